This is an optimization exercise on Yosys and OpenROAD, whose aim is small area, not a production implementation. At most, simulation tests tie the RTL to the original design; equivalence was not proved. Order is by start time. A run may have started before the one above it ended, and the first run may already hold edits. Some runs may be left out. An edit can pass the tests and still lose a function that they never use. Function not checked in runs 5 to 7, 9 and 15: the RTL went through the layout flow alone. Power figures rest on the tool's default switching activity, not on a simulated workload.

==> flow/design.v <==
module PNC_STMC_Control_Unit (
    clk, rst,
    iAddr,
    ctrl
);
input clk, rst;
input [15:0] iAddr;
output [1:0] ctrl;
reg [1:0] o_ctrl;
always @(posedge clk) begin
    if (rst == 1) begin
        o_ctrl <= 2'b10;
    end
    else begin
        if (iAddr[15] == 1) begin    
            o_ctrl <= 2'b01;
        end
        else begin       
            if (iAddr[14] == 1) begin    
                o_ctrl <= 2'b10;
            end
            else begin
                if (iAddr[13:7] == 7'b0) begin   
                    if (iAddr[6:0] == 7'b0) begin    
                        o_ctrl <= 2'b00;     
                    end
                    else begin                       
                        o_ctrl <= 2'b01;
                    end
                end
                else begin                       
                    o_ctrl <= 2'b11;
                end
            end
        end
    end
end
assign ctrl = o_ctrl;
endmodule
module STACK_MACHINE_ADDR ( clk, rst,
						ctl, o_wait,
						DATA_in, DATA_out
);
parameter DATA_WIDTH = 16;
parameter STACK_SIZE = 3;        
input clk, rst;
input [1:0] ctl;
input [DATA_WIDTH-1:0] DATA_in;
output reg o_wait;
output [DATA_WIDTH-1:0] DATA_out;
reg [1:0] next_state_reg, state_reg;
reg[DATA_WIDTH-1:0] _STACK_REG[STACK_SIZE-1:0];
reg[DATA_WIDTH-1:0] _next_STACK_REG[STACK_SIZE-1:0];
reg [DATA_WIDTH-1:0] buf_DATA_out;
always @(posedge clk) begin
	if (rst == 1'b1) begin
		state_reg <= 0;
	end
	else begin
		state_reg <= next_state_reg;
	end
end
always @(posedge clk) begin
    if (rst == 1'b1)  begin
        _STACK_REG[0] <= 0;
        _STACK_REG[1] <= 0;
        _STACK_REG[2] <= 0;
    end
    else begin
        _STACK_REG[0] <= _next_STACK_REG[0];
        _STACK_REG[1] <= _next_STACK_REG[1];
        _STACK_REG[2] <= _next_STACK_REG[2];
    end
end
always @(posedge clk) begin
	if (rst == 1'b1) begin
		next_state_reg <= 0;
	end
	else begin
		case(state_reg)
			2'b00:
				case (ctl)
				2'b00:
					next_state_reg <= 2'b00;
				2'b01:
					next_state_reg <= 2'b00;
				2'b10:
					next_state_reg <= 2'b00;
				2'b11:
					next_state_reg <= 2'b01;
				default:
					next_state_reg <= 2'b00;
				endcase
			2'b01:
				case (ctl)
				2'b00:
					next_state_reg <= 2'b00;
				2'b01:
					next_state_reg <= 2'b01;
				2'b10:
					next_state_reg <= 2'b01;
				2'b11:
					next_state_reg <= 2'b10;
				default:
					next_state_reg <= 2'b00;
				endcase
			2'b10:
				case (ctl)
				2'b00:
					next_state_reg <= 2'b01;
				2'b01:
					next_state_reg <= 2'b10;
				2'b10:
					next_state_reg <= 2'b10;
				2'b11:
					next_state_reg <= 2'b11;
				default:
					next_state_reg <= 2'b00;
				endcase
			2'b11:
				case (ctl)
				2'b00:
					next_state_reg <= 2'b10;
				2'b01:
					next_state_reg <= 2'b11;
				2'b10:
					next_state_reg <= 2'b11;
				2'b11:
					next_state_reg <= 2'b10;
				default:
					next_state_reg <= 2'b00;
				endcase
			default:
				next_state_reg <= next_state_reg;
		endcase
	end
end
always @(posedge clk) begin
	if (rst == 1'b1) begin
        buf_DATA_out <= 0;
		o_wait <= 1'b0;
        _next_STACK_REG[0] <= 0;
        _next_STACK_REG[1] <= 0;
        _next_STACK_REG[2] <= 0;
	end
	else begin
		case (state_reg)
		2'b00:
			case (ctl)
			2'b00:
            begin
                buf_DATA_out <= _STACK_REG[0];
				o_wait <= 1'b0;
                _next_STACK_REG[0] <= 0;
                _next_STACK_REG[1] <= 0;
                _next_STACK_REG[2] <= 0;
            end
			2'b01:
            begin
                buf_DATA_out <= {DATA_in[DATA_WIDTH-1: DATA_WIDTH-4], {(DATA_WIDTH/2-4){1'b0}}, DATA_in[DATA_WIDTH/2-1:0]};
				o_wait <= 1'b0;
                _next_STACK_REG[0] <= 0;
                _next_STACK_REG[1] <= 0;
                _next_STACK_REG[2] <= 0;
            end
			2'b10:
            begin
                buf_DATA_out <= {DATA_in[DATA_WIDTH-1: DATA_WIDTH-4], {(DATA_WIDTH/2-4){1'b0}}, DATA_in[DATA_WIDTH/2-1:0]};
				o_wait <= 1'b0;
                _next_STACK_REG[0] <= 0;
                _next_STACK_REG[1] <= 0;
                _next_STACK_REG[2] <= 0;
            end
			2'b11:
            begin
                buf_DATA_out <= {DATA_in[DATA_WIDTH-1: DATA_WIDTH-4], {(DATA_WIDTH/2-4){1'b0}}, DATA_in[(DATA_WIDTH/2)-1:0]};
				o_wait <= 1'b0;
                _next_STACK_REG[0] <= {DATA_in[DATA_WIDTH-1: DATA_WIDTH-4], {(DATA_WIDTH/2-4){1'b0}}, DATA_in[DATA_WIDTH-1:(DATA_WIDTH/2)]};
                _next_STACK_REG[1] <= 0;
                _next_STACK_REG[2] <= 0;
            end
			endcase
		2'b01:
			case (ctl)
			2'b00:
            begin
                buf_DATA_out <= _STACK_REG[0];
				o_wait <= 1'b0;
                _next_STACK_REG[0] <= 0;
                _next_STACK_REG[1] <= 0;
                _next_STACK_REG[2] <= 0;
            end
			2'b01:
            begin
                buf_DATA_out <= _STACK_REG[0];
				o_wait <= 1'b0;
                _next_STACK_REG[0] <= {DATA_in[DATA_WIDTH-1: DATA_WIDTH-4], {(DATA_WIDTH/2-4){1'b0}}, DATA_in[(DATA_WIDTH/2)-1:0]};
                _next_STACK_REG[1] <= 0;
                _next_STACK_REG[2] <= 0;
            end
			2'b10:
            begin
                buf_DATA_out <= _STACK_REG[0];
				o_wait <= 1'b0;
                _next_STACK_REG[0] <= {DATA_in[DATA_WIDTH-1: DATA_WIDTH-4], {(DATA_WIDTH/2-4){1'b0}}, DATA_in[(DATA_WIDTH/2)-1:0]};
                _next_STACK_REG[1] <= 0;
                _next_STACK_REG[2] <= 0;
            end
			2'b11:
            begin
                buf_DATA_out <= _STACK_REG[0];
				o_wait <= 1'b0;
                _next_STACK_REG[0] <= {DATA_in[DATA_WIDTH-1: DATA_WIDTH-4], {(DATA_WIDTH/2-4){1'b0}}, DATA_in[(DATA_WIDTH/2)-1:0]};
                _next_STACK_REG[1] <= {DATA_in[DATA_WIDTH-1: DATA_WIDTH-4], {(DATA_WIDTH/2-4){1'b0}}, DATA_in[DATA_WIDTH-1:(DATA_WIDTH/2)]};
                _next_STACK_REG[2] <= 0;
            end
			endcase
		2'b10:
			case (ctl)
			2'b00:
            begin
                buf_DATA_out <= _STACK_REG[0];
				o_wait <= 1'b0;
                _next_STACK_REG[0] <= _STACK_REG[1];
                _next_STACK_REG[1] <= 0;
                _next_STACK_REG[2] <= 0;
            end
			2'b01:
            begin
                buf_DATA_out <= _STACK_REG[0];
				o_wait <= 1'b0;
                _next_STACK_REG[0] <= _STACK_REG[1];
                _next_STACK_REG[1] <= {DATA_in[DATA_WIDTH-1: DATA_WIDTH-4], {(DATA_WIDTH/2-4){1'b0}}, DATA_in[(DATA_WIDTH/2)-1:0]};
                _next_STACK_REG[2] <= 0;
            end
			2'b10:
            begin
                buf_DATA_out <= _STACK_REG[0];
				o_wait <= 1'b0;
                _next_STACK_REG[0] <= _STACK_REG[1];
                _next_STACK_REG[1] <= {DATA_in[DATA_WIDTH-1: DATA_WIDTH-4], {(DATA_WIDTH/2-4){1'b0}}, DATA_in[(DATA_WIDTH/2)-1:0]};
                _next_STACK_REG[2] <= 0;
            end
			2'b11:
            begin
                buf_DATA_out <= _STACK_REG[0];
				o_wait <= 1'b0;
                _next_STACK_REG[0] <= _STACK_REG[1];
                _next_STACK_REG[1] <= {DATA_in[DATA_WIDTH-1: DATA_WIDTH-4], {(DATA_WIDTH/2-4){1'b0}}, DATA_in[(DATA_WIDTH/2)-1:0]};
                _next_STACK_REG[2] <= {DATA_in[DATA_WIDTH-1: DATA_WIDTH-4], {(DATA_WIDTH/2-4){1'b0}}, DATA_in[DATA_WIDTH-1:(DATA_WIDTH/2)]};
            end
			endcase
		2'b11:
			case (ctl)
			2'b00:
            begin
                buf_DATA_out <= _STACK_REG[0];
				o_wait <= 1'b0;
                _next_STACK_REG[0] <= _STACK_REG[1];
                _next_STACK_REG[1] <= _STACK_REG[2];
                _next_STACK_REG[2] <= 0;
            end
			2'b01:
            begin
                buf_DATA_out <= _STACK_REG[0];
				o_wait <= 1'b0;
                _next_STACK_REG[0] <= _STACK_REG[1];
                _next_STACK_REG[1] <= _STACK_REG[2];
                _next_STACK_REG[2] <= {DATA_in[DATA_WIDTH-1: DATA_WIDTH-4], {(DATA_WIDTH/2-4){1'b0}}, DATA_in[(DATA_WIDTH/2)-1:0]};
            end
			2'b10:
            begin
                buf_DATA_out <= _STACK_REG[0];
				o_wait <= 1'b0;
                _next_STACK_REG[0] <= _STACK_REG[1];
                _next_STACK_REG[1] <= _STACK_REG[2];
                _next_STACK_REG[2] <= {DATA_in[DATA_WIDTH-1: DATA_WIDTH-4], {(DATA_WIDTH/2-4){1'b0}}, DATA_in[(DATA_WIDTH/2)-1:0]};
            end
			2'b11:
            begin
                buf_DATA_out <= _STACK_REG[0];
				o_wait <= 1'b1;
                _next_STACK_REG[0] <= _STACK_REG[1];
                _next_STACK_REG[1] <= _STACK_REG[2];
                _next_STACK_REG[2] <= 0;
            end
			endcase
		endcase
	end
end
assign DATA_out = buf_DATA_out;
endmodule
module STACK_MACHINE_DATA  ( clk, rst,
								ctl, o_wait,
								DATA_in, DATA_out,
                            o_STACK_REG0, o_STACK_REG1, o_STACK_REG2,   
                            o_state, o_state_next
);
parameter DATA_WIDTH = 32;
parameter STACK_SIZE = 3;        
input clk, rst;
input [1:0] ctl;
input [DATA_WIDTH-1:0] DATA_in;
output reg o_wait;
output [DATA_WIDTH-1:0] DATA_out;
output [15:0]  o_STACK_REG0, o_STACK_REG1, o_STACK_REG2;   
output [1:0] o_state, o_state_next;
reg [1:0] next_state_reg, state_reg;
reg[DATA_WIDTH-1:0] _STACK_REG[STACK_SIZE-1:0];
reg[DATA_WIDTH-1:0] _next_STACK_REG[STACK_SIZE-1:0];
reg [DATA_WIDTH-1:0] buf_DATA_out;
always @(posedge clk) begin
	state_reg <= next_state_reg;
end
always @(posedge clk) begin
    if (rst)  begin
        _STACK_REG[0] <= 0;
        _STACK_REG[1] <= 0;
        _STACK_REG[2] <= 0;
    end
    else begin
        _STACK_REG[0] <= _next_STACK_REG[0];
        _STACK_REG[1] <= _next_STACK_REG[1];
        _STACK_REG[2] <= _next_STACK_REG[2];
    end
end
always @(posedge clk) begin
	if (rst) begin
		next_state_reg <= 0;
	end
	else begin
		case(state_reg)
			2'b00:
				case (ctl)
				2'b00:
					next_state_reg <= 2'b00;
				2'b01:
					next_state_reg <= 2'b00;
				2'b10:
					next_state_reg <= 2'b00;
				2'b11:
					next_state_reg <= 2'b01;
				default:
					next_state_reg <= 2'b00;
				endcase
			2'b01:
				case (ctl)
				2'b00:
					next_state_reg <= 2'b00;
				2'b01:
					next_state_reg <= 2'b01;
				2'b10:
					next_state_reg <= 2'b01;
				2'b11:
					next_state_reg <= 2'b10;
				default:
					next_state_reg <= 2'b00;
				endcase
			2'b10:
				case (ctl)
				2'b00:
					next_state_reg <= 2'b01;
				2'b01:
					next_state_reg <= 2'b10;
				2'b10:
					next_state_reg <= 2'b10;
				2'b11:
					next_state_reg <= 2'b11;
				default:
					next_state_reg <= 2'b00;
				endcase
			2'b11:
				case (ctl)
				2'b00:
					next_state_reg <= 2'b10;
				2'b01:
					next_state_reg <= 2'b11;
				2'b10:
					next_state_reg <= 2'b11;
				2'b11:
					next_state_reg <= 2'b10;
				default:
					next_state_reg <= 2'b00;
				endcase
			default:
				next_state_reg <= next_state_reg;
		endcase
	end
end
always @(posedge clk) begin
	if (rst) begin
        buf_DATA_out <= 0;
		o_wait <= 1'b0;
        _next_STACK_REG[0] <= 0;
        _next_STACK_REG[1] <= 0;
        _next_STACK_REG[2] <= 0;
	end
	else begin
		case (state_reg)
		2'b00:
			case (ctl)
			2'b00:
            begin
                buf_DATA_out <= _STACK_REG[0];
				o_wait <= 1'b0;
                _next_STACK_REG[0] <= 0;
                _next_STACK_REG[1] <= 0;
                _next_STACK_REG[2] <= 0;
            end
			2'b01:
            begin
                buf_DATA_out <= {{(DATA_WIDTH/2){1'b0}}, DATA_in[DATA_WIDTH/2-1:0]};
				o_wait <= 1'b0;
                _next_STACK_REG[0] <= 0;
                _next_STACK_REG[1] <= 0;
                _next_STACK_REG[2] <= 0;
            end
			2'b10:
            begin
                buf_DATA_out <= DATA_in;
				o_wait <= 1'b0;
                _next_STACK_REG[0] <= 0;
                _next_STACK_REG[1] <= 0;
                _next_STACK_REG[2] <= 0;
            end
			2'b11:
            begin
                buf_DATA_out <= {{(DATA_WIDTH/2){1'b0}}, DATA_in[(DATA_WIDTH/2)-1:0]};
				o_wait <= 1'b0;
                _next_STACK_REG[0] <= {{(DATA_WIDTH/2){1'b0}}, DATA_in[DATA_WIDTH-1:(DATA_WIDTH/2)]};
                _next_STACK_REG[1] <= 0;
                _next_STACK_REG[2] <= 0;
            end
			endcase
		2'b01:
			case (ctl)
			2'b00:
            begin
                buf_DATA_out <= _STACK_REG[0];
				o_wait <= 1'b0;
                _next_STACK_REG[0] <= 0;
                _next_STACK_REG[1] <= 0;
                _next_STACK_REG[2] <= 0;
            end
			2'b01:
            begin
                buf_DATA_out <= _STACK_REG[0];
				o_wait <= 1'b0;
                _next_STACK_REG[0] <= {{(DATA_WIDTH/2){1'b0}}, DATA_in[(DATA_WIDTH/2)-1:0]};
                _next_STACK_REG[1] <= 0;
                _next_STACK_REG[2] <= 0;
            end
			2'b10:
            begin
                buf_DATA_out <= _STACK_REG[0];
				o_wait <= 1'b0;
                _next_STACK_REG[0] <= DATA_in;
                _next_STACK_REG[1] <= 0;
                _next_STACK_REG[2] <= 0;
            end
			2'b11:
            begin
                buf_DATA_out <= _STACK_REG[0];
				o_wait <= 1'b0;
                _next_STACK_REG[0] <= {{(DATA_WIDTH/2){1'b0}}, DATA_in[(DATA_WIDTH/2)-1:0]};
                _next_STACK_REG[1] <= {{(DATA_WIDTH/2){1'b0}}, DATA_in[DATA_WIDTH-1:(DATA_WIDTH/2)]};
                _next_STACK_REG[2] <= 0;
            end
			endcase
		2'b10:
			case (ctl)
			2'b00:
            begin
                buf_DATA_out <= _STACK_REG[0];
				o_wait <= 1'b0;
                _next_STACK_REG[0] <= _STACK_REG[1];
                _next_STACK_REG[1] <= 0;
                _next_STACK_REG[2] <= 0;
            end
			2'b01:
            begin
                buf_DATA_out <= _STACK_REG[0];
				o_wait <= 1'b0;
                _next_STACK_REG[0] <= _STACK_REG[1];
                _next_STACK_REG[1] <= {{(DATA_WIDTH/2){1'b0}}, DATA_in[(DATA_WIDTH/2)-1:0]};
                _next_STACK_REG[2] <= 0;
            end
			2'b10:
            begin
                buf_DATA_out <= _STACK_REG[0];
				o_wait <= 1'b0;
                _next_STACK_REG[0] <= _STACK_REG[1];
                _next_STACK_REG[1] <= DATA_in;
                _next_STACK_REG[2] <= 0;
            end
			2'b11:
            begin
                buf_DATA_out <= _STACK_REG[0];
				o_wait <= 1'b0;
                _next_STACK_REG[0] <= _STACK_REG[1];
                _next_STACK_REG[1] <= {{(DATA_WIDTH/2){1'b0}}, DATA_in[(DATA_WIDTH/2)-1:0]};
                _next_STACK_REG[2] <= {{(DATA_WIDTH/2){1'b0}}, DATA_in[DATA_WIDTH-1:(DATA_WIDTH/2)]};
            end
			endcase
		2'b11:
			case (ctl)
			2'b00:
            begin
                buf_DATA_out <= _STACK_REG[0];
				o_wait <= 1'b0;
                _next_STACK_REG[0] <= _STACK_REG[1];
                _next_STACK_REG[1] <= _STACK_REG[2];
                _next_STACK_REG[2] <= 0;
            end
			2'b01:
            begin
                buf_DATA_out <= _STACK_REG[0];
				o_wait <= 1'b0;
                _next_STACK_REG[0] <= _STACK_REG[1];
                _next_STACK_REG[1] <= _STACK_REG[2];
                _next_STACK_REG[2] <= {{(DATA_WIDTH/2){1'b0}}, DATA_in[(DATA_WIDTH/2)-1:0]}; 
            end
			2'b10:
            begin
                buf_DATA_out <= _STACK_REG[0];
				o_wait <= 1'b0;
                _next_STACK_REG[0] <= _STACK_REG[1];
                _next_STACK_REG[1] <= _STACK_REG[2];
                _next_STACK_REG[2] <= DATA_in;
            end
			2'b11:
            begin
                buf_DATA_out <= _STACK_REG[0];
				o_wait <= 1'b1;
                _next_STACK_REG[0] <= _STACK_REG[1];
                _next_STACK_REG[1] <= _STACK_REG[2];
                _next_STACK_REG[2] <= 0;
            end
			endcase
		endcase
	end
end
assign o_STACK_REG0 = _STACK_REG[0];
assign o_STACK_REG1 = _STACK_REG[1];
assign o_STACK_REG2 = _STACK_REG[2];
assign o_state_next = next_state_reg;
assign o_state = state_reg;
assign DATA_out = buf_DATA_out;
endmodule
module PNC_ADDR_Control_Unit(clk,
                        iADDR_ctl,
                        EN_SYNAPSE, EN_SOMA, EN_STDP,
                        RC_SYNAPSE, RC_SOMA, RC_STDP,
                        W_EN2Synapse, W_EN2SOMA, W_EN2STDP
);
input clk;
input [3:0] iADDR_ctl;
output reg EN_SYNAPSE, EN_SOMA, EN_STDP;
output reg RC_SYNAPSE, RC_SOMA, RC_STDP;
output reg W_EN2SOMA, W_EN2Synapse, W_EN2STDP;
always @(posedge clk) begin
    if (iADDR_ctl[3] == 1) begin    
        case (iADDR_ctl[1:0])
            2'b00:           
            begin
                EN_SYNAPSE <= 1'b1;
                RC_SYNAPSE <= 1'b1;
                W_EN2Synapse <= 1'b1;
                EN_SOMA <= 1'b0;
                RC_SOMA <= 1'b0;
                W_EN2SOMA <= 1'b0;
                EN_STDP <= 1'b0;
                RC_STDP <= 1'b0;
                W_EN2STDP <= 1'b0;
            end
            2'b01:           
            begin
                EN_SYNAPSE <= 1'b1;
                RC_SYNAPSE <= 1'b0;
                W_EN2Synapse <= 1'b1;
                EN_SOMA <= 1'b0;
                RC_SOMA <= 1'b0;
                W_EN2SOMA <= 1'b0;
                EN_STDP <= 1'b0;
                RC_STDP <= 1'b0;
                W_EN2STDP <= 1'b0;
            end
            2'b10:           
            begin
                EN_SYNAPSE <= 1'b0;
                RC_SYNAPSE <= 1'b0;
                W_EN2Synapse <= 1'b0;
                EN_SOMA <= 1'b1;
                RC_SOMA <= 1'b0;
                W_EN2SOMA <= 1'b1;
                EN_STDP <= 1'b0;
                RC_STDP <= 1'b0;
                W_EN2STDP <= 1'b0;
            end
            2'b11:           
            begin
                EN_SYNAPSE <= 1'b0;
                RC_SYNAPSE <= 1'b0;
                W_EN2Synapse <= 1'b0;
                EN_SOMA <= 1'b0;	
                RC_SOMA <= 1'b0;
                W_EN2SOMA <= 1'b0;
                EN_STDP <= 1'b1;
                RC_STDP <= 1'b0;
                W_EN2STDP <= 1'b1;
            end
            default:
            begin
                EN_SYNAPSE <= 1'b0;
                RC_SYNAPSE <= 1'b0;
                W_EN2Synapse <= 1'b0;
                EN_SOMA <= 1'b0;
                RC_SOMA <= 1'b0;
                W_EN2SOMA <= 1'b0;
                EN_STDP <= 1'b1;
                RC_STDP <= 1'b0;
                W_EN2STDP <= 1'b1;
            end
        endcase
    end
    else begin                   
        if (iADDR_ctl[2] == 1) begin    
            EN_SYNAPSE <= 1'b1;
            RC_SYNAPSE <= 1'b1;
            W_EN2Synapse <= 1'b0;
            EN_SOMA <= 1'b0;
            RC_SOMA <= 1'b0;
            W_EN2SOMA <= 1'b0;
            EN_STDP <= 1'b0;
            RC_STDP <= 1'b0;
            W_EN2STDP <= 1'b0;            
        end
        else begin
            EN_SYNAPSE <= 1'b1;
            RC_SYNAPSE <= 1'b0;
            W_EN2Synapse <= 1'b0;
            EN_SOMA <= 1'b0;
            RC_SOMA <= 1'b0;
            W_EN2SOMA <= 1'b0;
            EN_STDP <= 1'b0;
            RC_STDP <= 1'b0;
            W_EN2STDP <= 1'b0;       
        end
    end
end
endmodule
module PhysicalNeuronController_iLoop(
    clk, rst, kill,
    iADDR, W_DATA,
    SWU_EN, SWU_ADDR, SWU_DATA,
    Addr2SYNAPSE, Addr2SOMA, Addr2STDP,
    Data2SYNAPSE, Data2SOMA, Data2STDP,
    EN_SYNAPSE, EN_SOMA, EN_STDP,
    RC_SYNAPSE, RC_SOMA, RC_STDP,
    W_EN2Synapse, W_EN2SOMA, W_EN2STDP,
    o_ctrl, dbg_DATA1, dbg_DATA2
);
input clk, rst, kill;
input [15:0] iADDR;
input [31:0] W_DATA;
input SWU_EN;
input [15:0] SWU_ADDR;
input [7:0] SWU_DATA;
output [6:0] Addr2SYNAPSE, Addr2SOMA, Addr2STDP;
output [31:0] Data2SYNAPSE, Data2SOMA, Data2STDP;
output EN_SYNAPSE, EN_SOMA, EN_STDP;
output RC_SYNAPSE, RC_SOMA, RC_STDP;
output W_EN2Synapse, W_EN2SOMA, W_EN2STDP;
output [1:0] o_ctrl;
output [31:0] dbg_DATA1, dbg_DATA2;
wire [15:0] STMC_gate_ADDR_Din;
wire [15:0] STMC_gate_ADDR_Dout;
wire STMC_gate_ADDR_wait_out;
wire [31:0] STMC_gate_DATA_Din;
wire [31:0] STMC_gate_DATA_Dout;
wire STMC_gate_DATA_wait_out;
assign STMC_gate_ADDR_Din = SWU_EN ? SWU_ADDR : iADDR;  
assign STMC_gate_DATA_Din = SWU_EN ? {24'b0, SWU_DATA} : W_DATA;   
wire [1:0] ctl_line;
PNC_STMC_Control_Unit STMC_CU (
    .clk(clk),
	.rst(rst),
    .iAddr(STMC_gate_ADDR_Din),
    .ctrl(ctl_line)
);
assign o_ctrl = ctl_line;
STACK_MACHINE_ADDR STMC_gate_ADDR (
    .clk(clk),
    .rst(kill),
	 .ctl(ctl_line),
    .o_wait(STMC_gate_ADDR_wait_out),
    .DATA_in(STMC_gate_ADDR_Din),
    .DATA_out(STMC_gate_ADDR_Dout)
);
STACK_MACHINE_DATA STMC_gate_DATA  (
    .clk(clk),
    .rst(kill),
	.ctl(ctl_line),
    .o_wait(STMC_gate_DATA_wait_out),
    .DATA_in(STMC_gate_DATA_Din),
    .DATA_out(STMC_gate_DATA_Dout)
);
assign dbg_DATA1 = STMC_gate_DATA_Din;
assign dbg_DATA2 = STMC_gate_DATA_Dout;
wire w_EN_SYNAPSE, w_EN_SOMA, w_EN_STDP;
wire w_RC_SYNAPSE, w_RC_SOMA, w_RC_STDP;
wire w_W_EN2Synapse, w_W_EN2SOMA, w_W_EN2STDP;
PNC_ADDR_Control_Unit PNC_ADDR_CU(
    .clk(clk),
    .iADDR_ctl(STMC_gate_ADDR_Dout[15:12]),
    .EN_SYNAPSE(w_EN_SYNAPSE), 
    .EN_SOMA(w_EN_SOMA), 
    .EN_STDP(w_EN_STDP),
    .RC_SYNAPSE(w_RC_SYNAPSE), 
    .RC_SOMA(w_RC_SOMA), 
    .RC_STDP(w_RC_STDP),
    .W_EN2Synapse(w_W_EN2Synapse), 
    .W_EN2SOMA(w_W_EN2SOMA), 
    .W_EN2STDP(w_W_EN2STDP)
);
assign Addr2SYNAPSE = w_EN_SYNAPSE ? STMC_gate_ADDR_Dout : 0;
assign Addr2SOMA = w_EN_SOMA ? STMC_gate_ADDR_Dout : 0;
assign Addr2STDP = w_EN_STDP ? STMC_gate_ADDR_Dout : 0;
assign Data2SYNAPSE = w_EN_SYNAPSE ? STMC_gate_DATA_Dout : 0;
assign Data2SOMA = w_EN_SOMA ? STMC_gate_DATA_Dout : 0;
assign Data2STDP = w_EN_STDP ? STMC_gate_DATA_Dout : 0;
assign EN_SYNAPSE = w_EN_SYNAPSE;
assign EN_SOMA = w_EN_SOMA;
assign EN_STDP = w_EN_STDP;
assign RC_SYNAPSE = w_RC_SYNAPSE;
assign RC_SOMA = w_RC_SOMA;
assign RC_STDP = w_RC_STDP;
assign W_EN2Synapse = w_W_EN2Synapse;
assign W_EN2SOMA = w_W_EN2SOMA;
assign W_EN2STDP = w_W_EN2STDP;
endmodule
==> flow/run.sh <==
#!/bin/bash
# synth_recipe.tcl (not shown) runs the flow's synth.tcl, then flattens the netlist and writes it again
# the make line also repeats each setting of config.mk as NAME=value (left out here)
make -C /OpenROAD-flow-scripts/flow DESIGN_CONFIG=/design/flow/config.mk WORK_HOME=/design/flow/orfs CLKGATE_MAP_FILE= SYNTH_SCRIPT=/design/flow/synth_recipe.tcl finish
==> flow/config.mk <==
export PLATFORM = sky130hd
export DESIGN_NAME = PhysicalNeuronController_iLoop
export DESIGN_NICKNAME = PhysicalNeuronController_iLoop
export VERILOG_FILES = /design/flow/design.v
export SDC_FILE = /design/flow/constraint.sdc
export NUM_CORES = 4
export LEC_CHECK = 0
export CAP_MARGIN = 20
export CORE_MARGIN = 2
export CORE_UTILIZATION = 40
export SLEW_MARGIN = 20
==> flow/constraint.sdc <==
create_clock -name core_clock -period 5.0 [get_ports {clk}]
set_input_delay 1.0000 -clock core_clock [delete_from_list [all_inputs] [get_ports {clk}]]
set_output_delay 1.0000 -clock core_clock [all_outputs]
set_load 0.01 [all_outputs]
==> results of run 1 <==
[report_power, final]
group	total (mW)	internal [mW]	switching, mW
Sequential	2.61	2.57	0.0409
Combinational	0.591	0.246	0.344
Clock	2.34	1.36	0.977
[routing by layer]
| metal | vias to the layer above | global-route usage, % | routed length [um] | share of wire [%] |
|---|---|---|---|---|
| met5 | - | 0 | 0 | 0 |
| met4 | 0 | 6.44 | 781 | 2.2 |
| met3 | 47 | 4.99 | 2740 | 7.7 |
| met2 | 361 | 35.1 | 15600 | 44 |
| met1 | 4308 | 32.9 | 16700 | 47 |
| li1 | 4509 | - | - | - |
[worst reg2reg max path: stages (launching register included)]
cell,delay [ps]
dfxtp_1,470
inv_1,100
ha_1,350
or4b_4,710
nand2b_1,600
o22ai_1,520
[how the worst max path moves through the flow]
stage               startpoint           end  slack [ps]  cells past startpoint
floorplan               SWU_EN  dbg_DATA1[0]        2010                      5
global placement        SWU_EN  dbg_DATA1[6]        1120                      4
detailed placement      SWU_EN  dbg_DATA1[3]        1090                      4
CTS                     SWU_EN  dbg_DATA1[3]        1090                      4
global route            SWU_EN  dbg_DATA1[3]        1000                      4
finish                  SWU_EN  dbg_DATA1[3]        1070                      4
[cell usage after synthesis (all sizes together) (6+ instances only)]
master and instances:
buf 23, inv 35, a22oi 57, clkbuf 74, ha 6, nor3 24, o21ai 33, a21oi 52
mux2 21, nand2 50, nor2 152, nor2b 142, nand3b 16, nand2b 30, o22ai 21, mux2i 14
a22o 7, and2 117, a32oi 20, dfxtp 316
[cell type report]
type | instances | share of cell area, %
Sequential cell | 316 | 40.9
Multi-Input combinational cell | 793 | 30.6
Timing Repair Buffer | 282 | 17.9
Clock buffer | 38 | 5.50
Tap cell | 384 | 3.10
Clock inverter | 16 | 1.13
Inverter | 35 | 0.849
Antenna cell | 1 | 0.0162
[metrics by stage]
step | area [um^2] | setup slack (ps) | hold slack (ps)
after floorplan | 11600 | 2010 | 310
after global placement | 14400 | 1120 | 311
after detailed placement | 14400 | 1090 | 313
after CTS | 15500 | 1090 | 327
after global routing | 15500 | 998 | 342
final | 15500 | 1070 | 326
[logic make-up (layout without fill, tap and decap cells)]
family	count (synthesis)	after routing	synth area share [%]
and+or+nand+nor	549	549	25.4
DFF	316	316	54.5
AOI/OAI and AO/OA	201	201	11.3
buffers and inverters	132	371	4.74
muxes	35	35	3.31
adders and majority gates	6	6	0.647
other	1	3	0.0323
==> summary.md, run 1 <==
| Metric | Value |
|---|---|
| Synth-to-Final Area Change | `33.5%` |
| FF+latch area | `6330 um^2` |
| Die area | `30,400 um^2` |
| Core Util, Final | `54.1%` |
| Setup total negative slack | `0 ps` |
| Most used DFF post-synth | `dfxtp_1` |
| Most frequent cells in the layout | `dfxtp_1, clkdlybuf4s50_1, nor2_1` |
| Worst Hold Class | `reg2reg` |
| H-tree Lvls | `1` |
| Fill cell count | `2,624` |
| Min-delay src | `STMC_gate_DATA.next_state_reg[1]$_SDFF_PP0_` |
| RePlAce Congestion | `0.831` |
| Synth cell types | `45` |
| Buffers and inverters on the worst path | `3` |
| Ys async rst share | `0%` |
| Initial core utilization | `40.5%` |
| Total number of vias | `around 9,200` |
| Post-route non-filler standard cell count | `~1,900` |
| Nature of the critical path endpoint | `output pin` |
| Gr usage total | `between 20 and 25%` |
| Global-route wire length before repair | `~54,000 um` |
| Final min period | `3930 ps` |
| Static Leak | `5.87 nW` |
| Share of layout cells above drive strength 1 | `just under 7%` |
| Largest net degree at the start of global routing | `87` |
| Max FO, Critical Path | `26` |
| Vias in the first global route | `8,692` |
| Synth Cell Area | `11,600 um^2` |
| Final ANT Viol Nets | `0` |
| Worst skew pair latency | `560 ps` |
| Mapped Avg Cell Area | `9.35 um^2` |
| Achievable frequency | `254 MHz` |
| Worst slew pin tran | `1040 ps` |
| PD cells | `358 nW/um^2` |
| CTS Hold Buffers Added | `0` |
| Status | `finished clean` |
| Critical-path cell list | `buf_2 -> buf_4 -> mux2_2 -> clkdlybuf4s50_1` |
| Hold endpoint | `STMC_gate_DATA.state_reg[1]$_DFF_P_` |
| Crit path DAT | `2930 ps` |
| Most common library cell in the layout ignoring fill and taps | `dfxtp_1` |
| Unrepaired setup endpoints after global routing | `no` |
| Slowest stage delay, CP | `roughly 560 ps` |
| Relative max-transition margin | `30.5%` |
| Sequential element share of the synthesized area | `54.5%` |
| VDD IR max | `0.254 mV` |
| Slew Viols, Final | `0` |
| TritonCTS Sinks | `316` |
| Final period utilization | `78.6%` |
| Crit Path Class | `in2out` |
| Initial antenna violation count | `1` |
| Gate count after technology mapping | `1,240` |
| Row cnt | `62` |
| Reg2Reg Depth | `5` |
| DR iter-0 viols | `728` |
| Max-Cap Viols | `0` |
| Post-cts gate resize count | `0` |
| Total wire length | `35,700 um` |
| Area of the multi-input gates | `4730 um^2` |
| CP delay by family, top | `buffers and inverters` |
| Clock Root Buffer | `clkbuf_16` |
| Clk_skew | `6.95 ps` |
| TritonCTS clock tree | `built` |
| Setup violators final | `0` |
| Top-area cell type share of the netlist area | `a little over half` |
| Buffer count from post-CTS setup fixing | `0` |
| Worst-path clk slew | `60 ps` |
| DIE WIDTH | `174 um` |
| Hold Path Stages | `0` |
| Tot Pwr | `between 5 and 6 mW` |
| Number of synthesized flops with an enable pin | `0` |
| Yosys warnings | `8` |
| Reg2reg end | `STMC_gate_DATA._next_STACK_REG[0][9]$_SDFF_PP0_` |
| HPWL after DPL | `24,900 um` |
| Top flop regs | `STMC_gate_DATA._STACK_REG (96), STMC_gate_DATA._next_STACK_REG (96)` |
| Post-route DRC | `0` |
| Nets | `approximately 1,500` |
| Reg2reg setup slack | `2130 ps` |
| Top-level I/O count | `268` |
| Worst R2R Start | `STMC_CU.o_ctrl[0]$_SDFF_PP0_` |
| Post-detailed-route wirelength per cell | `around 19 um` |
| Synth area leaders | `dfxtp_1, nor2b_1, and2_1, nor2_1, a22oi_1` |
| Core area | `28,600 um^2` |
| Grt total ovfl | `0` |
| Worst path required time | `4000 ps` |
| Drt via density | `4.95` |
| Final hold violations | `0` |
| FF+latch count, synth | `316` |
| Post-Place Cells | `1,810` |
| Synth area leader | `dfxtp_1` |
| Initial DRT Pass Iterations | `5` |
| Startpoint types | `input port` |
| Clock buffer depth | `3` |
| Num CTS Buffers | `31` |
| Die height | `roughly 170 um` |
| Port Buffers | `265` |
| Highest-delay cell along the critical path | `buf_2` |
==> inputs of run 2 (changes only) <==
==> flow/design.v (replaced) <==
module PhysicalNeuronController_iLoop(
    clk, rst, kill,
    iADDR, W_DATA,
    SWU_EN, SWU_ADDR, SWU_DATA,
    Addr2SYNAPSE, Addr2SOMA, Addr2STDP,
    Data2SYNAPSE, Data2SOMA, Data2STDP,
    EN_SYNAPSE, EN_SOMA, EN_STDP,
    RC_SYNAPSE, RC_SOMA, RC_STDP,
    W_EN2Synapse, W_EN2SOMA, W_EN2STDP,
    o_ctrl, dbg_DATA1, dbg_DATA2
);
input clk, rst, kill;
input [15:0] iADDR;
input [31:0] W_DATA;
input SWU_EN;
input [15:0] SWU_ADDR;
input [7:0] SWU_DATA;
output [6:0] Addr2SYNAPSE, Addr2SOMA, Addr2STDP;
output [31:0] Data2SYNAPSE, Data2SOMA, Data2STDP;
output EN_SYNAPSE, EN_SOMA, EN_STDP;
output RC_SYNAPSE, RC_SOMA, RC_STDP;
output W_EN2Synapse, W_EN2SOMA, W_EN2STDP;
output [1:0] o_ctrl;
output [31:0] dbg_DATA1, dbg_DATA2;
wire [15:0] a_in = SWU_EN ? SWU_ADDR : iADDR;
wire [31:0] d_in = SWU_EN ? {24'b0, SWU_DATA} : W_DATA;
assign dbg_DATA1 = d_in;
reg [1:0] ctl;
always @(posedge clk) begin
    if (rst)
        ctl <= 2'b10;
    else if (a_in[15])
        ctl <= 2'b01;
    else if (a_in[14])
        ctl <= 2'b10;
    else if (|a_in[13:7])
        ctl <= 2'b11;
    else if (|a_in[6:0])
        ctl <= 2'b01;
    else
        ctl <= 2'b00;
end
assign o_ctrl = ctl;
reg [1:0] nst, st;
always @(posedge clk) begin
    st <= nst;
    if (kill)
        nst <= 2'b00;
    else
        case (st)
        2'b00: nst <= (ctl == 2'b11) ? 2'b01 : 2'b00;
        2'b01: nst <= (ctl == 2'b00) ? 2'b00 : (ctl == 2'b11) ? 2'b10 : 2'b01;
        2'b10: nst <= (ctl == 2'b00) ? 2'b01 : (ctl == 2'b11) ? 2'b11 : 2'b10;
        2'b11: nst <= (ctl == 2'b01 || ctl == 2'b10) ? 2'b11 : 2'b10;
        endcase
end
wire [42:0] w_word = {a_in[15:12], a_in[6:0],
                      (ctl == 2'b10) ? d_in[31:16] : 16'b0, d_in[15:0]};
wire [42:0] h_word = {a_in[15:12], a_in[14:8], 16'b0, d_in[31:16]};
reg [42:0] n0, n1, n2, s0, s1, s2, buf_out;
always @(posedge clk) begin
    s0 <= n0;
    s1 <= n1;
    s2 <= n2;
    n0 <= st[1] ? s1 : (st[0] ? w_word : h_word);
    n1 <= st[1] ? (st[0] ? s2 : w_word) : h_word;
    n2 <= st[0] ? w_word : h_word;
    if (kill)
        buf_out <= 43'b0;
    else if (st != 2'b00)
        buf_out <= s0;
    else if (ctl != 2'b00)
        buf_out <= w_word;
    else
        buf_out <= 43'b0;
end
wire [3:0] nib = buf_out[42:39];
reg f_a, f_b, f_c;
always @(posedge clk) begin
    f_a <= nib[3] & nib[1];
    f_b <= nib[3] & (~nib[1] | nib[0]);
    f_c <= nib[3] ? (nib[1:0] == 2'b00) : nib[2];
end
assign EN_SYNAPSE = ~f_a;
assign EN_SOMA = f_a & ~f_b;
assign EN_STDP = f_a & f_b;
assign RC_SYNAPSE = f_c;
assign RC_SOMA = 1'b0;
assign RC_STDP = 1'b0;
assign W_EN2Synapse = ~f_a & f_b;
assign W_EN2SOMA = EN_SOMA;
assign W_EN2STDP = EN_STDP;
wire [6:0] a_out = buf_out[38:32];
wire [31:0] d_out = buf_out[31:0];
assign Addr2SYNAPSE = EN_SYNAPSE ? a_out : 7'b0;
assign Addr2SOMA = EN_SOMA ? a_out : 7'b0;
assign Addr2STDP = EN_STDP ? a_out : 7'b0;
assign Data2SYNAPSE = EN_SYNAPSE ? d_out : 32'b0;
assign Data2SOMA = EN_SOMA ? d_out : 32'b0;
assign Data2STDP = EN_STDP ? d_out : 32'b0;
assign dbg_DATA2 = d_out;
endmodule
==> summary.md, run 2 <==
| Metric | Value |
|---|---|
| Count leader, synth | `dfxtp_1` |
| Fill cell count | `2,249 (-14%)` |
| Post-synthesis adder-cell area fraction | `0.486% (-0.16 points)` |
| Worst-path clk slew | `60 ps (about the same)` |
| H-tree Lvls | `1 (unchanged)` |
| Final period utilization | `72.2% (-6.4 points)` |
| Die height | `164 um (-5.7%)` |
| HPWL after DPL | `18,000 um (-28%)` |
| Diodes inserted | `0 (-1)` |
| Grt total ovfl | `0 (unchanged)` |
| Initial antenna violation count | `0 (-1)` |
| TritonCTS Sinks | `310 (-1.9%)` |
| Row cnt | `58 (-6.5%)` |
| Sequential element share of the synthesized area | `60.3% (+5.8 points)` |
| Worst path required time | `4000 ps (about the same)` |
| Worst R2R Start | `st[1]$_DFF_P_` |
| DIE WIDTH | `164 um (-5.7%)` |
| Clk_skew | `13.8 ps (+6.80 ps)` |
| Design area | `13,800 um^2 (-11%)` |
| Number of synthesized flops with an enable pin | `0 (unchanged)` |
| Largest net degree at the start of global routing | `86 (-1.1%)` |
| Port Buffers | `265 (unchanged)` |
| Most common library cell in the layout ignoring fill and taps | `dfxtp_1` |
| Xor-xnor portion of the synthesized cell area | `0% (unchanged)` |
| Num CTS Buffers | `30 (-3.2%)` |
| Crit path DAT | `2610 ps (-320 ps)` |
| Tot Pwr | `5.51 mW (-0.41%)` |
| Global-route wire length before repair | `38,900 um (-28%)` |
| CTS Hold Buffers Added | `0 (unchanged)` |
| Relative max-transition margin | `34.0% (+3.4 points)` |
| Mux cell area share after synthesis | `7.05% (+3.7 points)` |
| Hold WS | `320 ps (-6.20 ps)` |
| Slew Viols, Final | `0 (unchanged)` |
| Total wire length | `26,200 um (-27%)` |
| Share of layout cells above drive strength 1 | `9.82% (+2.9 points)` |
| Max FO, Critical Path | `34 (+31%)` |
| VDD IR max | `0.260 mV (+2.1%)` |
| Synth area leader | `dfxtp_1` |
| Hold endpoint | `s2[6]$_DFF_P_` |
| Reg2Reg Depth | `6 (+1)` |
| RePlAce Congestion | `0.731 (-12%)` |
| Final ANT Viol Nets | `0 (unchanged)` |
| Mapped Avg Cell Area | `10.5 um^2 (+12%)` |
| Clock Root Buffer | `clkbuf_16` |
| Cell area after placement | `12,900 um^2 (-11%)` |
| Post-cts gate resize count | `0 (unchanged)` |
| Ys async rst share | `0% (unchanged)` |
| Crit Path Class | `in2out` |
| Max-Cap Viols | `0 (unchanged)` |
| Post-detailed-route wirelength per cell | `17.1 um (-11%)` |
| Startpoint types | `input port` |
| Nature of the critical path endpoint | `output pin` |
| Final hold violations | `0 (unchanged)` |
| Synth Cell Area | `10,300 um^2 (-11%)` |
| Gate count after technology mapping | `978 (-21%)` |
| Top-area cell type share of the netlist area | `60.3% (+5.8 points)` |
| Reg2reg setup slack | `2210 ps (+80 ps)` |
| PD cells | `398 nW/um^2 (+11%)` |
| Reg2reg end | `buf_out[33]$_SDFF_PP0_` |
| Synth cell types | `34 (-24%)` |
| Synth-to-Final Area Change | `34.6%` |
| Buffer count from post-CTS setup fixing | `0 (unchanged)` |
| Min-delay src | `n2[6]$_DFF_P_` |
| Post-synthesis compound-gate area fraction | `9.40% (-1.9 points)` |
| Synth area leaders | `dfxtp_1, mux2_2, a22oi_1, nor2b_1, nor2_1` |
| DR iter-0 viols | `282 (-61%)` |
| Vias in the first global route | `6,777 (-22%)` |
| Setup total negative slack | `0 ps (unchanged)` |
| Static Leak | `5.70 nW (-2.8%)` |
| Worst slew pin tran | `991 ps (-49.1 ps)` |
| Nets | `1,263 (-18%)` |
| Most frequent cells in the layout | `dfxtp_1, clkdlybuf4s50_1, nor2_1` |
| Top-level I/O count | `268 (unchanged)` |
| FF+latch count, synth | `310 (-1.9%)` |
| Worst skew pair latency | `540 ps (-20 ps)` |
| Unrepaired setup endpoints after global routing | `no` |
| TritonCTS clock tree | `built` |
| Hold Path Stages | `0 (unchanged)` |
| Post-route DRC | `0 (unchanged)` |
| Worst Hold Class | `reg2reg` |
| Core area | `25,300 um^2 (-12%)` |
| Setup violators final | `0 (unchanged)` |
| Initial DRT Pass Iterations | `4 (-1)` |
| Most used DFF post-synth | `dfxtp_1` |
| Initial core utilization | `40.7% (+0.23 points)` |
| Clock buffer depth | `3 (unchanged)` |
| Commonest cells post-synth | `dfxtp_1, nor2_1, nor2b_1` |
| Achievable frequency | `277 MHz (+8.9%)` |
| Gr usage total | `18.6% (-4.5 points)` |
| Die area | `27,000 um^2 (-11%)` |
| Yosys warnings | `1 (-7)` |
| Total number of vias | `7,195 (-22%)` |
| Largest family of logic cells by synthesized area | `simple AND/OR/NAND/NOR gates` |
| Drt via density | `4.70 (-5.1%)` |
| Final min period | `3610 ps (-320 ps)` |
| Status | `finished clean` |
| Simple-gate area share of the yosys netlist | `16.2% (-9.1 points)` |
## run 2: changes by cell type in the layout (fill, tap and decap cells not counted), sizes merged, moves of 13 or more
cell	before	now
nor2	152	79
o31ai	0	16
and2	117	41
nor3	24	11
and3	3	39
a32oi	20	0
mux2	21	54
o22ai	21	0
a21oi	52	27
nor2b	142	57
nand3b	16	0
## run 2: worst max-delay path, stage by stage
cell,delay [ps]
buf_2,590
nand2b_1,350
inv_1,140
clkdlybuf4s50_1,510
## run 2: stage by stage
stage / setup WS, ps / utilization (%) / std cells
after floorplan: 2290 / - / 979
after global placement: 1380 / 51.0 / 1481
after detailed placement: 1350 / 51.0 / 1481
after CTS: 1350 / 54.8 / 1532
after global routing: 1250 / 54.8 / 1532
final: 1390 / 54.8 / 1532
## run 2: report_power, final
part           switching (mW)  internal [mW]
logic                   0.303          0.286
registers              0.0862           2.66
clock network           0.896           1.28
total                    1.28           4.23
## run 2: worst max path at each step
stage	startpoint	end	slack [ps]	cells past startpoint
after floorplan	SWU_EN	dbg_DATA1[0]	2290	3
after global placement	SWU_EN	dbg_DATA1[16]	1380	4
after detailed placement	SWU_EN	dbg_DATA1[16]	1350	4
after CTS	SWU_EN	dbg_DATA1[16]	1350	4
after global routing	f_a$_DFF_P_	Data2SOMA[16]	1250	5
final	SWU_EN	dbg_DATA1[20]	1390	4
## run 2: metal layers
metal  GRT usage (%)  up-vias  wire (um)
met5               0        -          0
met4            4.03        0        320
li1                -     3598          -
met3            2.74       26       1600
met2            31.8      220      12400
met1            24.9     3351      11900
## run 2: final cells by class
type                    count  area [um^2]  area share, %
clock buffers              46          902           6.52
clock inverters             5         52.6          0.380
inverters                  32          120          0.868
multi-input cells         534         3420           24.7
flip-flops and latches    310         6210           44.9
well taps                 330          413           2.98
repair buffers            275         2720           19.6
## run 2: kinds of logic (layout without fill, tap and decap cells)
group	after synthesis	count (layout)
adder cells (fa/ha/maj)	4	4
flip-flops	310	310
AND/OR/NAND/NOR	317	317
AO/OA/AOI/OAI	146	146
multiplexers	65	65
other	1	2
buffers and inverters	135	358
==> inputs of run 3 (changes only) <==
==> flow/flow/run.sh (new file) <==
#!/bin/bash
set -euo pipefail
export BUFFER_PORTS_ARGS="-buffer_cell sky130_fd_sc_hd__buf_1"
export CTS_ARGS="-sink_clustering_enable -repair_clock_nets -dont_use_dummy_load -buf_list {${CTS_BUFS:-sky130_fd_sc_hd__clkbuf_8}} -sink_clustering_size ${CTS_SIZE:-20} -sink_clustering_max_diameter ${CTS_DIAM:-60}"
bash standard.sh > standard.log 2>&1
==> flow/standard.sh (new file) <==
#!/bin/bash
# synth_recipe.tcl (not shown) runs the flow's synth.tcl, then flattens the netlist and writes it again
# the make line also repeats each setting of config.mk as NAME=value (left out here)
make -C /OpenROAD-flow-scripts/flow DESIGN_CONFIG=/design/flow/config.mk WORK_HOME=/design/flow/orfs CLKGATE_MAP_FILE= SYNTH_SCRIPT=/design/flow/synth_recipe.tcl "${@:-finish}"
removed: flow/run.sh
==> summary.md, run 3 <==
| Metric | Value |
|---|---|
| Status | `finished clean` |
| Post-synthesis adder-cell area fraction | `0.486% (unchanged)` |
| Final ANT Viol Nets | `0 (unchanged)` |
| Buffer count from post-CTS setup fixing | `0 (unchanged)` |
| Worst setup margin | `1680 ps (+294 ps)` |
| Core area | `25,300 um^2 (unchanged)` |
| Top-level I/O count | `268 (unchanged)` |
| Total wire length | `25,300 um (-3.5%)` |
| Grt total ovfl | `0 (unchanged)` |
| Setup total negative slack | `0 ps (unchanged)` |
| Setup violators final | `0 (unchanged)` |
| Crit Path Class | `in2out` |
| Yosys warnings | `1 (unchanged)` |
| Max-Cap Viols | `0 (unchanged)` |
| Worst Hold Class | `reg2reg` |
| Mux cell area share after synthesis | `7.05% (unchanged)` |
| Synth-to-Final Area Change | `12.4%` |
| Final period utilization | `66.3% (-5.9 points)` |
| Synth area leaders | `dfxtp_1, mux2_2, a22oi_1, nor2b_1, nor2_1` |
| Worst-path clk slew | `100 ps (+40 ps)` |
| Share of layout cells above drive strength 1 | `8.43% (-1.4 points)` |
| Tot Pwr | `4.36 mW (-21%)` |
| Most common library cell in the layout ignoring fill and taps | `dfxtp_1` |
| Worst skew pair latency | `540 ps (about the same)` |
| Relative max-transition margin | `40.0% (+6.0 points)` |
| Worst slew pin tran | `899 ps (-91.3 ps)` |
| Clock Root Buffer | `clkbuf_8` |
| Die area | `27,000 um^2 (unchanged)` |
| Post-cts gate resize count | `0 (unchanged)` |
| Mapped Avg Cell Area | `10.5 um^2 (unchanged)` |
| Commonest cells post-synth | `dfxtp_1, nor2_1, nor2b_1` |
| DR iter-0 viols | `327 (+16%)` |
| Initial core utilization | `40.7% (unchanged)` |
| H-tree Lvls | `1 (unchanged)` |
| Gate count after technology mapping | `978 (unchanged)` |
| TritonCTS Sinks | `310 (unchanged)` |
| Row cnt | `58 (unchanged)` |
| Worst path required time | `4000 ps (about the same)` |
| Largest net degree at the start of global routing | `81 (-5.8%)` |
| DIE WIDTH | `164 um (unchanged)` |
| Slew Viols, Final | `0 (unchanged)` |
| Top-area cell type share of the netlist area | `60.3% (unchanged)` |
| Most frequent cells in the layout | `dfxtp_1, buf_1, nor2_1` |
| Simple-gate area share of the yosys netlist | `16.2% (unchanged)` |
| Static Leak | `4.77 nW (-16%)` |
| CTS Hold Buffers Added | `0 (unchanged)` |
| Number of synthesized flops with an enable pin | `0 (unchanged)` |
| Most used DFF post-synth | `dfxtp_1` |
| Post-route DRC | `0 (unchanged)` |
| Post-place setup slack | `1580 ps (+228 ps)` |
| Initial DRT Pass Iterations | `4 (unchanged)` |
| VDD IR max | `0.168 mV (-35%)` |
| Sequential element share of the synthesized area | `60.3% (unchanged)` |
| Clk_skew | `45.2 ps (+31.5 ps)` |
| Final hold violations | `0 (unchanged)` |
| Reg2reg setup slack | `2420 ps (+210 ps)` |
| Synth Cell Area | `10,300 um^2 (unchanged)` |
| TritonCTS clock tree | `built` |
| Initial antenna violation count | `0 (unchanged)` |
| Die height | `164 um (unchanged)` |
| Count leader, synth | `dfxtp_1` |
| Fill cell count | `2,477 (+10%)` |
| Nets | `1,257 (-0.48%)` |
| Crit path DAT | `2320 ps (-290 ps)` |
| Achievable frequency | `301 MHz (+8.9%)` |
| RePlAce Congestion | `0.760 (+4.0%)` |
| FF+latch count, synth | `310 (unchanged)` |
| Gr usage total | `18.1% (-0.42 points)` |
| Post-detailed-route wirelength per cell | `16.8 um (-1.8%)` |
| Vias in the first global route | `6,597 (-2.7%)` |
| Ys async rst share | `0% (unchanged)` |
| PD cells | `377 nW/um^2 (-5.3%)` |
| Xor-xnor portion of the synthesized cell area | `0% (unchanged)` |
| Diodes inserted | `0 (unchanged)` |
| Unrepaired setup endpoints after global routing | `no` |
| Port Buffers | `265 (unchanged)` |
| Synth cell types | `34 (unchanged)` |
| HPWL after DPL | `17,600 um (-1.9%)` |
| Startpoint types | `input port` |
| Synth area leader | `dfxtp_1` |
| Num CTS Buffers | `23 (-23%)` |
| Nature of the critical path endpoint | `output pin` |
| Drt via density | `4.70 (about the same)` |
| Total number of vias | `7,069 (-1.8%)` |
| Global-route wire length before repair | `37,600 um (-3.3%)` |
| Post-synthesis compound-gate area fraction | `9.40% (unchanged)` |
| Final min period | `3320 ps (-294 ps)` |
| Max FO, Critical Path | `34 (unchanged)` |
| Clock buffer depth | `3 (unchanged)` |
| Largest family of logic cells by synthesized area | `simple AND/OR/NAND/NOR gates` |
[run 3: per-layer routing]
layer	wire, um	GRT usage [%]	part of all wire [%]
met1	12200	25.0	48
met2	11600	30.7	46
met3	1230	2.61	4.9
met4	292	3.32	1.2
met5	0	0	0
[run 3: worst paths after layout]
| check | start | end | cells after the start |
|---|---|---|---|
| setup reg to reg | st[1]$_DFF_P_ | buf_out[31]$_SDFF_PP0_ | 4 |
| hold / removal | n2[0]$_DFF_P_ | s2[0]$_DFF_P_ | 0 |
| hold reg to reg | n2[0]$_DFF_P_ | s2[0]$_DFF_P_ | 0 |
| setup / recovery | SWU_EN | dbg_DATA1[19] | 4 |
[run 3: final cells by class]
class	count	area (um^2)	share of cell area, %
inverters	32	120	1.04
repair buffers	276	1080	9.33
well taps	330	413	3.57
multi-input cells	534	3420	29.6
clock buffers	23	317	2.74
flip-flops and latches	310	6210	53.7
[run 3: worst max-delay path, stage by stage]
cell	delay, ps
clkbuf_2	660
nand2b_1	360
inv_1	120
buf_1	150
[run 3: kinds of logic after synthesis]
kind of cell    count (synthesis)
flops                         310
fa+ha+maj                       4
mux                            65
simple gates                  317
other cells                     1
buf+inv                       135
compound gates                146
[run 3: where the power goes]
group	leakage (nW)	internal (mW)	switching, mW	total, mW
sequential	2.56	2.66	0.0783	2.74
clock	0.165	0.414	0.729	1.14
combinational	2.04	0.173	0.309	0.482
[run 3: through the flow]
step           std cells  hold WS, ps  util, %  area [um^2]
2_1_floorplan        979          310        -        10300
4_1_cts             1505          287     45.8        11600
6_report            1505          285     45.8        11600
5_1_grt             1505          286     45.8        11600
3_3_place_gp        1482          310     44.6        11300
3_5_place_dp        1482          312     44.6        11300
==> inputs of run 4 (changes only) <==
==> flow/flow/run.sh (replaced) <==
#!/bin/bash
set -euo pipefail
export BUFFER_PORTS_ARGS="-buffer_cell sky130_fd_sc_hd__buf_1"
export CTS_ARGS="-sink_clustering_enable -repair_clock_nets -dont_use_dummy_load -buf_list {${CTS_BUFS:-sky130_fd_sc_hd__clkbuf_4}} -sink_clustering_size ${CTS_SIZE:-12} -sink_clustering_max_diameter ${CTS_DIAM:-40}"
bash standard.sh > standard.log 2>&1
==> summary.md, run 4 <==
| Metric | Value |
|---|---|
| Ys async rst share | `0% (unchanged)` |
| Min-delay src | `nst[0]$_SDFF_PP0_` |
| HPWL after DPL | `17,600 um (unchanged)` |
| Max FO, Critical Path | `42 (+24%)` |
| Largest net degree at the start of global routing | `81 (unchanged)` |
| VDD IR max | `0.196 mV (+16%)` |
| FF+latch count, synth | `310 (unchanged)` |
| Crit path DAT | `2330 ps (about the same)` |
| Post-route DRC | `0 (unchanged)` |
| Number of synthesized flops with an enable pin | `0 (unchanged)` |
| Synth area leaders | `dfxtp_1, mux2_2, a22oi_1, nor2b_1, nor2_1` |
| Most common library cell in the layout ignoring fill and taps | `dfxtp_1` |
| Worst-path clk slew | `120 ps (+20 ps)` |
| Top-level I/O count | `268 (unchanged)` |
| Nature of the critical path endpoint | `output pin` |
| CTS Hold Buffers Added | `0 (unchanged)` |
| Worst path required time | `4000 ps (about the same)` |
| Xor-xnor portion of the synthesized cell area | `0% (unchanged)` |
| Top-area cell type share of the netlist area | `60.3% (unchanged)` |
| Hold WS | `242 ps (-43.2 ps)` |
| Final min period | `3330 ps (+10.4 ps)` |
| Die height | `164 um (unchanged)` |
| Synth Cell Area | `10,300 um^2 (unchanged)` |
| Status | `finished clean` |
| Setup total negative slack | `0 ps (unchanged)` |
| Relative max-transition margin | `39.9% (-0.13 points)` |
| Achievable frequency | `301 MHz (-0.31%)` |
| Critical path origin | `f_b$_DFF_P_` |
| Nets | `1,274 (+1.4%)` |
| Worst slew pin tran | `901 ps (+1.88 ps)` |
| Most frequent cells in the layout | `dfxtp_1, buf_1, nor2_1` |
| Reg2Reg Depth | `4 (unchanged)` |
| Drt via density | `4.71 (+0.36%)` |
| Most used DFF post-synth | `dfxtp_1` |
| Clock buffer depth | `3 (unchanged)` |
| Global-route wire length before repair | `38,100 um (+1.4%)` |
| Post-cts gate resize count | `0 (unchanged)` |
| Worst Hold Class | `reg2reg` |
| Worst R2R Start | `st[0]$_DFF_P_` |
| Post-synthesis compound-gate area fraction | `9.40% (unchanged)` |
| Unrepaired setup endpoints after global routing | `no` |
| Row cnt | `58 (unchanged)` |
| Setup violators final | `0 (unchanged)` |
| Total wire length | `25,400 um (+0.17%)` |
| Final ANT Viol Nets | `0 (unchanged)` |
| Synth-to-Final Area Change | `12.3%` |
| Initial DRT Pass Iterations | `4 (unchanged)` |
| Sequential element share of the synthesized area | `60.3% (unchanged)` |
| Gate count after technology mapping | `978 (unchanged)` |
| Vias in the first global route | `6,768 (+2.6%)` |
| Core area | `25,300 um^2 (unchanged)` |
| RePlAce Congestion | `0.760 (unchanged)` |
| Final period utilization | `66.6% (+0.21 points)` |
| Hold Path Stages | `0 (unchanged)` |
| Port Buffers | `265 (unchanged)` |
| Synth cell types | `34 (unchanged)` |
| Max-Cap Viols | `0 (unchanged)` |
| Clock Root Buffer | `clkbuf_4` |
| Grt total ovfl | `0 (unchanged)` |
| Buffer count from post-CTS setup fixing | `0 (unchanged)` |
| Final hold violations | `0 (unchanged)` |
| Gr usage total | `18.5% (+0.39 points)` |
| Count leader, synth | `dfxtp_1` |
| Clk_skew | `73.4 ps (+28.2 ps)` |
| Slew Viols, Final | `0 (unchanged)` |
| DIE WIDTH | `164 um (unchanged)` |
| H-tree Lvls | `2 (+1)` |
| Largest family of logic cells by synthesized area | `simple AND/OR/NAND/NOR gates` |
| Post-synthesis adder-cell area fraction | `0.486% (unchanged)` |
| PD cells | `375 nW/um^2 (-0.59%)` |
| TritonCTS Sinks | `310 (unchanged)` |
| Worst skew pair latency | `650 ps (+110 ps)` |
| Post-route non-filler standard cell count | `1,523 (+1.2%)` |
| Simple-gate area share of the yosys netlist | `16.2% (unchanged)` |
| DR iter-0 viols | `299 (-8.6%)` |
| Startpoint types | `flip-flop` |
| Mux cell area share after synthesis | `7.05% (unchanged)` |
| Fill cell count | `2,478 (+0.040%)` |
| Die area | `27,000 um^2 (unchanged)` |
| Yosys warnings | `1 (unchanged)` |
| Reg2reg setup slack | `2440 ps (+20 ps)` |
| Crit Path Class | `reg2out` |
| Initial antenna violation count | `1 (+1)` |
| Initial core utilization | `40.7% (unchanged)` |
| Post-detailed-route wirelength per cell | `16.6 um (-1.0%)` |
| Total number of vias | `7,179 (+1.6%)` |
| Num CTS Buffers | `40 (+74%)` |
| Static Leak | `4.78 nW (+0.39%)` |
| Post-Place Cells | `1,482 (unchanged)` |
| Mapped Avg Cell Area | `10.5 um^2 (unchanged)` |
| Synth area leader | `dfxtp_1` |
| Share of layout cells above drive strength 1 | `9.73% (+1.3 points)` |
| Commonest cells post-synth | `dfxtp_1, nor2_1, nor2b_1` |
| TritonCTS clock tree | `built` |
-- run 4: stage by stage --
stage	worst slack (ps)	cell area [um^2]	utilization [%]	power, mW
2_1_floorplan	2290	10300	-	3.11
3_3_place_gp	1590	11300	44.6	3.28
3_5_place_dp	1580	11300	44.6	3.29
4_1_cts	1550	11600	45.7	4.40
5_1_grt	1460	11600	45.8	4.58
6_report	1670	11600	45.8	4.33
-- run 4: cell families after synthesis --
group	Yosys count
flip-flops	310
buffers and inverters	135
other	1
AO/OA/AOI/OAI	146
adder cells (fa/ha/maj)	4
multiplexers	65
AND/OR/NAND/NOR	317
-- run 4: worst paths after layout --
| path | endpoint |
|---|---|
| max | Data2SOMA[16] |
| min | st[0]$_DFF_P_ |
| max reg2reg | buf_out[31]$_SDFF_PP0_ |
| min reg2reg | st[0]$_DFF_P_ |
-- run 4: final cells by class --
class                      instances  area (um^2)  share of cell area [%]
sequential                       310         6210                    53.8
clock buffer                      40          300                    2.60
inverter                          32          120                    1.04
tap                              330          413                    3.57
multi-input combinational        534         3420                    29.6
timing repair buffer             276         1080                    9.34
antenna                            1         2.50                  0.0217
-- run 4: metal layers --
layer  vias to the layer above  track usage, %  share of wire, %
li1                       3605               -                 -
met1                      3314            24.8                47
met2                       218            30.9                46
met3                        42            3.16               5.1
met4                         0            5.22               1.7
met5                         -               0                 0
-- run 4: power by group --
group	switching (mW)	leakage (nW)	internal [mW]
registers	0.0784	2.56	2.66
logic	0.308	2.04	0.173
clock network	0.744	0.184	0.369
total	1.13	4.78	3.20
-- run 4: worst max-delay path: stages (launching register included) --
cell and delay, ps:
dfxtp_1 300, buf_4 240, nor2_2 450, buf_4 370, and2_1 200, buf_1 150
==> inputs of run 5 (changes only) <==
--- a/flow/design.v
+++ b/flow/design.v
@@ -54,10 +54,12 @@
         2'b11: nst <= (ctl == 2'b01 || ctl == 2'b10) ? 2'b11 : 2'b10;
         endcase
 end
-wire [42:0] w_word = {a_in[15:12], a_in[6:0],
+wire [3:0] t = a_in[15:12];
+wire [2:0] k = {t[3] & t[1], t[3] & (~t[1] | t[0]), t[3] ? (t[1:0] == 2'b00) : t[2]};
+wire [41:0] w_word = {k, a_in[6:0],
                       (ctl == 2'b10) ? d_in[31:16] : 16'b0, d_in[15:0]};
-wire [42:0] h_word = {a_in[15:12], a_in[14:8], 16'b0, d_in[31:16]};
-reg [42:0] n0, n1, n2, s0, s1, s2, buf_out;
+wire [41:0] h_word = {k, a_in[14:8], 16'b0, d_in[31:16]};
+reg [41:0] n0, n1, n2, s0, s1, s2, buf_out;
 always @(posedge clk) begin
     s0 <= n0;
     s1 <= n1;
@@ -66,21 +68,18 @@
     n1 <= st[1] ? (st[0] ? s2 : w_word) : h_word;
     n2 <= st[0] ? w_word : h_word;
     if (kill)
-        buf_out <= 43'b0;
+        buf_out <= 42'b0;
     else if (st != 2'b00)
         buf_out <= s0;
     else if (ctl != 2'b00)
         buf_out <= w_word;
     else
-        buf_out <= 43'b0;
+        buf_out <= 42'b0;
 end
-wire [3:0] nib = buf_out[42:39];
-reg f_a, f_b, f_c;
-always @(posedge clk) begin
-    f_a <= nib[3] & nib[1];
-    f_b <= nib[3] & (~nib[1] | nib[0]);
-    f_c <= nib[3] ? (nib[1:0] == 2'b00) : nib[2];
-end
+reg [2:0] f;
+always @(posedge clk)
+    f <= buf_out[41:39];
+wire f_a = f[2], f_b = f[1], f_c = f[0];
 assign EN_SYNAPSE = ~f_a;
 assign EN_SOMA = f_a & ~f_b;
 assign EN_STDP = f_a & f_b;
==> flow/flow/run.sh (replaced) <==
#!/bin/bash
set -euo pipefail
export BUFFER_PORTS_ARGS="-buffer_cell sky130_fd_sc_hd__buf_1"
export CTS_ARGS="-sink_clustering_enable -repair_clock_nets -dont_use_dummy_load -buf_list {${CTS_BUFS:-sky130_fd_sc_hd__clkbuf_8}} -sink_clustering_size ${CTS_SIZE:-16} -sink_clustering_max_diameter ${CTS_DIAM:-50}"
bash standard.sh > standard.log 2>&1
--- a/flow/config.mk
+++ b/flow/config.mk
@@ -7,5 +7,5 @@
 export LEC_CHECK = 0
 export CAP_MARGIN = 20
 export CORE_MARGIN = 2
-export CORE_UTILIZATION = 40
+export CORE_UTILIZATION = 60
 export SLEW_MARGIN = 20
==> summary.md, run 5 <==
| Metric | Value |
|---|---|
| FF+latch area | `6070 um^2 (-2.3%)` |
| Die area | `18,100 um^2 (-33%)` |
| Synth area leaders | `dfxtp_1, mux2_2, buf_4, a22oi_1, nor2b_1` |
| Sequential element share of the synthesized area | `59.2% (-1.2 points)` |
| Synth cell types | `35 (+2.9%)` |
| Worst skew pair latency | `550 ps (-100 ps)` |
| Nets | `1,248 (-2.0%)` |
| Num CTS Buffers | `24 (-40%)` |
| Synth-to-Final Area Change | `9.95%` |
| HPWL after DPL | `16,100 um (-8.4%)` |
| Achievable frequency | `311 MHz (+3.5%)` |
| H-tree Lvls | `1 (-1)` |
| Max-Cap Viols | `0 (unchanged)` |
| Post-cts gate resize count | `0 (unchanged)` |
| Setup total negative slack | `0 ps (unchanged)` |
| Status | `finished clean` |
| TritonCTS clock tree | `built` |
| Post-route DRC | `0 (unchanged)` |
| Post-route non-filler standard cell count | `1,386 (-9.0%)` |
| Nature of the critical path endpoint | `output pin` |
| Final period utilization | `64.3% (-2.3 points)` |
| Tot Pwr | `4.29 mW (-1.1%)` |
| Number of synthesized flops with an enable pin | `0 (unchanged)` |
| Flop pwr share | `62.2% (-1.0 points)` |
| Max FO, Critical Path | `33 (-21%)` |
| Initial core utilization | `61.6% (+21 points)` |
| Port Buffers | `265 (unchanged)` |
| Final hold violations | `0 (unchanged)` |
| Gr usage total | `25.1% (+6.6 points)` |
| Startpoint types | `input port` |
| Final min period | `3210 ps (-113 ps)` |
| FF+latch count, synth | `303 (-2.3%)` |
| Largest net degree at the start of global routing | `104 (+28%)` |
| VDD IR max | `0.283 mV (+45%)` |
| Share of layout cells above drive strength 1 | `8.15% (-1.6 points)` |
| Top-area cell type share of the netlist area | `59.2% (-1.2 points)` |
| DR iter-0 viols | `429 (+43%)` |
| DIE WIDTH | `135 um (-18%)` |
| Initial DRT Pass Iterations | `5 (+1)` |
| Cell area after placement | `10,900 um^2 (-2.8%)` |
| Grt total ovfl | `0 (unchanged)` |
| Worst path required time | `4000 ps (about the same)` |
| PD cells | `380 nW/um^2 (+1.4%)` |
| Clk_skew | `49.6 ps (-23.8 ps)` |
| Design area | `11,300 um^2 (-2.4%)` |
| Post-Place Cells | `1,362 (-8.1%)` |
| Switching pwr | `1.08 mW (-4.0%)` |
| Clock Root Buffer | `clkbuf_8` |
| Core area | `16,600 um^2 (-34%)` |
| Row cnt | `47 (-19%)` |
| Unrepaired setup endpoints after global routing | `no` |
| Total wire length | `23,500 um (-7.3%)` |
| Top-level I/O count | `268 (unchanged)` |
| Area of the multi-input gates | `3420 um^2 (-0.18%)` |
| Int Pwr | `3.20 mW (about the same)` |
| TritonCTS Sinks | `303 (-2.3%)` |
| Most common library cell in the layout ignoring fill and taps | `dfxtp_1` |
| Total number of vias | `7,116 (-0.88%)` |
| Slew Viols, Final | `0 (unchanged)` |
| Most used DFF post-synth | `dfxtp_1` |
| Crit path DAT | `2210 ps (-120 ps)` |
| Vias in the first global route | `6,456 (-4.6%)` |
| Static Leak | `4.68 nW (-2.1%)` |
| Setup violators final | `0 (unchanged)` |
| Count leader, synth | `dfxtp_1` |
| Initial antenna violation count | `1 (unchanged)` |
| Clk network pwr share | `26.3% (+0.6 points)` |
| Worst-path clk slew | `100 ps (-20 ps)` |
| Relative max-transition margin | `23.9% (-16 points)` |
| Sw frac | `25.3% (-0.79 points)` |
| Most frequent cells in the layout | `dfxtp_1, buf_1, nor2_1` |
| Buffer count from post-CTS setup fixing | `0 (unchanged)` |
| Comb power frac | `11.6% (+0.5 points)` |
| Synth Cell Area | `10,300 um^2 (-0.35%)` |
| Mapped Avg Cell Area | `10.4 um^2 (-1.2%)` |
| Yosys warnings | `1 (unchanged)` |
| Synth area leader | `dfxtp_1` |
| RePlAce Congestion | `0.771 (+1.4%)` |
| Final ANT Viol Nets | `0 (unchanged)` |
| Global-route wire length before repair | `35,700 um (-6.3%)` |
| Ys async rst share | `0% (unchanged)` |
| Diodes inserted | `0 (-1)` |
| Fill cell count | `1,365 (-45%)` |
| Gate count after technology mapping | `986 (+0.82%)` |
| Hold WS | `304 ps (+61.8 ps)` |
| Clock buffer depth | `3 (unchanged)` |
| Die height | `135 um (-18%)` |
| Commonest cells post-synth | `dfxtp_1, nor2_1, nor2b_1` |
| CTS Hold Buffers Added | `0 (unchanged)` |
| Worst slew pin tran | `1140 ps (+241 ps)` |
| Drt via density | `5.13 (+8.9%)` |
| Crit Path Class | `in2out` |
| Worst Hold Class | `reg2reg` |
| Post-detailed-route wirelength per cell | `17.0 um (+1.9%)` |
-- run 5: cell count changes after synthesis, moves of 4 or more --
cell     before  now
nand2_1      50   54
o21ai_0      33   38
nor2_1       78   74
buf_4        37   53
dfxtp_1     310  303
-- run 5: per-stage QoR --
stage / setup WS (ps) / util [%]
floorplan: 2260 / -
global placement: 1740 / 65.7
detailed placement: 1700 / 65.7
CTS: 1780 / 67.7
global route: 1690 / 67.7
finish: 1790 / 67.7
-- run 5: logic make-up (layout without fill, tap and decap cells) --
| group | Yosys count | count (layout) | share of synthesized area, % |
|---|---|---|---|
| simple gates | 321 | 321 | 16.5 |
| flops | 303 | 303 | 59.2 |
| buf+inv | 148 | 327 | 7.60 |
| compound gates | 146 | 146 | 9.37 |
| mux | 63 | 63 | 6.85 |
| fa+ha+maj | 4 | 4 | 0.488 |
| other cells | 1 | 2 | 0.0366 |
-- run 5: critical path: stages --
cell and delay, ps:
clkbuf_2 570, mux2_2 450, buf_1 160
-- run 5: worst paths after layout --
| check | slack, ps | start | depth (start not counted) | end |
|---|---|---|---|---|
| worst min register to register | 300 | n0[29]$_DFF_P_ | 0 | s0[29]$_DFF_P_ |
| worst max register to register | 2650 | ctl[0]$_SDFF_PP0_ | 5 | buf_out[37]$_SDFF_PP0_ |
| worst max-delay path | 1790 | SWU_EN | 3 | dbg_DATA1[4] |
| worst min-delay path | 300 | n0[29]$_DFF_P_ | 0 | s0[29]$_DFF_P_ |
-- run 5: routing by layer --
metal | wire, um | track usage, % | share of wire, % | vias up
met4 | 370 | 5.56 | 1.6 | 0
met2 | 11100 | 42.1 | 47 | 234
met5 | 0 | 0 | 0 | -
met1 | 10800 | 35.0 | 46 | 3336
met3 | 1270 | 3.34 | 5.4 | 24
li1 | - | - | - | 3522
-- run 5: power groups by stage --
stage / Sequential, mW / Clock [mW] / Combinational, mW
floorplan: 2.69 / 0 / 0.364
finish: 2.66 / 1.13 / 0.495
global placement: 2.72 / 0 / 0.495
detailed placement: 2.72 / 0 / 0.496
CTS: 2.67 / 1.16 / 0.498
global route: 2.68 / 1.24 / 0.546
-- run 5: final cells by class --
class	instances	share of cell area, %
multi-input combinational	536	30.3
inverter	29	0.966
sequential	303	53.9
tap	220	2.44
timing repair buffer	274	9.45
clock buffer	24	2.93
==> inputs of run 6 (changes only) <==
==> flow/flow/run.sh (replaced) <==
#!/bin/bash
set -euo pipefail
export BUFFER_PORTS_ARGS="-buffer_cell sky130_fd_sc_hd__buf_1"
export CTS_ARGS="-sink_clustering_enable -repair_clock_nets -dont_use_dummy_load -buf_list {${CTS_BUFS:-sky130_fd_sc_hd__clkbuf_4}} -sink_clustering_size ${CTS_SIZE:-10} -sink_clustering_max_diameter ${CTS_DIAM:-35}"
bash standard.sh > standard.log 2>&1
==> summary.md, run 6 <==
| Metric | Value |
|---|---|
| Worst R2R Start | `st[1]$_DFF_P_` |
| Static Leak | `4.69 nW (+0.24%)` |
| Most common library cell in the layout ignoring fill and taps | `dfxtp_1` |
| Post-detailed-route wirelength per cell | `16.9 um (-0.26%)` |
| Core Util, Final | `67.6% (-0.18 points)` |
| CP delay by family, top | `buffers and inverters` |
| Max FO, Critical Path | `33 (unchanged)` |
| Die height | `135 um (unchanged)` |
| DIE WIDTH | `135 um (unchanged)` |
| Relative max-transition margin | `23.9% (about the same)` |
| Synth area leaders | `dfxtp_1, mux2_2, buf_4, a22oi_1, nor2b_1` |
| Initial DRT Pass Iterations | `5 (unchanged)` |
| Clock buffer depth | `3 (unchanged)` |
| H-tree Lvls | `2 (+1)` |
| Die area | `18,100 um^2 (unchanged)` |
| Total number of vias | `7,210 (+1.3%)` |
| Most frequent cells in the layout | `dfxtp_1, buf_1, nor2_1` |
| Number of synthesized flops with an enable pin | `0 (unchanged)` |
| Mapped Avg Cell Area | `10.4 um^2 (unchanged)` |
| VDD IR max | `0.263 mV (-7.2%)` |
| Slowest stage delay, CP | `560 ps (about the same)` |
| Cell area after placement | `10,900 um^2 (unchanged)` |
| Worst-path clk slew | `100 ps (about the same)` |
| Gate count after technology mapping | `986 (unchanged)` |
| Post-route non-filler standard cell count | `1,402 (+1.2%)` |
| Post-route DRC | `0 (unchanged)` |
| Crit Path Class | `in2out` |
| CTS Hold Buffers Added | `0 (unchanged)` |
| Sequential element share of the synthesized area | `59.2% (unchanged)` |
| Worst path required time | `4000 ps (about the same)` |
| FF+latch count, synth | `303 (unchanged)` |
| Diodes inserted | `0 (unchanged)` |
| Initial core utilization | `61.6% (unchanged)` |
| Largest net degree at the start of global routing | `104 (unchanged)` |
| Post-place setup slack | `1700 ps (unchanged)` |
| WP depth | `3 (unchanged)` |
| Final period utilization | `64.0% (-0.25 points)` |
| Final min period | `3200 ps (-12.4 ps)` |
| Worst setup margin | `1800 ps (+12.4 ps)` |
| Row cnt | `47 (unchanged)` |
| Buffers and inverters on the worst path | `2 (unchanged)` |
| Critical path origin | `SWU_EN` |
| Grt total ovfl | `0 (unchanged)` |
| Post-Place Cells | `1,362 (unchanged)` |
| Clock Root Buffer | `clkbuf_4` |
| Top-level I/O count | `268 (unchanged)` |
| RePlAce Congestion | `0.771 (unchanged)` |
| Drt via density | `5.14 (+0.16%)` |
| Initial antenna violation count | `1 (unchanged)` |
| Synth-to-Final Area Change | `9.65%` |
| DR iter-0 viols | `368 (-14%)` |
| Worst slew pin tran | `1140 ps (-0.0567 ps)` |
| Share of layout cells above drive strength 1 | `9.39% (+1.2 points)` |
| Gr usage total | `25.7% (+0.54 points)` |
| Reg2reg setup slack | `2710 ps (+60 ps)` |
| Highest-delay cell along the critical path | `clkbuf_2` |
| Startpoint types | `input port` |
| Max-Cap Viols | `0 (unchanged)` |
| Post-cts gate resize count | `0 (unchanged)` |
| Unrepaired setup endpoints after global routing | `no` |
| TritonCTS Sinks | `303 (unchanged)` |
| Synth cell types | `35 (unchanged)` |
| Global-route wire length before repair | `36,100 um (+0.99%)` |
| Achievable frequency | `312 MHz (+0.39%)` |
| Buffer count from post-CTS setup fixing | `0 (unchanged)` |
| Reg2reg end | `n1[39]$_DFF_P_` |
| Synth area leader | `dfxtp_1` |
| Worst Hold Class | `reg2reg` |
| Status | `finished clean` |
| Count leader, synth | `dfxtp_1` |
| Core area | `16,600 um^2 (unchanged)` |
| Most used DFF post-synth | `dfxtp_1` |
| Final hold violations | `0 (unchanged)` |
| PD cells | `377 nW/um^2 (-0.90%)` |
| Ys async rst share | `0% (unchanged)` |
| Slew Viols, Final | `0 (unchanged)` |
| Port Buffers | `265 (unchanged)` |
| Nets | `1,264 (+1.3%)` |
| Commonest cells post-synth | `dfxtp_1, nor2_1, nor2b_1` |
| TritonCTS clock tree | `built` |
| Total wire length | `23,700 um (+0.89%)` |
| Vias in the first global route | `6,545 (+1.4%)` |
| Crit path DAT | `2200 ps (about the same)` |
| Design area | `11,200 um^2 (-0.27%)` |
| Clk_skew | `47.8 ps (-1.81 ps)` |
| Tot Pwr | `4.24 mW (-1.2%)` |
| Critical-path cell list | `clkbuf_2 -> mux2_2 -> buf_1` |
| Worst setup endpoint | `dbg_DATA1[4]` |
| Reg2Reg Depth | `3 (-2)` |
| Final ANT Viol Nets | `0 (unchanged)` |
| Nature of the critical path endpoint | `output pin` |
| HPWL after DPL | `16,100 um (unchanged)` |
| Top-area cell type share of the netlist area | `59.2% (unchanged)` |
| Num CTS Buffers | `40 (+67%)` |
| Setup total negative slack | `0 ps (unchanged)` |
| Worst skew pair latency | `620 ps (+70 ps)` |
| Hold Path Stages | `0 (unchanged)` |
| Yosys warnings | `1 (unchanged)` |
| Hold WS | `297 ps (-6.26 ps)` |
| Setup violators final | `0 (unchanged)` |
| Synth Cell Area | `10,300 um^2 (unchanged)` |
==> run 6: cell counts after synthesis <==
Identical to the previous run, type by type.
==> run 6: report_power, final <==
group / internal [mW] / switching, mW / leakage, nW
clock: 0.370 / 0.705 / 0.184
sequential: 2.60 / 0.0663 / 2.50
combinational: 0.173 / 0.323 / 2.01
==> run 6: how the worst min path moves through the flow <==
stage,start,endpoint,slack (ps)
CTS,n1[29]$_SDFF_PN0_,s1[29]$_DFF_P_,300
global route,n2[22]$_DFF_P_,s2[22]$_DFF_P_,300
detailed placement,n0[13]$_DFF_P_,s0[13]$_DFF_P_,310
floorplan,buf_out[39]$_SDFF_PP0_,f[0]$_DFF_P_,310
finish,n2[22]$_DFF_P_,s2[22]$_DFF_P_,300
global placement,nst[1]$_SDFF_PP0_,st[1]$_DFF_P_,310
==> run 6: metal layers <==
metal / GRT usage [%] / routed length [um]
met1: 35.1 / 10800
met2: 41.9 / 11100
met3: 5.03 / 1350
met4: 6.96 / 444
met5: 0 / 0
==> run 6: kinds of logic (layout without fill, tap and decap cells) <==
logic type / count (synthesis) / after routing / share of synthesized area (%)
buf+inv: 148 / 343 / 7.60
flops: 303 / 303 / 59.2
mux: 63 / 63 / 6.85
compound gates: 146 / 146 / 9.37
fa+ha+maj: 4 / 4 / 0.488
simple gates: 321 / 321 / 16.5
other cells: 1 / 2 / 0.0366
==> run 6: area by class of cell <==
type,count,area (um^2)
tap,220,275
inverter,29,109
fill,1361,5400
timing repair buffer,274,1060
clock buffer,40,300
multi-input combinational,536,3420
sequential,303,6070
==> run 6: worst register-to-register path, delay by kind of cell, from the launching register on <==
kind / cells / cell delay [ps]
buffers and inverters: 1 / 790
flip-flops: 1 / 660
AND/OR/NAND/NOR: 1 / 370
multiplexers: 1 / 370
==> inputs of run 7 (changes only) <==
--- a/flow/design.v
+++ b/flow/design.v
@@ -59,23 +59,26 @@
 wire [41:0] w_word = {k, a_in[6:0],
                       (ctl == 2'b10) ? d_in[31:16] : 16'b0, d_in[15:0]};
 wire [41:0] h_word = {k, a_in[14:8], 16'b0, d_in[31:16]};
-reg [41:0] n0, n1, n2, s0, s1, s2, buf_out;
+parameter [41:0] P0 = 42'h0, P1 = {42{1'b1}}, P2 = {42{1'b1}}, PB = {42{1'b1}};
+reg [41:0] n0, n1, n2, s0, s1, s2, buf_q;
+wire [41:0] v0 = s0 ^ P0, v1 = s1 ^ P1, v2 = s2 ^ P2;
 always @(posedge clk) begin
     s0 <= n0;
     s1 <= n1;
     s2 <= n2;
-    n0 <= st[1] ? s1 : (st[0] ? w_word : h_word);
-    n1 <= st[1] ? (st[0] ? s2 : w_word) : h_word;
-    n2 <= st[0] ? w_word : h_word;
+    n0 <= P0 ^ (st[1] ? v1 : (st[0] ? w_word : h_word));
+    n1 <= P1 ^ (st[1] ? (st[0] ? v2 : w_word) : h_word);
+    n2 <= P2 ^ (st[0] ? w_word : h_word);
     if (kill)
-        buf_out <= 42'b0;
+        buf_q <= PB;
     else if (st != 2'b00)
-        buf_out <= s0;
+        buf_q <= PB ^ v0;
     else if (ctl != 2'b00)
-        buf_out <= w_word;
+        buf_q <= PB ^ w_word;
     else
-        buf_out <= 42'b0;
+        buf_q <= PB;
 end
+wire [41:0] buf_out = buf_q ^ PB;
 reg [2:0] f;
 always @(posedge clk)
     f <= buf_out[41:39];
==> flow/flow/run.sh (replaced) <==
#!/bin/bash
set -euo pipefail
F=$(cd "$(dirname "${BASH_SOURCE[0]}")" && pwd)
export MY_ABC_SCRIPT=$F/abc_area.script
export BUFFER_PORTS_ARGS="-buffer_cell sky130_fd_sc_hd__buf_1"
export CTS_ARGS="-sink_clustering_enable -repair_clock_nets -dont_use_dummy_load -buf_list {sky130_fd_sc_hd__clkbuf_4} -sink_clustering_size 10 -sink_clustering_max_diameter 35"
bash standard.sh SYNTH_SCRIPT=$F/synth.tcl finish > standard.log 2>&1
==> flow/flow/abc_area.script (new file) <==
strash
dch -f
amap
topo
==> flow/flow/synth.tcl (new file) <==
proc synth {args} { yosys synth -nofsm -noshare {*}$args }
proc abc {args} {
  set i [lsearch $args -script]
  if {$i >= 0 && [info exists ::env(MY_ABC_SCRIPT)] && $::env(MY_ABC_SCRIPT) ne ""} {
    lset args [expr {$i + 1}] $::env(MY_ABC_SCRIPT)
  }
  yosys abc {*}$args
}
source $::env(SCRIPTS_DIR)/synth.tcl
# left out here: clear keep_hierarchy, flatten, clean up, hide names made inside functions, write 1_2_yosys.v
--- a/flow/config.mk
+++ b/flow/config.mk
@@ -5,6 +5,7 @@
 export SDC_FILE = /design/flow/constraint.sdc
 export NUM_CORES = 4
 export LEC_CHECK = 0
+export ABC_AREA = 1
 export CAP_MARGIN = 20
 export CORE_MARGIN = 2
 export CORE_UTILIZATION = 60
==> summary.md, run 7 <==
| Metric | Value |
|---|---|
| Num CTS Buffers | `40 (unchanged)` |
| Die height | `127 um (-5.9%)` |
| Initial DRT Pass Iterations | `5 (unchanged)` |
| Largest net degree at the start of global routing | `67 (-36%)` |
| Top-level I/O count | `268 (unchanged)` |
| Initial core utilization | `61.8% (+0.18 points)` |
| Top-area cell type share of the netlist area | `67.0% (+7.9 points)` |
| Achievable frequency | `268 MHz (-14%)` |
| Vias in the first global route | `6,754 (+3.2%)` |
| GR met3 Demand/Resource | `4.56% (-0.47 points)` |
| Gr usage total | `27.5% (+1.8 points)` |
| Yosys warnings | `1 (unchanged)` |
| Int Pwr | `3.19 mW (+1.6%)` |
| Clock Root Buffer | `clkbuf_4` |
| Most common library cell in the layout ignoring fill and taps | `dfxtp_1` |
| Slowest stage delay, CP | `930 ps (+370 ps)` |
| Tot Pwr | `4.36 mW (+2.9%)` |
| Flop pwr share | `63.3% (+0.4 points)` |
| DIE WIDTH | `127 um (-5.9%)` |
| Number of synthesized flops with an enable pin | `0 (unchanged)` |
| Clock buffer depth | `3 (unchanged)` |
| Sequential element share of the synthesized area | `67.0% (+7.9 points)` |
| Worst slew pin tran | `1130 ps (-7.47 ps)` |
| Status | `finished clean` |
| Synth-to-Final Area Change | `15.3%` |
| DR iter-0 viols | `528 (+43%)` |
| Grt total ovfl | `0 (unchanged)` |
| CTS Hold Buffers Added | `0 (unchanged)` |
| HPWL after DPL | `13,200 um (-19%)` |
| Mapped Avg Cell Area | `10.6 um^2 (+1.9%)` |
| Synth area leaders | `dfxtp_1, nor2_1, o22ai_1, o221ai_1, buf_4` |
| Hold endpoint | `s0[35]$_DFF_P_` |
| Total number of vias | `7,267 (+0.79%)` |
| RePlAce Congestion | `0.786 (+2.0%)` |
| Worst Hold Class | `reg2reg` |
| Synth cell types | `24 (-31%)` |
| Clk_skew | `67.9 ps (+20.1 ps)` |
| Sw frac | `26.8% (+0.92 points)` |
| Reg2reg end | `n1[40]$_DFF_P_` |
| Min-delay src | `n0[35]$_DFF_P_` |
| Ys async rst share | `0% (unchanged)` |
| Max-Cap Viols | `0 (unchanged)` |
| Initial antenna violation count | `1 (unchanged)` |
| Synth Cell Area | `9050 um^2 (-12%)` |
| Clk network pwr share | `24.7% (-0.7 points)` |
| Startpoint types | `flip-flop` |
| Worst path required time | `4000 ps (about the same)` |
| Reg2Reg Depth | `5 (+2)` |
| Port Buffers | `265 (unchanged)` |
| Post-route DRC | `0 (unchanged)` |
| Die area | `16,100 um^2 (-11%)` |
| Comb power frac | `12.0% (+0.3 points)` |
| Nature of the critical path endpoint | `output pin` |
| Reg2reg setup slack | `2240 ps (-470 ps)` |
| Crit path DAT | `2730 ps (+530 ps)` |
| Worst R2R Start | `st[0]$_DFF_P_` |
| GR peak layer | `met2` |
| Nets | `1,220 (-3.5%)` |
| Total wire length | `22,700 um (-4.4%)` |
| Final min period | `3730 ps (+524 ps)` |
| GRT met2 Usage | `46.5% (+4.6 points)` |
| Final hold violations | `0 (unchanged)` |
| Unrepaired setup endpoints after global routing | `no` |
| FF+latch count, synth | `303 (unchanged)` |
| Highest-delay cell along the critical path | `dfxtp_2` |
| TritonCTS clock tree | `built` |
| Buffer count from post-CTS setup fixing | `0 (unchanged)` |
| Final period utilization | `74.5% (+10 points)` |
| Area of the multi-input gates | `2460 um^2 (-28%)` |
| Drt via density | `5.49 (+6.7%)` |
| Setup total negative slack | `0 ps (unchanged)` |
| Max FO, Critical Path | `41 (+24%)` |
| Post-detailed-route wirelength per cell | `17.1 um (+1.2%)` |
| Relative max-transition margin | `24.4% (+0.50 points)` |
| Count leader, synth | `dfxtp_1` |
| Slew Viols, Final | `0 (unchanged)` |
| Most frequent cells in the layout | `dfxtp_1, buf_1, nor2_1` |
| Worst skew pair latency | `630 ps (about the same)` |
| Worst-path clk slew | `100 ps (about the same)` |
| Setup violators final | `0 (unchanged)` |
| Gate count after technology mapping | `854 (-13%)` |
| Global-route wire length before repair | `35,100 um (-2.8%)` |
| H-tree Lvls | `2 (unchanged)` |
| Static Leak | `3.90 nW (-17%)` |
| Hold Path Stages | `0 (unchanged)` |
| Fill cell count | `1,167 (-14%)` |
| Final ANT Viol Nets | `0 (unchanged)` |
| Switching pwr | `1.17 mW (+6.6%)` |
| GR Util met1 | `36.8% (+1.6 points)` |
| VDD IR max | `0.287 mV (+9.0%)` |
| Row cnt | `44 (-6.4%)` |
| Commonest cells post-synth | `dfxtp_1, nor2_1, o22ai_1` |
| Post-cts gate resize count | `0 (unchanged)` |
| FF+latch area | `6070 um^2 (about the same)` |
| Core area | `14,600 um^2 (-12%)` |
| TritonCTS Sinks | `303 (unchanged)` |
| Most used DFF post-synth | `dfxtp_1` |
| Crit Path Class | `reg2out` |
| PD cells | `418 nW/um^2 (+11%)` |
| Synth area leader | `dfxtp_1` |
| Share of layout cells above drive strength 1 | `5.45% (-3.9 points)` |
| Critical-path cell list | `clkinv_1 -> nor2_1 -> clkinv_1 -> buf_4 -> nor2_1 -> buf_1` |
==> run 7: cell families (layout without fill, tap and decap cells) <==
kind of cell | after synthesis | after routing | share of synthesized area (%)
DFF | 303 | 303 | 67.0
and+or+nand+nor | 257 | 257 | 11.5
AOI/OAI and AO/OA | 183 | 183 | 15.0
buffers and inverters | 106 | 389 | 5.89
adders and majority gates | 4 | 4 | 0.553
other | 1 | 4 | 0.0414
==> run 7: power by group through the flow <==
stage | logic [mW] | clock network, mW | registers [mW]
finish | 0.521 | 1.08 | 2.76
global route | 0.573 | 1.21 | 2.79
CTS | 0.521 | 1.11 | 2.76
detailed placement | 0.519 | 0 | 2.82
global placement | 0.514 | 0 | 2.81
floorplan | 0.344 | 0 | 2.79
==> run 7: how the worst max path moves through the flow <==
stage | startpoint | end | slack [ps]
5_1_grt | f[2]$_DFF_P_ | Data2SOMA[21] | 1060
3_3_place_gp | SWU_EN | dbg_DATA1[6] | 1660
2_1_floorplan | st[1]$_DFF_P_ | n1[40]$_DFF_P_ | 200
6_report | f[2]$_DFF_P_ | Data2STDP[20] | 1270
3_5_place_dp | SWU_EN | dbg_DATA1[6] | 1550
4_1_cts | f[2]$_DFF_P_ | Data2SOMA[10] | 1220
==> run 7: worst max-delay path: cells and delay by family, from the launching register on <==
family | cells | cell delay [ps]
buf+inv | 4 | 780
flops | 1 | 930
simple gates | 2 | 380
==> run 7: cell type report <==
type,count,share of cell area [%]
Multi-Input combinational cell,446,23.6
Sequential cell,303,58.2
Inverter,70,2.52
Tap cell,184,2.21
Antenna cell,2,0.0480
Clock buffer,40,2.88
Timing Repair Buffer,279,10.6
==> run 7: through the flow <==
step | instance area (um^2) | setup slack [ps] | util, % | hold WS, ps | cells
floorplan | 9050 | 199 | - | 310 | 855
global placement | 10100 | 1660 | 69.2 | 310 | 1282
detailed placement | 10100 | 1550 | 69.2 | 312 | 1282
CTS | 10400 | 1220 | 71.2 | 297 | 1322
global route | 10400 | 1060 | 71.2 | 300 | 1323
finish | 10400 | 1270 | 71.2 | 295 | 1324
==> run 7: layer usage <==
metal / up-vias / part of all wire [%]
met5: - / 0
met4: 0 / 1.3
met3: 29 / 6.6
met2: 276 / 48
met1: 3444 / 44
li1: 3518 / -
==> inputs of run 8 (changes only) <==
--- a/flow/design.v
+++ b/flow/design.v
@@ -59,7 +59,7 @@
 wire [41:0] w_word = {k, a_in[6:0],
                       (ctl == 2'b10) ? d_in[31:16] : 16'b0, d_in[15:0]};
 wire [41:0] h_word = {k, a_in[14:8], 16'b0, d_in[31:16]};
-parameter [41:0] P0 = 42'h0, P1 = {42{1'b1}}, P2 = {42{1'b1}}, PB = {42{1'b1}};
+parameter [41:0] P0 = {42{1'b1}}, P1 = 42'h0, P2 = 42'h0, PB = 42'h0;
 reg [41:0] n0, n1, n2, s0, s1, s2, buf_q;
 wire [41:0] v0 = s0 ^ P0, v1 = s1 ^ P1, v2 = s2 ^ P2;
 always @(posedge clk) begin
==> summary.md, run 8 <==
| Metric | Value |
|---|---|
| Share of layout cells above drive strength 1 | `4.87% (-0.58 points)` |
| Num CTS Buffers | `37 (-7.5%)` |
| Final hold violations | `0 (unchanged)` |
| Nature of the critical path endpoint | `output pin` |
| Hold Path Stages | `0 (unchanged)` |
| Final min period | `3670 ps (-57.1 ps)` |
| Port Buffers | `265 (unchanged)` |
| HPWL after DPL | `13,400 um (+2.1%)` |
| Post-route DRC | `0 (unchanged)` |
| FF+latch count, synth | `303 (unchanged)` |
| Critical-path cell list | `clkinv_1 -> nor2_1 -> clkinv_1 -> buf_4 -> nor2_1 -> buf_1` |
| Top-area cell type share of the netlist area | `66.1% (-0.91 points)` |
| Worst path required time | `4000 ps (about the same)` |
| Clock Root Buffer | `clkbuf_4` |
| Most common library cell in the layout ignoring fill and taps | `dfxtp_1` |
| Top-level I/O count | `268 (unchanged)` |
| Static Leak | `3.91 nW (+0.13%)` |
| Relative max-transition margin | `30.2% (+5.8 points)` |
| Hold endpoint | `s2[39]$_DFF_P_` |
| Synth area leaders | `dfxtp_1, nor2_1, o22ai_1, buf_4, o22a_1` |
| Reg2reg setup slack | `2130 ps (-110 ps)` |
| Status | `finished clean` |
| Sequential element share of the synthesized area | `66.1% (-0.91 points)` |
| Most frequent cells in the layout | `dfxtp_1, buf_1, nor2_1` |
| TritonCTS clock tree | `built` |
| Min-delay src | `n2[39]$_DFF_P_` |
| Buffer count from post-CTS setup fixing | `0 (unchanged)` |
| CTS Hold Buffers Added | `0 (unchanged)` |
| Total wire length | `22,000 um (-3.0%)` |
| Post-cts gate resize count | `0 (unchanged)` |
| Startpoint types | `flip-flop` |
| Die height | `128 um (+0.67%)` |
| DR iter-0 viols | `444 (-16%)` |
| Mapped Avg Cell Area | `10.1 um^2 (-4.5%)` |
| Ys async rst share | `0% (unchanged)` |
| Nets | `1,252 (+2.6%)` |
| Die area | `16,300 um^2 (+1.3%)` |
| Worst Hold Class | `reg2reg` |
| Slew Viols, Final | `0 (unchanged)` |
| Worst slew pin tran | `1050 ps (-89.1 ps)` |
| Clock buffer depth | `3 (unchanged)` |
| Core area | `15,100 um^2 (+3.0%)` |
| Final ANT Viol Nets | `0 (unchanged)` |
| Max-Cap Viols | `0 (unchanged)` |
| Initial antenna violation count | `1 (unchanged)` |
| Setup total negative slack | `0 ps (unchanged)` |
| Yosys warnings | `1 (unchanged)` |
| Initial DRT Pass Iterations | `4 (-1)` |
| Buffers and inverters on the worst path | `4 (unchanged)` |
| Post-route non-filler standard cell count | `1,359 (+2.6%)` |
| Crit path DAT | `2670 ps (-60 ps)` |
| RePlAce Congestion | `0.753 (-4.2%)` |
| Critical path origin | `f[2]$_DFF_P_` |
| Post-Place Cells | `1,321 (+3.0%)` |
| Synth cell types | `21 (-13%)` |
| Commonest cells post-synth | `dfxtp_1, nor2_1, clkinv_1` |
| Setup violators final | `0 (unchanged)` |
| Count leader, synth | `dfxtp_1` |
| Vias in the first global route | `6,459 (-4.4%)` |
| Reg2reg end | `n1[40]$_DFF_P_` |
| Achievable frequency | `273 MHz (+1.6%)` |
| Worst skew pair latency | `620 ps (about the same)` |
| VDD IR max | `0.274 mV (-4.4%)` |
| Total number of vias | `7,136 (-1.8%)` |
| Post-place setup slack | `1560 ps (+5.13 ps)` |
| Post-detailed-route wirelength per cell | `16.2 um (-5.5%)` |
| TritonCTS Sinks | `303 (unchanged)` |
| Gate count after technology mapping | `907 (+6.2%)` |
| Synth-to-Final Area Change | `13.4%` |
| Drt via density | `5.25 (-4.3%)` |
| Final period utilization | `73.4% (-1.1 points)` |
| Clk_skew | `41.6 ps (-26.3 ps)` |
| Initial core utilization | `60.8% (-0.99 points)` |
| Unrepaired setup endpoints after global routing | `no` |
| Gr usage total | `26.5% (-1.0 points)` |
| Global-route wire length before repair | `33,700 um (-3.9%)` |
| Most used DFF post-synth | `dfxtp_1` |
| Reg2Reg Depth | `5 (unchanged)` |
| Max FO, Critical Path | `22 (-46%)` |
| Row cnt | `45 (+2.3%)` |
| Worst R2R Start | `st[1]$_DFF_P_` |
| Synth area leader | `dfxtp_1` |
| Number of synthesized flops with an enable pin | `0 (unchanged)` |
| WP depth | `6 (unchanged)` |
| Highest-delay cell along the critical path | `clkinv_1` |
| Largest net degree at the start of global routing | `48 (-28%)` |
| H-tree Lvls | `2 (unchanged)` |
| Grt total ovfl | `0 (unchanged)` |
| Slowest stage delay, CP | `600 ps (-330 ps)` |
| Synth Cell Area | `9170 um^2 (+1.4%)` |
| CP delay by family, top | `buffers and inverters` |
| DIE WIDTH | `128 um (+0.67%)` |
| PD cells | `408 nW/um^2 (-2.4%)` |
| Crit Path Class | `reg2out` |
| Worst-path clk slew | `100 ps (about the same)` |
| Worst setup margin | `1330 ps (+57.1 ps)` |
| Fill cell count | `1,266 (+8.5%)` |
## run 8: final cells by class
type / count / area (um^2) / area share (%)
multi-input combinational: 461 / 2390 / 23.0
sequential: 303 / 6070 / 58.3
tap: 188 / 235 / 2.26
timing repair buffer: 277 / 1090 / 10.4
inverter: 92 / 345 / 3.32
antenna: 1 / 2.50 / 0.0240
clock buffer: 37 / 278 / 2.67
## run 8: worst max path at each step
| stage | end | slack [ps] |
|---|---|---|
| 2_1_floorplan | n1[40]$_DFF_P_ | 80 |
| 3_3_place_gp | dbg_DATA1[5] | 1590 |
| 3_5_place_dp | dbg_DATA1[5] | 1560 |
| 4_1_cts | Data2SOMA[16] | 1300 |
| 5_1_grt | Addr2STDP[6] | 1240 |
| 6_report | Data2SOMA[16] | 1330 |
## run 8: per-layer routing
layer / vias to the layer above / GRT usage, % / share of wire, %
met5: - / 0 / 0
met4: 0 / 7.89 / 1.4
met1: 3290 / 36.1 / 45
met2: 287 / 43.9 / 47
li1: 3535 / - / -
met3: 24 / 4.36 / 6.4
## run 8: cell families (layout without fill, tap and decap cells)
logic type | Yosys count | after routing | synth area share (%)
other | 1 | 3 | 0.0409
adder cells (fa/ha/maj) | 4 | 4 | 0.546
AND/OR/NAND/NOR | 272 | 272 | 11.3
flip-flops | 303 | 303 | 66.1
AO/OA/AOI/OAI | 183 | 183 | 14.0
buffers and inverters | 144 | 406 | 8.02
## run 8: where the power goes
part | internal (mW) | total [mW] | leakage, nW | switching, mW
Clock | 0.344 | 1.03 | 0.170 | 0.686
Combinational | 0.168 | 0.506 | 1.23 | 0.338
Sequential | 2.63 | 2.71 | 2.50 | 0.0721
Total | 3.15 | 4.24 | 3.91 | 1.10
## run 8: worst register-to-register path: cells and delay by family, from the launching register on
family | cells | cell delay (ps)
AOI/OAI and AO/OA | 1 | 50
DFF | 1 | 720
buffers and inverters | 2 | 950
and+or+nand+nor | 2 | 1000
## run 8: stage by stage
stage / instance area [um^2] / hold slack [ps] / util [%] / power (mW)
floorplan: 9180 / 310 / - / 3.08
global placement: 10100 / 310 / 67.1 / 3.26
detailed placement: 10100 / 312 / 67.1 / 3.27
CTS: 10400 / 306 / 68.9 / 4.27
global route: 10400 / 312 / 69.0 / 4.44
finish: 10400 / 304 / 69.0 / 4.24
==> inputs of run 9 (changes only) <==
--- a/flow/design.v
+++ b/flow/design.v
@@ -59,24 +59,20 @@
 wire [41:0] w_word = {k, a_in[6:0],
                       (ctl == 2'b10) ? d_in[31:16] : 16'b0, d_in[15:0]};
 wire [41:0] h_word = {k, a_in[14:8], 16'b0, d_in[31:16]};
-parameter [41:0] P0 = {42{1'b1}}, P1 = 42'h0, P2 = 42'h0, PB = 42'h0;
+parameter [41:0] P0 = {42{1'b1}}, P1 = 42'h0, P2 = {42{1'b1}}, PB = 42'h0;
 reg [41:0] n0, n1, n2, s0, s1, s2, buf_q;
 wire [41:0] v0 = s0 ^ P0, v1 = s1 ^ P1, v2 = s2 ^ P2;
+wire sel_w = ~kill & (st == 2'b00) & (ctl != 2'b00);
+wire sel_s = ~kill & (st != 2'b00);
+wire [41:0] x_word = st[0] ? w_word : h_word;
 always @(posedge clk) begin
     s0 <= n0;
     s1 <= n1;
     s2 <= n2;
-    n0 <= P0 ^ (st[1] ? v1 : (st[0] ? w_word : h_word));
-    n1 <= P1 ^ (st[1] ? (st[0] ? v2 : w_word) : h_word);
-    n2 <= P2 ^ (st[0] ? w_word : h_word);
-    if (kill)
-        buf_q <= PB;
-    else if (st != 2'b00)
-        buf_q <= PB ^ v0;
-    else if (ctl != 2'b00)
-        buf_q <= PB ^ w_word;
-    else
-        buf_q <= PB;
+    n0 <= P0 ^ (st[1] ? v1 : x_word);
+    n1 <= P1 ^ ((st == 2'b11) ? v2 : (st[0] ? h_word : w_word));
+    n2 <= P2 ^ x_word;
+    buf_q <= PB ^ ({42{sel_w}} & w_word | {42{sel_s}} & v0);
 end
 wire [41:0] buf_out = buf_q ^ PB;
 reg [2:0] f;
==> summary.md, run 9 <==
| Metric | Value |
|---|---|
| Static Leak | `3.84 nW (-1.7%)` |
| Most used DFF post-synth | `dfxtp_1` |
| Initial DRT Pass Iterations | `5 (+1)` |
| Mapped Avg Cell Area | `10.3 um^2 (+2.0%)` |
| Relative max-transition margin | `45.6% (+15 points)` |
| Clk_skew | `44.6 ps (+2.96 ps)` |
| Initial antenna violation count | `0 (-1)` |
| Sequential element share of the synthesized area | `68.5% (+2.3 points)` |
| Top-area cell type share of the netlist area | `68.5% (+2.3 points)` |
| Post-cts gate resize count | `0 (unchanged)` |
| Yosys warnings | `1 (unchanged)` |
| Cell area after placement | `9950 um^2 (-1.7%)` |
| Post-route DRC | `0 (unchanged)` |
| Slew Viols, Final | `0 (unchanged)` |
| Startpoint types | `flip-flop` |
| Diodes inserted | `0 (-1)` |
| Port Buffers | `265 (unchanged)` |
| Synth Cell Area | `8860 um^2 (-3.4%)` |
| Post-detailed-route wirelength per cell | `15.1 um (-6.6%)` |
| Num CTS Buffers | `39 (+5.4%)` |
| Clock buffer depth | `3 (unchanged)` |
| H-tree Lvls | `2 (unchanged)` |
| Total number of vias | `6,944 (-2.7%)` |
| Count leader, synth | `dfxtp_1` |
| Synth area leaders | `dfxtp_1, nor2_1, o22ai_1, clkinv_1, buf_4` |
| Grt total ovfl | `0 (unchanged)` |
| Final min period | `3840 ps (+172 ps)` |
| Max FO, Critical Path | `41 (+86%)` |
| Synth area leader | `dfxtp_1` |
| Worst Hold Class | `reg2reg` |
| TritonCTS clock tree | `built` |
| RePlAce Congestion | `0.760 (+0.89%)` |
| Worst skew pair latency | `620 ps (about the same)` |
| Ys async rst share | `0% (unchanged)` |
| Largest net degree at the start of global routing | `72 (+50%)` |
| Gr usage total | `25.0% (-1.5 points)` |
| Unrepaired setup endpoints after global routing | `no` |
| Final hold violations | `0 (unchanged)` |
| TritonCTS Sinks | `303 (unchanged)` |
| Final period utilization | `76.8% (+3.4 points)` |
| Share of layout cells above drive strength 1 | `5.17% (+0.29 points)` |
| Core area | `14,500 um^2 (-4.0%)` |
| HPWL after DPL | `12,500 um (-7.2%)` |
| Design area | `10,200 um^2 (-1.6%)` |
| Achievable frequency | `260 MHz (-4.5%)` |
| DIE WIDTH | `126 um (-1.7%)` |
| CTS Hold Buffers Added | `0 (unchanged)` |
| Synth cell types | `19 (-9.5%)` |
| Drt via density | `5.24 (-0.27%)` |
| Core Util, Final | `70.7% (+1.8 points)` |
| Clock Root Buffer | `clkbuf_4` |
| Worst path required time | `4000 ps (about the same)` |
| Setup violators final | `0 (unchanged)` |
| Total wire length | `20,000 um (-8.9%)` |
| Synth-to-Final Area Change | `15.6%` |
| Most frequent cells in the layout | `dfxtp_1, buf_1, nor2_1` |
| FF+latch count, synth | `303 (unchanged)` |
| Initial core utilization | `61.2% (+0.39 points)` |
| Max-Cap Viols | `0 (unchanged)` |
| Nets | `1,224 (-2.2%)` |
| Worst slew pin tran | `816 ps (-229 ps)` |
| Status | `finished clean` |
| Die area | `15,800 um^2 (-3.3%)` |
| Global-route wire length before repair | `31,800 um (-5.8%)` |
| Number of synthesized flops with an enable pin | `0 (unchanged)` |
| Buffer count from post-CTS setup fixing | `0 (unchanged)` |
| Nature of the critical path endpoint | `output pin` |
| VDD IR max | `0.272 mV (-0.55%)` |
| Crit Path Class | `reg2out` |
| Final ANT Viol Nets | `0 (unchanged)` |
| Vias in the first global route | `6,349 (-1.7%)` |
| Commonest cells post-synth | `dfxtp_1, nor2_1, o22ai_1` |
| Setup total negative slack | `0 ps (unchanged)` |
| Top-level I/O count | `268 (unchanged)` |
| DR iter-0 viols | `356 (-20%)` |
| Gate count after technology mapping | `859 (-5.3%)` |
| PD cells | `419 nW/um^2 (+2.8%)` |
| Most common library cell in the layout ignoring fill and taps | `dfxtp_1` |
| Die height | `126 um (-1.7%)` |
| Crit path DAT | `2840 ps (+170 ps)` |
| Row cnt | `44 (-2.2%)` |
| Worst-path clk slew | `100 ps (about the same)` |
==> run 9: cell types whose count changed after synthesis, sizes merged, moves of 17 or more <==
cell | previous run | this run
o22a | 44 | 5
nand2 | 79 | 51
a21oi | 5 | 42
nor2 | 187 | 169
nand3 | 0 | 17
==> run 9: worst paths after layout <==
check,start,to,slack (ps),cells past startpoint
worst min-delay path,buf_q[41]$_DFF_P_,f[2]$_DFF_P_,280,0
worst max register to register,st[0]$_DFF_P_,n1[34]$_DFF_P_,2630,5
worst max-delay path,f[2]$_DFF_P_,Data2SOMA[11],1160,7
worst min register to register,buf_q[41]$_DFF_P_,f[2]$_DFF_P_,280,0
==> run 9: area by class of cell <==
| type | instances | area, um^2 |
|---|---|---|
| Fill cell | 1177 | 4240 |
| Tap cell | 184 | 230 |
| Clock buffer | 39 | 293 |
| Inverter | 76 | 285 |
| Sequential cell | 303 | 6070 |
| Timing Repair Buffer | 279 | 1110 |
| Multi-Input combinational cell | 445 | 2250 |
==> run 9: worst max-delay path, cell delays in order, from the launching register on <==
cell      delay (ps)
dfxtp_2          330
buf_4            420
clkinv_1         200
nor2_1           210
clkinv_1         350
buf_4            370
nor2_1           130
buf_1            160
==> run 9: where the power goes <==
group	total (mW)	internal (mW)	switching [mW]	leakage, nW
Combinational	0.487	0.152	0.334	1.15
Sequential	2.75	2.67	0.0822	2.52
Clock	1.05	0.361	0.691	0.179
Total	4.29	3.19	1.11	3.84
==> run 9: layer usage <==
layer,up-vias,part of all wire (%),GRT usage [%]
met4,0,1.8,7.45
met3,30,6.1,5.56
met1,3215,44,31.6
met5,-,0,0
met2,249,48,43.0
li1,3450,-,-
==> run 9: per-stage QoR <==
stage | total power [mW] | hold WS [ps] | setup WS (ps) | cells
after global placement | 3.29 | 310 | 1530 | 1286
final | 4.29 | 282 | 1160 | 1326
after CTS | 4.33 | 287 | 1110 | 1326
after floorplan | 3.11 | 310 | 465 | 860
after global routing | 4.51 | 297 | 839 | 1326
after detailed placement | 3.30 | 312 | 1490 | 1287
==> run 9: kinds of logic after synthesis <==
kind of cell             share of synthesized area, %
buffers and inverters                            6.27
flip-flops                                       68.5
AND/OR/NAND/NOR                                  11.7
AO/OA/AOI/OAI                                    13.0
adder cells (fa/ha/maj)                         0.565
other                                          0.0423
==> inputs of run 10 (changes only) <==
--- a/flow/design.v
+++ b/flow/design.v
@@ -59,7 +59,7 @@
 wire [41:0] w_word = {k, a_in[6:0],
                       (ctl == 2'b10) ? d_in[31:16] : 16'b0, d_in[15:0]};
 wire [41:0] h_word = {k, a_in[14:8], 16'b0, d_in[31:16]};
-parameter [41:0] P0 = {42{1'b1}}, P1 = 42'h0, P2 = {42{1'b1}}, PB = 42'h0;
+parameter [41:0] P0 = {42{1'b1}}, P1 = 42'h0, P2 = 42'h0, PB = 42'h0;
 reg [41:0] n0, n1, n2, s0, s1, s2, buf_q;
 wire [41:0] v0 = s0 ^ P0, v1 = s1 ^ P1, v2 = s2 ^ P2;
 wire sel_w = ~kill & (st == 2'b00) & (ctl != 2'b00);
==> summary.md, run 10 <==
| Metric | Value |
|---|---|
| Xor-xnor portion of the synthesized cell area | `0% (unchanged)` |
| Mux cell area share after synthesis | `0% (unchanged)` |
| Most used DFF post-synth | `dfxtp_1` |
| Unrepaired setup endpoints after global routing | `no` |
| Share of layout cells above drive strength 1 | `5.24% (+0.069 points)` |
| Slowest stage delay, CP | `930 ps (+510 ps)` |
| Nature of the critical path endpoint | `output pin` |
| DR iter-0 viols | `372 (+4.5%)` |
| Reg2reg setup slack | `2000 ps (-630 ps)` |
| Synth Cell Area | `8910 um^2 (+0.58%)` |
| Simple-gate area share of the yosys netlist | `9.11% (-2.6 points)` |
| Commonest cells post-synth | `dfxtp_1, nor2_1, o22ai_1` |
| Crit Path Class | `reg2out` |
| Post-synthesis compound-gate area fraction | `14.1% (+1.2 points)` |
| GR peak layer | `met2` |
| Post-synthesis adder-cell area fraction | `0.562% (-0.0033 points)` |
| Largest family of logic cells by synthesized area | `compound AO/OA/AOI/OAI gates` |
| Row cnt | `44 (unchanged)` |
| Worst R2R Start | `st[1]$_DFF_P_` |
| Worst slew pin tran | `1070 ps (+253 ps)` |
| Min-delay src | `n0[35]$_DFF_P_` |
| Count leader, synth | `dfxtp_1` |
| Synth area leaders | `dfxtp_1, o22ai_1, nor2_1, buf_4, clkinv_1` |
| DIE WIDTH | `126 um (+0.28%)` |
| Final ANT Viol Nets | `0 (unchanged)` |
| Setup violators final | `0 (unchanged)` |
| Mapped Avg Cell Area | `10.3 um^2 (+0.11%)` |
| Tot Pwr | `4.28 mW (-0.33%)` |
| Num CTS Buffers | `39 (unchanged)` |
| RePlAce Congestion | `0.750 (-1.3%)` |
| HPWL after DPL | `12,800 um (+2.5%)` |
| Buffer count from post-CTS setup fixing | `0 (unchanged)` |
| Total wire length | `20,900 um (+4.4%)` |
| Grt total ovfl | `0 (unchanged)` |
| Synth-to-Final Area Change | `13.9%` |
| Worst skew pair latency | `640 ps (+20 ps)` |
| Initial DRT Pass Iterations | `4 (-1)` |
| Fill cell count | `1,207 (+2.5%)` |
| Gr usage total | `25.7% (+0.73 points)` |
| Setup total negative slack | `0 ps (unchanged)` |
| Relative max-transition margin | `28.5% (-17 points)` |
| Slew Viols, Final | `0 (unchanged)` |
| Global-route wire length before repair | `32,400 um (+2.2%)` |
| Worst-path clk slew | `100 ps (about the same)` |
| GRT met2 Usage | `43.0% (+0.064 points)` |
| Reg2Reg Depth | `4 (-1)` |
| Die area | `15,800 um^2 (+0.57%)` |
| Static Leak | `3.80 nW (-1.1%)` |
| Max-Cap Viols | `0 (unchanged)` |
| Achievable frequency | `245 MHz (-5.9%)` |
| Critical path origin | `f[2]$_DFF_P_` |
| Core area | `14,500 um^2 (+0.38%)` |
| Initial antenna violation count | `1 (+1)` |
| CP delay by family, top | `buffers and inverters` |
| Startpoint types | `flip-flop` |
| Post-route DRC | `0 (unchanged)` |
| Number of synthesized flops with an enable pin | `0 (unchanged)` |
| Synth area leader | `dfxtp_1` |
| Final min period | `4080 ps (+239 ps)` |
| Post-detailed-route wirelength per cell | `16.0 um (+5.6%)` |
| Max FO, Critical Path | `41 (unchanged)` |
| Most frequent cells in the layout | `dfxtp_1, buf_1, nor2_1` |
| Gate count after technology mapping | `863 (+0.47%)` |
| GR met3 Demand/Resource | `5.06% (-0.51 points)` |
| Worst path required time | `4000 ps (about the same)` |
| Status | `finished clean` |
| H-tree Lvls | `2 (unchanged)` |
| Clk_skew | `68.4 ps (+23.8 ps)` |
| PD cells | `421 nW/um^2 (+0.58%)` |
| Top-area cell type share of the netlist area | `68.1% (-0.39 points)` |
| Crit path DAT | `3080 ps (+240 ps)` |
| Final period utilization | `81.6% (+4.8 points)` |
| Buffers and inverters on the worst path | `4 (-1)` |
| Initial core utilization | `61.3% (+0.12 points)` |
| Die height | `126 um (+0.28%)` |
| WP depth | `6 (-1)` |
| Nets | `1,209 (-1.2%)` |
| Top-level I/O count | `268 (unchanged)` |
| Yosys warnings | `1 (unchanged)` |
| Ys async rst share | `0% (unchanged)` |
| Drt via density | `5.23 (about the same)` |
| Worst Hold Class | `reg2reg` |
| Reg2reg end | `buf_q[41]$_DFF_P_` |
| VDD IR max | `0.223 mV (-18%)` |
| Total number of vias | `6,866 (-1.1%)` |
| FF+latch count, synth | `303 (unchanged)` |
| Clock Root Buffer | `clkbuf_4` |
| Post-cts gate resize count | `0 (unchanged)` |
| Critical-path cell list | `clkinv_1 -> nor2_1 -> clkinv_1 -> buf_4 -> nor2_1 -> buf_1` |
| Synth cell types | `18 (-1)` |
| TritonCTS Sinks | `303 (unchanged)` |
| Worst setup endpoint | `Data2SOMA[22]` |
| Most common library cell in the layout ignoring fill and taps | `dfxtp_1` |
| Largest net degree at the start of global routing | `70 (-2.8%)` |
| GR Util met1 | `34.6% (+3.0 points)` |
| CTS Hold Buffers Added | `0 (unchanged)` |
| Sequential element share of the synthesized area | `68.1% (-0.39 points)` |
| Hold Path Stages | `0 (unchanged)` |
| TritonCTS clock tree | `built` |
| Port Buffers | `265 (unchanged)` |
| Clock buffer depth | `3 (unchanged)` |
| Final hold violations | `0 (unchanged)` |
| Highest-delay cell along the critical path | `dfxtp_2` |
| Vias in the first global route | `6,307 (-0.66%)` |
[run 10: worst reg2reg max path: stages, from the launching register on]
cell and delay [ps]:
dfxtp_2 330, inv_2 710, nand4_1 1070, buf_4 590, o32ai_1 250
[run 10: how the worst min path moves through the flow]
| stage | end |
|---|---|
| 3_3_place_gp | s2[21]$_DFF_P_ |
| 2_1_floorplan | f[0]$_DFF_P_ |
| 3_5_place_dp | s0[11]$_DFF_P_ |
| 6_report | s0[35]$_DFF_P_ |
| 4_1_cts | s0[35]$_DFF_P_ |
| 5_1_grt | s0[35]$_DFF_P_ |
[run 10: cells by family (layout without fill, tap and decap cells)]
kind of cell             count (synthesis)  count (layout)
flip-flops                             303             303
AND/OR/NAND/NOR                        212             212
AO/OA/AOI/OAI                          203             203
buffers and inverters                  140             403
adder cells (fa/ha/maj)                  4               4
other                                    1               3
[run 10: layer usage]
metal	part of all wire (%)	wire (um)
met1	45	9370
met5	0	0
met2	47	9930
met4	1.4	296
met3	6.4	1350
[run 10: cell type report]
class	count	area [um^2]	share of cell area (%)
sequential	303	6070	59.8
multi-input combinational	421	2150	21.2
timing repair buffer	276	1080	10.6
inverter	88	330	3.25
clock buffer	39	293	2.88
tap	184	230	2.27
antenna	1	2.50	0.0247
[run 10: power breakdown]
part	internal, mW	switching (mW)	leakage (nW)
clock network	0.361	0.703	0.179
logic	0.145	0.321	1.11
registers	2.67	0.0825	2.51
total	3.17	1.11	3.80
[run 10: stage by stage]
step	cell area, um^2	cells	worst slack (ps)	hold slack, ps	utilization, %
after floorplan	8910	864	320	310	-
after global placement	9860	1272	1740	310	67.8
after detailed placement	9860	1272	1570	312	67.8
after CTS	10100	1311	854	313	69.8
after global routing	10200	1312	696	317	69.8
final	10200	1312	920	308	69.8
==> inputs of run 11 (changes only) <==
--- a/flow/design.v
+++ b/flow/design.v
@@ -57,20 +57,20 @@
 wire [3:0] t = a_in[15:12];
 wire [2:0] k = {t[3] & t[1], t[3] & (~t[1] | t[0]), t[3] ? (t[1:0] == 2'b00) : t[2]};
 wire [41:0] w_word = {k, a_in[6:0],
-                      (ctl == 2'b10) ? d_in[31:16] : 16'b0, d_in[15:0]};
+                      {16{ctl[1] & ~ctl[0]}} & d_in[31:16], d_in[15:0]};
 wire [41:0] h_word = {k, a_in[14:8], 16'b0, d_in[31:16]};
 parameter [41:0] P0 = {42{1'b1}}, P1 = 42'h0, P2 = 42'h0, PB = 42'h0;
 reg [41:0] n0, n1, n2, s0, s1, s2, buf_q;
 wire [41:0] v0 = s0 ^ P0, v1 = s1 ^ P1, v2 = s2 ^ P2;
-wire sel_w = ~kill & (st == 2'b00) & (ctl != 2'b00);
-wire sel_s = ~kill & (st != 2'b00);
+wire sel_w = ~kill & ~st[1] & ~st[0] & (ctl[1] | ctl[0]);
+wire sel_s = ~kill & (st[1] | st[0]);
 wire [41:0] x_word = st[0] ? w_word : h_word;
 always @(posedge clk) begin
     s0 <= n0;
     s1 <= n1;
     s2 <= n2;
     n0 <= P0 ^ (st[1] ? v1 : x_word);
-    n1 <= P1 ^ ((st == 2'b11) ? v2 : (st[0] ? h_word : w_word));
+    n1 <= P1 ^ ((st[1] & st[0]) ? v2 : (st[0] ? h_word : w_word));
     n2 <= P2 ^ x_word;
     buf_q <= PB ^ ({42{sel_w}} & w_word | {42{sel_s}} & v0);
 end
==> flow/flow/abc_area.script (replaced) <==
strash
dch -f
amap
strash
dch -f
amap
topo
--- a/flow/config.mk
+++ b/flow/config.mk
@@ -8,5 +8,5 @@
 export ABC_AREA = 1
 export CAP_MARGIN = 20
 export CORE_MARGIN = 2
-export CORE_UTILIZATION = 60
+export CORE_UTILIZATION = 70
 export SLEW_MARGIN = 20
==> summary.md, run 11 <==
| Metric | Value |
|---|---|
| Status | `finished clean` |
| Fill cell count | `855 (-29%)` |
| Sw frac | `25.6% (-0.31 points)` |
| Max FO, Critical Path | `41 (unchanged)` |
| Clock buffer depth | `3 (unchanged)` |
| Final ANT Viol Nets | `0 (unchanged)` |
| Reg2Reg Depth | `4 (unchanged)` |
| Nature of the critical path endpoint | `output pin` |
| PD cells | `422 nW/um^2 (about the same)` |
| Reg2reg setup slack | `2640 ps (+640 ps)` |
| Most used DFF post-synth | `dfxtp_1` |
| Mapped Avg Cell Area | `10.3 um^2 (about the same)` |
| Grt total ovfl | `0 (unchanged)` |
| Crit path DAT | `2710 ps (-370 ps)` |
| Initial DRT Pass Iterations | `9 (+5)` |
| Yosys warnings | `1 (unchanged)` |
| H-tree Lvls | `2 (unchanged)` |
| Drt via density | `5.36 (+2.5%)` |
| DR iter-0 viols | `450 (+21%)` |
| Gate count after technology mapping | `862 (-0.12%)` |
| Worst-path clk slew | `100 ps (about the same)` |
| Total number of vias | `6,938 (+1.0%)` |
| Post-cts gate resize count | `0 (unchanged)` |
| Min-delay src | `n0[32]$_DFF_P_` |
| Largest net degree at the start of global routing | `65 (-7.1%)` |
| Total wire length | `20,400 um (-2.4%)` |
| Worst Hold Class | `reg2reg` |
| RePlAce Congestion | `0.749 (about the same)` |
| Worst slew pin tran | `1090 ps (+24.2 ps)` |
| Slowest stage delay, CP | `920 ps (about the same)` |
| Most frequent cells in the layout | `dfxtp_1, buf_1, nor2_1` |
| Final min period | `3710 ps (-373 ps)` |
| Global-route wire length before repair | `30,300 um (-6.7%)` |
| Synth Cell Area | `8890 um^2 (-0.20%)` |
| FF+latch count, synth | `303 (unchanged)` |
| Int Pwr | `3.16 mW (-0.29%)` |
| Reg2reg end | `buf_q[14]$_DFF_P_` |
| Synth-to-Final Area Change | `13.2%` |
| Static Leak | `3.76 nW (-0.97%)` |
| Row cnt | `41 (-6.8%)` |
| Share of layout cells above drive strength 1 | `4.82% (-0.42 points)` |
| Sequential element share of the synthesized area | `68.2% (+0.13 points)` |
| Synth area leaders | `dfxtp_1, o22ai_1, nor2_1, buf_4, nand2_1` |
| Highest-delay cell along the critical path | `dfxtp_2` |
| DIE WIDTH | `117 um (-7.3%)` |
| Relative max-transition margin | `27.1% (-1.4 points)` |
| Number of synthesized flops with an enable pin | `0 (unchanged)` |
| Gr usage total | `29.0% (+3.3 points)` |
| Top-level I/O count | `268 (unchanged)` |
| Hold Path Stages | `0 (unchanged)` |
| TritonCTS clock tree | `built` |
| Cell area after placement | `9790 um^2 (-0.67%)` |
| Nets | `1,203 (-0.50%)` |
| Initial core utilization | `71.0% (+9.7 points)` |
| Top-area cell type share of the netlist area | `68.2% (+0.13 points)` |
| Worst path required time | `4000 ps (about the same)` |
| Vias in the first global route | `5,949 (-5.7%)` |
| Core area | `12,500 um^2 (-14%)` |
| FF+latch area | `6070 um^2 (unchanged)` |
| Buffer count from post-CTS setup fixing | `0 (unchanged)` |
| Final period utilization | `74.1% (-7.5 points)` |
| Num CTS Buffers | `37 (-5.1%)` |
| Setup violators final | `0 (unchanged)` |
| Synth cell types | `17 (-1)` |
| Achievable frequency | `270 MHz (+10%)` |
| Clk_skew | `24.9 ps (-43.5 ps)` |
| Synth area leader | `dfxtp_1` |
| Comb power frac | `11.0% (about the same)` |
| Crit Path Class | `reg2out` |
| Flop pwr share | `64.9% (+0.7 points)` |
| Die area | `13,600 um^2 (-14%)` |
| Initial antenna violation count | `1 (unchanged)` |
| Final hold violations | `0 (unchanged)` |
| Slew Viols, Final | `0 (unchanged)` |
| Clk network pwr share | `24.0% (-0.9 points)` |
| Critical-path cell list | `clkinv_1 -> nor2_1 -> clkinv_1 -> buf_4 -> nor2_1 -> buf_1` |
| Count leader, synth | `dfxtp_1` |
| Commonest cells post-synth | `dfxtp_1, nor2_1, o22ai_1` |
| Unrepaired setup endpoints after global routing | `no` |
| TritonCTS Sinks | `303 (unchanged)` |
| Post-detailed-route wirelength per cell | `15.8 um (-1.1%)` |
| Die height | `117 um (-7.3%)` |
| Post-route DRC | `0 (unchanged)` |
| Area of the multi-input gates | `2130 um^2 (-0.99%)` |
| Most common library cell in the layout ignoring fill and taps | `dfxtp_1` |
| Ys async rst share | `0% (unchanged)` |
| Setup total negative slack | `0 ps (unchanged)` |
| Port Buffers | `265 (unchanged)` |
| VDD IR max | `0.276 mV (+24%)` |
| Design area | `10,100 um^2 (-0.80%)` |
| CTS Hold Buffers Added | `0 (unchanged)` |
| Tot Pwr | `4.25 mW (-0.71%)` |
| Worst R2R Start | `st[0]$_DFF_P_` |
| Startpoint types | `flip-flop` |
| HPWL after DPL | `12,500 um (-2.2%)` |
| Switching pwr | `1.09 mW (-1.9%)` |
| Max-Cap Viols | `0 (unchanged)` |
| Hold endpoint | `s0[32]$_DFF_P_` |
| Clock Root Buffer | `clkbuf_4` |
| Worst skew pair latency | `560 ps (-80 ps)` |
[run 11: cells by family (layout without fill, tap and decap cells)]
kind of cell	count (synthesis)	count (layout)	share of synthesized area [%]
buffers and inverters	138	396	8.02
other	1	3	0.0422
AND/OR/NAND/NOR	237	237	10.2
adder cells (fa/ha/maj)	4	4	0.563
flip-flops	303	303	68.2
AO/OA/AOI/OAI	179	179	13.0
[run 11: final cells by class]
cell class | count | share of cell area (%)
Tap cell | 172 | 2.14
Timing Repair Buffer | 273 | 10.5
Antenna cell | 1 | 0.0249
Inverter | 86 | 3.21
Sequential cell | 303 | 60.3
Clock buffer | 37 | 2.76
Multi-Input combinational cell | 422 | 21.1
[run 11: critical path, delay by kind of cell, from the launching register on]
kind          cells  cell delay (ps)
buf+inv           4              820
flops             1              920
simple gates      2              390
[run 11: routing by layer]
layer / GRT usage [%] / wire (um) / share of wire (%)
met1: 38.8 / 8460 / 41
met2: 49.0 / 9940 / 49
met3: 4.67 / 1720 / 8.4
met4: 8.78 / 312 / 1.5
met5: 0 / 0 / 0
[run 11: stage by stage]
stage / util [%] / worst slack (ps) / cells / hold WS, ps
4_1_cts: 80.4 / 1270 / 1293 / 310
3_3_place_gp: 78.2 / 1510 / 1256 / 310
3_5_place_dp: 78.2 / 1450 / 1256 / 312
2_1_floorplan: - / 570 / 863 / 310
6_report: 80.4 / 1290 / 1294 / 311
5_1_grt: 80.4 / 1020 / 1294 / 314
[run 11: power by group through the flow]
stage	Sequential [mW]	Combinational [mW]	Clock [mW]
2_1_floorplan	2.80	0.306	0
3_3_place_gp	2.80	0.458	0
3_5_place_dp	2.81	0.466	0
4_1_cts	2.76	0.467	1.04
5_1_grt	2.78	0.522	1.13
6_report	2.76	0.469	1.02
[run 11: worst max path at each step]
stage	from	end	slack, ps	cells past startpoint
2_1_floorplan	st[0]$_DFF_P_	n1[41]$_DFF_P_	570	3
3_3_place_gp	SWU_EN	dbg_DATA1[25]	1510	7
3_5_place_dp	SWU_EN	dbg_DATA1[25]	1450	7
4_1_cts	f[2]$_DFF_P_	Data2SOMA[15]	1270	6
5_1_grt	f[2]$_DFF_P_	Data2STDP[7]	1020	6
6_report	f[2]$_DFF_P_	Data2SOMA[15]	1290	6
==> inputs of run 12 (changes only) <==
==> flow/flow/run.sh (replaced) <==
#!/bin/bash
set -euo pipefail
F=$(cd "$(dirname "${BASH_SOURCE[0]}")" && pwd)
export MY_ABC_SCRIPT=$F/abc_area.script
export BUFFER_PORTS_ARGS="-buffer_cell sky130_fd_sc_hd__buf_1"
export CTS_ARGS="-sink_clustering_enable -repair_clock_nets -dont_use_dummy_load -buf_list {sky130_fd_sc_hd__clkbuf_4} -sink_clustering_size 12 -sink_clustering_max_diameter 35"
bash standard.sh SYNTH_SCRIPT=$F/synth.tcl finish > standard.log 2>&1
==> summary.md, run 12 <==
| Metric | Value |
|---|---|
| Grt total ovfl | `0 (unchanged)` |
| FF+latch count, synth | `303 (unchanged)` |
| Gate count after technology mapping | `862 (unchanged)` |
| Sequential element share of the synthesized area | `68.2% (unchanged)` |
| Hold Path Stages | `0 (unchanged)` |
| Xor-xnor portion of the synthesized cell area | `0% (unchanged)` |
| Synth Cell Area | `8890 um^2 (unchanged)` |
| Static Leak | `3.76 nW (-0.12%)` |
| Reg2Reg Depth | `4 (unchanged)` |
| Crit path DAT | `2750 ps (+40 ps)` |
| Commonest cells post-synth | `dfxtp_1, nor2_1, o22ai_1` |
| Clk_skew | `62.9 ps (+38.0 ps)` |
| Slew Viols, Final | `0 (unchanged)` |
| Count leader, synth | `dfxtp_1` |
| Crit Path Class | `reg2out` |
| Share of layout cells above drive strength 1 | `4.73% (-0.085 points)` |
| Synth cell types | `17 (unchanged)` |
| Die height | `117 um (unchanged)` |
| Setup violators final | `0 (unchanged)` |
| Achievable frequency | `266 MHz (-1.3%)` |
| Gr usage total | `29.2% (+0.18 points)` |
| Worst slew pin tran | `1110 ps (+19.2 ps)` |
| Mapped Avg Cell Area | `10.3 um^2 (unchanged)` |
| VDD IR max | `0.251 mV (-8.9%)` |
| Startpoint types | `flip-flop` |
| Diodes inserted | `0 (-1)` |
| CTS Hold Buffers Added | `0 (unchanged)` |
| Max FO, Critical Path | `41 (unchanged)` |
| Final period utilization | `75.1% (+0.94 points)` |
| Mux cell area share after synthesis | `0% (unchanged)` |
| Die area | `13,600 um^2 (unchanged)` |
| Setup total negative slack | `0 ps (unchanged)` |
| H-tree Lvls | `2 (unchanged)` |
| Yosys warnings | `1 (unchanged)` |
| Status | `finished clean` |
| Worst setup margin | `1250 ps (-47.2 ps)` |
| Clock Root Buffer | `clkbuf_4` |
| Relative max-transition margin | `25.8% (-1.3 points)` |
| Post-synthesis adder-cell area fraction | `0.563% (unchanged)` |
| Top-level I/O count | `268 (unchanged)` |
| TritonCTS Sinks | `303 (unchanged)` |
| PD cells | `421 nW/um^2 (-0.12%)` |
| Largest net degree at the start of global routing | `65 (unchanged)` |
| Final min period | `3750 ps (+47.2 ps)` |
| Most frequent cells in the layout | `dfxtp_1, buf_1, nor2_1` |
| Post-place setup slack | `1450 ps (unchanged)` |
| Tot Pwr | `4.24 mW (-0.22%)` |
| Global-route wire length before repair | `30,400 um (+0.39%)` |
| Nets | `1,202 (-0.083%)` |
| RePlAce Congestion | `0.749 (unchanged)` |
| Initial DRT Pass Iterations | `5 (-4)` |
| Drt via density | `5.32 (-0.83%)` |
| DIE WIDTH | `117 um (unchanged)` |
| Total number of vias | `6,870 (-0.98%)` |
| Initial antenna violation count | `0 (-1)` |
| Worst Hold Class | `reg2reg` |
| Largest family of logic cells by synthesized area | `compound AO/OA/AOI/OAI gates` |
| Final ANT Viol Nets | `0 (unchanged)` |
| Port Buffers | `265 (unchanged)` |
| Number of synthesized flops with an enable pin | `0 (unchanged)` |
| Num CTS Buffers | `36 (-2.7%)` |
| Core area | `12,500 um^2 (unchanged)` |
| Synth area leader | `dfxtp_1` |
| Max-Cap Viols | `0 (unchanged)` |
| Post-cts gate resize count | `0 (unchanged)` |
| Worst path required time | `4000 ps (about the same)` |
| Final hold violations | `0 (unchanged)` |
| Vias in the first global route | `5,974 (+0.42%)` |
| Buffer count from post-CTS setup fixing | `0 (unchanged)` |
| Unrepaired setup endpoints after global routing | `no` |
| TritonCTS clock tree | `built` |
| Post-synthesis compound-gate area fraction | `13.0% (unchanged)` |
| Nature of the critical path endpoint | `output pin` |
| Most used DFF post-synth | `dfxtp_1` |
| Simple-gate area share of the yosys netlist | `10.2% (unchanged)` |
| Post-detailed-route wirelength per cell | `15.8 um (-0.18%)` |
| Post-route DRC | `0 (unchanged)` |
| Total wire length | `20,400 um (-0.33%)` |
| Row cnt | `41 (unchanged)` |
| Clock buffer depth | `3 (unchanged)` |
| Top-area cell type share of the netlist area | `68.2% (unchanged)` |
| Initial core utilization | `71.0% (unchanged)` |
| Worst-path clk slew | `110 ps (about the same)` |
| Ys async rst share | `0% (unchanged)` |
| Synth area leaders | `dfxtp_1, o22ai_1, nor2_1, buf_4, nand2_1` |
| Most common library cell in the layout ignoring fill and taps | `dfxtp_1` |
| Synth-to-Final Area Change | `13.1%` |
| HPWL after DPL | `12,500 um (unchanged)` |
| Worst skew pair latency | `600 ps (+40 ps)` |
| DR iter-0 viols | `393 (-13%)` |
[run 12: cell counts after synthesis]
No cell type changed its count.
[run 12: report_power, final]
group          internal (mW)  leakage (nW)  switching, mW  total, mW
clock                  0.335         0.166          0.676       1.01
sequential              2.67          2.51         0.0866       2.76
combinational          0.146          1.08          0.323      0.469
total                   3.15          3.76           1.09       4.24
[run 12: logic make-up (layout without fill, tap and decap cells)]
group | count (synthesis) | count (layout)
and+or+nand+nor | 237 | 237
other | 1 | 2
AOI/OAI and AO/OA | 179 | 179
DFF | 303 | 303
adders and majority gates | 4 | 4
buffers and inverters | 138 | 395
[run 12: worst max-delay path: stages, from the launching register on]
cell      delay [ps]
dfxtp_2          930
clkinv_1         260
nor2_1           230
clkinv_1          90
buf_4            280
nor2_1           160
buf_1            190
[run 12: path summary, 6_finish.rpt]
kind / startpoint / to / slack (ps)
min reg2reg: n0[32]$_DFF_P_ / s0[32]$_DFF_P_ / 300
max: f[2]$_DFF_P_ / Data2SOMA[15] / 1250
min: n0[32]$_DFF_P_ / s0[32]$_DFF_P_ / 300
max reg2reg: st[0]$_DFF_P_ / buf_q[14]$_DFF_P_ / 2610
[run 12: routing by layer]
metal | routed length [um] | GRT usage, %
met1 | 8770 | 39.2
met2 | 9790 | 48.8
met3 | 1410 | 4.67
met4 | 397 | 9.33
met5 | 0 | 0
[run 12: layout make-up]
cell class / instances / area, um^2
clock buffers: 36 / 270
fillers: 843 / 2460
flip-flops and latches: 303 / 6070
well taps: 172 / 215
multi-input cells: 422 / 2130
repair buffers: 273 / 1050
inverters: 86 / 323
[run 12: per-stage QoR]
step | hold WS (ps) | area [um^2] | std cells | utilization (%)
6_report | 299 | 10100 | 1292 | 80.4
5_1_grt | 287 | 10100 | 1292 | 80.4
4_1_cts | 292 | 10100 | 1292 | 80.4
3_5_place_dp | 312 | 9790 | 1256 | 78.2
2_1_floorplan | 310 | 8900 | 863 | -
3_3_place_gp | 310 | 9790 | 1256 | 78.2
==> inputs of run 13 (changes only) <==
==> flow/flow/run.sh (replaced) <==
#!/bin/bash
set -euo pipefail
F=$(cd "$(dirname "${BASH_SOURCE[0]}")" && pwd)
export MY_ABC_SCRIPT=$F/abc_area.script
export BUFFER_PORTS_ARGS="-buffer_cell sky130_fd_sc_hd__buf_1"
export CTS_ARGS="-sink_clustering_enable -repair_clock_nets -dont_use_dummy_load -buf_list {sky130_fd_sc_hd__clkbuf_4} -sink_clustering_size 11 -sink_clustering_max_diameter 45"
bash standard.sh SYNTH_SCRIPT=$F/synth.tcl finish > standard.log 2>&1
--- a/flow/config.mk
+++ b/flow/config.mk
@@ -8,5 +8,5 @@
 export ABC_AREA = 1
 export CAP_MARGIN = 20
 export CORE_MARGIN = 2
-export CORE_UTILIZATION = 70
+export CORE_UTILIZATION = 80
 export SLEW_MARGIN = 20
==> summary.md, run 13 <==
| Metric | Value |
|---|---|
| Status | `finished clean` |
| Critical-path cell list | `clkinv_1 -> nor2_1 -> clkinv_1 -> buf_4 -> nor2_1 -> buf_1` |
| PD cells | `426 nW/um^2 (+1.1%)` |
| Most frequent cells in the layout | `dfxtp_1, buf_1, nor2_1` |
| Port Buffers | `265 (unchanged)` |
| Reg2reg end | `n1[14]$_DFF_P_` |
| Worst R2R Start | `st[1]$_DFF_P_` |
| Initial DRT Pass Iterations | `13 (+8)` |
| Worst skew pair latency | `650 ps (+50 ps)` |
| Gr usage total | `42.2% (+13 points)` |
| Diodes inserted | `0 (unchanged)` |
| Synth Cell Area | `8890 um^2 (unchanged)` |
| Cell area after placement | `9770 um^2 (-0.15%)` |
| Setup total negative slack | `0 ps (unchanged)` |
| Slew Viols, Final | `0 (unchanged)` |
| Max FO, Critical Path | `41 (unchanged)` |
| Synth area leader | `dfxtp_1` |
| Die area | `12,000 um^2 (-12%)` |
| Slowest stage delay, CP | `970 ps (+40 ps)` |
| Clock buffer depth | `3 (unchanged)` |
| Clk_skew | `49.3 ps (-13.6 ps)` |
| Mapped Avg Cell Area | `10.3 um^2 (unchanged)` |
| Commonest cells post-synth | `dfxtp_1, nor2_1, o22ai_1` |
| Unrepaired setup endpoints after global routing | `no` |
| Die height | `109 um (-6.2%)` |
| CTS Hold Buffers Added | `0 (unchanged)` |
| Final min period | `4680 ps (+925 ps)` |
| Nature of the critical path endpoint | `output pin` |
| Min-delay src | `n2[38]$_DFF_P_` |
| Crit Path Class | `reg2out` |
| Drt via density | `6.11 (+15%)` |
| Top-level I/O count | `268 (unchanged)` |
| Top-area cell type share of the netlist area | `68.2% (unchanged)` |
| TritonCTS Sinks | `303 (unchanged)` |
| Static Leak | `3.74 nW (-0.49%)` |
| Total number of vias | `7,673 (+12%)` |
| DR iter-0 viols | `882 (+120%)` |
| Tot Pwr | `4.26 mW (+0.55%)` |
| Post-route DRC | `0 (unchanged)` |
| Achievable frequency | `214 MHz (-20%)` |
| Post-cts gate resize count | `0 (unchanged)` |
| Max-Cap Viols | `0 (unchanged)` |
| Gate count after technology mapping | `862 (unchanged)` |
| Ys async rst share | `0% (unchanged)` |
| Sequential element share of the synthesized area | `68.2% (unchanged)` |
| Worst Hold Class | `reg2reg` |
| Core area | `10,800 um^2 (-13%)` |
| Synth-to-Final Area Change | `12.5%` |
| Hold WS | `314 ps (+15.1 ps)` |
| Setup violators final | `0 (unchanged)` |
| Final period utilization | `93.6% (+19 points)` |
| Highest-delay cell along the critical path | `dfxtp_2` |
| Worst-path clk slew | `110 ps (about the same)` |
| RePlAce Congestion | `0.830 (+11%)` |
| Synth cell types | `17 (unchanged)` |
| Yosys warnings | `1 (unchanged)` |
| Number of synthesized flops with an enable pin | `0 (unchanged)` |
| FF+latch count, synth | `303 (unchanged)` |
| Most common library cell in the layout ignoring fill and taps | `dfxtp_1` |
| Initial antenna violation count | `0 (unchanged)` |
| Grt total ovfl | `0 (unchanged)` |
| Post-route non-filler standard cell count | `1,256 (-2.8%)` |
| Hold Path Stages | `0 (unchanged)` |
| Core Util, Final | `92.3% (+12 points)` |
| Clock Root Buffer | `clkbuf_4` |
| Design area | `10,000 um^2 (-0.52%)` |
| Buffers and inverters on the worst path | `4 (unchanged)` |
| Worst path required time | `4000 ps (about the same)` |
| Reg2Reg Depth | `3 (-1)` |
| Xor-xnor portion of the synthesized cell area | `0% (unchanged)` |
| Worst setup margin | `321 ps (-925 ps)` |
| Crit path DAT | `3680 ps (+930 ps)` |
| Startpoint types | `flip-flop` |
| Simple-gate area share of the yosys netlist | `10.2% (unchanged)` |
| Reg2reg setup slack | `1400 ps (-1210 ps)` |
| Largest family of logic cells by synthesized area | `compound AO/OA/AOI/OAI gates` |
| Initial core utilization | `82.0% (+11 points)` |
| Post-place setup slack | `1010 ps (-437 ps)` |
| Num CTS Buffers | `31 (-14%)` |
| Mux cell area share after synthesis | `0% (unchanged)` |
| Final ANT Viol Nets | `0 (unchanged)` |
| Count leader, synth | `dfxtp_1` |
| Row cnt | `38 (-7.3%)` |
| Share of layout cells above drive strength 1 | `4.03% (-0.70 points)` |
| Post-Place Cells | `1,225 (-2.5%)` |
| Final hold violations | `0 (unchanged)` |
| Vias in the first global route | `7,346 (+23%)` |
| Worst slew pin tran | `1160 ps (+47.9 ps)` |
| Post-synthesis adder-cell area fraction | `0.563% (unchanged)` |
| TritonCTS clock tree | `built` |
| Nets | `1,198 (-0.33%)` |
| Post-synthesis compound-gate area fraction | `13.0% (unchanged)` |
| Largest net degree at the start of global routing | `48 (-26%)` |
| H-tree Lvls | `1 (-1)` |
| CP delay by family, top | `buffers and inverters` |
| Synth area leaders | `dfxtp_1, o22ai_1, nor2_1, buf_4, nand2_1` |
| HPWL after DPL | `15,600 um (+25%)` |
| DIE WIDTH | `109 um (-6.2%)` |
| Most used DFF post-synth | `dfxtp_1` |
| Relative max-transition margin | `22.4% (-3.4 points)` |
| Post-detailed-route wirelength per cell | `20.4 um (+29%)` |
| Hold endpoint | `s2[38]$_DFF_P_` |
| VDD IR max | `0.359 mV (+43%)` |
| Total wire length | `25,600 um (+26%)` |
| Buffer count from post-CTS setup fixing | `0 (unchanged)` |
| Global-route wire length before repair | `38,000 um (+25%)` |
run 13: layer usage:
metal  track usage (%)  part of all wire (%)  up-vias
met2              71.9                    50      654
met3              9.43                    11      129
li1                  -                     -     3368
met1              49.8                    34     3522
met4              23.0                   4.5        0
met5                 0                     0        -
run 13: worst register-to-register path: stages, from the launching register on:
cell	delay (ps)
dfxtp_2	1030
clkinv_1	900
nand2_1	1150
o221ai_1	320
run 13: cell type report:
| type | count | area [um^2] |
|---|---|---|
| Timing Repair Buffer | 274 | 1080 |
| Clock buffer | 31 | 233 |
| Sequential cell | 303 | 6070 |
| Inverter | 86 | 323 |
| Multi-Input combinational cell | 422 | 2120 |
| Tap cell | 140 | 175 |
| Fill cell | 424 | 833 |
run 13: cell families after synthesis:
| family | Yosys count |
|---|---|
| AOI/OAI and AO/OA | 179 |
| adders and majority gates | 4 |
| DFF | 303 |
| other | 1 |
| buffers and inverters | 138 |
| and+or+nand+nor | 237 |
run 13: power by group:
part | total [mW] | switching [mW] | internal [mW]
Sequential | 2.79 | 0.118 | 2.67
Clock | 0.976 | 0.691 | 0.285
Combinational | 0.494 | 0.347 | 0.147
Total | 4.26 | 1.16 | 3.11
run 13: worst max path at each step:
stage                       start             end  cells after the start
detailed placement         SWU_EN   dbg_DATA1[24]                      7
global route         f[2]$_DFF_P_    Data2SOMA[2]                      6
global placement           SWU_EN    dbg_DATA1[0]                      6
floorplan           st[0]$_DFF_P_  n1[41]$_DFF_P_                      3
CTS                  f[2]$_DFF_P_    Data2SOMA[2]                      6
finish               f[2]$_DFF_P_    Data2SOMA[2]                      6
==> inputs of run 14 (changes only) <==
--- a/flow/config.mk
+++ b/flow/config.mk
@@ -8,5 +8,5 @@
 export ABC_AREA = 1
 export CAP_MARGIN = 20
 export CORE_MARGIN = 2
-export CORE_UTILIZATION = 80
+export CORE_UTILIZATION = 70
 export SLEW_MARGIN = 20
==> summary.md, run 14 <==
| Metric | Value |
|---|---|
| Status | `finished clean` |
| Final hold violations | `0 (unchanged)` |
| Initial core utilization | `71.0% (-11 points)` |
| Final ANT Viol Nets | `0 (unchanged)` |
| Worst path required time | `4000 ps (about the same)` |
| Setup violators final | `0 (unchanged)` |
| PD cells | `417 nW/um^2 (-2.1%)` |
| Post-cts gate resize count | `0 (unchanged)` |
| Number of synthesized flops with an enable pin | `0 (unchanged)` |
| RePlAce Congestion | `0.749 (-9.8%)` |
| Die area | `13,600 um^2 (+14%)` |
| CP delay by family, top | `flip-flops` |
| H-tree Lvls | `1 (unchanged)` |
| Clock Root Buffer | `clkbuf_4` |
| Most frequent cells in the layout | `dfxtp_1, buf_1, nor2_1` |
| Reg2reg end | `buf_q[14]$_DFF_P_` |
| Largest family of logic cells by synthesized area | `compound AO/OA/AOI/OAI gates` |
| Most common library cell in the layout ignoring fill and taps | `dfxtp_1` |
| Hold endpoint | `s0[32]$_DFF_P_` |
| Top-area cell type share of the netlist area | `68.2% (unchanged)` |
| Final min period | `3800 ps (-884 ps)` |
| Slew Viols, Final | `0 (unchanged)` |
| Max FO, Critical Path | `41 (unchanged)` |
| DR iter-0 viols | `425 (-52%)` |
| Worst slew pin tran | `1110 ps (-54.6 ps)` |
| Max-Cap Viols | `0 (unchanged)` |
| Mapped Avg Cell Area | `10.3 um^2 (unchanged)` |
| Largest net degree at the start of global routing | `65 (+35%)` |
| Unrepaired setup endpoints after global routing | `no` |
| Post-detailed-route wirelength per cell | `15.8 um (-22%)` |
| TritonCTS clock tree | `built` |
| Worst-path clk slew | `110 ps (about the same)` |
| Vias in the first global route | `5,947 (-19%)` |
| Slowest stage delay, CP | `930 ps (-40 ps)` |
| Simple-gate area share of the yosys netlist | `10.2% (unchanged)` |
| Worst Hold Class | `reg2reg` |
| Commonest cells post-synth | `dfxtp_1, nor2_1, o22ai_1` |
| Global-route wire length before repair | `30,200 um (-20%)` |
| TritonCTS Sinks | `303 (unchanged)` |
| Relative max-transition margin | `26.3% (+3.8 points)` |
| Worst R2R Start | `st[0]$_DFF_P_` |
| Area of the multi-input gates | `2130 um^2 (+0.12%)` |
| Static Leak | `3.73 nW (-0.12%)` |
| Die height | `117 um (+6.7%)` |
| Drt via density | `5.31 (-13%)` |
| Xor-xnor portion of the synthesized cell area | `0% (unchanged)` |
| Ys async rst share | `0% (unchanged)` |
| Clk_skew | `31.7 ps (-17.6 ps)` |
| Final period utilization | `75.9% (-18 points)` |
| Hold Path Stages | `0 (unchanged)` |
| CTS Hold Buffers Added | `0 (unchanged)` |
| Hold WS | `318 ps (+3.87 ps)` |
| Critical-path cell list | `clkinv_1 -> nor2_1 -> clkinv_1 -> buf_4 -> nor2_1 -> buf_1` |
| Startpoint types | `flip-flop` |
| Achievable frequency | `263 MHz (+23%)` |
| Top-level I/O count | `268 (unchanged)` |
| Crit Path Class | `reg2out` |
| Share of layout cells above drive strength 1 | `4.30% (+0.27 points)` |
| Grt total ovfl | `0 (unchanged)` |
| Synth cell types | `17 (unchanged)` |
| Synth-to-Final Area Change | `12.7%` |
| Yosys warnings | `1 (unchanged)` |
| Buffers and inverters on the worst path | `4 (unchanged)` |
| Clock buffer depth | `3 (unchanged)` |
| Sequential element share of the synthesized area | `68.2% (unchanged)` |
| Gr usage total | `28.8% (-13 points)` |
| Fill cell count | `853 (+100%)` |
| Post-synthesis adder-cell area fraction | `0.563% (unchanged)` |
| VDD IR max | `0.316 mV (-12%)` |
| Total number of vias | `6,842 (-11%)` |
| Initial DRT Pass Iterations | `5 (-8)` |
| Crit path DAT | `2800 ps (-880 ps)` |
| Core area | `12,500 um^2 (+15%)` |
| Post-route DRC | `0 (unchanged)` |
| DIE WIDTH | `117 um (+6.7%)` |
| Reg2reg setup slack | `2640 ps (+1240 ps)` |
| Most used DFF post-synth | `dfxtp_1` |
| Post-synthesis compound-gate area fraction | `13.0% (unchanged)` |
| Mux cell area share after synthesis | `0% (unchanged)` |
| Synth area leaders | `dfxtp_1, o22ai_1, nor2_1, buf_4, nand2_1` |
| Setup total negative slack | `0 ps (unchanged)` |
| Highest-delay cell along the critical path | `dfxtp_2` |
| Synth area leader | `dfxtp_1` |
| Total wire length | `20,400 um (-20%)` |
| HPWL after DPL | `12,500 um (-20%)` |
| FF+latch area | `6070 um^2 (unchanged)` |
| FF+latch count, synth | `303 (unchanged)` |
| Worst skew pair latency | `620 ps (-30 ps)` |
| Reg2Reg Depth | `4 (+1)` |
| Row cnt | `41 (+7.9%)` |
| Synth Cell Area | `8890 um^2 (unchanged)` |
| Num CTS Buffers | `31 (unchanged)` |
| Nets | `1,197 (-0.083%)` |
| Buffer count from post-CTS setup fixing | `0 (unchanged)` |
| Min-delay src | `n0[32]$_DFF_P_` |
| Port Buffers | `265 (unchanged)` |
| Nature of the critical path endpoint | `output pin` |
| Count leader, synth | `dfxtp_1` |
| Initial antenna violation count | `1 (+1)` |
| Gate count after technology mapping | `862 (unchanged)` |
-- run 14: cell counts after synthesis --
No cell type changed its count.
-- run 14: cells by family (layout without fill, tap and decap cells) --
logic type,count (synthesis),in the layout
buffers and inverters,138,390
flip-flops,303,303
adder cells (fa/ha/maj),4,4
AND/OR/NAND/NOR,237,237
AO/OA/AOI/OAI,179,179
other,1,3
-- run 14: worst register-to-register path: cells and delay by family (launching register included) --
kind                   cells  cell delay [ps]
AOI/OAI and AO/OA          1              260
and+or+nand+nor            2              990
buffers and inverters      1              580
DFF                        1              360
-- run 14: through the flow --
stage | total power, mW | std cells | instance area, um^2 | utilization (%) | setup slack, ps
3_3_place_gp | 3.26 | 1256 | 9790 | 78.2 | 1510
2_1_floorplan | 3.10 | 863 | 8900 | - | 570
3_5_place_dp | 3.28 | 1256 | 9790 | 78.2 | 1450
6_report | 4.18 | 1288 | 10000 | 80.1 | 1200
4_1_cts | 4.19 | 1287 | 10000 | 80.1 | 1210
5_1_grt | 4.37 | 1288 | 10000 | 80.1 | 942
-- run 14: worst max path at each step --
stage                  start              to  slack, ps  depth (start not counted)
2_1_floorplan  st[0]$_DFF_P_  n1[41]$_DFF_P_        570                          3
3_3_place_gp          SWU_EN   dbg_DATA1[25]       1510                          7
3_5_place_dp          SWU_EN   dbg_DATA1[25]       1450                          7
4_1_cts         f[2]$_DFF_P_   Data2SOMA[15]       1210                          6
5_1_grt         f[2]$_DFF_P_    Data2STDP[7]        940                          6
6_report        f[2]$_DFF_P_   Data2SOMA[15]       1200                          6
-- run 14: cell type report --
class | instances | area share [%]
Antenna cell | 1 | 0.0250
Clock buffer | 31 | 2.32
Inverter | 86 | 3.22
Multi-Input combinational cell | 422 | 21.2
Sequential cell | 303 | 60.5
Tap cell | 172 | 2.15
Timing Repair Buffer | 273 | 10.5
-- run 14: layer usage --
metal  global-route usage (%)  wire length (um)
met5                        0                 0
met1                     38.9              8600
met4                     8.63               299
met3                     5.14              1630
met2                     48.1              9870
-- run 14: power by group --
part	switching [mW]	total [mW]	leakage (nW)	internal [mW]
Combinational	0.323	0.469	1.08	0.146
Clock	0.666	0.951	0.143	0.285
Sequential	0.0860	2.76	2.51	2.67
Total	1.08	4.18	3.73	3.10
==> inputs of run 15 (changes only) <==
--- a/flow/design.v
+++ b/flow/design.v
@@ -59,7 +59,7 @@
 wire [41:0] w_word = {k, a_in[6:0],
                       {16{ctl[1] & ~ctl[0]}} & d_in[31:16], d_in[15:0]};
 wire [41:0] h_word = {k, a_in[14:8], 16'b0, d_in[31:16]};
-parameter [41:0] P0 = {42{1'b1}}, P1 = 42'h0, P2 = 42'h0, PB = 42'h0;
+parameter [41:0] P0 = {42{1'b1}}, P1 = 42'h0, P2 = {42{1'b1}}, PB = 42'h0;
 reg [41:0] n0, n1, n2, s0, s1, s2, buf_q;
 wire [41:0] v0 = s0 ^ P0, v1 = s1 ^ P1, v2 = s2 ^ P2;
 wire sel_w = ~kill & ~st[1] & ~st[0] & (ctl[1] | ctl[0]);
==> summary.md, run 15 <==
| Metric | Value |
|---|---|
| Vias in the first global route | `6,424 (+8.0%)` |
| Final ANT Viol Nets | `0 (unchanged)` |
| Clk_skew | `33.3 ps (+1.64 ps)` |
| Row cnt | `41 (unchanged)` |
| Worst R2R Start | `st[0]$_DFF_P_` |
| Wl on met1 | `8790 um (+2.3%)` |
| Worst skew pair latency | `630 ps (about the same)` |
| Port Buffers | `265 (unchanged)` |
| Synth area leaders | `dfxtp_1, o22ai_1, nor2_1, clkinv_1, buf_4` |
| Sw frac | `26.1% (+0.35 points)` |
| DR iter-0 viols | `425 (unchanged)` |
| TritonCTS Sinks | `303 (unchanged)` |
| Synth cell types | `19 (+2)` |
| Synth-to-Final Area Change | `14.3%` |
| Grt total ovfl | `0 (unchanged)` |
| Slew Viols, Final | `0 (unchanged)` |
| Static Leak | `3.78 nW (+1.4%)` |
| Final period utilization | `72.5% (-3.4 points)` |
| Initial DRT Pass Iterations | `5 (unchanged)` |
| Initial core utilization | `71.1% (+0.090 points)` |
| Reg2reg setup slack | `2090 ps (-550 ps)` |
| Initial antenna violation count | `0 (-1)` |
| Most common library cell in the layout ignoring fill and taps | `dfxtp_1` |
| Status | `finished clean` |
| Crit path DAT | `2620 ps (-180 ps)` |
| Nets | `1,239 (+3.5%)` |
| VDD IR max | `0.253 mV (-20%)` |
| Post-place setup slack | `1410 ps (-43.9 ps)` |
| Synth area leader | `dfxtp_1` |
| CTS Hold Buffers Added | `0 (unchanged)` |
| Yosys warnings | `1 (unchanged)` |
| Clock Root Buffer | `clkbuf_4` |
| TritonCTS clock tree | `built` |
| PD cells | `412 nW/um^2 (-1.1%)` |
| RePlAce Congestion | `0.808 (+7.8%)` |
| Final min period | `3620 ps (-171 ps)` |
| Clock buffer depth | `3 (unchanged)` |
| Number of synthesized flops with an enable pin | `0 (unchanged)` |
| Core Util, Final | `81.3% (+1.2 points)` |
| Max FO, Critical Path | `48 (+17%)` |
| Crit Path Class | `in2out` |
| Top-area cell type share of the netlist area | `68.1% (-0.086 points)` |
| Die height | `117 um (about the same)` |
| Design area | `10,200 um^2 (+1.5%)` |
| Final hold violations | `0 (unchanged)` |
| Global-route wire length before repair | `30,900 um (+2.3%)` |
| Total number of vias | `7,136 (+4.3%)` |
| Reg2reg end | `n1[34]$_DFF_P_` |
| Post-route DRC | `0 (unchanged)` |
| Die area | `13,600 um^2 (+0.12%)` |
| Setup violators final | `0 (unchanged)` |
| Max-Cap Viols | `0 (unchanged)` |
| Worst-path clk slew | `110 ps (about the same)` |
| Met3 Wirelength | `1350 um (-18%)` |
| Worst slew pin tran | `1110 ps (-0.105 ps)` |
| Achievable frequency | `276 MHz (+4.7%)` |
| Ys async rst share | `0% (unchanged)` |
| Fill cell count | `842 (-1.3%)` |
| Gr usage total | `29.3% (+0.45 points)` |
| FF+latch count, synth | `303 (unchanged)` |
| Nature of the critical path endpoint | `output pin` |
| Post-detailed-route wirelength per cell | `15.7 um (-0.98%)` |
| Relative max-transition margin | `26.3% (about the same)` |
| WL met2 | `10,300 um (+4.2%)` |
| Top-level I/O count | `268 (unchanged)` |
| Clk network pwr share | `22.7% (about the same)` |
| H-tree Lvls | `1 (unchanged)` |
| Count leader, synth | `dfxtp_1` |
| Num CTS Buffers | `31 (unchanged)` |
| DIE WIDTH | `117 um (about the same)` |
| Total wire length | `20,800 um (+2.2%)` |
| Post-cts gate resize count | `0 (unchanged)` |
| Most used DFF post-synth | `dfxtp_1` |
| Critical path origin | `SWU_EN` |
| Worst setup endpoint | `dbg_DATA1[7]` |
| Buffer count from post-CTS setup fixing | `0 (unchanged)` |
| Gate count after technology mapping | `885 (+2.7%)` |
| Share of layout cells above drive strength 1 | `4.15% (-0.16 points)` |
| Worst setup margin | `1380 ps (+171 ps)` |
| Int Pwr | `3.10 mW (-0.11%)` |
| Unrepaired setup endpoints after global routing | `no` |
| Drt via density | `5.37 (+1.1%)` |
| Commonest cells post-synth | `dfxtp_1, nor2_1, o22ai_1` |
| Setup total negative slack | `0 ps (unchanged)` |
| Most frequent cells in the layout | `dfxtp_1, buf_1, nor2_1` |
| Area of the multi-input gates | `2170 um^2 (+1.9%)` |
| FF+latch area | `6070 um^2 (unchanged)` |
| Startpoint types | `input port` |
| Core area | `12,500 um^2 (unchanged)` |
| Comb power frac | `12.0% (+0.8 points)` |
| Mapped Avg Cell Area | `10.1 um^2 (-2.5%)` |
| Flop pwr share | `65.3% (-0.7 points)` |
| HPWL after DPL | `13,100 um (+5.0%)` |
| Switching pwr | `1.09 mW (+1.7%)` |
| Worst Hold Class | `reg2reg` |
| Cell area after placement | `9930 um^2 (+1.4%)` |
| Synth Cell Area | `8900 um^2 (+0.13%)` |
| Sequential element share of the synthesized area | `68.1% (-0.086 points)` |
| Worst path required time | `4000 ps (about the same)` |
| Largest net degree at the start of global routing | `72 (+11%)` |
| Reg2Reg Depth | `7 (+3)` |
| Diodes inserted | `0 (-1)` |
| Highest routed layer | `met4` |
run 15: cell types whose count changed in the layout (fill, tap and decap cells not counted), moves of 5 or more:
cell / change
o221ai_1: -23
a21oi_1: +33
nand2_1: -40
o22ai_1: +6
o21bai_1: +5
nand3_1: +17
nor2_1: +19
clkinv_1: +24
run 15: through the flow:
step           hold WS (ps)  total power [mW]  instances
2_1_floorplan           310              3.10        886
3_3_place_gp            310              3.27       1297
3_5_place_dp            312              3.29       1297
4_1_cts                 291              4.20       1328
5_1_grt                 293              4.37       1329
6_report                291              4.19       1329
run 15: logic make-up (layout without fill, tap and decap cells):
kind of cell | Yosys count | count (layout) | synth area share (%)
AOI/OAI and AO/OA | 203 | 203 | 13.7
adders and majority gates | 4 | 4 | 0.562
buffers and inverters | 144 | 415 | 7.59
DFF | 303 | 303 | 68.1
other | 1 | 2 | 0.0421
and+or+nand+nor | 230 | 230 | 10.0
run 15: layer usage:
layer	up-vias	GRT usage (%)
met5	-	0
met4	0	10.3
met3	33	3.96
met2	309	52.2
met1	3314	36.8
li1	3480	-
run 15: power by group through the flow:
stage	logic (mW)	clock network, mW	registers, mW
floorplan	0.310	0	2.79
global placement	0.484	0	2.78
detailed placement	0.498	0	2.79
CTS	0.500	0.962	2.74
global route	0.559	1.05	2.76
finish	0.504	0.951	2.74
run 15: critical path, cell delays in order:
cell and delay [ps]:
buf_1 70, buf_4 220, inv_2 700, o22ai_1 370, clkinv_1 100, buf_1 150
run 15: area by class of cell:
type	count	share of cell area, %
repair buffers	276	10.7
flip-flops and latches	303	59.6
clock buffers	31	2.29
inverters	108	3.98
multi-input cells	439	21.3
well taps	172	2.11
run 15: worst min-delay path by stage:
stage,cells past startpoint,end,from
after global routing,0,s1[39]$_DFF_P_,n1[39]$_DFF_P_
after detailed placement,0,s0[10]$_DFF_P_,n0[10]$_DFF_P_
final,0,f[2]$_DFF_P_,buf_q[41]$_DFF_P_
after CTS,0,s1[39]$_DFF_P_,n1[39]$_DFF_P_
after global placement,0,s0[1]$_DFF_P_,n0[1]$_DFF_P_
after floorplan,0,f[0]$_DFF_P_,buf_q[39]$_DFF_P_

## port drivers added, routing unchanged
The flow's constraints put no driver on any port. The routed layouts listed below were extracted and timed again, unchanged, in two steps. Step 1 sets driving cells, clkbuf_16 on the clock port and buf_2 on the other inputs (assumed; they add their load-dependent delay and slew). Step 2 also shifts input and output timing later by t, the mid clock arrival at the registers, as if the neighbouring blocks saw the same clock. a / b / c = ideal / step 1 / step 2; a / b = the first two.
run | t, ns | setup WS [ns] | cell pins on the clock port's net
run 1 | 0.607 | 1.069 / 1.031 / 1.031 | 1
run 2 | 0.577 | 1.389 / 1.361 / 1.364 | 1
run 3 | 0.562 | 1.683 / 1.662 / 1.617 | 1
run 4 | 0.652 | 1.672 / 1.635 / 1.646 | 1
run 5 | 0.566 | 1.786 / 1.765 / 1.744 | 1
run 6 | 0.639 | 1.798 / 1.777 / 1.725 | 1
run 7 | 0.631 | 1.274 / 1.234 / 1.526 | 1
run 8 | 0.635 | 1.331 / 1.290 / 1.519 | 1
run 9 | 0.635 | 1.159 / 1.124 / 1.477 | 1
run 10 | 0.648 | 0.920 / 0.881 / 1.529 | 1
run 11 | 0.592 | 1.293 / 1.256 / 1.418 | 1
run 12 | 0.603 | 1.246 / 1.210 / 1.420 | 1
run 13 | 0.667 | 0.321 / 0.285 / 0.825 | 1
run 14 | 0.647 | 1.204 / 1.166 / 1.436 | 1
run 15 | 0.651 | 1.376 / 1.354 / 1.354 | 1
After both steps every run listed still meets setup and hold. For run 6, which loses most, drivers alone change the setup slack by -0.021 ns; drivers and shift together by -0.073 ns.
